What follows belongs to an exercise in optimizing a design on an open flow for small area, a short achievable clock period and few clock cycles; a production flow would make more cautious choices. RTL that was checked went through simulation tests only; none was proved equivalent to the original. Order is by start time. A run may have started before the one above it ended, and the first run may already hold edits. The series may have gaps, and a smaller design here may also do less where the tests do not look. For runs 2, 4 to 6, 15 and 16, only the layout was checked, not whether the RTL still works.

**design/flow/config.mk**
```make
export PLATFORM = sky130hd
export DESIGN_NAME = CacheController
export DESIGN_NICKNAME = CacheController
export VERILOG_FILES = /design/flow/design.v
export SDC_FILE = /design/flow/constraint.sdc
export NUM_CORES = 4
export LEC_CHECK = 0
export CAP_MARGIN = 20
export CORE_MARGIN = 2
export CORE_UTILIZATION = 40
export SLEW_MARGIN = 20
```
**design/flow/constraint.sdc**
```tcl
create_clock -name core_clock -period 6.5 [get_ports {clk}]
set_input_delay 1.3000 -clock core_clock [delete_from_list [all_inputs] [get_ports {clk}]]
set_output_delay 1.3000 -clock core_clock [all_outputs]
set_load 0.01 [all_outputs]
```
**design/flow/design.v**
```verilog
`timescale 1ns / 1ps
module CacheController(
    rst,
    clk,
    wr,
    rd,
    data_rd,
    data_wr,
    addr_req,
    addr_resp,
    rdy,
    busy,
    wr_mem,
    rd_mem,
    busy_mem,
    data_rd_mem,
    data_wr_mem,
    addr_mem,
    cache_miss_count,
    cache_hit_count
    );
    input  rst; 
    input  clk; 
    input  wr;
    input  rd;
    output [31:0] data_rd;
    reg    [31:0] data_rd;
    input  [31:0] data_wr;
    input  [31:0] addr_req;
    output [31:0] addr_resp;
    reg    [31:0] addr_resp;
    output rdy;
    reg    rdy;
    output busy;
    output  wr_mem;
    output  rd_mem;
    input   busy_mem;
    input  [31:0] data_rd_mem;
    output [31:0] data_wr_mem;
    output [31:0] addr_mem;
    output [31:0] cache_miss_count;
    reg    [31:0] cache_miss_count;
    output [31:0] cache_hit_count;
    reg    [31:0] cache_hit_count;
    reg [15:0]  cache_valid;
    reg [23:0]  cache_tag [15:0];
    wire [23:0] addr_tag   = addr_req[31:8];
    wire [3:0]  addr_index = addr_req[7:4];
    assign busy        = busy_mem;
    assign rd_mem      = rd & ~rst;
    assign wr_mem      = wr & ~rst;
    assign addr_mem    = addr_req;
    assign data_wr_mem = data_wr;
    wire accept = (rd | wr) & ~busy_mem;
    wire hit    = cache_valid[addr_index] && (cache_tag[addr_index] == addr_tag);
    always @(posedge clk) begin
        addr_resp <= addr_req;
        data_rd   <= data_rd_mem;
    end
    always @(posedge clk) begin
        if (accept)
            cache_tag[addr_index] <= addr_tag;
    end
    always @(posedge clk or posedge rst) begin
        if (rst) begin
            rdy              <= 1'b0;
            cache_valid      <= 16'h0000;
            cache_hit_count  <= 32'h0;
            cache_miss_count <= 32'h0;
        end else begin
            rdy <= accept;
            if (accept) begin
                cache_valid[addr_index] <= 1'b1;
                if (hit)
                    cache_hit_count  <= cache_hit_count + 1'b1;
                else
                    cache_miss_count <= cache_miss_count + 1'b1;
            end
        end
    end
endmodule
```
**design/flow/run.sh**
```bash
#!/bin/bash
# synth_recipe.tcl (not shown) runs the flow's synth.tcl, then flattens the netlist and writes it again
# the make line also repeats each setting of config.mk as NAME=value (left out here)
make -C /OpenROAD-flow-scripts/flow DESIGN_CONFIG=/design/flow/config.mk WORK_HOME=/design/flow/orfs CLKGATE_MAP_FILE= SYNTH_SCRIPT=/design/flow/synth_recipe.tcl finish
```
==> flow_metrics.tcl, run 1 <==
set metrics [dict create \
    status "timing/DRC/antenna clean" \
    dp_hpwl_um 31900 \
    postSynthAreaPerCell_sq_um 17.1 \
    layout-drive-gt1-share_pct 15.9 \
    fin_crit_sh_pct 74.0 \
    ant_nets 0 \
    hold_path_depth 1 \
    cp_max_fo 60 \
    avgViaCountPerCell 5.35 \
    crit_cells 12 \
    dieWidth_um 233 \
    maxCapViolCount 0 \
    start_kind "input port" \
    grtUsageTotal_pct 18.6 \
    rr_worst_depth 10 \
    grt_max_degree 82 \
    min_from "cache_valid[11]" \
    cts_resized 0 \
    synth-seq-cells 529 \
    syn-cell-area_sq_mm 0.0210 \
    areaGrowthSynthToFinish_pct 21.7 \
    slew_headroom_pct 27.9 \
    synth_flop_cell "edfxtp_1" \
    ctsHtreeMaxLevel 2 \
    drc_errors 0 \
    worstMarginPinSlew_ps 1080 \
    initial_utilization_pct 40.2 \
    r2r_start "cache_tag[15][5]" \
    port_buffers 232 \
    via_count 11700 \
    insertion_delay_ps 620 \
    ys_warn_count 1 \
    antenna_cells 0 \
    grt_antenna_before_repair 0 \
    coreArea_sq_mm 0.0522 \
    timing.final.max_slew_violations 0 \
    crit_top_cell "buf_4" \
    synth_nets 1338 \
    grt_pass1_vias 11600 \
    skew_ps 16.3 \
    slowest_delay_ps 550 \
    wire_per_inst_um 23.2 \
    fin_crit_ps 4810 \
    drt_pass1_iterations 5 \
    drt-initial-drc-count 1035 \
    ys_types 60 \
    synthCells 1230 \
    post_cts_buffers 0 \
    path_cells "clkbuf_8 > buf_4 > mux4_2 > mux2i_1 > o32ai_1 > nor3_1 > nand4_1 > a2bb2oi_1 > nand3_2 > buf_4 > nor4_1 > xor2_1" \
    cts.sinks 529 \
    holdWs_ps 456 \
    startpoint "addr_req[4]" \
    critPathTopFamily "buffers and inverters" \
    synth-edff-count 384 \
    final_cell_area_sq_mm 0.0256 \
    gp_congestion 0.809 \
    final-setup-viol-count 0 \
    die_y_um 233 \
    criticalPathCategory "input port to flip-flop" \
    nNetsFinal 1558 \
    max_freq_mhz 208 \
    gr-total-overflow 0 \
    hold_class "flip-flop to flip-flop" \
    cts_root_buf "clkbuf_16" \
    fillerInstances 4423 \
    clockBufferDepth 3 \
    path_clk_slew_ps 60 \
    fin_tns_setup_ps 0 \
    cts_hold_buf 0 \
    grt_setup_unrepaired "no" \
    arrival_ps 5340 \
    cts_tree "yes" \
    synth_async_sr_flop_share_pct 15.3 \
    die-area_sq_mm 0.0544 \
    rows 84 \
    routed_wl_um 50700 \
    hold_viol 0 \
    cts_buffers 57 \
    dpl-instance-area_sq_mm 0.0238 \
    yosysSeqAreaShare_pct 70.6 \
    ios 297 \
    cp_slowest_cell "mux4_2" \
    endpoint_kind "flip-flop" \
    required_ps 7030 \
    grt_pass1_wl_um 74700 \
    cp_num_buf_inv 3 \
    final_util_pct 49.0 \
]
cell families (layout without fill, tap and decap cells):
| group | count (synthesis) | in the layout | synth area share [%] |
|---|---|---|---|
| adders and majority gates | 7 | 7 | 0.417 |
| muxes | 151 | 151 | 11.6 |
| xor gates and xnor gates | 91 | 91 | 3.79 |
| and+or+nand+nor | 208 | 208 | 5.78 |
| buffers and inverters | 143 | 411 | 4.20 |
| AOI/OAI and AO/OA | 101 | 101 | 3.64 |
| DFF | 529 | 529 | 70.6 |
Yosys cell counts, drive strengths merged, types with 2 or more instances:
cell / count / area [sq um]
edfxtp: 384 / 11500
buf: 97 / 709
dfrtp: 81 / 2030
mux2i: 74 / 741
mux4: 73 / 1640
dfxtp: 64 / 1280
xnor2: 59 / 517
nand2: 40 / 150
xor2: 32 / 280
and3: 31 / 194
nor2: 30 / 113
inv: 25 / 93.8
nand3: 25 / 130
nand4: 23 / 144
clkbuf: 21 / 78.8
a22oi: 16 / 120
nor3: 16 / 80.1
nor4: 16 / 178
a21o: 15 / 113
a21oi: 14 / 70.1
a22o: 9 / 78.8
and2: 8 / 50.1
ha: 7 / 87.6
nor2b: 6 / 37.5
nor4b: 6 / 90.1
a221oi: 5 / 43.8
a2bb2oi: 5 / 43.8
o21ai: 5 / 25.0
a31oi: 4 / 25.0
mux2: 4 / 45.0
a211oi: 3 / 27.5
nand2b: 3 / 18.8
o32ai: 3 / 26.3
a221o: 2 / 20.0
o2111ai: 2 / 17.5
o211ai: 2 / 15.0
o221a: 2 / 22.5
o22ai: 2 / 12.5
o2bb2ai: 2 / 17.5
o31ai: 2 / 15.0
or2: 2 / 12.5
sequential cells by signal (all words and copies together), names as in the netlist:
signal / cells
data_rd: 32
cache_tag: 384
rdy: 1
cache_hit_count: 32
cache_miss_count: 32
cache_valid: 16
addr_resp: 32
cell usage in the layout, fill, tap and decap left out, types with 28 or more instances in the layout:
cell and n:
nor2_1 28, nand2_1 40, xnor2_1 59, edfxtp_1 384, buf_4 45, dfxtp_1 64, dfrtp_1 81, clkdlybuf4s50_1 229
mux2i_1 74, clkbuf_16 58, xor2_1 32, mux4_2 73, and3_1 31
cell type report:
| class | count | area, sq um | share of cell area [%] |
|---|---|---|---|
| tap | 688 | 861 | 3.37 |
| clock buffer | 79 | 1560 | 6.10 |
| multi-input combinational | 558 | 5300 | 20.7 |
| timing repair buffer | 279 | 2690 | 10.5 |
| sequential | 529 | 14800 | 58.0 |
| inverter | 25 | 95.1 | 0.372 |
| clock inverter | 28 | 231 | 0.905 |
per-layer routing:
layer  GRT usage, %  part of all wire [%]  wire, um  up-vias
met5              0                     0         0        -
met4           5.75                   2.4      1230        0
met3           4.58                   8.1      4090       81
met2           29.6                    47     24000      462
met1           25.3                    42     21300     6035
li1               -                     -         -     5117
metrics by stage:
| stage | std cells | setup slack (ps) |
|---|---|---|
| after detailed placement | 2079 | 1150 |
| after global routing | 2186 | 1550 |
| after floorplan | 1230 | 2520 |
| final | 2186 | 1690 |
| after CTS | 2186 | 1780 |
| after global placement | 2079 | 1090 |
final timing paths:
check	endpoint	slack [ps]
setup / recovery	cache_hit_count[28]	1690
hold / removal	cache_valid[11]	460
setup reg to reg	cache_hit_count[28]	2940
hold reg to reg	cache_valid[11]	460
max in group asynchronous	cache_miss_count[27]	4720
min in group asynchronous	cache_miss_count[9]	1280
Testbench counts, summed over its fixed seeds: cycles 12,008.
Power of run 1 is not shown: the default activity estimate is doubtful for this run.
==> run 2: changes to the inputs <==
--- a/design/flow/design.v
+++ b/design/flow/design.v
@@ -32,6 +32,7 @@
     output rdy;
     reg    rdy;
     output busy;
+    reg    busy;
     output  wr_mem;
     output  rd_mem;
     input   busy_mem;
@@ -44,33 +45,60 @@
     reg    [31:0] cache_hit_count;
     reg [15:0]  cache_valid;
     reg [23:0]  cache_tag [15:0];
-    wire [23:0] addr_tag   = addr_req[31:8];
-    wire [3:0]  addr_index = addr_req[7:4];
-    assign busy        = busy_mem;
-    assign rd_mem      = rd & ~rst;
-    assign wr_mem      = wr & ~rst;
-    assign addr_mem    = addr_req;
-    assign data_wr_mem = data_wr;
-    wire accept = (rd | wr) & ~busy_mem;
-    wire hit    = cache_valid[addr_index] && (cache_tag[addr_index] == addr_tag);
+    reg         r_valid;
+    reg         r_wr;
+    reg  [31:0] r_addr;
+    reg  [31:0] r_data;
+    reg         s_wr;
+    assign rd_mem      = r_valid & ~r_wr;
+    assign wr_mem      = r_valid &  r_wr;
+    assign addr_mem    = r_addr;
+    assign data_wr_mem = r_data;
+    wire done   = r_valid & ~busy_mem;
+    wire accept = (rd | wr) & ~busy;
+    wire [23:0] r_tag   = r_addr[31:8];
+    wire [3:0]  r_index = r_addr[7:4];
+    wire        hit     = cache_valid[r_index] && (cache_tag[r_index] == r_tag);
     always @(posedge clk) begin
-        addr_resp <= addr_req;
-        data_rd   <= data_rd_mem;
-    end
-    always @(posedge clk) begin
+        if (done) begin
+            addr_resp <= r_addr;
+            data_rd   <= data_rd_mem;
+        end else if (accept & r_valid) begin
+            addr_resp <= addr_req;
+            data_rd   <= data_wr;
+        end
+        if (done & busy) begin
+            r_addr <= addr_resp;
+            r_data <= data_rd;
+            r_wr   <= s_wr;
+        end else if (accept & (done | ~r_valid)) begin
+            r_addr <= addr_req;
+            r_data <= data_wr;
+            r_wr   <= wr;
+        end
         if (accept)
-            cache_tag[addr_index] <= addr_tag;
+            s_wr <= wr;
+        if (done)
+            cache_tag[r_index] <= r_tag;
     end
     always @(posedge clk or posedge rst) begin
         if (rst) begin
             rdy              <= 1'b0;
+            busy             <= 1'b0;
+            r_valid          <= 1'b0;
             cache_valid      <= 16'h0000;
             cache_hit_count  <= 32'h0;
             cache_miss_count <= 32'h0;
         end else begin
-            rdy <= accept;
-            if (accept) begin
-                cache_valid[addr_index] <= 1'b1;
+            rdy <= done;
+            if (done)
+                busy <= 1'b0;
+            else if (accept & r_valid)
+                busy <= 1'b1;
+            if (done | accept)
+                r_valid <= busy | accept;
+            if (done) begin
+                cache_valid[r_index] <= 1'b1;
                 if (hit)
                     cache_hit_count  <= cache_hit_count + 1'b1;
                 else
==> run 2 against run 1 <==
Wire length is 37% higher. Final cell count is 29% higher. Count of clock-buffer cells in the layout is 9 higher. Design area is 24% higher. Maximum frequency is 7.8% higher. Synthesized cell count is 29% higher. Sequential share of layout area is 2.6 points lower. Sequential cell count is 72 higher. Non-clock buffer count is 68 higher. Hold slack worse by 2.0 ps. Largest cell class unchanged. Synthesized area is 21% higher. Critical path type is now flip-flop to flip-flop. Register-to-register slack worse by 900 ps. Still clean.
==> flow_metrics.tcl, run 2 <==
set metrics [dict create \
    port_buffers 296 \
    ys_types 67 \
    fin_tns_setup_ps 0 \
    dpl-instance-area_sq_mm 0.0294 \
    hold_path_depth 1 \
    status "timing/DRC/antenna clean" \
    dp_hpwl_um 43200 \
    cp_max_fo 31 \
    hold_class "flip-flop to flip-flop" \
    routed_wl_um 69500 \
    skew_ps 24.4 \
    via_count 15600 \
    wire_per_inst_um 24.6 \
    fin_crit_ps 4460 \
    ys_warn_count 1 \
    holdWs_ps 454 \
    max_freq_mhz 224 \
    grt_antenna_before_repair 4 \
    path_clk_slew_ps 60 \
    endpoint_kind "flip-flop" \
    coreArea_sq_mm 0.0629 \
    final_common_cell "edfxtp_1" \
    synth-seq-cells 601 \
    min_from "cache_valid[6]" \
    cts_resized 0 \
    grtUsageTotal_pct 21.1 \
    synth_flop_cell "edfxtp_1" \
    synth.area.top_cells "edfxtp_1 61%, dfrtp_1 8.2%, mux4_2 7.2%" \
    largest_register "cache_tag" \
    initial_utilization_pct 40.3 \
    syn-cell-area_sq_mm 0.0253 \
    layout_common_cells "514 x edfxtp_1, 296 x clkdlybuf4s50_1, 232 x nand2_1" \
    clockBufferDepth 3 \
    maxCapViolCount 0 \
    synth_commonest_cells "514 x edfxtp_1, 234 x nand2_1, 83 x dfrtp_1" \
    ctsHtreeMaxLevel 3 \
    grt_pass1_vias 16000 \
    arrival_ps 4890 \
    layout-drive-gt1-share_pct 18.0 \
    nNetsFinal 2030 \
    ant_nets 0 \
    yosys.cell_count.top_type "edfxtp_1" \
    required_ps 6930 \
    synth_top_area_share_pct 60.9 \
    cts_root_buf "clkbuf_16" \
    die-area_sq_mm 0.0654 \
    yosysSeqAreaShare_pct 69.5 \
    cts_hold_buf 0 \
    worstMarginPinSlew_ps 1100 \
    drt-initial-drc-count 1339 \
    post_cts_buffers 0 \
    grt_setup_unrepaired "no" \
    grt_max_degree 84 \
    slew_headroom_pct 26.8 \
    drc_errors 0 \
    avgViaCountPerCell 5.51 \
    final_cell_area_sq_mm 0.0317 \
    grt_pass1_wl_um 104000 \
    start_kind "flip-flop" \
    ios 297 \
    synthCells 1592 \
    criticalPathCategory "flip-flop to flip-flop" \
    cts_tree "yes" \
    cts.sinks 601 \
    postSynthAreaPerCell_sq_um 15.9 \
    fin_crit_sh_pct 68.6 \
    insertion_delay_ps 600 \
    timing.final.max_slew_violations 0 \
    die_y_um 256 \
    synth_async_sr_flop_share_pct 13.8 \
    rows 92 \
    final-setup-viol-count 0 \
    yosysTopAreaCell "edfxtp_1" \
    synth-edff-count 514 \
    dieWidth_um 256 \
    areaGrowthSynthToFinish_pct 25.3 \
    cts_buffers 66 \
    rr_worst_depth 10 \
    gp_congestion 0.844 \
    final_util_pct 50.5 \
    hold_viol 0 \
    synth_nets 1700 \
    drt_pass1_iterations 7 \
    largest_reg_flops 384 \
    gr-total-overflow 0 \
]
-- run 2: cell types whose count changed after synthesis, moves of 19 or more --
cell,change
mux2_2,+71
and3_1,-21
xnor2_1,-41
nand2_1,+194
nor4_1,+19
xor2_1,+31
edfxtp_1,+130
buf_4,-64
dfxtp_1,-60
-- run 2: worst paths after layout --
path                                        end  slack [ps]
setup / recovery           cache_miss_count[23]        2040
setup reg to reg           cache_miss_count[23]        2040
hold / removal                   cache_valid[6]         450
hold reg to reg                  cache_valid[6]         450
max in group asynchronous        cache_valid[7]        4730
min in group asynchronous   cache_hit_count[31]        1250
-- run 2: stage by stage --
step | setup WS, ps | instances
2_1_floorplan | 868 | 1592
3_3_place_gp | 1960 | 2698
3_5_place_dp | 1900 | 2698
4_1_cts | 2040 | 2820
5_1_grt | 1730 | 2824
6_report | 2040 | 2826
-- run 2: layer usage --
layer / up-vias / wire length, um / global-route usage [%]
met4: 0 / 2310 / 8.11
met2: 601 / 32000 / 32.6
li1: 6831 / - / -
met3: 121 / 5750 / 6.06
met1: 8006 / 29400 / 28.1
met5: - / 0 / 0
-- run 2: kinds of logic after synthesis --
family | Yosys count | share of synthesized area [%]
buffers and inverters | 107 | 2.05
XOR/XNOR | 81 | 2.80
flip-flops | 601 | 69.5
AND/OR/NAND/NOR | 451 | 8.54
adder cells (fa/ha/maj) | 7 | 0.346
AO/OA/AOI/OAI | 126 | 3.77
multiplexers | 219 | 13.0
-- run 2: layout make-up --
cell class / count / area, sq um
flip-flops and latches: 601 / 17600
diodes: 4 / 10.0
multi-input cells: 884 / 7310
clock inverters: 34 / 457
inverters: 22 / 85.1
clock buffers: 88 / 1830
well taps: 846 / 1060
repair buffers: 347 / 3380
fillers: 5310 / 31100
-- run 2: worst max-delay path, cell delays in order (launching register included) --
cell and delay [ps]:
dfxtp_4 740, buf_4 350, nor2b_1 510, buf_4 280, a22oi_1 120, and4b_1 230
nor4_1 660, nor4_1 120, and4_2 490, a2111oi_0 600, xor2_1 130
Power of run 2 is not shown: the default activity estimate is doubtful for this run.
==> run 3: changes to the inputs <==
==> design/flow/design.v (replaced) <==
`timescale 1ns / 1ps
module CacheController(
    rst,
    clk,
    wr,
    rd,
    data_rd,
    data_wr,
    addr_req,
    addr_resp,
    rdy,
    busy,
    wr_mem,
    rd_mem,
    busy_mem,
    data_rd_mem,
    data_wr_mem,
    addr_mem,
    cache_miss_count,
    cache_hit_count
    );
    input  rst; 
    input  clk; 
    input  wr;
    input  rd;
    output [31:0] data_rd;
    reg    [31:0] data_rd;
    input  [31:0] data_wr;
    input  [31:0] addr_req;
    output [31:0] addr_resp;
    reg    [31:0] addr_resp;
    output rdy;
    reg    rdy;
    output busy;
    output  wr_mem;
    output  rd_mem;
    input   busy_mem;
    input  [31:0] data_rd_mem;
    output [31:0] data_wr_mem;
    output [31:0] addr_mem;
    output [31:0] cache_miss_count;
    reg    [31:0] cache_miss_count;
    output [31:0] cache_hit_count;
    reg    [31:0] cache_hit_count;
    reg [15:0]  cache_valid;
    reg [23:0]  cache_tag [15:0];
    wire [23:0] addr_tag   = addr_req[31:8];
    wire [3:0]  addr_index = addr_req[7:4];
    assign busy        = busy_mem;
    assign rd_mem      = rd & ~rst;
    assign wr_mem      = wr & ~rst;
    assign addr_mem    = addr_req;
    assign data_wr_mem = data_wr;
    wire accept = (rd | wr) & ~busy_mem;
    wire hit    = cache_valid[addr_index] && (cache_tag[addr_index] == addr_tag);
    always @(posedge clk) begin
        addr_resp <= addr_req;
        data_rd   <= data_rd_mem;
    end
    always @(posedge clk) begin
        if (accept)
            cache_tag[addr_index] <= addr_tag;
    end
    always @(posedge clk or posedge rst) begin
        if (rst) begin
            rdy              <= 1'b0;
            cache_valid      <= 16'h0000;
            cache_hit_count  <= 32'h0;
            cache_miss_count <= 32'h0;
        end else begin
            rdy <= accept;
            if (accept) begin
                cache_valid[addr_index] <= 1'b1;
                if (hit)
                    cache_hit_count  <= cache_hit_count + 1'b1;
                else
                    cache_miss_count <= cache_miss_count + 1'b1;
            end
        end
    end
endmodule
--- a/design/flow/config.mk
+++ b/design/flow/config.mk
@@ -5,7 +5,9 @@
 export SDC_FILE = /design/flow/constraint.sdc
 export NUM_CORES = 4
 export LEC_CHECK = 0
+export ABC_CLOCK_PERIOD_IN_PS = 3000
 export CAP_MARGIN = 20
 export CORE_MARGIN = 2
-export CORE_UTILIZATION = 40
+export CORE_UTILIZATION = 55
+export SETUP_SLACK_MARGIN = 3.6
 export SLEW_MARGIN = 20
==> run 3 against run 2 <==
Global-route usage up 7.7 points. Synthesized area decreased by 17%. Register-to-register slack better by 1400 ps. Final cell count down 26%. Critical path type is now input port to flip-flop. Highest routed layer unchanged.
==> flow_metrics.tcl, run 3 <==
set metrics [dict create \
    path_clk_slew_ps 60 \
    via_count 12500 \
    grtUsageTotal_pct 28.8 \
    grtUsageMet2_pct 44.8 \
    r2r_start "cache_tag[9][22]" \
    yosysSeqAreaShare_pct 70.6 \
    worstSetupEndpoint "cache_hit_count[8]" \
    grt_busiest_layer "met2" \
    antenna_cells 0 \
    path_cells "clkbuf_8 > mux4_2 > xor2_1 > o31ai_2 > o2111ai_2 > nor3_4 > a2bb2oi_4 > nand3_4 > buf_12 > nor4_2 > xor2_1" \
    startpoint "addr_req[4]" \
    worst-r2r-setup-slack_ps 3400 \
    layout-drive-gt1-share_pct 30.8 \
    nNetsFinal 1650 \
    areaGrowthSynthToFinish_pct 32.1 \
    cp_slowest_cell "mux4_2" \
    wire_per_inst_um 26.9 \
    rr_worst_depth 10 \
    cts_hold_buf 0 \
    worstReg2RegEnd "cache_hit_count[8]" \
    yosysTopAreaCell "edfxtp_1" \
    synth_nets 1338 \
    clockBufferDepth 3 \
    largest_reg_flops 384 \
    syn-cell-area_sq_mm 0.0210 \
    final-setup-viol-count 0 \
    gp_congestion 0.824 \
    synth_flop_cell "edfxtp_1" \
    synth-seq-cells 529 \
    synth.area.top_cells "edfxtp_1 55%, dfrtp_1 9.6%, mux4_2 7.8%" \
    routed_wl_um 56400 \
    grt_pass1_wl_um 81500 \
    drc_errors 0 \
    crit_top_cell "xor2_1" \
    hold_viol 0 \
    synth_async_sr_flop_share_pct 15.3 \
    cts.sinks 529 \
    yosys.cell_count.top_type "edfxtp_1" \
    layout_common_cells "384 x edfxtp_1, 140 x clkdlybuf4s50_1, 76 x dfrtp_1" \
    arrival_ps 4140 \
    maxCapViolCount 0 \
    drt_pass1_iterations 5 \
    status "timing/DRC/antenna clean" \
    dp_hpwl_um 28600 \
    synth-edff-count 384 \
    synthCells 1230 \
    largest_register "cache_tag" \
    endpoint_kind "flip-flop" \
    cts_buffers 54 \
    grt_max_degree 82 \
    gr-total-overflow 0 \
    cts_tree "yes" \
    port_buffers 232 \
    start_kind "input port" \
    hold_class "flip-flop to flip-flop" \
    skew_ps 21.6 \
    slew_headroom_pct 35.8 \
    grt_antenna_before_repair 0 \
    die_y_um 199 \
    ys_types 60 \
    timing.final.max_slew_violations 0 \
    insertion_delay_ps 600 \
    ctsHtreeMaxLevel 2 \
    coreArea_sq_mm 0.0377 \
    required_ps 7000 \
    grt_pass1_vias 12300 \
    ys_warn_count 1 \
    grt_setup_unrepaired "yes" \
    worstMarginPinSlew_ps 962 \
    synth_top_area_share_pct 54.9 \
    slowest_delay_ps 510 \
    met3_usage_pct 5.47 \
    ios 297 \
    fin_tns_setup_ps 0 \
    fin_crit_sh_pct 56.0 \
    postSynthAreaPerCell_sq_um 17.1 \
    dieWidth_um 199 \
    cts_root_buf "clkbuf_16" \
    final_common_cell "edfxtp_1" \
    max_freq_mhz 275 \
    fin_crit_ps 3640 \
    cp_max_fo 6 \
    rows 71 \
    avgViaCountPerCell 5.95 \
    die-area_sq_mm 0.0398 \
    criticalPathCategory "input port to flip-flop" \
    ant_nets 0 \
    drt-initial-drc-count 1134 \
    initial_utilization_pct 55.8 \
    synth_commonest_cells "384 x edfxtp_1, 81 x dfrtp_1, 74 x buf_4, 74 x mux2i_1, 73 x mux4_2" \
    globalRouteMet1Util_pct 41.5 \
]
[run 3: cell count changes in the layout (fill, tap and decap cells not counted), sizes merged, moves of 16 or more]
cell,change
nand2,-194
clkdlybuf4s50,-156
buf,+133
edfxtp,-130
mux2,-72
dfxtp,+60
xnor2,+41
xor2,-31
and3,+21
a2111oi,-16
bufbuf,+16
[run 3: repair_timing]
action | CTS | global route
endpoints found under the setup margin | 498 | 107
gates resized for setup | 501 | 61
setup buffers | 60 | 11
cloned | 30 | 2
pin swaps | 35 | 31
[run 3: worst min path at each step]
stage                    start              end  slack [ps]  depth (start not counted)
3_5_place_dp   cache_valid[11]  cache_valid[11]         440                          1
2_1_floorplan  cache_valid[10]  cache_valid[10]         420                          1
5_1_grt        cache_valid[14]  cache_valid[14]         470                          1
6_report       cache_valid[11]  cache_valid[11]         450                          1
4_1_cts        cache_valid[11]  cache_valid[11]         460                          1
3_3_place_gp   cache_valid[11]  cache_valid[11]         430                          1
[run 3: worst max-delay path: cells and delay by family]
kind / cells / cell delay [ps]
AND/OR/NAND/NOR: 3 / 720
XOR/XNOR: 2 / 400
multiplexers: 1 / 510
AO/OA/AOI/OAI: 3 / 820
buffers and inverters: 2 / 360
[run 3: per-layer routing]
| layer | wire length [um] | share of wire, % |
|---|---|---|
| met1 | 23100 | 41 |
| met3 | 5170 | 9.2 |
| met4 | 1400 | 2.5 |
| met5 | 0 | 0 |
| met2 | 26700 | 47 |
[run 3: area by class of cell]
cell class,count,area [sq um]
Clock buffer,87,1660
Clock inverter,14,76.3
Fill cell,2378,9920
Inverter,25,100
Multi-Input combinational cell,563,6050
Sequential cell,529,14800
Tap cell,511,639
Timing Repair Buffer,369,4380
[run 3: kinds of logic (layout without fill, tap and decap cells)]
family                     count (synthesis)  after routing  synth area share, %
DFF                                      529            529                 70.6
and+or+nand+nor                          208            213                 5.78
muxes                                    151            151                 11.6
buffers and inverters                    143            495                 4.20
AOI/OAI and AO/OA                        101            101                 3.64
xor gates and xnor gates                  91             91                 3.79
adders and majority gates                  7              7                0.417
[run 3: through the flow]
step	worst slack, ps	hold WS [ps]	util, %	cells	area [sq um]
floorplan	2640	423	-	1230	21500
global placement	1080	433	63.3	1894	23900
detailed placement	999	441	63.3	1894	23900
CTS	3000	455	72.6	2085	27300
global route	2770	468	73.7	2098	27800
finish	2860	453	73.7	2098	27800
Testbench counts for the RTL of run 3, summed over its fixed seeds: cycles 12,008.
Power of run 3 is not shown: the default activity estimate is doubtful for this run.
==> run 4: changes to the inputs <==
==> design/flow/design.v: back to that of run 2 <==
==> design/flow/config.mk (replaced) <==
export PLATFORM = sky130hd
export DESIGN_NAME = CacheController
export DESIGN_NICKNAME = CacheController
export VERILOG_FILES = /design/flow/design.v
export SDC_FILE = /design/flow/constraint.sdc
export NUM_CORES = 4
export LEC_CHECK = 0
export ABC_CLOCK_PERIOD_IN_PS = 2300
export CAP_MARGIN = 20
export CORE_MARGIN = 2
export CORE_UTILIZATION = 55
export SETUP_SLACK_MARGIN = 4.2
export SLEW_MARGIN = 20
==> run 4 against run 3 <==
Non-clock buffer count grew 238. First-iteration DRC count rose by 110%. Clock skew rose by 4.2 ps. Still clean on timing, DRC and antenna. Critical endpoint is now cache_hit_count[20]. Maximum frequency shrank 0.84%. Critical path type is now flip-flop to flip-flop.
==> flow_metrics.tcl, run 4 <==
set metrics [dict create \
    synth-edff-count 514 \
    gp_congestion 0.829 \
    synth-seq-cells 601 \
    dp_hpwl_um 40900 \
    endpoint_kind "flip-flop" \
    fin_crit_ps 3670 \
    cp_num_buf_inv 6 \
    grt_busiest_layer "met2" \
    ctsHtreeMaxLevel 2 \
    worstSetupEndpoint "cache_hit_count[20]" \
    hold_viol 0 \
    drt_pass1_iterations 5 \
    yosys.cell_count.top_type "edfxtp_1" \
    path_cells "buf_12 > buf_12 > bufbuf_16 > mux2i_1 > a32oi_1 > a21boi_0 > nor3_1 > nor4bb_1 > nand4_1 > buf_6 > buf_12 > buf_16 > nor4_4 > xor2_1" \
    final-setup-viol-count 0 \
    cts_root_buf "clkbuf_16" \
    drc_errors 0 \
    largest_reg_flops 384 \
    coreArea_sq_mm 0.0454 \
    synth_nets 1700 \
    syn-cell-area_sq_mm 0.0253 \
    cp_slowest_cell "a32oi_1" \
    synth_top_area_share_pct 60.9 \
    slowest_delay_ps 430 \
    nNetsFinal 2307 \
    cts_buffers 60 \
    rr_worst_depth 14 \
    synthCells 1592 \
    initial_utilization_pct 55.8 \
    yosysTopAreaCell "edfxtp_1" \
    cts_tree "yes" \
    gr-total-overflow 0 \
    ys_types 67 \
    worst-r2r-setup-slack_ps 2830 \
    criticalPathCategory "flip-flop to flip-flop" \
    grtUsageMet2_pct 54.7 \
    cp_max_fo 15 \
    wire_per_inst_um 30.3 \
    postSynthAreaPerCell_sq_um 15.9 \
    path_clk_slew_ps 60 \
    grt_pass1_wl_um 122000 \
    synth.area.top_cells "edfxtp_1 61%, dfrtp_1 8.2%, mux4_2 7.2%" \
    critPathTopFamily "simple AND/OR/NAND/NOR gates" \
    required_ps 7030 \
    grt_antenna_before_repair 4 \
    max_freq_mhz 272 \
    yosysSeqAreaShare_pct 69.5 \
    areaGrowthSynthToFinish_pct 38.7 \
    status "timing/DRC/antenna clean" \
    die_y_um 219 \
    largest_register "cache_tag" \
    drt-initial-drc-count 2397 \
    clockBufferDepth 3 \
    cts.sinks 601 \
    ys_warn_count 1 \
    dieWidth_um 219 \
    worstMarginPinSlew_ps 1030 \
    timing.final.max_slew_violations 0 \
    synth_async_sr_flop_share_pct 13.8 \
    layout-drive-gt1-share_pct 41.5 \
    slew_headroom_pct 31.6 \
    grt_pass1_vias 17700 \
    insertion_delay_ps 640 \
    ios 297 \
    cts_hold_buf 0 \
    final_common_cell "edfxtp_1" \
    hold_class "flip-flop to flip-flop" \
    fin_tns_setup_ps 0 \
    crit_top_cell "buf_12" \
    via_count 18000 \
    maxCapViolCount 0 \
    fillerInstances 2634 \
    globalRouteMet1Util_pct 50.1 \
    fin_crit_sh_pct 56.5 \
    die-area_sq_mm 0.0478 \
    crit_cells 14 \
    arrival_ps 4210 \
    skew_ps 25.8 \
    layout_common_cells "514 x edfxtp_1, 227 x nand2_1, 207 x buf_4" \
    met3_usage_pct 10.4 \
    rows 78 \
    avgViaCountPerCell 6.33 \
    worstReg2RegEnd "cache_hit_count[20]" \
    ant_nets 0 \
    routed_wl_um 86500 \
    start_kind "flip-flop" \
    synth_flop_cell "edfxtp_1" \
    port_buffers 296 \
    grt_setup_unrepaired "yes" \
    synth_commonest_cells "514 x edfxtp_1, 234 x nand2_1, 83 x dfrtp_1" \
    grt_max_degree 64 \
    grtUsageTotal_pct 35.8 \
]
run 4: final cells by class:
cell class / instances / area, sq um / area share (%)
antenna: 1 / 2.50 / 0.00712
clock buffer: 74 / 1570 / 4.48
clock inverter: 38 / 537 / 1.53
inverter: 22 / 106 / 0.303
multi-input combinational: 904 / 8570 / 24.4
sequential: 601 / 17600 / 50.2
tap: 600 / 751 / 2.14
timing repair buffer: 607 / 5950 / 16.9
timing repair inverter: 3 / 22.5 / 0.0641
run 4: through the flow:
| step | instances | hold WS, ps | instance area (sq um) | setup WS [ps] | utilization [%] |
|---|---|---|---|---|---|
| 3_5_place_dp | 2422 | 442 | 29300 | 1880 | 64.6 |
| 5_1_grt | 2850 | 470 | 35100 | 2820 | 77.4 |
| 3_3_place_gp | 2422 | 432 | 29300 | 1970 | 64.6 |
| 2_1_floorplan | 1592 | 423 | 26200 | 3220 | - |
| 6_report | 2850 | 455 | 35100 | 2830 | 77.4 |
| 4_1_cts | 2788 | 456 | 34300 | 3090 | 75.5 |
run 4: worst min path at each step:
| stage | slack, ps | depth (start not counted) | to | from |
|---|---|---|---|---|
| after floorplan | 420 | 1 | cache_valid[14] | cache_valid[14] |
| after global placement | 430 | 1 | cache_valid[14] | cache_valid[14] |
| after detailed placement | 440 | 1 | cache_valid[15] | cache_valid[15] |
| after CTS | 460 | 1 | cache_valid[15] | cache_valid[15] |
| after global routing | 470 | 1 | cache_valid[3] | cache_valid[3] |
| final | 460 | 1 | cache_valid[7] | cache_valid[7] |
run 4: kinds of logic (layout without fill, tap and decap cells):
kind of cell    Yosys count  count (layout)  share of synthesized area [%]
flops                   601             601                           69.5
simple gates            451             470                           8.54
mux                     219             219                           13.0
compound gates          126             127                           3.77
buf+inv                 107             744                           2.05
xor+xnor                 81              81                           2.80
fa+ha+maj                 7               7                          0.346
other cells               0               1                              0
run 4: metal layers:
| layer | wire length (um) | part of all wire [%] | up-vias |
|---|---|---|---|
| met1 | 32200 | 37 | 9155 |
| li1 | - | - | 7430 |
| met4 | 3300 | 3.8 | 6 |
| met5 | 44 | 0.051 | - |
| met2 | 39900 | 46 | 1219 |
| met3 | 11000 | 13 | 225 |
run 4: timing repair:
action | in CTS | in global routing
gates cloned | 33 | 4
buffers inserted | 221 | 57
resized for setup | 1051 | 61
setup endpoints to repair | 978 | 504
pin swaps | 73 | 28
Power of run 4 is not shown: the default activity estimate is doubtful for this run.
==> run 5: changes to the inputs <==
==> design/flow/design.v (replaced) <==
`timescale 1ns / 1ps
module CacheController(
    rst,
    clk,
    wr,
    rd,
    data_rd,
    data_wr,
    addr_req,
    addr_resp,
    rdy,
    busy,
    wr_mem,
    rd_mem,
    busy_mem,
    data_rd_mem,
    data_wr_mem,
    addr_mem,
    cache_miss_count,
    cache_hit_count
    );
    input  rst; 
    input  clk; 
    input  wr;
    input  rd;
    output [31:0] data_rd;
    reg    [31:0] data_rd;
    input  [31:0] data_wr;
    input  [31:0] addr_req;
    output [31:0] addr_resp;
    reg    [31:0] addr_resp;
    output rdy;
    reg    rdy;
    output busy;
    output  wr_mem;
    output  rd_mem;
    input   busy_mem;
    input  [31:0] data_rd_mem;
    output [31:0] data_wr_mem;
    output [31:0] addr_mem;
    output [31:0] cache_miss_count;
    reg    [31:0] cache_miss_count;
    output [31:0] cache_hit_count;
    reg    [31:0] cache_hit_count;
    reg [15:0]  cache_valid;
    reg [23:0]  cache_tag [15:0];
    assign busy        = busy_mem;
    assign rd_mem      = rd & ~rst;
    assign wr_mem      = wr & ~rst;
    assign addr_mem    = addr_req;
    assign data_wr_mem = data_wr;
    wire accept = (rd | wr) & ~busy_mem;
    reg         v1;
    reg  [31:0] a1;
    reg  [31:0] d1;
    wire [23:0] a1_tag   = a1[31:8];
    wire [3:0]  a1_index = a1[7:4];
    wire        hit      = cache_valid[a1_index] && (cache_tag[a1_index] == a1_tag);
    always @(posedge clk) begin
        a1        <= addr_req;
        d1        <= data_rd_mem;
        addr_resp <= a1;
        data_rd   <= d1;
        if (v1)
            cache_tag[a1_index] <= a1_tag;
    end
    always @(posedge clk or posedge rst) begin
        if (rst) begin
            v1               <= 1'b0;
            rdy              <= 1'b0;
            cache_valid      <= 16'h0000;
            cache_hit_count  <= 32'h0;
            cache_miss_count <= 32'h0;
        end else begin
            v1  <= accept;
            rdy <= v1;
            if (v1) begin
                cache_valid[a1_index] <= 1'b1;
                if (hit)
                    cache_hit_count  <= cache_hit_count + 1'b1;
                else
                    cache_miss_count <= cache_miss_count + 1'b1;
            end
        end
    end
endmodule
==> design/flow/config.mk (replaced) <==
export PLATFORM = sky130hd
export DESIGN_NAME = CacheController
export DESIGN_NICKNAME = CacheController
export VERILOG_FILES = /design/flow/design.v
export SDC_FILE = /design/flow/constraint.sdc
export NUM_CORES = 4
export LEC_CHECK = 0
export ABC_CLOCK_PERIOD_IN_PS = 2500
export CAP_MARGIN = 20
export CORE_MARGIN = 2
export CORE_UTILIZATION = 55
export SETUP_SLACK_MARGIN = 3.7
export SLEW_MARGIN = 20
==> run 5 against run 4 <==
Utilization is 6.4 points lower. Worst setup slack gained 380 ps. Hold slack got worse by 140 ps. Critical path type unchanged. Largest cell class unchanged.
==> flow_metrics.tcl, run 5 <==
set metrics [dict create \
    initial_utilization_pct 56.0 \
    insertion_delay_ps 610 \
    final-setup-viol-count 0 \
    die_y_um 205 \
    synth_async_sr_flop_share_pct 13.8 \
    status "timing/DRC/antenna clean" \
    startpoint "a1[4]" \
    synthCells 1300 \
    fin_crit_ps 3290 \
    fin_crit_sh_pct 50.6 \
    gp_congestion 0.809 \
    ys_types 66 \
    path_clk_slew_ps 70 \
    cp_num_buf_inv 5 \
    cts_hold_buf 0 \
    synth-seq-cells 594 \
    critPathTopFamily "multiplexers" \
    drc_errors 0 \
    grt_setup_unrepaired "yes" \
    start_kind "flip-flop" \
    dp_hpwl_um 28700 \
    worstReg2RegEnd "cache_hit_count[1]" \
    dp_cells 1981 \
    coreArea_sq_mm 0.0398 \
    synth.area.top_cells "edfxtp_1 52%, dfxtp_1 11%, dfrtp_1 9.2%" \
    wire_per_inst_um 23.6 \
    final_common_cell "edfxtp_1" \
    nNetsFinal 1707 \
    antenna_cells 0 \
    fin_tns_setup_ps 0 \
    required_ps 6990 \
    path_cells "buf_12 > buf_16 > mux4_2 > mux2i_1 > xor2_1 > nand4_1 > buf_6 > a2111oi_4 > buf_4 > buf_12 > nand4_4 > mux2_2" \
    drt-initial-drc-count 913 \
    hold_class "flip-flop to flip-flop" \
    ys_warn_count 1 \
    synth-edff-count 384 \
    clockBufferDepth 3 \
    ctsHtreeMaxLevel 2 \
    cts.sinks 594 \
    endpoint_kind "flip-flop" \
    timing.final.max_slew_violations 0 \
    cp_max_fo 6 \
    rows 73 \
    hold_viol 0 \
    drt_pass1_iterations 7 \
    cts_root_buf "clkbuf_16" \
    ios 297 \
    r2r_start "a1[4]" \
    skew_ps 16.1 \
    arrival_ps 3780 \
    synth_commonest_cells "384 x edfxtp_1, 128 x dfxtp_1, 82 x dfrtp_1, 82 x mux2i_1, 73 x buf_4" \
    port_buffers 232 \
    ant_nets 0 \
    largest_register "cache_tag" \
    crit_top_cell "buf_12" \
    yosysTopAreaCell "edfxtp_1" \
    dieWidth_um 205 \
    avgViaCountPerCell 5.70 \
    grt_max_degree 83 \
    postSynthAreaPerCell_sq_um 17.1 \
    largest_reg_flops 384 \
    via_count 12400 \
    synth_nets 1408 \
    synth_top_area_share_pct 51.7 \
    grt_pass1_wl_um 76300 \
    cts_tree "yes" \
    worst-r2r-setup-slack_ps 3210 \
    worstMarginPinSlew_ps 877 \
    yosysSeqAreaShare_pct 72.4 \
    die-area_sq_mm 0.0422 \
    layout-drive-gt1-share_pct 28.0 \
    maxCapViolCount 0 \
    yosys.cell_count.top_type "edfxtp_1" \
    criticalPathCategory "flip-flop to flip-flop" \
    syn-cell-area_sq_mm 0.0223 \
    grtUsageTotal_pct 24.8 \
    areaGrowthSynthToFinish_pct 26.9 \
    gr-total-overflow 0 \
    grt_antenna_before_repair 0 \
    layout_common_cells "384 x edfxtp_1, 125 x dfxtp_1, 82 x clkdlybuf4s50_1, 82 x buf_4, 81 x dfrtp_1" \
    cts_buffers 58 \
    routed_wl_um 51400 \
    slew_headroom_pct 41.3 \
    finalNonFillerCells 2173 \
    max_freq_mhz 304 \
    cp_slowest_cell "mux4_2" \
    rr_worst_depth 12 \
    crit_cells 12 \
    grt_pass1_vias 12300 \
    synth_flop_cell "edfxtp_1" \
    slowest_delay_ps 510 \
    worstSetupEndpoint "cache_hit_count[1]" \
]
run 5: through the flow:
step	worst slack, ps	hold slack [ps]	util [%]	cell area (sq um)
final	3210	320	71.0	28300
after global routing	3130	331	71.0	28300
after CTS	3260	322	70.2	27900
after detailed placement	1710	312	62.5	24900
after global placement	1500	310	62.5	24900
after floorplan	3480	310	-	22400
run 5: layout make-up:
cell class	count	area (sq um)
clock buffer	95	1880
clock inverter	14	80.1
fill	2618	11500
inverter	29	120
multi-input combinational	569	5790
sequential	594	16200
tap	525	657
timing repair buffer	347	3610
run 5: how the worst min path moves through the flow:
stage,to,cells past startpoint,startpoint,slack (ps)
after global routing,data_rd[18],0,d1[18],330
after CTS,data_rd[15],0,d1[15],320
after detailed placement,data_rd[20],0,d1[20],310
after floorplan,addr_resp[0],0,a1[0],310
after global placement,data_rd[31],0,d1[31],310
final,data_rd[15],0,d1[15],320
run 5: kinds of logic after synthesis:
kind of cell | after synthesis | share of synthesized area [%]
DFF | 594 | 72.4
xor gates and xnor gates | 96 | 3.77
and+or+nand+nor | 212 | 4.88
adders and majority gates | 7 | 0.393
muxes | 158 | 11.2
buffers and inverters | 139 | 3.99
AOI/OAI and AO/OA | 94 | 3.37
run 5: layer usage:
metal	GRT usage (%)	vias up	wire (um)
li1	-	5492	-
met1	35.1	6306	21800
met2	39.0	494	24200
met3	4.48	100	3790
met4	8.84	0	1520
met5	0	-	0
run 5: worst reg2reg max path, stage by stage, from the launching register on:
cell	delay [ps]
dfxtp_4	380
buf_12	160
buf_16	150
mux4_2	520
mux2i_1	190
xor2_1	310
nand4_1	160
buf_6	180
a2111oi_4	330
buf_4	210
buf_12	110
nand4_4	150
mux2_2	320
run 5: repair_timing:
| action | CTS | global route |
|---|---|---|
| pin swaps | 18 | 19 |
| buffers inserted | 62 | 14 |
| setup endpoints to repair | 536 | 151 |
| gates resized for setup | 490 | 43 |
| gates cloned | 6 | 1 |
Power of run 5 is not shown: the default activity estimate is doubtful for this run.
==> run 6: changes to the inputs <==
--- a/design/flow/design.v
+++ b/design/flow/design.v
@@ -44,6 +44,7 @@
     reg    [31:0] cache_hit_count;
     reg [15:0]  cache_valid;
     reg [23:0]  cache_tag [15:0];
+    wire [3:0]  addr_index = addr_req[7:4];
     assign busy        = busy_mem;
     assign rd_mem      = rd & ~rst;
     assign wr_mem      = wr & ~rst;
@@ -53,12 +54,17 @@
     reg         v1;
     reg  [31:0] a1;
     reg  [31:0] d1;
+    reg  [23:0] old_tag;
+    reg         old_valid;
     wire [23:0] a1_tag   = a1[31:8];
     wire [3:0]  a1_index = a1[7:4];
-    wire        hit      = cache_valid[a1_index] && (cache_tag[a1_index] == a1_tag);
+    wire        hit      = old_valid && (old_tag == a1_tag);
+    wire        same_line = v1 && (a1_index == addr_index);
     always @(posedge clk) begin
         a1        <= addr_req;
         d1        <= data_rd_mem;
+        old_tag   <= same_line ? a1_tag : cache_tag[addr_index];
+        old_valid <= same_line | cache_valid[addr_index];
         addr_resp <= a1;
         data_rd   <= d1;
         if (v1)
==> run 6 against run 5 <==
Wire length increased by 4.6%. Critical path depth decreased by 1. Final cell count decreased by 1.5%. Clock skew decreased by 2.6 ps. Non-clock buffer count increased by 49. Count of clock-buffer cells in the layout decreased by 6. Die area increased by 0.15%. Synthesized area increased by 0.16%. Sequential cell count increased by 1. Synthesized cell count decreased by 5.7%. Via count about the same. Largest cell class unchanged.
==> flow_metrics.tcl, run 6 <==
set metrics [dict create \
    hold_viol 0 \
    arrival_ps 4020 \
    fin_crit_ps 3520 \
    grtUsageTotal_pct 25.4 \
    final_common_cell "edfxtp_1" \
    grt_pass1_vias 12400 \
    cts_buffers 59 \
    nNetsFinal 1674 \
    gp_congestion 0.774 \
    synth-seq-cells 595 \
    dieWidth_um 205 \
    avgViaCountPerCell 5.79 \
    routed_wl_um 53700 \
    synth.area.top_cells "edfxtp_1 52%, dfxtp_1 12%, mux4_2 10%" \
    cts_tree "yes" \
    synth_nets 1334 \
    dp_hpwl_um 28300 \
    wire_per_inst_um 25.1 \
    fin_crit_sh_pct 54.2 \
    layout-drive-gt1-share_pct 34.4 \
    synth_async_sr_flop_share_pct 13.8 \
    die-area_sq_mm 0.0422 \
    yosysTopAreaCell "edfxtp_1" \
    rr_worst_depth 11 \
    cts.sinks 595 \
    hold_class "flip-flop to flip-flop" \
    min_from "d1[21]" \
    endpoint_kind "flip-flop" \
    clockBufferDepth 3 \
    initial_utilization_pct 55.9 \
    status "timing/DRC/antenna clean" \
    grt_setup_unrepaired "yes" \
    skew_ps 13.5 \
    rows 73 \
    yosys.cell_count.top_type "edfxtp_1" \
    startpoint "a1[4]" \
    timing.final.max_slew_violations 0 \
    grt_antenna_before_repair 0 \
    ys_warn_count 1 \
    synth_top_area_share_pct 51.7 \
    ant_nets 0 \
    drc_errors 0 \
    port_buffers 232 \
    synthCells 1226 \
    cts_root_buf "clkbuf_16" \
    gr-total-overflow 0 \
    final-setup-viol-count 0 \
    grt_max_degree 58 \
    insertion_delay_ps 620 \
    layout_common_cells "384 x edfxtp_1, 125 x dfxtp_1, 112 x buf_4" \
    synth_flop_cell "edfxtp_1" \
    antenna_cells 0 \
    drt-initial-drc-count 1131 \
    largest_register "cache_tag" \
    maxCapViolCount 0 \
    ctsHtreeMaxLevel 2 \
    cts_hold_buf 0 \
    grt_pass1_wl_um 78100 \
    fin_tns_setup_ps 0 \
    slew_headroom_pct 30.4 \
    path_clk_slew_ps 60 \
    worstMarginPinSlew_ps 1040 \
    areaGrowthSynthToFinish_pct 31.8 \
    synth_commonest_cells "384 x edfxtp_1, 129 x dfxtp_1, 100 x mux4_2" \
    coreArea_sq_mm 0.0399 \
    ios 297 \
    hold_path_depth 0 \
    cp_max_fo 7 \
    yosysSeqAreaShare_pct 72.4 \
    syn-cell-area_sq_mm 0.0223 \
    required_ps 7000 \
    final_util_pct 73.7 \
    drt_pass1_iterations 5 \
    r2r_start "a1[4]" \
    postSynthAreaPerCell_sq_um 18.2 \
    synth-edff-count 384 \
    die_y_um 205 \
    largest_reg_flops 384 \
    criticalPathCategory "flip-flop to flip-flop" \
    start_kind "flip-flop" \
    via_count 12400 \
    max_freq_mhz 284 \
    holdWs_ps 323 \
    ys_types 55 \
]
-- run 6: changes by cell type in the layout (fill, tap and decap cells not counted), moves of 15 or more --
cell             previous run  this run
clkdlybuf4s50_1            82        60
xnor2_1                    58        43
mux2i_1                    77        20
buf_4                      82       112
o211ai_1                    1        18
mux4_2                     72       100
nor4_4                      0        27
-- run 6: layout make-up --
| class | count | area, sq um |
|---|---|---|
| inverter | 14 | 56.3 |
| clock buffer | 89 | 1730 |
| tap | 525 | 657 |
| timing repair buffer | 396 | 4250 |
| fill | 2447 | 10500 |
| clock inverter | 22 | 262 |
| multi-input combinational | 500 | 6280 |
| sequential | 595 | 16200 |
-- run 6: what timing repair did --
action / 4_1_cts / 5_1_grt
endpoints found under the setup margin: 463 / 246
pin swaps: 102 / 57
gates resized for setup: 565 / 73
buffers inserted: 83 / 40
cloned: 12 / 3
-- run 6: per-layer routing --
metal	vias up	global-route usage (%)	share of wire (%)
met2	421	39.9	49
met5	-	0	0
met1	6502	36.8	42
met3	85	4.18	6.4
met4	0	8.22	2.4
li1	5394	-	-
-- run 6: logic make-up (layout without fill, tap and decap cells) --
family	after synthesis	count (layout)	synth area share (%)
xor+xnor	95	95	3.73
simple gates	167	169	4.77
buf+inv	135	521	3.73
fa+ha+maj	7	7	0.392
flops	595	595	72.4
compound gates	96	98	3.47
mux	131	131	11.5
-- run 6: per-stage QoR --
stage / setup WS, ps / cell area [sq um] / cells
2_1_floorplan: 3450 / 22500 / 1226
3_3_place_gp: 1900 / 24900 / 1892
3_5_place_dp: 1830 / 24900 / 1892
4_1_cts: 3030 / 28600 / 2098
5_1_grt: 2870 / 29400 / 2141
6_report: 2980 / 29400 / 2141
-- run 6: worst paths after layout --
kind	endpoint	slack, ps
min	data_rd[21]	320
max	cache_hit_count[1]	2980
min reg2reg	data_rd[21]	320
max in group asynchronous	cache_hit_count[11]	4520
max reg2reg	cache_hit_count[1]	2980
min in group asynchronous	cache_miss_count[12]	850
-- run 6: worst max-delay path: stages (launching register included) --
cell and delay (ps):
dfxtp_4 370, buf_12 150, buf_12 140, mux4_2 520, mux4_2 540, xor2_4 210, nor4_4 390, o2111ai_4 190
buf_12 190, buf_12 140, nor3_4 220, mux2_4 320
Power of run 6 is not shown: the default activity estimate is doubtful for this run.
==> run 7: changes to the inputs <==
--- a/design/flow/design.v
+++ b/design/flow/design.v
@@ -67,9 +67,15 @@
         old_valid <= same_line | cache_valid[addr_index];
         addr_resp <= a1;
         data_rd   <= d1;
-        if (v1)
-            cache_tag[a1_index] <= a1_tag;
     end
+    genvar i;
+    generate
+        for (i = 0; i < 16; i = i + 1) begin : line
+            always @(posedge clk)
+                if (v1 && a1_index == i)
+                    cache_tag[i] <= a1_tag;
+        end
+    endgenerate
     always @(posedge clk or posedge rst) begin
         if (rst) begin
             v1               <= 1'b0;
==> run 7 against run 6 <==
Highest routed layer unchanged. Design area is 5.6% lower. Sequential cell count grew 24. Worst setup slack better by 600 ps. Maximum frequency grew 21%. Non-clock buffer count decreased by 78. Utilization is 5.4 points lower. Register-to-register slack gained 980 ps. Wire length is 11% higher. Die area increased by 1.2%. Count of clock-buffer cells in the layout is 5 lower. Still clean.
==> flow_metrics.tcl, run 7 <==
set metrics [dict create \
    synthSimpleGateAreaFrac_pct 8.08 \
    syn-cell-area_sq_mm 0.0226 \
    endpoint_kind "output pin" \
    cts_buffers 60 \
    insertion_delay_ps 640 \
    status "timing/DRC/antenna clean" \
    synth.area.top_cells "edfxtp_1 51%, dfxtp_1 14%, dfrtp_1 9.1%" \
    grt_setup_unrepaired "yes" \
    worstMarginPinSlew_ps 1010 \
    grt_max_degree 54 \
    cp_slowest_cell "nor2b_4" \
    fin_crit_sh_pct 44.9 \
    wire_per_inst_um 25.5 \
    synth_async_sr_flop_share_pct 13.2 \
    ys_warn_count 2 \
    port_buffers 232 \
    fin_tns_setup_ps 0 \
    coreArea_sq_mm 0.0406 \
    skew_ps 21.0 \
    hold_viol 0 \
    cts_tree "yes" \
    drt-initial-drc-count 1469 \
    yosysTopAreaCell "edfxtp_1" \
    synthCells 1499 \
    cp_num_buf_inv 2 \
    synth-edff-count 384 \
    hold_class "flip-flop to flip-flop" \
    cts.sinks 619 \
    synth_commonest_cells "384 x edfxtp_1, 153 x dfxtp_1, 82 x dfrtp_1" \
    timing.final.max_slew_violations 0 \
    drt_pass1_iterations 6 \
    avgViaCountPerCell 6.00 \
    largest_reg_flops 384 \
    clockBufferDepth 3 \
    criticalPathCategory "input port to output pin" \
    layout_common_cells "384 x edfxtp_1, 135 x dfxtp_1, 93 x dlygate4sd2_1" \
    synth_flop_cell "edfxtp_1" \
    die_y_um 207 \
    postSynthAreaPerCell_sq_um 15.1 \
    max_freq_mhz 342 \
    seq_area_sq_mm 0.0167 \
    ys_types 68 \
    required_ps 5200 \
    via_count 14000 \
    ctsHtreeMaxLevel 2 \
    ant_nets 0 \
    final-setup-viol-count 0 \
    gr-total-overflow 0 \
    nNetsFinal 1853 \
    dp_hpwl_um 33800 \
    synth_top_area_share_pct 51.0 \
    slowest_delay_ps 120 \
    final_common_cell "edfxtp_1" \
    cts_root_buf "clkbuf_16" \
    ios 297 \
    fin_crit_ps 2920 \
    cp_max_fo 2 \
    rows 74 \
    largest_register "cache_tag" \
    die-area_sq_mm 0.0427 \
    layout-drive-gt1-share_pct 19.2 \
    synthAdderAreaFrac_pct 0.388 \
    yosysSeqAreaShare_pct 73.7 \
    critPathTopFamily "buffers and inverters" \
    crit_top_cell "buf_6" \
    gp_congestion 0.844 \
    start_kind "input port" \
    grt_pass1_wl_um 86500 \
    synth-compound-area-share_pct 8.48 \
    synth-seq-cells 619 \
    path_cells "buf_6 > nor2b_4 > buf_6" \
    drc_errors 0 \
    path_clk_slew_ps 60 \
    slew_headroom_pct 32.2 \
    dieWidth_um 207 \
    maxCapViolCount 0 \
    areaGrowthSynthToFinish_pct 23.0 \
    synth_xor_area_share_pct 3.53 \
    antenna_cells 0 \
    multiInputGateArea_sq_mm 0.00526 \
    grt_antenna_before_repair 0 \
    initial_utilization_pct 55.6 \
    synth_nets 1607 \
    fillerInstances 2855 \
    synthMuxAreaShare_pct 1.91 \
    synth_top_family_by_area "compound AO/OA/AOI/OAI gates" \
    yosys.cell_count.top_type "edfxtp_1" \
    routed_wl_um 59500 \
    arrival_ps 1620 \
    grt_pass1_vias 13500 \
    grtUsageTotal_pct 28.2 \
]
## run 7: changes by cell type in the layout (fill, tap and decap cells not counted), moves of 20 or more
cell / delta
a221oi_1: +20
mux4_2: -94
buf_4: -31
nand2_1: +46
buf_12: -24
nand4_1: +33
a22oi_1: +47
nor4_4: -26
nor2_1: +35
a22o_1: +23
a21oi_1: +29
## run 7: path summary, 6_finish.rpt
check,slack [ps],cells after the start,end,from
worst max-delay path,3580,3,rd_mem,rd
worst min-delay path,320,0,data_rd[22],d1[22]
worst max register to register,3960,6,cache_miss_count[1],a1[16]
worst min register to register,320,0,data_rd[22],d1[22]
max in group asynchronous,4480,4,cache_hit_count[17],rst
min in group asynchronous,880,3,cache_miss_count[25],rst
## run 7: repair_timing
action                                  CTS  global route
endpoints found under the setup margin  217            98
hold buffers                              0             0
pin swaps                                 4             0
hold endpoints to repair                  0             0
cloned                                    3             0
setup buffers                            34            10
resized for setup                       453            50
## run 7: final cells by class
cell class | instances | share of cell area (%)
repair buffers | 318 | 11.3
multi-input cells | 726 | 18.9
clock buffers | 84 | 6.10
clock inverters | 30 | 0.977
well taps | 532 | 2.40
inverters | 20 | 0.284
flip-flops and latches | 619 | 60.0
## run 7: metrics by stage
stage / hold WS, ps / instance area [sq um] / utilization, % / worst slack [ps] / cells
global route: 322 / 27800 / 68.3 / 3560 / 2329
floorplan: 310 / 22600 / - / 3700 / 1499
global placement: 310 / 25200 / 61.9 / 2380 / 2168
finish: 322 / 27800 / 68.3 / 3580 / 2329
detailed placement: 312 / 25200 / 61.9 / 2240 / 2168
CTS: 322 / 27600 / 67.9 / 3540 / 2319
## run 7: layer usage
metal / vias up / share of wire, % / track usage [%]
met5: - / 0 / 0
met3: 111 / 8.9 / 4.95
met4: 0 / 3.1 / 10.4
li1: 6125 / - / -
met1: 7066 / 41 / 38.7
met2: 683 / 47 / 45.5
## run 7: kinds of logic (layout without fill, tap and decap cells)
family                   count (synthesis)  after routing
AND/OR/NAND/NOR                        336            336
buffers and inverters                  154            452
XOR/XNOR                                91             91
adder cells (fa/ha/maj)                  7              7
multiplexers                            34             34
flip-flops                             619            619
AO/OA/AOI/OAI                          258            258
Testbench counts for the RTL of run 7, summed over its fixed seeds: cycles 12,016.
Power of run 7 is not shown: the default activity estimate is doubtful for this run.
==> run 8: changes to the inputs <==
--- a/design/flow/config.mk
+++ b/design/flow/config.mk
@@ -8,6 +8,8 @@
 export ABC_CLOCK_PERIOD_IN_PS = 2500
 export CAP_MARGIN = 20
 export CORE_MARGIN = 2
-export CORE_UTILIZATION = 55
+export CORE_UTILIZATION = 65
+export CTS_CLUSTER_DIAMETER = 100
+export CTS_CLUSTER_SIZE = 20
 export SETUP_SLACK_MARGIN = 3.7
 export SLEW_MARGIN = 20
==> run 8 against run 7 <==
Still clean on timing, DRC and antenna. Non-clock buffer count up 35. Hold slack improved by 7.3 ps. Wire length shrank 2.6%. Design area down 2.1%. Die area fell by 15%. Critical path type unchanged. Highest routed layer unchanged.
==> flow_metrics.tcl, run 8 <==
set metrics [dict create \
    cp_max_fo 2 \
    worstMarginPinSlew_ps 1110 \
    largest_reg_flops 384 \
    ys_types 68 \
    synth_commonest_cells "384 x edfxtp_1, 153 x dfxtp_1, 82 x dfrtp_1" \
    post-place-ws_ps 2240 \
    yosysTopAreaCell "edfxtp_1" \
    final_common_cell "edfxtp_1" \
    r2r_start "a1[19]" \
    cts_buffers 36 \
    seq_area_sq_mm 0.0167 \
    antenna_cells 0 \
    drt_pass1_iterations 8 \
    yosys.cell_count.top_type "edfxtp_1" \
    hold_class "flip-flop to flip-flop" \
    avgViaCountPerCell 6.40 \
    grt_pass1_wl_um 85200 \
    fillerInstances 1970 \
    startpoint "wr" \
    synth.area.top_cells "edfxtp_1 51%, dfxtp_1 14%, dfrtp_1 9.1%" \
    postSynthAreaPerCell_sq_um 15.1 \
    fin_crit_sh_pct 45.1 \
    wire_per_inst_um 25.9 \
    grt_pass1_vias 13800 \
    routed_wl_um 57900 \
    drc_errors 0 \
    dpl-instance-area_sq_mm 0.0251 \
    cts_root_buf "clkbuf_16" \
    final_cell_area_sq_mm 0.0272 \
    required_ps 5200 \
    synth_nets 1607 \
    synth-seq-cells 619 \
    arrival_ps 1630 \
    dp_hpwl_um 33300 \
    ios 297 \
    clockBufferDepth 3 \
    slew_headroom_pct 25.8 \
    endpoint_kind "output pin" \
    via_count 14300 \
    start_kind "input port" \
    syn-cell-area_sq_mm 0.0226 \
    dieWidth_um 190 \
    areaGrowthSynthToFinish_pct 20.4 \
    path_clk_slew_ps 70 \
    final-setup-viol-count 0 \
    fin_crit_ps 2930 \
    skew_ps 15.4 \
    worstReg2RegEnd "cache_miss_count[1]" \
    synthCells 1499 \
    rows 68 \
    layout_common_cells "384 x edfxtp_1, 143 x dfxtp_1, 113 x clkdlybuf4s50_1" \
    synth_flop_cell "edfxtp_1" \
    hold_viol 0 \
    gp_congestion 0.852 \
    max_freq_mhz 341 \
    die-area_sq_mm 0.0363 \
    multiInputGateArea_sq_mm 0.00525 \
    drt-initial-drc-count 1690 \
    die_y_um 190 \
    rr_worst_depth 6 \
    ys_warn_count 2 \
    initial_utilization_pct 65.7 \
    fin_tns_setup_ps 0 \
    worstSetupEndpoint "wr_mem" \
    ant_nets 0 \
    synth_top_area_share_pct 51.0 \
    nNetsFinal 1864 \
    gr-total-overflow 0 \
    cts.sinks 619 \
    setup_ws_ps 3570 \
    insertion_delay_ps 570 \
    cts_tree "yes" \
    layout-drive-gt1-share_pct 17.9 \
    maxCapViolCount 0 \
    port_buffers 232 \
    synth_async_sr_flop_share_pct 13.2 \
    final_util_pct 79.1 \
    grt_setup_unrepaired "yes" \
    criticalPathCategory "input port to output pin" \
    largest_register "cache_tag" \
    worst-r2r-setup-slack_ps 3820 \
    ctsHtreeMaxLevel 2 \
    coreArea_sq_mm 0.0344 \
    synth-edff-count 384 \
    timing.final.max_slew_violations 0 \
    grt_max_degree 56 \
    yosysSeqAreaShare_pct 73.7 \
    grtUsageTotal_pct 31.9 \
    status "timing/DRC/antenna clean" \
    cts_hold_buf 0 \
    grt_antenna_before_repair 0 \
]
==> run 8: cell counts after synthesis <==
Identical to the previous run, type by type.
==> run 8: layout make-up <==
cell class / instances / share of cell area (%)
inverter: 20 / 0.304
clock buffer: 63 / 3.69
clock inverter: 3 / 0.166
tap: 455 / 2.09
sequential: 619 / 61.3
timing repair buffer: 353 / 13.2
multi-input combinational: 726 / 19.3
==> run 8: cells by family (layout without fill, tap and decap cells) <==
family,count (synthesis),after routing,share of synthesized area (%)
AND/OR/NAND/NOR,336,336,8.08
flip-flops,619,619,73.7
AO/OA/AOI/OAI,258,258,8.48
XOR/XNOR,91,91,3.53
buffers and inverters,154,439,3.93
adder cells (fa/ha/maj),7,7,0.388
multiplexers,34,34,1.91
==> run 8: per-stage QoR <==
| step | hold WS, ps | cells |
|---|---|---|
| final | 329 | 2239 |
| after floorplan | 310 | 1499 |
| after detailed placement | 312 | 2091 |
| after global routing | 336 | 2239 |
| after global placement | 310 | 2091 |
| after CTS | 331 | 2216 |
==> run 8: per-layer routing <==
layer / share of wire (%) / global-route usage (%)
met3: 12 / 6.55
met4: 3.8 / 11.7
met1: 37 / 43.6
met5: 0 / 0
met2: 47 / 51.4
==> run 8: worst min path at each step <==
stage               startpoint            to  slack, ps  cells after the start
finish                  d1[16]   data_rd[16]        330                      0
global route             d1[2]    data_rd[2]        340                      0
CTS                      a1[3]  addr_resp[3]        330                      0
detailed placement      d1[11]   data_rd[11]        310                      0
global placement         d1[1]    data_rd[1]        310                      0
floorplan                a1[0]  addr_resp[0]        310                      0
==> run 8: repair_timing <==
action | in CTS | in global routing
cloned | 4 | 1
gates resized for setup | 398 | 37
setup buffers | 55 | 22
pin swaps | 6 | 4
setup endpoints to repair | 182 | 82
==> run 8: worst max-delay path: stages <==
cell	delay, ps
buf_6	90
nor2b_1	110
buf_2	130
Power of run 8 is not shown: the default activity estimate is doubtful for this run.
==> run 9: changes to the inputs <==
--- a/design/flow/config.mk
+++ b/design/flow/config.mk
@@ -9,7 +9,8 @@
 export CAP_MARGIN = 20
 export CORE_MARGIN = 2
 export CORE_UTILIZATION = 65
-export CTS_CLUSTER_DIAMETER = 100
-export CTS_CLUSTER_SIZE = 20
+export CTS_BUF_LIST = sky130_fd_sc_hd__clkbuf_8
+export CTS_CLUSTER_DIAMETER = 60
+export CTS_CLUSTER_SIZE = 14
 export SETUP_SLACK_MARGIN = 3.7
 export SLEW_MARGIN = 20
==> run 9 against run 8 <==
Non-clock buffer count increased by 1. Count of clock-buffer cells in the layout decreased by 11. Register-to-register slack about the same. Via count increased by 0.73%. Hold slack about the same. Worst setup slack got worse by 26 ps. Die area unchanged. Largest cell class unchanged.
==> flow_metrics.tcl, run 9 <==
set metrics [dict create \
    status "timing/DRC/antenna clean" \
    yosys.cell_count.top_type "edfxtp_1" \
    synth-compound-area-share_pct 8.48 \
    postSynthAreaPerCell_sq_um 15.1 \
    hold_class "flip-flop to flip-flop" \
    ys_warn_count 2 \
    grt_pass1_wl_um 85100 \
    cts_hold_buf 0 \
    fin_tns_setup_ps 0 \
    criticalPathCategory "input port to output pin" \
    port_buffers 232 \
    grtUsageMet2_pct 51.1 \
    synth.area.top_cells "edfxtp_1 51%, dfxtp_1 14%, dfrtp_1 9.1%" \
    cp_max_fo 3 \
    globalRouteMet1Util_pct 42.4 \
    yosysTopAreaCell "edfxtp_1" \
    die_y_um 190 \
    cp_slowest_cell "buf_2" \
    synth_xor_area_share_pct 3.53 \
    seq_area_sq_mm 0.0167 \
    grtUsageTotal_pct 31.9 \
    avgViaCountPerCell 6.36 \
    hold_viol 0 \
    synthAdderAreaFrac_pct 0.388 \
    final_common_cell "edfxtp_1" \
    grt_busiest_layer "met2" \
    grt_max_degree 56 \
    die-area_sq_mm 0.0363 \
    multiInputGateArea_sq_mm 0.00524 \
    skew_ps 22.2 \
    final-setup-viol-count 0 \
    critPathTopFamily "buffers and inverters" \
    areaGrowthSynthToFinish_pct 19.2 \
    fin_crit_sh_pct 45.4 \
    grt_antenna_before_repair 1 \
    cts_tree "yes" \
    path_clk_slew_ps 90 \
    synthMuxAreaShare_pct 1.91 \
    synth_nets 1607 \
    cp_num_buf_inv 2 \
    cts_root_buf "clkbuf_8" \
    endpoint_kind "output pin" \
    synth-edff-count 384 \
    drt_pass1_iterations 6 \
    ys_types 68 \
    via_count 14400 \
    synth_top_area_share_pct 51.0 \
    rows 68 \
    coreArea_sq_mm 0.0344 \
    arrival_ps 1650 \
    drt-initial-drc-count 1735 \
    final_cell_area_sq_mm 0.0269 \
    grt_pass1_vias 14000 \
    synth-seq-cells 619 \
    layout-drive-gt1-share_pct 18.5 \
    synth_commonest_cells "384 x edfxtp_1, 153 x dfxtp_1, 82 x dfrtp_1" \
    gp_congestion 0.852 \
    synthCells 1499 \
    path_cells "buf_8 > nor2b_1 > buf_2" \
    synth_async_sr_flop_share_pct 13.2 \
    cts_buffers 50 \
    maxCapViolCount 0 \
    insertion_delay_ps 650 \
    dieWidth_um 190 \
    dp_cells 2091 \
    synthSimpleGateAreaFrac_pct 8.08 \
    antenna_cells 0 \
    finalNonFillerCells 2268 \
    ctsHtreeMaxLevel 2 \
    final_util_pct 78.3 \
    fillerInstances 2061 \
    nNetsFinal 1879 \
    met3_usage_pct 8.15 \
    dp_hpwl_um 33300 \
    grt_setup_unrepaired "yes" \
    cts.sinks 619 \
    worstMarginPinSlew_ps 1140 \
    initial_utilization_pct 65.7 \
    gr-total-overflow 0 \
    layout_common_cells "384 x edfxtp_1, 143 x dfxtp_1, 114 x buf_4" \
    synth_top_family_by_area "compound AO/OA/AOI/OAI gates" \
    clockBufferDepth 3 \
    ant_nets 0 \
    timing.final.max_slew_violations 0 \
    ios 297 \
    drc_errors 0 \
    syn-cell-area_sq_mm 0.0226 \
    required_ps 5200 \
    slew_headroom_pct 23.2 \
    yosysSeqAreaShare_pct 73.7 \
    synth_flop_cell "edfxtp_1" \
    wire_per_inst_um 25.5 \
    fin_crit_ps 2950 \
    start_kind "input port" \
    dpl-instance-area_sq_mm 0.0251 \
    slowest_delay_ps 140 \
    largest_reg_flops 384 \
    largest_register "cache_tag" \
    routed_wl_um 57900 \
    max_freq_mhz 339 \
]
[run 9: cell counts after synthesis]
Identical to the previous run, type by type.
[run 9: what timing repair did]
action,4_1_cts,5_1_grt
endpoints found under the setup margin,231,88
setup buffers,61,17
pin swaps,3,3
cloned,4,1
resized for setup,471,38
endpoints found under the hold margin,0,0
[run 9: kinds of logic after synthesis]
family / Yosys count
and+or+nand+nor: 336
xor gates and xnor gates: 91
buffers and inverters: 154
DFF: 619
AOI/OAI and AO/OA: 258
muxes: 34
adders and majority gates: 7
[run 9: path summary, 6_finish.rpt]
kind / start / endpoint / slack, ps / depth (start not counted)
hold / removal: d1[15] / data_rd[15] / 330 / 0
min in group asynchronous: rst / cache_valid[7] / 710 / 2
max in group asynchronous: rst / cache_hit_count[6] / 4680 / 3
setup / recovery: rst / wr_mem / 3550 / 3
setup reg to reg: a1[4] / cache_tag[3][15] / 3820 / 4
hold reg to reg: d1[15] / data_rd[15] / 330 / 0
[run 9: routing by layer]
metal	vias up	wire length, um	part of all wire (%)
li1	6160	-	-
met5	-	9	0.016
met2	1029	27400	47
met3	187	7260	13
met4	2	2240	3.9
met1	7052	21000	36
[run 9: area by class of cell]
type | instances | share of cell area, %
clock inverter | 42 | 0.730
tap | 455 | 2.11
multi-input combinational | 726 | 19.5
clock buffer | 52 | 2.66
sequential | 619 | 61.9
timing repair buffer | 354 | 12.8
inverter | 20 | 0.307
[run 9: metrics by stage]
| stage | hold WS, ps | worst slack [ps] |
|---|---|---|
| floorplan | 310 | 3700 |
| global placement | 310 | 2360 |
| detailed placement | 312 | 2240 |
| CTS | 331 | 3550 |
| global route | 339 | 3540 |
| finish | 329 | 3550 |
Power of run 9 is not shown: the default activity estimate is doubtful for this run.
==> run 10: changes to the inputs <==
--- a/design/flow/config.mk
+++ b/design/flow/config.mk
@@ -12,5 +12,5 @@
 export CTS_BUF_LIST = sky130_fd_sc_hd__clkbuf_8
 export CTS_CLUSTER_DIAMETER = 60
 export CTS_CLUSTER_SIZE = 14
-export SETUP_SLACK_MARGIN = 3.7
+export SETUP_SLACK_MARGIN = 3.45
 export SLEW_MARGIN = 20
==> run 10 against run 9 <==
Largest cell class unchanged. Wire length fell by 6.7%. Critical endpoint is now addr_mem[4]. Global-route usage fell by 2.1 points. First-iteration DRC count fell by 14%. Count of clock-buffer cells in the layout did not move. Die area did not move. Final cell count fell by 3.6%. Worst setup slack got worse by 71 ps. Clock skew rose by 16 ps.
==> flow_metrics.tcl, run 10 <==
set metrics [dict create \
    status "timing/DRC/antenna clean" \
    dieWidth_um 190 \
    wire_per_inst_um 24.7 \
    largest_register "cache_tag" \
    gr-total-overflow 0 \
    cp_max_fo 31 \
    path_cells "buf_16 > clkdlybuf4s15_2" \
    cts_buffers 50 \
    max_freq_mhz 331 \
    hold_path_depth 0 \
    drt-initial-drc-count 1497 \
    nNetsFinal 1800 \
    fin_tns_setup_ps 0 \
    synth_commonest_cells "384 x edfxtp_1, 153 x dfxtp_1, 82 x dfrtp_1" \
    coreArea_sq_mm 0.0344 \
    synth_top_area_share_pct 51.0 \
    ctsHtreeMaxLevel 2 \
    final-setup-viol-count 0 \
    initial_utilization_pct 65.7 \
    skew_ps 38.2 \
    yosys.cell_count.top_type "edfxtp_1" \
    syn-cell-area_sq_mm 0.0226 \
    ios 297 \
    hold_viol 0 \
    synth.area.top_cells "edfxtp_1 51%, dfxtp_1 14%, dfrtp_1 9.1%" \
    grtUsageTotal_pct 29.8 \
    r2r_start "a1[27]" \
    path_clk_slew_ps 90 \
    antenna_cells 0 \
    grt_pass1_wl_um 80000 \
    postSynthAreaPerCell_sq_um 15.1 \
    criticalPathCategory "input port to output pin" \
    via_count 13700 \
    grt_max_degree 83 \
    grt_antenna_before_repair 0 \
    layout-drive-gt1-share_pct 12.0 \
    cp_num_buf_inv 2 \
    yosysSeqAreaShare_pct 73.7 \
    dp_hpwl_um 32100 \
    insertion_delay_ps 630 \
    areaGrowthSynthToFinish_pct 14.6 \
    ys_types 68 \
    start_kind "input port" \
    cts.sinks 619 \
    routed_wl_um 54100 \
    required_ps 5200 \
    worstReg2RegEnd "cache_miss_count[1]" \
    maxCapViolCount 0 \
    drt_pass1_iterations 5 \
    synth-edff-count 384 \
    hold_class "flip-flop to flip-flop" \
    slew_headroom_pct 29.8 \
    layout_common_cells "384 x edfxtp_1, 161 x clkdlybuf4s50_1, 149 x dfxtp_1" \
    min_from "d1[29]" \
    die-area_sq_mm 0.0363 \
    arrival_ps 1720 \
    yosysTopAreaCell "edfxtp_1" \
    port_buffers 232 \
    ant_nets 0 \
    grt_pass1_vias 13300 \
    final_common_cell "edfxtp_1" \
    cp_slowest_cell "clkdlybuf4s15_2" \
    worstMarginPinSlew_ps 1050 \
    clockBufferDepth 3 \
    hold_path_end "data_rd[29]" \
    cts_root_buf "clkbuf_8" \
    rr_worst_depth 6 \
    fin_crit_ps 3020 \
    fin_crit_sh_pct 46.5 \
    synth_flop_cell "edfxtp_1" \
    avgViaCountPerCell 6.27 \
    synth_nets 1607 \
    timing.final.max_slew_violations 0 \
    synth-seq-cells 619 \
    cts_tree "yes" \
    worst-r2r-setup-slack_ps 3690 \
    fillerInstances 2245 \
    gp_congestion 0.806 \
    ys_warn_count 2 \
    drc_errors 0 \
    endpoint_kind "output pin" \
    critPathTopFamily "buffers and inverters" \
    synth_async_sr_flop_share_pct 13.2 \
    die_y_um 190 \
    synthCells 1499 \
    rows 68 \
    slowest_delay_ps 250 \
    largest_reg_flops 384 \
    grt_setup_unrepaired "no" \
]
-- run 10: layer usage --
layer  up-vias  global-route usage [%]  routed length, um
li1       6011                       -                  -
met1      6747                    42.0              20700
met2       840                    47.7              25600
met3       120                    5.80               6150
met4         0                    9.33               1590
met5         -                       0                  0
-- run 10: stage by stage --
step | worst slack [ps] | hold slack [ps] | util, % | instances | cell area, sq um
after floorplan | 3600 | 310 | - | 1499 | 22600
after global placement | 2430 | 310 | 72.9 | 2088 | 25000
after detailed placement | 2410 | 312 | 72.9 | 2088 | 25000
after CTS | 3060 | 326 | 75.3 | 2187 | 25900
after global routing | 3450 | 331 | 75.3 | 2187 | 25900
final | 3480 | 323 | 75.3 | 2187 | 25900
-- run 10: cell families (layout without fill, tap and decap cells) --
group | count (synthesis) | after routing | synth area share (%)
muxes | 34 | 34 | 1.91
AOI/OAI and AO/OA | 258 | 258 | 8.48
and+or+nand+nor | 336 | 336 | 8.08
buffers and inverters | 154 | 387 | 3.93
DFF | 619 | 619 | 73.7
adders and majority gates | 7 | 7 | 0.388
xor gates and xnor gates | 91 | 91 | 3.53
-- run 10: final cells by class --
type	count	area (sq um)	area share, %
Timing Repair Buffer	275	2510	9.71
Clock buffer	52	716	2.76
Sequential cell	619	16700	64.3
Tap cell	455	569	2.20
Multi-Input combinational cell	726	5200	20.1
Clock inverter	40	159	0.614
Inverter	20	78.8	0.304
-- run 10: how the worst max path moves through the flow --
stage / startpoint / slack [ps] / to / depth (start not counted)
floorplan: a1[4] / 3600 / cache_tag[0][0] / 4
global placement: addr_req[6] / 2430 / old_tag[17] / 7
detailed placement: addr_req[5] / 2410 / old_tag[15] / 8
CTS: addr_req[5] / 3060 / addr_mem[5] / 2
global route: addr_req[4] / 3450 / addr_mem[4] / 2
finish: addr_req[4] / 3480 / addr_mem[4] / 2
-- run 10: timing repair --
action                                  4_1_cts  5_1_grt
hold buffers                                  0        0
pin swaps                                     2        0
resized for setup                           195       14
endpoints found under the setup margin      118       33
buffers inserted                              7        0
Power of run 10 is not shown: the default activity estimate is doubtful for this run.
==> run 11: changes to the inputs <==
==> design/flow/flow/run.sh (new file) <==
#!/bin/bash
# The standard layout (standard.sh, unchanged synthesis and steps),
# with the port buffers that global placement inserts made of the smallest
# buffer cell instead of the one buffer_ports picks by itself; the resizer
# still upsizes any that timing or slew needs.
set -euo pipefail
export BUFFER_PORTS_ARGS="-buffer_cell sky130_fd_sc_hd__buf_1"
bash standard.sh > standard_flow.log 2>&1
==> design/flow/standard.sh (new file) <==
#!/bin/bash
# synth_recipe.tcl (not shown) runs the flow's synth.tcl, then flattens the netlist and writes it again
# the make line also repeats each setting of config.mk as NAME=value (left out here)
make -C /OpenROAD-flow-scripts/flow DESIGN_CONFIG=/design/flow/config.mk WORK_HOME=/design/flow/orfs CLKGATE_MAP_FILE= SYNTH_SCRIPT=/design/flow/synth_recipe.tcl "${@:-finish}"
--- a/design/flow/config.mk
+++ b/design/flow/config.mk
@@ -12,5 +12,5 @@
 export CTS_BUF_LIST = sky130_fd_sc_hd__clkbuf_8
 export CTS_CLUSTER_DIAMETER = 60
 export CTS_CLUSTER_SIZE = 14
-export SETUP_SLACK_MARGIN = 3.45
+export SETUP_SLACK_MARGIN = 3.7
 export SLEW_MARGIN = 20
removed: design/flow/run.sh
==> run 11 against run 10 <==
Final cell count is 2.2% higher. Non-clock buffer count is 49 higher. Count of clock-buffer cells in the layout is 2 lower. Clock skew is 14 ps lower. Sequential share of layout area is 0.96 points higher. Via count is 2.9% higher. Critical path depth is 1 higher. Die area stayed put. Design area is 1.5% lower.
==> flow_metrics.tcl, run 11 <==
set metrics [dict create \
    arrival_ps 1690 \
    areaGrowthSynthToFinish_pct 12.9 \
    synthCells 1499 \
    avgViaCountPerCell 6.31 \
    routed_wl_um 56500 \
    gr-total-overflow 0 \
    ctsHtreeMaxLevel 2 \
    rr_worst_depth 6 \
    grt_pass1_vias 13400 \
    hold_class "flip-flop to flip-flop" \
    coreArea_sq_mm 0.0344 \
    final-setup-viol-count 0 \
    start_kind "input port" \
    synth.area.top_cells "edfxtp_1 51%, dfxtp_1 14%, dfrtp_1 9.1%" \
    port_buffers 232 \
    grt_max_degree 83 \
    cts_root_buf "clkbuf_8" \
    worstSetupEndpoint "addr_mem[7]" \
    drt-initial-drc-count 1537 \
    yosys.cell_count.top_type "edfxtp_1" \
    synth-seq-cells 619 \
    synth-edff-count 384 \
    slew_headroom_pct 31.7 \
    hold_viol 0 \
    endpoint_kind "output pin" \
    yosysSeqAreaShare_pct 73.7 \
    antenna_cells 0 \
    final_common_cell "edfxtp_1" \
    startpoint "addr_req[7]" \
    max_freq_mhz 334 \
    min_from "a1[1]" \
    synth_flop_cell "edfxtp_1" \
    worst-r2r-setup-slack_ps 3830 \
    r2r_start "a1[13]" \
    insertion_delay_ps 660 \
    cts_tree "yes" \
    layout_common_cells "384 x edfxtp_1, 179 x buf_1, 145 x dfxtp_1" \
    cts_buffers 50 \
    ys_warn_count 2 \
    criticalPathCategory "input port to output pin" \
    status "timing/DRC/antenna clean" \
    drc_errors 0 \
    grt_antenna_before_repair 1 \
    cts.sinks 619 \
    drt_pass1_iterations 6 \
    nNetsFinal 1849 \
    die_y_um 190 \
    setup_ws_ps 3510 \
    synth_nets 1607 \
    via_count 14100 \
    ios 297 \
    worstMarginPinSlew_ps 1020 \
    grt_pass1_wl_um 82600 \
    clockBufferDepth 3 \
    grtUsageTotal_pct 31.2 \
    post-place-ws_ps 2560 \
    path_clk_slew_ps 80 \
    worstReg2RegEnd "cache_hit_count[1]" \
    required_ps 5200 \
    synth_commonest_cells "384 x edfxtp_1, 153 x dfxtp_1, 82 x dfrtp_1" \
    largest_reg_flops 384 \
    syn-cell-area_sq_mm 0.0226 \
    skew_ps 23.8 \
    synth_async_sr_flop_share_pct 13.2 \
    wire_per_inst_um 25.3 \
    die-area_sq_mm 0.0363 \
    cts_hold_buf 0 \
    cp_max_fo 2 \
    rows 68 \
    yosysTopAreaCell "edfxtp_1" \
    grt_setup_unrepaired "yes" \
    gp_congestion 0.858 \
    fin_crit_ps 2990 \
    postSynthAreaPerCell_sq_um 15.1 \
    ys_types 68 \
    fin_tns_setup_ps 0 \
    synth_top_area_share_pct 51.0 \
    dieWidth_um 190 \
    initial_utilization_pct 65.7 \
    dp_hpwl_um 31800 \
    largest_register "cache_tag" \
    fin_crit_sh_pct 46.0 \
    maxCapViolCount 0 \
    layout-drive-gt1-share_pct 15.7 \
    ant_nets 0 \
    timing.final.max_slew_violations 0 \
]
run 11: cell counts after synthesis:
Identical to the previous run, type by type.
run 11: kinds of logic after synthesis:
logic type	after synthesis	share of synthesized area, %
simple gates	336	8.08
fa+ha+maj	7	0.388
flops	619	73.7
mux	34	1.91
buf+inv	154	3.93
compound gates	258	8.48
xor+xnor	91	3.53
run 11: through the flow:
stage	hold WS [ps]	utilization (%)	cells	instance area (sq um)
after floorplan	310	-	1499	22600
after global placement	310	68.8	2092	23600
after detailed placement	312	68.8	2092	23600
after CTS	325	73.2	2224	25200
after global routing	330	74.2	2236	25500
final	324	74.2	2236	25500
run 11: area by class of cell:
type                    count  area (sq um)
flip-flops and latches    619         16700
fillers                  2208          8860
multi-input cells         726          5250
repair buffers            324          2070
clock buffers              50           688
well taps                 455           569
clock inverters            42           190
inverters                  20          83.8
run 11: what timing repair did:
item                       4_1_cts  5_1_grt
setup endpoints to repair      124       81
gates cloned                     5        0
resized for setup               76       70
buffers inserted                35       12
pin swaps                        5        3
run 11: worst min-delay path by stage:
stage | endpoint | cells after the start | slack (ps)
final | addr_resp[1] | 0 | 320
after global routing | data_rd[4] | 0 | 330
after CTS | addr_resp[1] | 0 | 320
after detailed placement | addr_resp[1] | 0 | 310
after global placement | addr_resp[0] | 0 | 310
after floorplan | addr_resp[0] | 0 | 310
run 11: worst max-delay path: stages:
cell	delay, ps
clkbuf_16	140
buf_16	130
buf_6	120
run 11: metal layers:
| layer | global-route usage, % | vias to the layer above | share of wire (%) | wire, um |
|---|---|---|---|---|
| met5 | 0 | - | 0.023 | 13 |
| met4 | 11.1 | 2 | 3.3 | 1890 |
| met3 | 6.96 | 139 | 12 | 6870 |
| met2 | 48.6 | 901 | 46 | 26100 |
| met1 | 44.0 | 6980 | 38 | 21700 |
| li1 | - | 6093 | - | - |
Power of run 11 is not shown: the default activity estimate is doubtful for this run.
==> run 12: changes to the inputs <==
--- a/design/flow/config.mk
+++ b/design/flow/config.mk
@@ -12,5 +12,5 @@
 export CTS_BUF_LIST = sky130_fd_sc_hd__clkbuf_8
 export CTS_CLUSTER_DIAMETER = 60
 export CTS_CLUSTER_SIZE = 14
-export SETUP_SLACK_MARGIN = 3.7
+export SETUP_SLACK_MARGIN = 3.5
 export SLEW_MARGIN = 20
==> run 12 against run 11 <==
Synthesized cell count unchanged. Utilization down 1.6 points. Sequential share of layout area up 1.4 points. Register-to-register slack worse by 210 ps. Non-clock buffer count down 38. Count of clock-buffer cells in the layout up 2. Hold slack worse by 3.8 ps. Final cell count down 1.6%. Die area unchanged. Wire length down 2.0%. Maximum frequency down 3.8%. Global-route usage down 1.0 points. Critical endpoint is now addr_mem[4]. Highest routed layer is now met4.
==> flow_metrics.tcl, run 12 <==
set metrics [dict create \
    fillerInstances 2314 \
    ys_types 68 \
    gp_congestion 0.867 \
    rows 68 \
    cp_max_fo 11 \
    yosysTopAreaCell "edfxtp_1" \
    insertion_delay_ps 620 \
    worstMarginPinSlew_ps 1120 \
    cp_num_buf_inv 4 \
    layout_common_cells "384 x edfxtp_1, 221 x buf_1, 152 x dfxtp_1" \
    min_from "d1[8]" \
    final_common_cell "edfxtp_1" \
    cp_slowest_cell "buf_12" \
    yosys.cell_count.top_type "edfxtp_1" \
    port_buffers 232 \
    layout-drive-gt1-share_pct 10.8 \
    synth_nets 1607 \
    required_ps 5200 \
    crit_top_cell "buf_16" \
    clockBufferDepth 3 \
    routed_wl_um 55400 \
    holdWs_ps 320 \
    cts_tree "yes" \
    rr_worst_depth 6 \
    wire_per_inst_um 25.2 \
    synth_async_sr_flop_share_pct 13.2 \
    ios 297 \
    synthCells 1499 \
    start_kind "input port" \
    grtUsageTotal_pct 30.2 \
    timing.final.max_slew_violations 0 \
    critPathTopFamily "buffers and inverters" \
    syn-cell-area_sq_mm 0.0226 \
    post-place-ws_ps 2190 \
    arrival_ps 1810 \
    final_cell_area_sq_mm 0.0250 \
    yosysSeqAreaShare_pct 73.7 \
    dp_hpwl_um 32200 \
    synth.area.top_cells "edfxtp_1 51%, dfxtp_1 14%, dfrtp_1 9.1%" \
    via_count 13800 \
    skew_ps 26.7 \
    fin_crit_ps 3110 \
    grt_setup_unrepaired "yes" \
    grt_max_degree 83 \
    ant_nets 0 \
    avgViaCountPerCell 6.29 \
    drt_pass1_iterations 6 \
    gr-total-overflow 0 \
    die-area_sq_mm 0.0363 \
    initial_utilization_pct 65.7 \
    multiInputGateArea_sq_mm 0.00521 \
    final-setup-viol-count 0 \
    hold_path_end "data_rd[8]" \
    cts_hold_buf 0 \
    cts_root_buf "clkbuf_8" \
    fin_tns_setup_ps 0 \
    grt_antenna_before_repair 0 \
    seq_area_sq_mm 0.0166 \
    hold_viol 0 \
    max_freq_mhz 322 \
    maxCapViolCount 0 \
    hold_path_depth 0 \
    worst-r2r-setup-slack_ps 3620 \
    slowest_delay_ps 140 \
    path_cells "buf_16 > buf_12 > buf_16 > buf_6" \
    synth_flop_cell "edfxtp_1" \
    cts_buffers 50 \
    hold_class "flip-flop to flip-flop" \
    drt-initial-drc-count 1682 \
    path_clk_slew_ps 100 \
    synth_commonest_cells "384 x edfxtp_1, 153 x dfxtp_1, 82 x dfrtp_1" \
    ctsHtreeMaxLevel 2 \
    fin_crit_sh_pct 47.8 \
    r2r_start "a1[13]" \
    areaGrowthSynthToFinish_pct 10.5 \
    setup_ws_ps 3390 \
    synth-seq-cells 619 \
    dieWidth_um 190 \
    coreArea_sq_mm 0.0344 \
    status "timing/DRC/antenna clean" \
    die_y_um 190 \
    criticalPathCategory "input port to output pin" \
    dpl-instance-area_sq_mm 0.0236 \
    largest_reg_flops 384 \
    grt_pass1_wl_um 80700 \
    endpoint_kind "output pin" \
    slew_headroom_pct 24.6 \
    largest_register "cache_tag" \
    synth-edff-count 384 \
    grt_pass1_vias 13200 \
    ys_warn_count 2 \
    worstReg2RegEnd "cache_hit_count[1]" \
    drc_errors 0 \
    postSynthAreaPerCell_sq_um 15.1 \
    cts.sinks 619 \
    synth_top_area_share_pct 51.0 \
    nNetsFinal 1811 \
]
==> run 12: worst max path at each step <==
stage                     start              end  depth (start not counted)
finish              addr_req[4]      addr_mem[4]                          4
global route        addr_req[4]      addr_mem[4]                          4
CTS                 addr_req[4]      addr_mem[4]                          4
detailed placement  addr_req[7]       old_tag[5]                          7
global placement    addr_req[7]       old_tag[5]                          7
floorplan                 a1[4]  cache_tag[0][0]                          4
==> run 12: area by class of cell <==
class / instances / area share (%)
clock inverter: 42 / 0.787
timing repair buffer: 286 / 6.15
tap: 455 / 2.28
clock buffer: 52 / 2.87
sequential: 619 / 66.7
antenna: 1 / 0.0100
multi-input combinational: 726 / 20.9
inverter: 20 / 0.321
==> run 12: layer usage <==
metal  track usage [%]  wire length, um
met2              46.9            25400
met4              10.4             1640
met1              43.7            22100
met3              5.28             6270
met5                 0                0
==> run 12: metrics by stage <==
step,util [%],std cells
2_1_floorplan,-,1499
3_3_place_gp,68.8,2090
3_5_place_dp,68.8,2090
4_1_cts,72.1,2193
5_1_grt,72.6,2200
6_report,72.6,2201
==> run 12: repair_timing <==
action	in CTS	in global routing
buffers inserted	7	2
pin swaps	2	0
gates resized for setup	32	17
gates cloned	2	4
setup endpoints to repair	92	8
==> run 12: kinds of logic after synthesis <==
family,Yosys count,synth area share (%)
AO/OA/AOI/OAI,258,8.48
adder cells (fa/ha/maj),7,0.388
multiplexers,34,1.91
AND/OR/NAND/NOR,336,8.08
XOR/XNOR,91,3.53
buffers and inverters,154,3.93
flip-flops,619,73.7
Power of run 12 is not shown: the default activity estimate is doubtful for this run.
==> run 13: changes to the inputs <==
--- a/design/flow/config.mk
+++ b/design/flow/config.mk
@@ -9,8 +9,7 @@
 export CAP_MARGIN = 20
 export CORE_MARGIN = 2
 export CORE_UTILIZATION = 65
-export CTS_BUF_LIST = sky130_fd_sc_hd__clkbuf_8
-export CTS_CLUSTER_DIAMETER = 60
-export CTS_CLUSTER_SIZE = 14
-export SETUP_SLACK_MARGIN = 3.5
+export CTS_CLUSTER_DIAMETER = 100
+export CTS_CLUSTER_SIZE = 20
+export SETUP_SLACK_MARGIN = 3.6
 export SLEW_MARGIN = 20
==> run 13 against run 12 <==
Still clean. Clock skew shrank 1.7 ps. Count of clock-buffer cells in the layout is 11 higher. Wire length fell by 0.97%. Worst setup slack gained 65 ps. Final cell count fell by 1.1%. Hold slack gained 0.77 ps. Synthesized area did not move. Register-to-register slack improved by 130 ps. Critical path depth shrank 1. Sequential share of layout area shrank 0.43 points. Non-clock buffer count is 5 higher. Critical path type unchanged.
==> flow_metrics.tcl, run 13 <==
set metrics [dict create \
    layout-drive-gt1-share_pct 10.8 \
    drt-initial-drc-count 1603 \
    hold_class "flip-flop to flip-flop" \
    ys_types 68 \
    drc_errors 0 \
    areaGrowthSynthToFinish_pct 11.2 \
    synthCells 1499 \
    ant_nets 0 \
    routed_wl_um 54900 \
    layout_common_cells "384 x edfxtp_1, 216 x buf_1, 147 x dfxtp_1" \
    grt_antenna_before_repair 0 \
    cts_root_buf "clkbuf_16" \
    port_buffers 232 \
    grt_max_degree 83 \
    yosys.cell_count.top_type "edfxtp_1" \
    die-area_sq_mm 0.0363 \
    timing.final.max_slew_violations 0 \
    largest_register "cache_tag" \
    postSynthAreaPerCell_sq_um 15.1 \
    max_freq_mhz 328 \
    crit_top_cell "buf_16" \
    arrival_ps 1740 \
    hold_viol 0 \
    yosysTopAreaCell "edfxtp_1" \
    die_y_um 190 \
    path_clk_slew_ps 80 \
    syn-cell-area_sq_mm 0.0226 \
    grt_pass1_vias 12900 \
    coreArea_sq_mm 0.0344 \
    final-setup-viol-count 0 \
    endpoint_kind "output pin" \
    synth_async_sr_flop_share_pct 13.2 \
    final_common_cell "edfxtp_1" \
    clockBufferDepth 3 \
    yosysSeqAreaShare_pct 73.7 \
    cts_buffers 36 \
    cp_slowest_cell "buf_16" \
    grtUsageTotal_pct 30.1 \
    via_count 13800 \
    worstMarginPinSlew_ps 1200 \
    synth.area.top_cells "edfxtp_1 51%, dfxtp_1 14%, dfrtp_1 9.1%" \
    ios 297 \
    dieWidth_um 190 \
    ctsHtreeMaxLevel 2 \
    cts_tree "yes" \
    rows 68 \
    synth_top_area_share_pct 51.0 \
    required_ps 5200 \
    synth_nets 1607 \
    slowest_delay_ps 150 \
    dp_hpwl_um 31600 \
    initial_utilization_pct 65.7 \
    cts.sinks 619 \
    wire_per_inst_um 25.2 \
    path_cells "buf_16 > buf_16 > clkbuf_2" \
    largest_reg_flops 384 \
    fillerInstances 2270 \
    cp_max_fo 17 \
    fin_crit_ps 3040 \
    status "timing/DRC/antenna clean" \
    grt_setup_unrepaired "yes" \
    avgViaCountPerCell 6.32 \
    antenna_cells 0 \
    gp_congestion 0.844 \
    synth_commonest_cells "384 x edfxtp_1, 153 x dfxtp_1, 82 x dfrtp_1" \
    criticalPathCategory "input port to output pin" \
    synth_flop_cell "edfxtp_1" \
    fin_crit_sh_pct 46.8 \
    maxCapViolCount 0 \
    gr-total-overflow 0 \
    skew_ps 25.0 \
    insertion_delay_ps 550 \
    fin_tns_setup_ps 0 \
    synth-seq-cells 619 \
    nNetsFinal 1802 \
    drt_pass1_iterations 6 \
    ys_warn_count 2 \
    slew_headroom_pct 19.7 \
    start_kind "input port" \
    grt_pass1_wl_um 80000 \
    synth-edff-count 384 \
]
-- run 13: cell counts after synthesis --
Identical to the previous run, type by type.
-- run 13: worst max-delay path: cells and delay by family --
kind	cells	cell delay, ps
buffers and inverters	3	420
-- run 13: cells by family (layout without fill, tap and decap cells) --
family | count (synthesis) | in the layout | synth area share [%]
XOR/XNOR | 91 | 91 | 3.53
AO/OA/AOI/OAI | 258 | 258 | 8.48
buffers and inverters | 154 | 376 | 3.93
multiplexers | 34 | 34 | 1.91
adder cells (fa/ha/maj) | 7 | 7 | 0.388
AND/OR/NAND/NOR | 336 | 336 | 8.08
flip-flops | 619 | 619 | 73.7
-- run 13: area by class of cell --
cell class / count / area [sq um] / area share [%]
inverter: 20 / 83.8 / 0.334
sequential: 619 / 16700 / 66.3
clock inverter: 2 / 25.0 / 0.0996
tap: 455 / 569 / 2.27
multi-input combinational: 726 / 5210 / 20.7
timing repair buffer: 291 / 1580 / 6.30
clock buffer: 63 / 1000 / 3.99
-- run 13: worst paths after layout --
path	start	to	cells past startpoint	slack, ps
worst max-delay path	addr_req[7]	addr_mem[7]	3	3460
min in group asynchronous	rst	cache_miss_count[21]	3	950
worst min register to register	d1[5]	data_rd[5]	0	320
max in group asynchronous	rst	cache_hit_count[17]	3	5010
worst max register to register	a1[8]	cache_hit_count[1]	6	3750
worst min-delay path	d1[5]	data_rd[5]	0	320
-- run 13: routing by layer --
layer	up-vias	GRT usage [%]	wire length, um
met5	-	0	0
met1	6785	43.5	21700
met2	841	46.9	25200
met4	0	10.6	1930
met3	132	5.08	6040
li1	6004	-	-
-- run 13: metrics by stage --
step / util, % / area, sq um / setup slack [ps] / std cells / hold WS [ps]
floorplan: - / 22600 / 3680 / 1499 / 310
global placement: 68.8 / 23600 / 2480 / 2091 / 309
detailed placement: 68.8 / 23600 / 2460 / 2091 / 312
CTS: 72.7 / 25000 / 3130 / 2173 / 324
global route: 73.1 / 25100 / 3450 / 2176 / 333
finish: 73.1 / 25100 / 3460 / 2176 / 321
-- run 13: repair_timing --
item                       CTS  global route
hold buffers                 0             0
setup buffers               16             1
gates cloned                 1             2
pin swaps                    2             1
setup endpoints to repair   94            24
resized for setup           40            25
Power of run 13 is not shown: the default activity estimate is doubtful for this run.
==> run 14: changes to the inputs <==
--- a/design/flow/config.mk
+++ b/design/flow/config.mk
@@ -8,8 +8,9 @@
 export ABC_CLOCK_PERIOD_IN_PS = 2500
 export CAP_MARGIN = 20
 export CORE_MARGIN = 2
-export CORE_UTILIZATION = 65
-export CTS_CLUSTER_DIAMETER = 100
-export CTS_CLUSTER_SIZE = 20
+export CORE_UTILIZATION = 75
+export CTS_BUF_LIST = sky130_fd_sc_hd__clkbuf_8
+export CTS_CLUSTER_DIAMETER = 60
+export CTS_CLUSTER_SIZE = 14
 export SETUP_SLACK_MARGIN = 3.6
 export SLEW_MARGIN = 20
==> run 14 against run 13 <==
Via count rose by 3.3%. Final cell count fell by 1.7%. Synthesized area did not move. First-iteration DRC count rose by 19%. Wire length rose by 0.65%. Sequential cell count did not move. Global-route usage rose by 5.3 points. Worst setup slack improved by 92 ps. Hold slack improved by 8.0 ps. Register-to-register slack got worse by 60 ps. Maximum frequency rose by 3.1%. Critical path depth did not move. Largest cell class unchanged. Highest routed layer unchanged.
==> flow_metrics.tcl, run 14 <==
set metrics [dict create \
    yosysSeqAreaShare_pct 73.7 \
    yosysTopAreaCell "edfxtp_1" \
    grt_pass1_vias 14000 \
    worstReg2RegEnd "cache_hit_count[1]" \
    r2r_start "a1[9]" \
    ios 297 \
    endpoint_kind "output pin" \
    synth_commonest_cells "384 x edfxtp_1, 153 x dfxtp_1, 82 x dfrtp_1" \
    start_kind "input port" \
    critPathTopFamily "buffers and inverters" \
    globalRouteMet1Util_pct 46.8 \
    coreArea_sq_mm 0.0296 \
    worstMarginPinSlew_ps 1070 \
    timing.final.max_slew_violations 0 \
    layout_common_cells "384 x edfxtp_1, 215 x buf_1, 148 x dfxtp_1" \
    rows 63 \
    gr-total-overflow 0 \
    drt-initial-drc-count 1908 \
    final-setup-viol-count 0 \
    nNetsFinal 1816 \
    min_from "d1[24]" \
    via_count 14200 \
    avgViaCountPerCell 6.64 \
    grtUsageTotal_pct 35.3 \
    drt_pass1_iterations 5 \
    maxCapViolCount 0 \
    synth_async_sr_flop_share_pct 13.2 \
    routed_wl_um 55200 \
    synth.area.top_cells "edfxtp_1 51%, dfxtp_1 14%, dfrtp_1 9.1%" \
    synth-seq-cells 619 \
    dp_hpwl_um 32000 \
    path_cells "clkbuf_16 > buf_12 > buf_6" \
    cp_num_buf_inv 3 \
    drc_errors 0 \
    cts_tree "yes" \
    synthCells 1499 \
    grt_busiest_layer "met2" \
    gp_congestion 0.839 \
    layout-drive-gt1-share_pct 11.7 \
    fin_crit_sh_pct 45.4 \
    ctsHtreeMaxLevel 2 \
    fillerInstances 1495 \
    criticalPathCategory "input port to output pin" \
    synth_nets 1607 \
    ys_types 68 \
    cts_root_buf "clkbuf_8" \
    slew_headroom_pct 28.3 \
    ant_nets 0 \
    yosys.cell_count.top_type "edfxtp_1" \
    hold_path_end "data_rd[24]" \
    hold_viol 0 \
    die-area_sq_mm 0.0315 \
    syn-cell-area_sq_mm 0.0226 \
    max_freq_mhz 339 \
    fin_crit_ps 2950 \
    hold_class "flip-flop to flip-flop" \
    synth-edff-count 384 \
    cp_max_fo 3 \
    ys_warn_count 2 \
    largest_reg_flops 384 \
    worst-r2r-setup-slack_ps 3690 \
    grt_pass1_wl_um 81600 \
    setup_ws_ps 3550 \
    grt_antenna_before_repair 0 \
    largest_register "cache_tag" \
    final_common_cell "edfxtp_1" \
    port_buffers 232 \
    skew_ps 30.7 \
    crit_cells 3 \
    areaGrowthSynthToFinish_pct 10.2 \
    status "timing/DRC/antenna clean" \
    grt_max_degree 83 \
    fin_tns_setup_ps 0 \
    grtUsageMet2_pct 54.6 \
    cts_hold_buf 0 \
    clockBufferDepth 3 \
    slowest_delay_ps 130 \
    cts_buffers 50 \
    synth_flop_cell "edfxtp_1" \
    hold_path_depth 0 \
    wire_per_inst_um 25.8 \
    required_ps 5200 \
    path_clk_slew_ps 90 \
    insertion_delay_ps 610 \
    post-place-ws_ps 2320 \
    rr_worst_depth 6 \
    postSynthAreaPerCell_sq_um 15.1 \
    dieWidth_um 178 \
    synth_top_area_share_pct 51.0 \
    die_y_um 178 \
    initial_utilization_pct 76.2 \
    cts.sinks 619 \
    cp_slowest_cell "clkbuf_16" \
    met3_usage_pct 9.92 \
    arrival_ps 1650 \
    grt_setup_unrepaired "yes" \
    antenna_cells 0 \
]
## run 14: worst max-delay path by stage
| stage | from | end | slack (ps) |
|---|---|---|---|
| global placement | addr_req[4] | old_tag[15] | 2430 |
| finish | addr_req[7] | addr_mem[7] | 3550 |
| global route | wr | wr_mem | 3500 |
| floorplan | addr_req[7] | old_tag[10] | 3680 |
| CTS | rd | rd_mem | 3530 |
| detailed placement | addr_req[4] | old_tag[13] | 2320 |
## run 14: per-stage QoR
stage	hold WS, ps	instance area (sq um)	util, %	cells
after detailed placement	312	23500	79.4	2021
final	329	24900	84.0	2140
after CTS	332	24800	83.6	2132
after global routing	333	24900	84.0	2140
after floorplan	310	22600	-	1499
after global placement	310	23500	79.4	2021
## run 14: layout make-up
class / count / area [sq um] / share of cell area (%)
sequential: 619 / 16700 / 66.9
multi-input combinational: 726 / 5210 / 20.9
timing repair buffer: 291 / 1590 / 6.38
clock buffer: 51 / 702 / 2.82
tap: 390 / 488 / 1.96
clock inverter: 43 / 179 / 0.718
inverter: 20 / 83.8 / 0.337
## run 14: cell families after synthesis
logic type | share of synthesized area [%]
adder cells (fa/ha/maj) | 0.388
buffers and inverters | 3.93
flip-flops | 73.7
XOR/XNOR | 3.53
multiplexers | 1.91
AND/OR/NAND/NOR | 8.08
AO/OA/AOI/OAI | 8.48
## run 14: routing by layer
layer  wire [um]  up-vias  part of all wire, %
met5           0        -                    0
met4        2920        0                  5.3
met3        7590      222                   14
met2       25400     1106                   46
met1       19300     6864                   35
li1            -     6020                    -
## run 14: worst register-to-register path: cells and delay by family (launching register included)
kind,cells,cell delay [ps]
xor gates and xnor gates,1,290
DFF,1,820
muxes,1,300
and+or+nand+nor,4,1300
## run 14: timing repair
item	CTS	global route
gates resized for setup	47	17
endpoints found under the setup margin	97	22
pin swaps	3	1
hold endpoints to repair	0	0
cloned	3	0
setup buffers	14	7
Power of run 14 is not shown: the default activity estimate is doubtful for this run.
==> run 15: changes to the inputs <==
--- a/design/flow/design.v
+++ b/design/flow/design.v
@@ -44,6 +44,7 @@
     reg    [31:0] cache_hit_count;
     reg [15:0]  cache_valid;
     reg [23:0]  cache_tag [15:0];
+    wire [23:0] addr_tag   = addr_req[31:8];
     wire [3:0]  addr_index = addr_req[7:4];
     assign busy        = busy_mem;
     assign rd_mem      = rd & ~rst;
@@ -51,20 +52,15 @@
     assign addr_mem    = addr_req;
     assign data_wr_mem = data_wr;
     wire accept = (rd | wr) & ~busy_mem;
+    wire hit    = cache_valid[addr_index] && (cache_tag[addr_index] == addr_tag);
     reg         v1;
+    reg         hit1;
     reg  [31:0] a1;
     reg  [31:0] d1;
-    reg  [23:0] old_tag;
-    reg         old_valid;
-    wire [23:0] a1_tag   = a1[31:8];
-    wire [3:0]  a1_index = a1[7:4];
-    wire        hit      = old_valid && (old_tag == a1_tag);
-    wire        same_line = v1 && (a1_index == addr_index);
     always @(posedge clk) begin
+        hit1      <= hit;
         a1        <= addr_req;
         d1        <= data_rd_mem;
-        old_tag   <= same_line ? a1_tag : cache_tag[addr_index];
-        old_valid <= same_line | cache_valid[addr_index];
         addr_resp <= a1;
         data_rd   <= d1;
     end
@@ -72,8 +68,8 @@
     generate
         for (i = 0; i < 16; i = i + 1) begin : line
             always @(posedge clk)
-                if (v1 && a1_index == i)
-                    cache_tag[i] <= a1_tag;
+                if (accept && addr_index == i)
+                    cache_tag[i] <= addr_tag;
         end
     endgenerate
     always @(posedge clk or posedge rst) begin
@@ -86,9 +82,10 @@
         end else begin
             v1  <= accept;
             rdy <= v1;
+            if (accept)
+                cache_valid[addr_index] <= 1'b1;
             if (v1) begin
-                cache_valid[a1_index] <= 1'b1;
-                if (hit)
+                if (hit1)
                     cache_hit_count  <= cache_hit_count + 1'b1;
                 else
                     cache_miss_count <= cache_miss_count + 1'b1;
==> run 15 against run 14 <==
Synthesized cell count is 9.3% lower. Critical path depth is 8 higher. Design area is 0.32% higher. Worst setup slack worse by 630 ps. First-iteration DRC count up 16%. Still clean on timing, DRC and antenna. Maximum frequency shrank 18%. Largest cell class unchanged. Count of clock-buffer cells in the layout fell by 1. Register-to-register slack gained 80 ps. Final cell count shrank 4.4%. Non-clock buffer count rose by 44. Sequential cell count decreased by 24. Highest routed layer unchanged. Wire length grew 3.5%.
==> flow_metrics.tcl, run 15 <==
set metrics [dict create \
    status "timing/DRC/antenna clean" \
    criticalPathCategory "input port to flip-flop" \
    hold_path_depth 0 \
    rows 62 \
    endpoint_kind "flip-flop" \
    cp_max_fo 11 \
    synth_commonest_cells "384 x edfxtp_1, 129 x dfxtp_1, 82 x dfrtp_1" \
    gp_congestion 0.855 \
    synth_nets 1467 \
    port_buffers 232 \
    postSynthAreaPerCell_sq_um 15.9 \
    coreArea_sq_mm 0.0285 \
    ant_nets 0 \
    required_ps 7030 \
    initial_utilization_pct 75.7 \
    dp_hpwl_um 28600 \
    fillerInstances 1238 \
    yosys.cell_count.top_type "edfxtp_1" \
    avgViaCountPerCell 6.78 \
    ys_types 67 \
    cts_tree "yes" \
    skew_ps 25.6 \
    arrival_ps 4110 \
    largest_reg_flops 384 \
    wire_per_inst_um 28.0 \
    cts.sinks 595 \
    die_y_um 174 \
    final-setup-viol-count 0 \
    r2r_start "cache_tag[9][11]" \
    synth_flop_cell "edfxtp_1" \
    ctsHtreeMaxLevel 2 \
    grt_pass1_wl_um 79600 \
    clockBufferDepth 3 \
    synth.area.top_cells "edfxtp_1 53%, dfxtp_1 12%, dfrtp_1 9.5%" \
    routed_wl_um 57200 \
    hold_viol 0 \
    grt_busiest_layer "met2" \
    synth-edff-count 384 \
    antenna_cells 0 \
    grt_pass1_vias 13000 \
    synth-seq-cells 595 \
    final_common_cell "edfxtp_1" \
    grt_max_degree 83 \
    synth_async_sr_flop_share_pct 13.8 \
    slew_headroom_pct 39.2 \
    drc_errors 0 \
    drt_pass1_iterations 7 \
    met3_usage_pct 7.96 \
    maxCapViolCount 0 \
    cts_hold_buf 0 \
    nNetsFinal 1730 \
    fin_crit_ps 3580 \
    die-area_sq_mm 0.0302 \
    grt_setup_unrepaired "yes" \
    dieWidth_um 174 \
    syn-cell-area_sq_mm 0.0216 \
    startpoint "addr_req[5]" \
    layout_common_cells "384 x edfxtp_1, 183 x buf_1, 129 x dfxtp_1" \
    cts_root_buf "clkbuf_8" \
    layout-drive-gt1-share_pct 18.1 \
    cts_buffers 48 \
    fin_crit_sh_pct 55.1 \
    areaGrowthSynthToFinish_pct 15.7 \
    worstReg2RegEnd "hit1" \
    multiInputGateArea_sq_mm 0.00497 \
    gr-total-overflow 0 \
    drt-initial-drc-count 2211 \
    rr_worst_depth 8 \
    ios 297 \
    grtUsageTotal_pct 35.9 \
    globalRouteMet1Util_pct 48.3 \
    worst-r2r-setup-slack_ps 3770 \
    start_kind "input port" \
    path_clk_slew_ps 100 \
    insertion_delay_ps 620 \
    yosysTopAreaCell "edfxtp_1" \
    max_freq_mhz 279 \
    ys_warn_count 2 \
    worstSetupEndpoint "hit1" \
    grtUsageMet2_pct 57.2 \
    yosysSeqAreaShare_pct 74.8 \
    seq_area_sq_mm 0.0162 \
    largest_register "cache_tag" \
    via_count 13900 \
    grt_antenna_before_repair 0 \
    fin_tns_setup_ps 0 \
    synthCells 1359 \
    timing.final.max_slew_violations 0 \
    hold_class "flip-flop to flip-flop" \
    synth_top_area_share_pct 53.4 \
    worstMarginPinSlew_ps 905 \
]
[run 15: per-stage QoR]
stage                     utilization [%]  std cells  cell area (sq um)  hold WS [ps]  setup slack [ps]
after global placement               78.9       1877              22500           310              1400
after detailed placement             78.9       1877              22500           312              1240
after global routing                 87.5       2045              25000           332              2930
after floorplan                         -       1359              21900           310              3000
after CTS                            85.1       2004              24300           329              3180
final                                87.5       2045              25000           328              2920
[run 15: critical path, stage by stage]
cell	delay, ps
buf_12	120
inv_4	50
ha_4	200
nor3_2	530
and2_4	350
a22o_1	170
a2111oi_2	50
xor2_1	260
nand4_1	140
or4_4	580
nor4_4	340
[run 15: how the worst min path moves through the flow]
stage | endpoint | startpoint | slack, ps
after CTS | data_rd[2] | d1[2] | 330
after floorplan | addr_resp[0] | a1[0] | 310
after global routing | data_rd[9] | d1[9] | 330
after global placement | addr_resp[19] | a1[19] | 310
after detailed placement | addr_resp[17] | a1[17] | 310
final | data_rd[9] | d1[9] | 330
[run 15: repair_timing]
action | 4_1_cts | 5_1_grt
gates cloned | 10 | 7
setup endpoints to repair | 410 | 185
pin swaps | 10 | 30
gates resized for setup | 146 | 63
setup buffers | 28 | 33
[run 15: kinds of logic after synthesis]
logic type	Yosys count	share of synthesized area, %
flip-flops	595	74.8
AND/OR/NAND/NOR	257	6.11
AO/OA/AOI/OAI	224	8.42
buffers and inverters	143	4.00
XOR/XNOR	88	3.57
multiplexers	45	2.65
adder cells (fa/ha/maj)	7	0.405
[run 15: area by class of cell]
class	instances	share of cell area, %
Clock buffer	50	2.75
Clock inverter	39	0.626
Tap cell	384	1.92
Multi-Input combinational cell	626	19.9
Timing Repair Buffer	335	9.78
Inverter	16	0.310
Sequential cell	595	64.7
[run 15: routing by layer]
| metal | wire (um) | vias to the layer above |
|---|---|---|
| met5 | 0 | - |
| met4 | 3480 | 0 |
| met3 | 7900 | 272 |
| met2 | 26800 | 1290 |
| met1 | 19000 | 6656 |
| li1 | - | 5655 |
Power of run 15 is not shown: the default activity estimate is doubtful for this run.
==> run 16: changes to the inputs <==
--- a/design/flow/config.mk
+++ b/design/flow/config.mk
@@ -8,7 +8,7 @@
 export ABC_CLOCK_PERIOD_IN_PS = 2500
 export CAP_MARGIN = 20
 export CORE_MARGIN = 2
-export CORE_UTILIZATION = 75
+export CORE_UTILIZATION = 85
 export CTS_BUF_LIST = sky130_fd_sc_hd__clkbuf_8
 export CTS_CLUSTER_DIAMETER = 60
 export CTS_CLUSTER_SIZE = 14
==> run 16 against run 15 <==
Synthesized cell count unchanged. The flow now stops in clock tree synthesis. Synthesized area unchanged.
==> flow_metrics.tcl, run 16 <==
set metrics [dict create \
    cts_root_buf "clkbuf_8" \
    cts_hold_buf 0 \
    dieWidth_um 163 \
    rows 58 \
    cts_resized 200 \
    cts.sinks 595 \
    port_buffers 232 \
    status "did not finish" \
    yosysTopAreaCell "edfxtp_1" \
    synth.area.top_cells "edfxtp_1 53%, dfxtp_1 12%, dfrtp_1 9.5%" \
    initial_utilization_pct 86.3 \
    synth_flop_cell "edfxtp_1" \
    ctsHtreeMaxLevel 2 \
    ys_types 67 \
    die_y_um 163 \
    synth_commonest_cells "384 x edfxtp_1, 129 x dfxtp_1, 82 x dfrtp_1" \
    ys_warn_count 2 \
    clockBufferDepth 3 \
    synth_nets 1467 \
    tool.error "[ERROR DPL-0033] detailed placement checks failed during check placement." \
    ios 297 \
    synth-edff-count 384 \
    cts_buffers 48 \
    postSynthAreaPerCell_sq_um 15.9 \
    synth-seq-cells 595 \
    gp_congestion 0.864 \
    yosys.cell_count.top_type "edfxtp_1" \
    post_cts_buffers 66 \
    synth_top_area_share_pct 53.4 \
    lastStage "clock tree synthesis" \
    syn-cell-area_sq_mm 0.0216 \
    yosysSeqAreaShare_pct 74.8 \
    dp_hpwl_um 32100 \
    synthCells 1359 \
    synth_async_sr_flop_share_pct 13.8 \
]
run 16: cell counts after synthesis:
No cell type changed its count.
run 16: worst max-delay path by stage:
stage	endpoint	slack [ps]
3_5_place_dp	hit1	1230
3_3_place_gp	hit1	1490
2_1_floorplan	hit1	3000
run 16: logic make-up after synthesis:
kind of cell               count (synthesis)  share of synthesized area, %
xor gates and xnor gates                  88                          3.57
buffers and inverters                    143                          4.00
adders and majority gates                  7                         0.405
AOI/OAI and AO/OA                        224                          8.42
DFF                                      595                          74.8
muxes                                     45                          2.65
and+or+nand+nor                          257                          6.11
run 16: metrics by stage:
step	setup slack [ps]	instances	hold slack (ps)	instance area, sq um	utilization, %
floorplan	3000	1359	310	21900	-
global placement	1490	1827	310	22500	89.8
detailed placement	1230	1827	312	22500	89.8
==> run 17: changes to the inputs <==
--- a/design/flow/design.v
+++ b/design/flow/design.v
@@ -52,13 +52,15 @@
     assign addr_mem    = addr_req;
     assign data_wr_mem = data_wr;
     wire accept = (rd | wr) & ~busy_mem;
-    wire hit    = cache_valid[addr_index] && (cache_tag[addr_index] == addr_tag);
     reg         v1;
-    reg         hit1;
     reg  [31:0] a1;
     reg  [31:0] d1;
+    reg  [23:0] old_tag;
+    reg         old_valid;
+    wire        hit1 = old_valid && (old_tag == a1[31:8]);
     always @(posedge clk) begin
-        hit1      <= hit;
+        old_tag   <= cache_tag[addr_index];
+        old_valid <= cache_valid[addr_index];
         a1        <= addr_req;
         d1        <= data_rd_mem;
         addr_resp <= a1;
--- a/design/flow/config.mk
+++ b/design/flow/config.mk
@@ -5,10 +5,9 @@
 export SDC_FILE = /design/flow/constraint.sdc
 export NUM_CORES = 4
 export LEC_CHECK = 0
-export ABC_CLOCK_PERIOD_IN_PS = 2500
 export CAP_MARGIN = 20
 export CORE_MARGIN = 2
-export CORE_UTILIZATION = 85
+export CORE_UTILIZATION = 75
 export CTS_BUF_LIST = sky130_fd_sc_hd__clkbuf_8
 export CTS_CLUSTER_DIAMETER = 60
 export CTS_CLUSTER_SIZE = 14
==> run 17 against run 16 <==
The run now finishes clean. Synthesized area grew 2.6%. Synthesized cell count grew 3.8%.
==> flow_metrics.tcl, run 17 <==
set metrics [dict create \
    status "timing/DRC/antenna clean" \
    start_kind "input port" \
    fillerInstances 1332 \
    layout-drive-gt1-share_pct 15.1 \
    synth-seq-cells 619 \
    ant_nets 0 \
    synth-edff-count 384 \
    ctsHtreeMaxLevel 2 \
    final_cell_area_sq_mm 0.0246 \
    synth.area.top_cells "edfxtp_1 52%, dfxtp_1 14%, dfrtp_1 9.3%" \
    cp_max_fo 8 \
    setup_ws_ps 3490 \
    grtUsageTotal_pct 35.6 \
    r2r_start "a1[21]" \
    path_clk_slew_ps 90 \
    dieWidth_um 176 \
    endpoint_kind "output pin" \
    gr-total-overflow 0 \
    synthCells 1410 \
    arrival_ps 1710 \
    hold_path_depth 0 \
    criticalPathCategory "input port to output pin" \
    worst-r2r-setup-slack_ps 3850 \
    dpl-instance-area_sq_mm 0.0229 \
    worstMarginPinSlew_ps 735 \
    timing.final.max_slew_violations 0 \
    hold_class "flip-flop to flip-flop" \
    synth_flop_cell "edfxtp_1" \
    via_count 13500 \
    grt_pass1_vias 13400 \
    cts_tree "yes" \
    required_ps 5200 \
    post-place-ws_ps 1960 \
    dr_wl_met2_um 26200 \
    final-setup-viol-count 0 \
    grt_setup_unrepaired "yes" \
    routed_wl_um 54800 \
    rr_worst_depth 6 \
    grt_max_degree 83 \
    yosysTopAreaCell "edfxtp_1" \
    maxCapViolCount 0 \
    hold_path_end "data_rd[13]" \
    die_y_um 176 \
    worstReg2RegEnd "cache_hit_count[23]" \
    clockBufferDepth 3 \
    rows 62 \
    slew_headroom_pct 51.0 \
    synth_commonest_cells "384 x edfxtp_1, 153 x dfxtp_1, 82 x dfrtp_1" \
    largest_register "cache_tag" \
    fin_crit_sh_pct 46.3 \
    ys_types 62 \
    yosysSeqAreaShare_pct 75.1 \
    fin_crit_ps 3010 \
    drt-initial-drc-count 2019 \
    initial_utilization_pct 76.8 \
    synth_nets 1518 \
    highest_layer "met4" \
    min_from "d1[13]" \
    skew_ps 35.6 \
    gp_congestion 0.825 \
    grt_pass1_wl_um 80700 \
    die-area_sq_mm 0.0309 \
    ios 297 \
    coreArea_sq_mm 0.0289 \
    cts_root_buf "clkbuf_8" \
    dp_hpwl_um 30700 \
    largest_reg_flops 384 \
    yosys.cell_count.top_type "edfxtp_1" \
    layout_common_cells "384 x edfxtp_1, 172 x buf_1, 153 x dfxtp_1" \
    grt_antenna_before_repair 0 \
    nNetsFinal 1707 \
    ys_warn_count 2 \
    drt_pass1_iterations 5 \
    antenna_cells 0 \
    synth_async_sr_flop_share_pct 13.2 \
    fin_tns_setup_ps 0 \
    synth_top_area_share_pct 52.1 \
    postSynthAreaPerCell_sq_um 15.7 \
    wl_met3_um 6710 \
    final_common_cell "edfxtp_1" \
    insertion_delay_ps 620 \
    port_buffers 232 \
    syn-cell-area_sq_mm 0.0222 \
    drc_errors 0 \
    m1WireLength_um 19000 \
    wire_per_inst_um 27.0 \
    areaGrowthSynthToFinish_pct 11.2 \
    max_freq_mhz 332 \
    cts_buffers 50 \
    hold_viol 0 \
    avgViaCountPerCell 6.67 \
    cts.sinks 619 \
]
-- run 17: cell count changes after synthesis, moves of 10 or more --
cell      change
buf_2        +12
a32oi_1      -16
a221oi_1     +10
xnor2_1      +10
and2_1       +20
dfxtp_1      +24
and3_1       +11
a22oi_1      +14
a41oi_1      +13
nor3_2       +15
-- run 17: what timing repair did --
item / CTS / global route
pin swaps: 2 / 2
gates resized for setup: 167 / 26
buffers inserted: 9 / 3
hold buffers: 0 / 0
setup endpoints to repair: 422 / 59
cloned: 7 / 1
-- run 17: logic make-up after synthesis --
group                    synth area share, %
flip-flops                              75.1
AND/OR/NAND/NOR                         7.26
AO/OA/AOI/OAI                           7.74
buffers and inverters                   3.87
XOR/XNOR                                3.52
multiplexers                            2.06
adder cells (fa/ha/maj)                0.395
-- run 17: per-layer routing --
| layer | GRT usage, % | vias up |
|---|---|---|
| li1 | - | 5622 |
| met1 | 47.3 | 6535 |
| met2 | 56.9 | 1122 |
| met3 | 7.62 | 219 |
| met4 | 17.6 | 0 |
| met5 | 0 | - |
-- run 17: worst max-delay path by stage --
stage,start,to,slack (ps),cells past startpoint
floorplan,addr_req[4],cache_tag[2][0],3600,6
global placement,addr_req[6],cache_tag[8][9],2020,4
detailed placement,addr_req[4],cache_tag[11][1],1960,5
CTS,addr_req[7],addr_mem[7],3470,3
global route,addr_req[7],addr_mem[7],3490,3
finish,addr_req[7],addr_mem[7],3490,3
-- run 17: critical path, cell delays in order --
cell       delay (ps)
clkbuf_16         150
buf_16            130
buf_2             130
-- run 17: layout make-up --
class / count / area [sq um] / area share (%)
clock buffer: 51 / 702 / 2.85
clock inverter: 43 / 200 / 0.813
inverter: 15 / 60.1 / 0.244
multi-input combinational: 644 / 4800 / 19.5
sequential: 619 / 16600 / 67.6
tap: 384 / 480 / 1.95
timing repair buffer: 269 / 1740 / 7.08
-- run 17: metrics by stage --
| stage | cells | hold slack [ps] | utilization [%] |
|---|---|---|---|
| after floorplan | 1410 | 310 | - |
| after global placement | 1911 | 310 | 79.4 |
| after detailed placement | 1911 | 312 | 79.4 |
| after CTS | 2021 | 323 | 84.8 |
| after global routing | 2025 | 336 | 85.4 |
| final | 2025 | 323 | 85.4 |
Testbench counts for the RTL of run 17, summed over its fixed seeds: cycles 12,016.
Power of run 17 is not shown: the default activity estimate is doubtful for this run.
==> run 18: changes to the inputs <==
==> design/flow/config.mk (replaced) <==
export PLATFORM = sky130hd
export DESIGN_NAME = CacheController
export DESIGN_NICKNAME = CacheController
export VERILOG_FILES = /design/flow/design.v
export SDC_FILE = /design/flow/constraint.sdc
export NUM_CORES = 4
export LEC_CHECK = 0
export CAP_MARGIN = 20
export CORE_MARGIN = 2
export CORE_UTILIZATION = 70
export CTS_BUF_LIST = sky130_fd_sc_hd__clkbuf_4
export CTS_CLUSTER_DIAMETER = 50
export CTS_CLUSTER_SIZE = 10
export SETUP_SLACK_MARGIN = 3.6
export SLEW_MARGIN = 20
==> run 18 against run 17 <==
Maximum frequency up 1.7%. Worst setup slack better by 49 ps. Sequential share of layout area about the same. Via count down 1.8%. Wire length down 4.6%. Critical path depth unchanged. Clock skew up 38 ps. Die area up 7.0%. Largest cell class unchanged. Utilization down 6.8 points.
==> flow_metrics.tcl, run 18 <==
set metrics [dict create \
    status "timing/DRC/antenna clean" \
    worstSetupEndpoint "rd_mem" \
    dp_hpwl_um 30200 \
    wire_per_inst_um 25.1 \
    die-area_sq_mm 0.0331 \
    worstReg2RegEnd "cache_hit_count[23]" \
    via_count 13200 \
    yosys.cell_count.top_type "edfxtp_1" \
    fin_crit_sh_pct 45.5 \
    synth_commonest_cells "384 x edfxtp_1, 153 x dfxtp_1, 82 x dfrtp_1" \
    yosysTopAreaCell "edfxtp_1" \
    worstMarginPinSlew_ps 730 \
    timing.final.max_slew_violations 0 \
    worst-r2r-setup-slack_ps 3790 \
    areaGrowthSynthToFinish_pct 11.3 \
    hold_class "flip-flop to flip-flop" \
    cts_root_buf "clkbuf_4" \
    largest_reg_flops 384 \
    path_clk_slew_ps 100 \
    synth_nets 1518 \
    ctsHtreeMaxLevel 3 \
    min_from "a1[1]" \
    required_ps 5200 \
    fin_tns_setup_ps 0 \
    max_freq_mhz 338 \
    die_y_um 182 \
    synth_flop_cell "edfxtp_1" \
    final_common_cell "edfxtp_1" \
    cts_tree "yes" \
    slew_headroom_pct 51.3 \
    synth_top_area_share_pct 52.1 \
    avgViaCountPerCell 6.38 \
    grt_setup_unrepaired "yes" \
    initial_utilization_pct 70.6 \
    port_buffers 232 \
    postSynthAreaPerCell_sq_um 15.7 \
    dieWidth_um 182 \
    grt_pass1_vias 13000 \
    rows 65 \
    synthCells 1410 \
    cts_hold_buf 0 \
    r2r_start "a1[15]" \
    ys_types 62 \
    arrival_ps 1660 \
    startpoint "rd" \
    gr-total-overflow 0 \
    nNetsFinal 1724 \
    final-setup-viol-count 0 \
    largest_register "cache_tag" \
    layout_common_cells "384 x edfxtp_1, 174 x buf_1, 153 x dfxtp_1" \
    gp_congestion 0.856 \
    grt_antenna_before_repair 1 \
    synth-edff-count 384 \
    final_cell_area_sq_mm 0.0247 \
    rr_worst_depth 6 \
    ant_nets 0 \
    drc_errors 0 \
    start_kind "input port" \
    ys_warn_count 2 \
    synth-seq-cells 619 \
    synth.area.top_cells "edfxtp_1 52%, dfxtp_1 14%, dfrtp_1 9.3%" \
    criticalPathCategory "input port to output pin" \
    dpl-instance-area_sq_mm 0.0229 \
    cts.sinks 619 \
    insertion_delay_ps 750 \
    cp_max_fo 2 \
    layout-drive-gt1-share_pct 18.9 \
    cts_buffers 72 \
    endpoint_kind "output pin" \
    clockBufferDepth 3 \
    fillerInstances 1831 \
    drt-initial-drc-count 1515 \
    maxCapViolCount 0 \
    grt_max_degree 79 \
    routed_wl_um 52200 \
    yosysSeqAreaShare_pct 75.1 \
    syn-cell-area_sq_mm 0.0222 \
    grtUsageTotal_pct 31.8 \
    ios 297 \
    coreArea_sq_mm 0.0314 \
    drt_pass1_iterations 6 \
    fin_crit_ps 2960 \
    skew_ps 73.2 \
    hold_viol 0 \
    synth_async_sr_flop_share_pct 13.2 \
    grt_pass1_wl_um 78000 \
]
[run 18: routing by layer]
layer | track usage [%] | part of all wire (%)
met1 | 44.3 | 38
met2 | 51.5 | 48
met3 | 5.70 | 11
met4 | 11.2 | 2.9
met5 | 0 | 0
[run 18: logic make-up (layout without fill, tap and decap cells)]
group           Yosys count  count (layout)  synth area share [%]
buf+inv                 150             411                  3.87
xor+xnor                 89              89                  3.52
simple gates            287             290                  7.26
mux                      36              36                  2.06
other cells               0               1                     0
compound gates          222             222                  7.74
flops                   619             619                  75.1
fa+ha+maj                 7               7                 0.395
[run 18: area by class of cell]
cell class                 instances  area, sq um  share of cell area (%)
multi-input combinational        644         4790                    19.4
timing repair buffer             264         1650                    6.67
sequential                       619        16600                    67.5
clock buffer                     124          931                    3.78
inverter                          15         60.1                   0.244
antenna                            1         2.50                  0.0102
tap                              402          503                    2.04
clock inverter                     8         78.8                   0.320
[run 18: through the flow]
step           utilization, %  hold slack [ps]  setup slack (ps)  instances
3_5_place_dp             73.0              312              2000       1928
2_1_floorplan               -              310              3600       1410
4_1_cts                  78.1              298              3530       2074
3_3_place_gp             73.0              310              2090       1928
6_report                 78.5              324              3540       2077
5_1_grt                  78.5              320              3520       2077
[run 18: worst min path at each step]
stage,cells after the start,endpoint,slack [ps]
after floorplan,0,addr_resp[0],310
after global placement,0,data_rd[2],310
after detailed placement,0,data_rd[8],310
after CTS,0,addr_resp[10],300
after global routing,0,data_rd[26],320
final,0,addr_resp[1],320
[run 18: worst max-delay path, cell delays in order]
cell and delay (ps):
buf_1 80, nor2b_1 130, buf_2 140
[run 18: timing repair]
item	CTS	global route
setup buffers	8	1
pin swaps	0	0
cloned	6	0
setup endpoints to repair	406	48
resized for setup	170	17
Power of run 18 is not shown: the default activity estimate is doubtful for this run.
==> run 19: changes to the inputs <==
--- a/design/flow/config.mk
+++ b/design/flow/config.mk
@@ -8,8 +8,8 @@
 export CAP_MARGIN = 20
 export CORE_MARGIN = 2
 export CORE_UTILIZATION = 70
-export CTS_BUF_LIST = sky130_fd_sc_hd__clkbuf_4
-export CTS_CLUSTER_DIAMETER = 50
-export CTS_CLUSTER_SIZE = 10
+export CTS_BUF_LIST = sky130_fd_sc_hd__clkbuf_8
+export CTS_CLUSTER_DIAMETER = 60
+export CTS_CLUSTER_SIZE = 14
 export SETUP_SLACK_MARGIN = 3.6
 export SLEW_MARGIN = 20
==> run 19 against run 18 <==
Hold slack about the same. Utilization down 0.096 points. Register-to-register slack better by 20 ps. First-iteration DRC count up 4.8%. Worst setup slack worse by 7.3 ps. Critical path depth up 4. Synthesized area unchanged. Critical endpoint is now cache_tag[1][5]. Largest cell class unchanged.
==> flow_metrics.tcl, run 19 <==
set metrics [dict create \
    status "timing/DRC/antenna clean" \
    die_y_um 182 \
    criticalPathCategory "input port to flip-flop" \
    drt-initial-drc-count 1588 \
    syn-cell-area_sq_mm 0.0222 \
    ant_nets 0 \
    grt_pass1_vias 12800 \
    synth_commonest_cells "384 x edfxtp_1, 153 x dfxtp_1, 82 x dfrtp_1" \
    rows 65 \
    maxCapViolCount 0 \
    timing.final.max_slew_violations 0 \
    initial_utilization_pct 70.6 \
    multiInputGateArea_sq_mm 0.00484 \
    cts.sinks 619 \
    path_clk_slew_ps 90 \
    gr-total-overflow 0 \
    coreArea_sq_mm 0.0314 \
    largest_reg_flops 384 \
    clockBufferDepth 3 \
    ctsHtreeMaxLevel 2 \
    seq_area_sq_mm 0.0166 \
    synth-seq-cells 619 \
    routed_wl_um 52900 \
    cp_max_fo 29 \
    die-area_sq_mm 0.0331 \
    synth_flop_cell "edfxtp_1" \
    yosysTopAreaCell "edfxtp_1" \
    final-setup-viol-count 0 \
    cts_buffers 50 \
    via_count 13100 \
    wire_per_inst_um 25.8 \
    synth.area.top_cells "edfxtp_1 52%, dfxtp_1 14%, dfrtp_1 9.3%" \
    ios 297 \
    synthCells 1410 \
    dp_hpwl_um 30200 \
    synth_async_sr_flop_share_pct 13.2 \
    yosysSeqAreaShare_pct 75.1 \
    grt_setup_unrepaired "yes" \
    fillerInstances 1800 \
    insertion_delay_ps 610 \
    slew_headroom_pct 47.8 \
    nNetsFinal 1712 \
    areaGrowthSynthToFinish_pct 11.2 \
    dieWidth_um 182 \
    start_kind "input port" \
    synth-edff-count 384 \
    fin_crit_ps 2970 \
    yosys.cell_count.top_type "edfxtp_1" \
    hold_class "flip-flop to flip-flop" \
    drt_pass1_iterations 6 \
    layout-drive-gt1-share_pct 15.2 \
    ys_types 62 \
    rr_worst_depth 6 \
    required_ps 6770 \
    worstMarginPinSlew_ps 783 \
    postSynthAreaPerCell_sq_um 15.7 \
    largest_register "cache_tag" \
    cts_tree "yes" \
    grt_pass1_wl_um 78200 \
    grt_antenna_before_repair 0 \
    avgViaCountPerCell 6.39 \
    grtUsageTotal_pct 32.0 \
    skew_ps 17.6 \
    port_buffers 232 \
    synth_nets 1518 \
    gp_congestion 0.856 \
    hold_path_depth 0 \
    fin_tns_setup_ps 0 \
    synth_top_area_share_pct 52.1 \
    hold_viol 0 \
    arrival_ps 3240 \
    layout_common_cells "384 x edfxtp_1, 174 x buf_1, 153 x dfxtp_1" \
    endpoint_kind "flip-flop" \
    cts_root_buf "clkbuf_8" \
    drc_errors 0 \
    antenna_cells 0 \
    max_freq_mhz 337 \
    ys_warn_count 2 \
    grt_max_degree 79 \
    fin_crit_sh_pct 45.6 \
    final_common_cell "edfxtp_1" \
]
==> run 19: cell counts after synthesis <==
No cell type changed its count.
==> run 19: logic make-up (layout without fill, tap and decap cells) <==
| kind of cell | after synthesis | after routing | synth area share, % |
|---|---|---|---|
| compound gates | 222 | 222 | 7.74 |
| mux | 36 | 36 | 2.06 |
| flops | 619 | 619 | 75.1 |
| simple gates | 287 | 296 | 7.26 |
| buf+inv | 150 | 377 | 3.87 |
| fa+ha+maj | 7 | 7 | 0.395 |
| xor+xnor | 89 | 89 | 3.52 |
==> run 19: metrics by stage <==
stage	instances	cell area [sq um]	utilization (%)	setup slack (ps)	hold WS [ps]
floorplan	1410	22300	-	3600	310
global placement	1928	22900	73.0	2090	310
detailed placement	1928	22900	73.0	2000	312
CTS	2042	24500	77.9	3460	332
global route	2048	24600	78.4	3500	335
finish	2048	24600	78.4	3530	324
==> run 19: layer usage <==
| metal | routed length (um) | up-vias | track usage, % |
|---|---|---|---|
| met3 | 5910 | 159 | 6.24 |
| met2 | 25300 | 881 | 51.9 |
| li1 | - | 5634 | - |
| met5 | 0 | - | 0 |
| met1 | 19400 | 6414 | 43.5 |
| met4 | 2310 | 0 | 13.0 |
==> run 19: final timing paths <==
path	endpoint	from	slack (ps)
worst max-delay path	cache_tag[1][5]	addr_req[5]	3530
worst min-delay path	data_rd[7]	d1[7]	320
worst max register to register	cache_hit_count[23]	a1[15]	3810
worst min register to register	data_rd[7]	d1[7]	320
max in group asynchronous	cache_miss_count[6]	rst	5090
min in group asynchronous	cache_hit_count[20]	rst	560
==> run 19: layout make-up <==
class | count | share of cell area, %
multi-input cells | 650 | 19.7
flip-flops and latches | 619 | 67.6
clock inverters | 43 | 0.716
repair buffers | 268 | 6.88
inverters | 15 | 0.244
well taps | 402 | 2.04
clock buffers | 51 | 2.85
==> run 19: critical path, cell delays in order <==
cell and delay [ps]:
buf_6 120, inv_1 100, ha_1 220, buf_6 310, and2_2 370, buf_4 360
and2_2 440
==> run 19: repair_timing <==
action                     4_1_cts  5_1_grt
cloned                          11        1
hold buffers                     0        0
buffers inserted                 9        4
pin swaps                        2        0
setup endpoints to repair      407       25
resized for setup              178       18
Power of run 19 is not shown: the default activity estimate is doubtful for this run.
==> run 20: changes to the inputs <==
--- a/design/flow/config.mk
+++ b/design/flow/config.mk
@@ -8,8 +8,8 @@
 export CAP_MARGIN = 20
 export CORE_MARGIN = 2
 export CORE_UTILIZATION = 70
-export CTS_BUF_LIST = sky130_fd_sc_hd__clkbuf_8
-export CTS_CLUSTER_DIAMETER = 60
-export CTS_CLUSTER_SIZE = 14
+export CTS_BUF_LIST = sky130_fd_sc_hd__clkbuf_16
+export CTS_CLUSTER_DIAMETER = 70
+export CTS_CLUSTER_SIZE = 30
 export SETUP_SLACK_MARGIN = 3.6
 export SLEW_MARGIN = 20
==> run 20 against run 19 <==
Sequential cell count stayed put. Hold slack improved by 4.1 ps. Critical path depth down 4. Global-route usage increased by 0.10 points. Highest routed layer is now met5. Critical path type is now input port to output pin. Count of clock-buffer cells in the layout shrank 19. Sequential share of layout area shrank 0.60 points. Die area is the same. Worst setup slack got worse by 20 ps. Largest cell class unchanged. Critical endpoint is now addr_mem[7].
==> flow_metrics.tcl, run 20 <==
set metrics [dict create \
    syn-cell-area_sq_mm 0.0222 \
    slowest_delay_ps 150 \
    fillerInstances 1754 \
    seq_area_sq_mm 0.0166 \
    grt_pass1_vias 12700 \
    worst-r2r-setup-slack_ps 3740 \
    grt_setup_unrepaired "yes" \
    yosysTopAreaCell "edfxtp_1" \
    cts_buffers 31 \
    nNetsFinal 1694 \
    hold_viol 0 \
    layout_common_cells "384 x edfxtp_1, 174 x buf_1, 153 x dfxtp_1" \
    hold_class "flip-flop to flip-flop" \
    status "timing/DRC/antenna clean" \
    layout-drive-gt1-share_pct 15.5 \
    criticalPathCategory "input port to output pin" \
    arrival_ps 1690 \
    dp_hpwl_um 30200 \
    worstMarginPinSlew_ps 638 \
    ctsHtreeMaxLevel 1 \
    synth_async_sr_flop_share_pct 13.2 \
    die-area_sq_mm 0.0331 \
    synth_commonest_cells "384 x edfxtp_1, 153 x dfxtp_1, 82 x dfrtp_1" \
    synth-seq-cells 619 \
    grt_max_degree 79 \
    synth-edff-count 384 \
    post-place-ws_ps 2000 \
    largest_reg_flops 384 \
    hold_path_depth 0 \
    fin_crit_ps 2990 \
    synth_flop_cell "edfxtp_1" \
    avgViaCountPerCell 6.47 \
    port_buffers 232 \
    yosys.cell_count.top_type "edfxtp_1" \
    synth_nets 1518 \
    ant_nets 0 \
    via_count 13000 \
    skew_ps 32.6 \
    finalNonFillerCells 2012 \
    drt_pass1_iterations 6 \
    dieWidth_um 182 \
    path_cells "clkbuf_16 > buf_16 > buf_6" \
    initial_utilization_pct 70.6 \
    drc_errors 0 \
    cts_tree "yes" \
    cts_hold_buf 0 \
    postSynthAreaPerCell_sq_um 15.7 \
    synthCells 1410 \
    cp_num_buf_inv 3 \
    routed_wl_um 53600 \
    grt_antenna_before_repair 1 \
    clockBufferDepth 3 \
    cts.sinks 619 \
    gr-total-overflow 0 \
    drt-initial-drc-count 1599 \
    final_common_cell "edfxtp_1" \
    fin_tns_setup_ps 0 \
    die_y_um 182 \
    yosysSeqAreaShare_pct 75.1 \
    grt_pass1_wl_um 78600 \
    wire_per_inst_um 26.6 \
    max_freq_mhz 335 \
    gp_congestion 0.856 \
    required_ps 5200 \
    critPathTopFamily "buffers and inverters" \
    r2r_start "a1[15]" \
    synth_top_area_share_pct 52.1 \
    worstReg2RegEnd "cache_hit_count[23]" \
    ios 297 \
    final-setup-viol-count 0 \
    slew_headroom_pct 57.4 \
    multiInputGateArea_sq_mm 0.00485 \
    setup_ws_ps 3510 \
    endpoint_kind "output pin" \
    timing.final.max_slew_violations 0 \
    start_kind "input port" \
    cp_max_fo 8 \
    dp_cells 1928 \
    ys_types 62 \
    synth.area.top_cells "edfxtp_1 52%, dfxtp_1 14%, dfrtp_1 9.3%" \
    fin_crit_sh_pct 45.9 \
    min_from "d1[11]" \
    antenna_cells 0 \
    insertion_delay_ps 620 \
    cts_root_buf "clkbuf_16" \
    ys_warn_count 2 \
    coreArea_sq_mm 0.0314 \
    areaGrowthSynthToFinish_pct 12.2 \
    grtUsageTotal_pct 32.1 \
    cp_slowest_cell "clkbuf_16" \
    rr_worst_depth 6 \
    largest_register "cache_tag" \
    path_clk_slew_ps 100 \
    maxCapViolCount 0 \
    hold_path_end "data_rd[11]" \
    rows 65 \
]
run 20: cell types whose count changed in the layout (fill, tap and decap cells not counted), sizes merged:
cell | before | now
clkinv | 0 | 7
and2 | 40 | 41
clkinvlp | 1 | 2
buf | 262 | 263
clkbuf | 56 | 36
inv | 57 | 31
run 20: how the worst max path moves through the flow:
stage	start	end	cells after the start
after CTS	addr_req[7]	addr_mem[7]	3
final	addr_req[7]	addr_mem[7]	3
after global placement	addr_req[7]	cache_tag[8][3]	4
after floorplan	addr_req[4]	cache_tag[2][0]	6
after global routing	addr_req[7]	addr_mem[7]	3
after detailed placement	addr_req[7]	cache_tag[4][3]	5
run 20: per-layer routing:
metal	vias to the layer above	share of wire (%)	GRT usage (%)
li1	5607	-	-
met4	4	3.4	10.5
met1	6406	38	44.8
met2	844	48	52.5
met5	-	0.045	0
met3	158	10	5.60
run 20: final cells by class:
type	count	area share, %
multi-input combinational	651	19.5
timing repair buffer	268	6.79
inverter	15	0.257
clock buffer	32	3.22
tap	402	2.02
clock inverter	25	1.16
sequential	619	67.0
run 20: kinds of logic after synthesis:
logic type,share of synthesized area (%)
mux,2.06
flops,75.1
fa+ha+maj,0.395
xor+xnor,3.52
simple gates,7.26
compound gates,7.74
buf+inv,3.87
run 20: through the flow:
step                area (sq um)  utilization (%)  hold WS [ps]
floorplan                  22300                -           310
global placement           22900             73.0           310
detailed placement         22900             73.0           312
CTS                        24700             78.6           330
global route               24800             79.1           333
finish                     24800             79.1           328
run 20: worst register-to-register path, cell delays in order (launching register included):
cell     delay [ps]
dfxtp_1         360
xnor2_1         250
nand4_1         320
nor4_4          640
nand3_2         490
nor4_2          410
xor2_1          190
run 20: timing repair:
action	in CTS	in global routing
gates cloned	12	1
endpoints found under the hold margin	0	0
setup endpoints to repair	409	45
buffers inserted	9	4
resized for setup	180	21
pin swaps	2	0
Power of run 20 is not shown: the default activity estimate is doubtful for this run.
==> run 21: changes to the inputs <==
--- a/design/flow/config.mk
+++ b/design/flow/config.mk
@@ -9,7 +9,7 @@
 export CORE_MARGIN = 2
 export CORE_UTILIZATION = 70
 export CTS_BUF_LIST = sky130_fd_sc_hd__clkbuf_16
-export CTS_CLUSTER_DIAMETER = 70
-export CTS_CLUSTER_SIZE = 30
-export SETUP_SLACK_MARGIN = 3.6
+export CTS_CLUSTER_DIAMETER = 100
+export CTS_CLUSTER_SIZE = 25
+export SETUP_SLACK_MARGIN = 3.3
 export SLEW_MARGIN = 20
==> run 21 against run 20 <==
First-iteration DRC count shrank 1.7%. Hold slack gained 1.6 ps. Register-to-register slack lost 90 ps. Sequential cell count is the same. Die area is the same. Wire length shrank 3.0%. Final cell count shrank 1.0%. Still clean. Largest cell class unchanged. Count of clock-buffer cells in the layout shrank 4. Non-clock buffer count shrank 9. Highest routed layer is now met4. Global-route usage shrank 0.47 points.
==> flow_metrics.tcl, run 21 <==
set metrics [dict create \
    wire_per_inst_um 26.1 \
    initial_utilization_pct 70.6 \
    synth_nets 1518 \
    synth_top_area_share_pct 52.1 \
    drt-initial-drc-count 1572 \
    ant_nets 0 \
    largest_reg_flops 384 \
    postSynthAreaPerCell_sq_um 15.7 \
    critPathTopFamily "buffers and inverters" \
    criticalPathCategory "input port to output pin" \
    cts_tree "yes" \
    required_ps 5200 \
    synth-edff-count 384 \
    routed_wl_um 52000 \
    path_clk_slew_ps 90 \
    die-area_sq_mm 0.0331 \
    cp_max_fo 18 \
    grt_max_degree 83 \
    fin_tns_setup_ps 0 \
    cts.sinks 619 \
    grt_pass1_wl_um 77200 \
    dp_hpwl_um 31200 \
    gr-total-overflow 0 \
    synth_flop_cell "edfxtp_1" \
    hold_viol 0 \
    synth.area.top_cells "edfxtp_1 52%, dfxtp_1 14%, dfrtp_1 9.3%" \
    gp_congestion 0.885 \
    hold_class "flip-flop to flip-flop" \
    maxCapViolCount 0 \
    fin_crit_ps 3190 \
    die_y_um 182 \
    insertion_delay_ps 600 \
    syn-cell-area_sq_mm 0.0222 \
    final-setup-viol-count 0 \
    status "timing/DRC/antenna clean" \
    ios 297 \
    layout_common_cells "384 x edfxtp_1, 204 x buf_1, 153 x dfxtp_1" \
    drc_errors 0 \
    fin_crit_sh_pct 49.0 \
    arrival_ps 1890 \
    slowest_delay_ps 200 \
    grt_antenna_before_repair 0 \
    endpoint_kind "output pin" \
    synth-seq-cells 619 \
    yosysTopAreaCell "edfxtp_1" \
    timing.final.max_slew_violations 0 \
    dieWidth_um 182 \
    cts_root_buf "clkbuf_16" \
    via_count 12800 \
    antenna_cells 0 \
    areaGrowthSynthToFinish_pct 8.38 \
    rows 65 \
    yosysSeqAreaShare_pct 75.1 \
    path_cells "clkbuf_8 > buf_12 > buf_1" \
    grtUsageTotal_pct 31.7 \
    clockBufferDepth 3 \
    final_common_cell "edfxtp_1" \
    grt_pass1_vias 12400 \
    synthCells 1410 \
    cts_hold_buf 0 \
    layout-drive-gt1-share_pct 11.0 \
    synth_async_sr_flop_share_pct 13.2 \
    nNetsFinal 1675 \
    slew_headroom_pct 37.6 \
    cp_num_buf_inv 3 \
    synth_commonest_cells "384 x edfxtp_1, 153 x dfxtp_1, 82 x dfrtp_1" \
    skew_ps 19.6 \
    ys_types 62 \
    drt_pass1_iterations 6 \
    avgViaCountPerCell 6.45 \
    yosys.cell_count.top_type "edfxtp_1" \
    largest_register "cache_tag" \
    max_freq_mhz 314 \
    ys_warn_count 2 \
    cp_slowest_cell "clkbuf_8" \
    port_buffers 232 \
    start_kind "input port" \
    coreArea_sq_mm 0.0314 \
    grt_setup_unrepaired "no" \
    ctsHtreeMaxLevel 1 \
    cts_buffers 28 \
    worstMarginPinSlew_ps 935 \
]
[run 21: cell count changes in the layout (fill, tap and decap cells not counted), sizes merged]
cell and change:
buf -8, clkbuf -5, clkinv -5, and2 -7, inv +5, clkinvlp -1
[run 21: stage by stage]
step | instance area, sq um | utilization (%) | instances | setup slack [ps] | hold slack (ps)
floorplan | 22200 | - | 1410 | 3320 | 310
global placement | 22900 | 73.1 | 1934 | 1880 | 310
CTS | 24000 | 76.4 | 1991 | 3320 | 333
global route | 24000 | 76.5 | 1991 | 3310 | 337
detailed placement | 22900 | 73.1 | 1934 | 1790 | 312
finish | 24000 | 76.5 | 1991 | 3310 | 330
[run 21: path summary, 6_finish.rpt]
check	end	depth (start not counted)	startpoint	slack, ps
worst max-delay path	addr_mem[7]	3	addr_req[7]	3310
worst min-delay path	data_rd[17]	0	d1[17]	330
worst max register to register	cache_hit_count[24]	6	a1[9]	3650
worst min register to register	data_rd[17]	0	d1[17]	330
max in group asynchronous	cache_miss_count[10]	3	rst	5030
min in group asynchronous	cache_valid[10]	3	rst	980
[run 21: routing by layer]
layer,vias to the layer above,GRT usage (%),share of wire [%]
li1,5546,-,-
met1,6348,44.3,38
met2,820,50.8,48
met3,127,6.24,11
met4,0,10.8,3.8
met5,-,0,0
[run 21: timing repair]
action | 4_1_cts | 5_1_grt
setup buffers | 1 | 0
pin swaps | 1 | 0
gates cloned | 4 | 0
setup endpoints to repair | 400 | 71
gates resized for setup | 86 | 7
endpoints found under the hold margin | 0 | 0
[run 21: cell families (layout without fill, tap and decap cells)]
logic type      Yosys count  count (layout)  share of synthesized area (%)
buf+inv                 150             326                           3.87
flops                   619             619                           75.1
fa+ha+maj                 7               7                          0.395
simple gates            287             290                           7.26
mux                      36              36                           2.06
xor+xnor                 89              89                           3.52
compound gates          222             222                           7.74
[run 21: cell type report]
type,count,area [sq um]
fillers,1905,7380
multi-input cells,644,4780
repair buffers,259,1210
flip-flops and latches,619,16600
clock inverters,24,108
inverters,15,60.1
well taps,402,503
clock buffers,28,701
Power of run 21 is not shown: the default activity estimate is doubtful for this run.
==> run 22: changes to the inputs <==
--- a/design/flow/config.mk
+++ b/design/flow/config.mk
@@ -11,5 +11,5 @@
 export CTS_BUF_LIST = sky130_fd_sc_hd__clkbuf_16
 export CTS_CLUSTER_DIAMETER = 100
 export CTS_CLUSTER_SIZE = 25
-export SETUP_SLACK_MARGIN = 3.3
+export SETUP_SLACK_MARGIN = 3.9
 export SLEW_MARGIN = 20
==> run 22 against run 21 <==
Count of clock-buffer cells in the layout unchanged. Global-route usage increased by 2.0 points. Sequential share of layout area is 4.7 points lower. Via count grew 6.2%. Maximum frequency increased by 7.8%. Design area rose by 7.4%. Non-clock buffer count grew 70. Die area unchanged. Worst setup slack gained 230 ps. Hold slack worse by 7.1 ps. First-iteration DRC count increased by 9.7%. Synthesized cell count stayed put. Critical path type unchanged. Largest cell class unchanged. Highest routed layer unchanged.
==> flow_metrics.tcl, run 22 <==
set metrics [dict create \
    drt_pass1_iterations 6 \
    skew_ps 35.9 \
    grtUsageTotal_pct 33.6 \
    grt_busiest_layer "met2" \
    via_count 13600 \
    grt_pass1_vias 12800 \
    synth_flop_cell "edfxtp_1" \
    synth-edff-count 384 \
    hold_class "flip-flop to flip-flop" \
    synth_commonest_cells "384 x edfxtp_1, 153 x dfxtp_1, 82 x dfrtp_1" \
    antenna_cells 0 \
    fin_tns_setup_ps 0 \
    met3_usage_pct 7.40 \
    clockBufferDepth 3 \
    drt-initial-drc-count 1724 \
    dieWidth_um 182 \
    routed_wl_um 58100 \
    layout_common_cells "384 x edfxtp_1, 165 x buf_1, 153 x dfxtp_1" \
    worstReg2RegEnd "cache_hit_count[24]" \
    grt_setup_unrepaired "yes" \
    synth_async_sr_flop_share_pct 13.2 \
    gr-total-overflow 0 \
    drc_errors 0 \
    wire_per_inst_um 28.0 \
    synth_top_area_share_pct 52.1 \
    grt_antenna_before_repair 0 \
    hold_path_depth 0 \
    cts_hold_buf 0 \
    fillerInstances 1612 \
    status "timing/DRC/antenna clean" \
    ys_warn_count 2 \
    rr_worst_depth 6 \
    maxCapViolCount 0 \
    slew_headroom_pct 49.9 \
    yosysSeqAreaShare_pct 75.1 \
    synth.area.top_cells "edfxtp_1 52%, dfxtp_1 14%, dfrtp_1 9.3%" \
    fin_crit_sh_pct 45.5 \
    initial_utilization_pct 70.6 \
    fin_crit_ps 2960 \
    cts.sinks 619 \
    layout-drive-gt1-share_pct 20.2 \
    cp_max_fo 2 \
    final-setup-viol-count 0 \
    dp_hpwl_um 29600 \
    nNetsFinal 1761 \
    criticalPathCategory "input port to output pin" \
    synth-seq-cells 619 \
    start_kind "input port" \
    grtUsageMet2_pct 54.3 \
    largest_reg_flops 384 \
    cts_tree "yes" \
    required_ps 5200 \
    worst-r2r-setup-slack_ps 4100 \
    rows 65 \
    r2r_start "a1[9]" \
    yosysTopAreaCell "edfxtp_1" \
    avgViaCountPerCell 6.57 \
    postSynthAreaPerCell_sq_um 15.7 \
    ctsHtreeMaxLevel 1 \
    ant_nets 0 \
    cts_buffers 28 \
    largest_register "cache_tag" \
    max_freq_mhz 338 \
    hold_path_end "data_rd[13]" \
    coreArea_sq_mm 0.0314 \
    worstMarginPinSlew_ps 751 \
    path_clk_slew_ps 100 \
    cts_root_buf "clkbuf_16" \
    grt_max_degree 83 \
    final_common_cell "edfxtp_1" \
    globalRouteMet1Util_pct 44.8 \
    ios 297 \
    endpoint_kind "output pin" \
    die_y_um 182 \
    synth_nets 1518 \
    timing.final.max_slew_violations 0 \
    ys_types 62 \
    port_buffers 232 \
    syn-cell-area_sq_mm 0.0222 \
    hold_viol 0 \
    arrival_ps 1660 \
    synthCells 1410 \
    min_from "d1[13]" \
    insertion_delay_ps 610 \
    gp_congestion 0.822 \
    yosys.cell_count.top_type "edfxtp_1" \
    die-area_sq_mm 0.0331 \
    areaGrowthSynthToFinish_pct 16.4 \
    grt_pass1_wl_um 81500 \
]
run 22: timing repair:
| item | CTS | global route |
|---|---|---|
| setup endpoints to repair | 497 | 433 |
| pin swaps | 5 | 8 |
| resized for setup | 245 | 36 |
| cloned | 15 | 9 |
| setup buffers | 49 | 29 |
run 22: worst max-delay path: stages:
cell and delay (ps):
clkbuf_16 130, buf_16 120, buf_6 110
run 22: final cells by class:
type	instances	area, sq um	share of cell area [%]
sequential	619	16600	64.6
inverter	15	76.3	0.296
tap	402	503	1.95
timing repair inverter	1	7.51	0.0291
timing repair buffer	329	2550	9.88
clock inverter	23	104	0.403
multi-input combinational	659	5190	20.1
clock buffer	28	701	2.72
run 22: cell families (layout without fill, tap and decap cells):
| family | count (synthesis) | in the layout | share of synthesized area (%) |
|---|---|---|---|
| XOR/XNOR | 89 | 89 | 3.52 |
| flip-flops | 619 | 619 | 75.1 |
| AO/OA/AOI/OAI | 222 | 222 | 7.74 |
| AND/OR/NAND/NOR | 287 | 305 | 7.26 |
| adder cells (fa/ha/maj) | 7 | 7 | 0.395 |
| buffers and inverters | 150 | 396 | 3.87 |
| multiplexers | 36 | 36 | 2.06 |
run 22: how the worst max path moves through the flow:
stage | start | slack (ps) | cells past startpoint | end
6_report | addr_req[7] | 3540 | 3 | addr_mem[7]
2_1_floorplan | addr_req[4] | 3640 | 10 | old_tag[20]
3_3_place_gp | addr_req[4] | 2240 | 5 | cache_tag[5][3]
4_1_cts | addr_req[7] | 3550 | 3 | addr_mem[7]
3_5_place_dp | addr_req[4] | 2200 | 5 | cache_tag[5][3]
5_1_grt | addr_req[7] | 3540 | 3 | addr_mem[7]
run 22: metal layers:
layer / wire length (um) / up-vias
li1: - / 5738
met1: 20200 / 6644
met2: 27600 / 1059
met3: 7530 / 190
met4: 2780 / 0
met5: 0 / -
run 22: through the flow:
step / area [sq um] / instances / hold WS (ps) / util (%) / worst slack (ps)
after global routing: 25800 / 2076 / 337 / 82.1 / 3540
final: 25800 / 2076 / 322 / 82.1 / 3540
after global placement: 23100 / 1923 / 310 / 73.7 / 2240
after CTS: 25400 / 2038 / 324 / 80.8 / 3550
after floorplan: 22900 / 1410 / 310 / - / 3640
after detailed placement: 23100 / 1923 / 312 / 73.7 / 2200
Power of run 22 is not shown: the default activity estimate is doubtful for this run.
==> run 23: changes to the inputs <==
--- a/design/flow/config.mk
+++ b/design/flow/config.mk
@@ -11,5 +11,5 @@
 export CTS_BUF_LIST = sky130_fd_sc_hd__clkbuf_16
 export CTS_CLUSTER_DIAMETER = 100
 export CTS_CLUSTER_SIZE = 25
-export SETUP_SLACK_MARGIN = 3.9
+export SETUP_SLACK_MARGIN = 3.7
 export SLEW_MARGIN = 20
==> run 23 against run 22 <==
Still clean on timing, DRC and antenna. Design area down 2.3%. Clock skew down 21 ps. Synthesized cell count unchanged. Count of clock-buffer cells in the layout up 1. Die area unchanged. Worst setup slack worse by 26 ps. Critical endpoint is now addr_mem[6].
==> flow_metrics.tcl, run 23 <==
set metrics [dict create \
    nNetsFinal 1729 \
    dpl-instance-area_sq_mm 0.0230 \
    synth_flop_cell "edfxtp_1" \
    cp_max_fo 5 \
    wire_per_inst_um 26.7 \
    layout-drive-gt1-share_pct 16.7 \
    arrival_ps 1680 \
    grt_setup_unrepaired "yes" \
    ctsHtreeMaxLevel 1 \
    coreArea_sq_mm 0.0314 \
    layout_common_cells "384 x edfxtp_1, 166 x buf_1, 153 x dfxtp_1" \
    insertion_delay_ps 590 \
    grt_pass1_vias 12800 \
    antenna_cells 0 \
    largest_register "cache_tag" \
    worstMarginPinSlew_ps 1020 \
    fillerInstances 1725 \
    yosysSeqAreaShare_pct 75.1 \
    fin_crit_ps 2980 \
    gr-total-overflow 0 \
    ys_warn_count 2 \
    synth_top_area_share_pct 52.1 \
    required_ps 5200 \
    synth_nets 1518 \
    skew_ps 14.8 \
    yosysTopAreaCell "edfxtp_1" \
    endpoint_kind "output pin" \
    yosys.cell_count.top_type "edfxtp_1" \
    initial_utilization_pct 70.6 \
    maxCapViolCount 0 \
    final_common_cell "edfxtp_1" \
    start_kind "input port" \
    largest_reg_flops 384 \
    final-setup-viol-count 0 \
    multiInputGateArea_sq_mm 0.00494 \
    dieWidth_um 182 \
    ios 297 \
    cts_tree "yes" \
    synth-edff-count 384 \
    fin_crit_sh_pct 45.9 \
    final_cell_area_sq_mm 0.0252 \
    fin_tns_setup_ps 0 \
    synth_commonest_cells "384 x edfxtp_1, 153 x dfxtp_1, 82 x dfrtp_1" \
    postSynthAreaPerCell_sq_um 15.7 \
    hold_class "flip-flop to flip-flop" \
    finalNonFillerCells 2045 \
    cts_buffers 28 \
    cts_root_buf "clkbuf_16" \
    grtUsageTotal_pct 32.2 \
    grt_pass1_wl_um 78900 \
    ant_nets 0 \
    slew_headroom_pct 31.6 \
    synthCells 1410 \
    drt_pass1_iterations 6 \
    grt_antenna_before_repair 0 \
    grt_max_degree 83 \
    die_y_um 182 \
    via_count 13300 \
    areaGrowthSynthToFinish_pct 13.7 \
    synth-seq-cells 619 \
    drc_errors 0 \
    timing.final.max_slew_violations 0 \
    max_freq_mhz 335 \
    synth_async_sr_flop_share_pct 13.2 \
    cts.sinks 619 \
    seq_area_sq_mm 0.0166 \
    dp_hpwl_um 29700 \
    criticalPathCategory "input port to output pin" \
    path_clk_slew_ps 90 \
    hold_viol 0 \
    gp_congestion 0.817 \
    drt-initial-drc-count 1791 \
    syn-cell-area_sq_mm 0.0222 \
    dp_cells 1926 \
    status "timing/DRC/antenna clean" \
    routed_wl_um 54600 \
    port_buffers 232 \
    avgViaCountPerCell 6.51 \
    ys_types 62 \
    synth.area.top_cells "edfxtp_1 52%, dfxtp_1 14%, dfrtp_1 9.3%" \
    clockBufferDepth 3 \
    rows 65 \
    die-area_sq_mm 0.0331 \
]
==> run 23: kinds of logic (layout without fill, tap and decap cells) <==
kind of cell	Yosys count	in the layout	synth area share, %
compound gates	222	222	7.74
flops	619	619	75.1
buf+inv	150	369	3.87
mux	36	36	2.06
fa+ha+maj	7	7	0.395
simple gates	287	301	7.26
xor+xnor	89	89	3.52
==> run 23: path summary, 6_finish.rpt <==
check,cells past startpoint,startpoint,end,slack [ps]
worst max-delay path,3,addr_req[6],addr_mem[6],3520
worst min-delay path,0,d1[23],data_rd[23],330
worst max register to register,6,a1[15],cache_hit_count[23],3870
worst min register to register,0,d1[23],data_rd[23],330
max in group asynchronous,3,rst,cache_miss_count[10],5070
min in group asynchronous,3,rst,cache_hit_count[20],890
==> run 23: what timing repair did <==
action,in CTS,in global routing
pin swaps,2,1
gates cloned,15,3
setup endpoints to repair,455,166
buffers inserted,36,13
gates resized for setup,241,18
hold buffers,0,0
==> run 23: final cells by class <==
type,instances,share of cell area (%)
tap,402,2.00
sequential,619,66.1
timing repair inverter,1,0.0199
multi-input combinational,655,19.6
clock buffer,29,2.88
clock inverter,23,0.363
inverter,15,0.303
timing repair buffer,301,8.76
==> run 23: metrics by stage <==
stage | util, % | hold slack [ps] | worst slack (ps)
2_1_floorplan | - | 310 | 3650
3_3_place_gp | 73.1 | 310 | 2130
3_5_place_dp | 73.1 | 312 | 2030
4_1_cts | 79.6 | 326 | 3300
5_1_grt | 80.2 | 336 | 3510
6_report | 80.2 | 326 | 3520
==> run 23: worst max-delay path, cell delays in order <==
cell	delay, ps
clkbuf_16	140
buf_16	130
buf_6	110
==> run 23: layer usage <==
metal  vias to the layer above  GRT usage, %  wire length (um)
met5                         -             0                 0
met4                         0          10.8              2030
met3                       160          4.95              6060
met2                       949          52.9             26400
met1                      6546          44.9             20200
li1                       5661             -                 -
Power of run 23 is not shown: the default activity estimate is doubtful for this run.
==> run 24: changes to the inputs <==
==> design/flow/design.v (replaced) <==
`timescale 1ns / 1ps
module CacheController(
    rst,
    clk,
    wr,
    rd,
    data_rd,
    data_wr,
    addr_req,
    addr_resp,
    rdy,
    busy,
    wr_mem,
    rd_mem,
    busy_mem,
    data_rd_mem,
    data_wr_mem,
    addr_mem,
    cache_miss_count,
    cache_hit_count
    );
    input  rst; 
    input  clk; 
    input  wr;
    input  rd;
    output [31:0] data_rd;
    reg    [31:0] data_rd;
    input  [31:0] data_wr;
    input  [31:0] addr_req;
    output [31:0] addr_resp;
    reg    [31:0] addr_resp;
    output rdy;
    reg    rdy;
    output busy;
    output  wr_mem;
    reg     wr_mem;
    output  rd_mem;
    reg     rd_mem;
    input   busy_mem;
    input  [31:0] data_rd_mem;
    output [31:0] data_wr_mem;
    reg    [31:0] data_wr_mem;
    output [31:0] addr_mem;
    reg    [31:0] addr_mem;
    output [31:0] cache_miss_count;
    reg    [31:0] cache_miss_count;
    output [31:0] cache_hit_count;
    reg    [31:0] cache_hit_count;
    reg [15:0]  cache_valid;
    reg [23:0]  cache_tag [15:0];
    reg  [23:0] old_tag;          
    reg         old_valid;
    wire [23:0] addr_tag   = addr_req[31:8];
    wire [3:0]  addr_index = addr_req[7:4];
    wire stall  = (rd_mem | wr_mem) & busy_mem;     
    wire done   = (rd_mem | wr_mem) & ~busy_mem;    
    assign busy = stall | (wr_mem & wr);
    wire accept = (rd | wr) & ~busy;
    wire hit = old_valid && (old_tag == addr_mem[31:8]);
    always @(posedge clk) begin
        if (!stall) begin
            addr_mem    <= addr_req;
            data_wr_mem <= data_wr;
        end
        if (accept) begin
            old_tag   <= cache_tag[addr_index];
            old_valid <= cache_valid[addr_index];
        end
        addr_resp <= addr_mem;
        data_rd   <= data_rd_mem;
    end
    genvar i;
    generate
        for (i = 0; i < 16; i = i + 1) begin : line
            always @(posedge clk)
                if (accept && addr_index == i)
                    cache_tag[i] <= addr_tag;
        end
    endgenerate
    always @(posedge clk or posedge rst) begin
        if (rst) begin
            rdy              <= 1'b0;
            rd_mem           <= 1'b0;
            wr_mem           <= 1'b0;
            cache_valid      <= 16'h0000;
            cache_hit_count  <= 32'h0;
            cache_miss_count <= 32'h0;
        end else begin
            rdy <= done;
            if (!stall) begin
                rd_mem <= rd & ~busy;
                wr_mem <= wr & ~busy;
            end
            if (accept)
                cache_valid[addr_index] <= 1'b1;
            if (done) begin
                if (hit)
                    cache_hit_count  <= cache_hit_count + 1'b1;
                else
                    cache_miss_count <= cache_miss_count + 1'b1;
            end
        end
    end
endmodule
--- a/design/flow/config.mk
+++ b/design/flow/config.mk
@@ -11,5 +11,5 @@
 export CTS_BUF_LIST = sky130_fd_sc_hd__clkbuf_16
 export CTS_CLUSTER_DIAMETER = 100
 export CTS_CLUSTER_SIZE = 25
-export SETUP_SLACK_MARGIN = 3.7
+export SETUP_SLACK_MARGIN = 3.6
 export SLEW_MARGIN = 20
==> run 24 against run 23 <==
Global-route usage grew 2.1 points. Sequential share of layout area grew 1.8 points. Die area rose by 1.9%. Final cell count grew 3.7%. Via count is 6.8% higher. Synthesized area is 1.9% higher. Synthesized cell count shrank 2.4%. Count of clock-buffer cells in the layout unchanged.
==> flow_metrics.tcl, run 24 <==
set metrics [dict create \
    status "timing/DRC/antenna clean" \
    synth.area.top_cells "edfxtp_1 63%, dfrtp_1 9.2%, dfxtp_1 5.7%" \
    coreArea_sq_mm 0.0316 \
    ys_warn_count 2 \
    fin_crit_ps 3040 \
    worstSetupEndpoint "busy" \
    drt_pass1_iterations 6 \
    antenna_cells 0 \
    fin_crit_sh_pct 46.8 \
    grt_pass1_wl_um 84100 \
    slew_headroom_pct 37.3 \
    rows 65 \
    nNetsFinal 1804 \
    layout_common_cells "473 x edfxtp_1, 289 x buf_1, 100 x nand2_1" \
    worstReg2RegEnd "cache_miss_count[19]" \
    rr_worst_depth 6 \
    ctsHtreeMaxLevel 1 \
    largest_reg_flops 384 \
    synth_async_sr_flop_share_pct 13.4 \
    final-setup-viol-count 0 \
    dpl-instance-area_sq_mm 0.0242 \
    synth-seq-cells 620 \
    cp_slowest_cell "buf_12" \
    endpoint_kind "output pin" \
    fin_tns_setup_ps 0 \
    hold_class "flip-flop to flip-flop" \
    ys_types 58 \
    grt_antenna_before_repair 0 \
    synth_top_area_share_pct 62.9 \
    grt_setup_unrepaired "yes" \
    grtUsageTotal_pct 34.2 \
    postSynthAreaPerCell_sq_um 16.4 \
    cts.sinks 620 \
    grt_max_degree 84 \
    routed_wl_um 58900 \
    critPathTopFamily "buffers and inverters" \
    ant_nets 0 \
    areaGrowthSynthToFinish_pct 14.5 \
    path_clk_slew_ps 90 \
    final_common_cell "edfxtp_1" \
    synth_flop_cell "edfxtp_1" \
    syn-cell-area_sq_mm 0.0226 \
    start_kind "input port" \
    timing.final.max_slew_violations 0 \
    layout-drive-gt1-share_pct 10.8 \
    drt-initial-drc-count 2069 \
    worstMarginPinSlew_ps 940 \
    die_y_um 184 \
    drc_errors 0 \
    largest_register "cache_tag" \
    clockBufferDepth 3 \
    insertion_delay_ps 590 \
    skew_ps 20.8 \
    post-place-ws_ps 1900 \
    arrival_ps 1740 \
    port_buffers 296 \
    dieWidth_um 184 \
    dp_hpwl_um 33000 \
    setup_ws_ps 3460 \
    slowest_delay_ps 120 \
    cts_buffers 28 \
    cp_max_fo 3 \
    cts_tree "yes" \
    startpoint "busy_mem" \
    synth_commonest_cells "473 x edfxtp_1, 105 x nand2_1, 83 x dfrtp_1" \
    required_ps 5200 \
    gp_congestion 0.844 \
    worst-r2r-setup-slack_ps 3760 \
    fillerInstances 1676 \
    cp_num_buf_inv 3 \
    synth-edff-count 473 \
    hold_viol 0 \
    wire_per_inst_um 27.8 \
    criticalPathCategory "input port to output pin" \
    die-area_sq_mm 0.0337 \
    synthCells 1376 \
    yosys.cell_count.top_type "edfxtp_1" \
    via_count 14200 \
    yosysTopAreaCell "edfxtp_1" \
    crit_cells 5 \
    ios 297 \
    synth_nets 1484 \
    initial_utilization_pct 71.4 \
    r2r_start "addr_mem[11]" \
    maxCapViolCount 0 \
    grt_pass1_vias 13800 \
    gr-total-overflow 0 \
    cts_root_buf "clkbuf_16" \
    max_freq_mhz 329 \
    path_cells "buf_8 > o21ai_4 > buf_12 > nand2_4 > buf_6" \
    yosysSeqAreaShare_pct 77.8 \
    avgViaCountPerCell 6.71 \
    final_cell_area_sq_mm 0.0259 \
    final_util_pct 81.7 \
]
run 24: cell count changes after synthesis, moves of 13 or more:
cell	change
xnor2_1	-16
buf_2	-14
xor2_1	+14
edfxtp_1	+89
clkbuf_1	+15
and2_1	-14
nor2_1	+13
dfxtp_1	-89
nand2_1	+36
o21ai_0	+14
nor3_2	-13
nor3_1	+16
buf_4	-65
run 24: worst min path at each step:
stage	startpoint	slack (ps)	to	cells past startpoint
after global routing	addr_mem[4]	400	addr_resp[4]	0
after detailed placement	addr_mem[4]	360	addr_resp[4]	0
after CTS	addr_mem[4]	380	addr_resp[4]	0
final	addr_mem[4]	380	addr_resp[4]	0
after floorplan	addr_mem[0]	420	addr_resp[0]	0
after global placement	addr_mem[0]	350	addr_resp[0]	0
run 24: layout make-up:
type	instances	area [sq um]	area share (%)
multi-input cells	687	5060	19.6
flip-flops and latches	620	17600	67.9
clock inverters	23	88.8	0.344
clock buffers	29	726	2.81
repair buffers	347	1850	7.14
well taps	402	503	1.95
inverters	12	70.1	0.271
run 24: routing by layer:
metal | vias up | global-route usage [%] | part of all wire (%)
met4 | 0 | 11.7 | 4.2
met5 | - | 0 | 0
met3 | 178 | 8.68 | 14
met2 | 1123 | 54.1 | 47
met1 | 6961 | 47.4 | 35
li1 | 5959 | - | -
run 24: cell families after synthesis:
group	synth area share, %
adder cells (fa/ha/maj)	0.388
buffers and inverters	1.42
flip-flops	77.8
XOR/XNOR	3.38
AND/OR/NAND/NOR	7.33
AO/OA/AOI/OAI	7.46
multiplexers	2.22
run 24: repair_timing:
action,4_1_cts,5_1_grt
setup endpoints to repair,337,355
gates cloned,10,2
hold buffers,0,0
setup buffers,9,23
gates resized for setup,44,22
pin swaps,12,22
run 24: stage by stage:
stage,hold WS [ps],std cells
after floorplan,416,1376
after global placement,350,2022
after detailed placement,359,2023
after CTS,381,2094
after global routing,396,2120
final,377,2120
Testbench counts for the RTL of run 24, summed over its fixed seeds: cycles 14,249.
Power of run 24 is not shown: the default activity estimate is doubtful for this run.
==> run 25: changes to the inputs <==
==> design/flow/design.v: back to that of run 17 <==
==> run 25 against run 24 <==
Highest routed layer unchanged. Maximum frequency rose by 2.6%. Critical path type unchanged. Utilization fell by 3.6 points. Global-route usage fell by 2.7 points. Sequential share of layout area fell by 0.075 points. Worst setup slack better by 76 ps.
==> flow_metrics.tcl, run 25 <==
set metrics [dict create \
    ctsHtreeMaxLevel 1 \
    path_cells "clkbuf_16 > buf_16 > buf_6" \
    coreArea_sq_mm 0.0314 \
    slew_headroom_pct 39.8 \
    die_y_um 182 \
    cp_max_fo 3 \
    clockBufferDepth 3 \
    criticalPathCategory "input port to output pin" \
    endpoint_kind "output pin" \
    fin_crit_ps 2960 \
    synthAdderAreaFrac_pct 0.395 \
    maxCapViolCount 0 \
    routed_wl_um 52400 \
    insertion_delay_ps 590 \
    ios 297 \
    yosysTopAreaCell "edfxtp_1" \
    dp_hpwl_um 30200 \
    final-setup-viol-count 0 \
    cts_buffers 28 \
    synth_nets 1518 \
    required_ps 5200 \
    syn-cell-area_sq_mm 0.0222 \
    worst-r2r-setup-slack_ps 3820 \
    cts_root_buf "clkbuf_16" \
    dieWidth_um 182 \
    synth_async_sr_flop_share_pct 13.2 \
    drt_pass1_iterations 5 \
    ant_nets 0 \
    port_buffers 232 \
    holdWs_ps 323 \
    slowest_delay_ps 130 \
    wire_per_inst_um 26.1 \
    via_count 12800 \
    ys_warn_count 2 \
    die-area_sq_mm 0.0331 \
    drc_errors 0 \
    cts.sinks 619 \
    drt-initial-drc-count 1507 \
    layout_common_cells "384 x edfxtp_1, 174 x buf_1, 153 x dfxtp_1" \
    synth-compound-area-share_pct 7.74 \
    status "timing/DRC/antenna clean" \
    hold_class "flip-flop to flip-flop" \
    ys_types 62 \
    path_clk_slew_ps 90 \
    synthCells 1410 \
    initial_utilization_pct 70.6 \
    arrival_ps 1660 \
    cts_hold_buf 0 \
    start_kind "input port" \
    rows 65 \
    synthSimpleGateAreaFrac_pct 7.26 \
    grt_antenna_before_repair 0 \
    skew_ps 13.0 \
    grt_setup_unrepaired "yes" \
    largest_reg_flops 384 \
    gp_congestion 0.856 \
    grtUsageTotal_pct 31.6 \
    fin_crit_sh_pct 45.6 \
    grt_pass1_vias 12500 \
    areaGrowthSynthToFinish_pct 10.8 \
    layout-drive-gt1-share_pct 14.0 \
    cp_slowest_cell "clkbuf_16" \
    synthMuxAreaShare_pct 2.06 \
    grt_pass1_wl_um 77500 \
    yosys.cell_count.top_type "edfxtp_1" \
    synth.area.top_cells "edfxtp_1 52%, dfxtp_1 14%, dfrtp_1 9.3%" \
    synth-seq-cells 619 \
    worstMarginPinSlew_ps 902 \
    timing.final.max_slew_violations 0 \
    nNetsFinal 1689 \
    avgViaCountPerCell 6.41 \
    hold_viol 0 \
    synth_top_family_by_area "compound AO/OA/AOI/OAI gates" \
    synth_commonest_cells "384 x edfxtp_1, 153 x dfxtp_1, 82 x dfrtp_1" \
    gr-total-overflow 0 \
    largest_register "cache_tag" \
    fin_tns_setup_ps 0 \
    final_common_cell "edfxtp_1" \
    synth_xor_area_share_pct 3.52 \
    max_freq_mhz 337 \
    postSynthAreaPerCell_sq_um 15.7 \
    synth_flop_cell "edfxtp_1" \
    yosysSeqAreaShare_pct 75.1 \
    synth_top_area_share_pct 52.1 \
    grt_max_degree 79 \
    synth-edff-count 384 \
    antenna_cells 0 \
    cts_tree "yes" \
]
==> run 25: cell count changes in the layout (fill, tap and decap cells not counted), moves of 16 or more <==
cell,delta
buf_1,-115
dfxtp_1,+89
edfxtp_1,-89
nand2_1,-31
nor2_4,-21
buf_12,-18
buf_6,+18
buf_8,+18
and2_4,+17
nor3_1,-17
xnor2_1,+16
==> run 25: cell families (layout without fill, tap and decap cells) <==
kind of cell / Yosys count / count (layout)
flops: 619 / 619
xor+xnor: 89 / 89
simple gates: 287 / 297
compound gates: 222 / 222
mux: 36 / 36
fa+ha+maj: 7 / 7
buf+inv: 150 / 332
==> run 25: layout make-up <==
cell class                 count  area, sq um
clock buffer                  29          726
clock inverter                22         87.6
tap                          402          503
timing repair buffer         266         1660
multi-input combinational    651         4850
inverter                      15         60.1
fill                        1810         6860
sequential                   619        16600
==> run 25: per-layer routing <==
metal  GRT usage, %  vias to the layer above  wire [um]
met5              0                        -          0
met4           11.4                        0       1860
met3           4.95                      119       5630
met2           51.7                      814      25200
met1           43.9                     6344      19700
li1               -                     5571          -
==> run 25: worst paths after layout <==
check	startpoint	end	cells past startpoint
setup / recovery	addr_req[7]	addr_mem[7]	3
hold / removal	d1[7]	data_rd[7]	0
setup reg to reg	a1[15]	cache_hit_count[23]	6
hold reg to reg	d1[7]	data_rd[7]	0
max in group asynchronous	rst	cache_miss_count[2]	4
min in group asynchronous	rst	cache_hit_count[20]	2
==> run 25: timing repair <==
item,in CTS,in global routing
hold endpoints to repair,0,0
setup endpoints to repair,410,33
cloned,12,1
buffers inserted,7,4
resized for setup,179,23
pin swaps,2,0
==> run 25: worst max-delay path: cells and delay by family <==
family / cells / cell delay (ps)
buffers and inverters: 3 / 360
==> run 25: metrics by stage <==
stage	util [%]	worst slack, ps	instances	area (sq um)
6_report	78.2	3540	2004	24500
5_1_grt	78.2	3510	2004	24500
4_1_cts	77.6	3460	1998	24400
3_5_place_dp	73.0	2000	1928	22900
3_3_place_gp	73.0	2090	1928	22900
2_1_floorplan	-	3600	1410	22300
Testbench counts for the RTL of run 25, summed over its fixed seeds: cycles 12,016.
Power of run 25 is not shown: the default activity estimate is doubtful for this run.
==> run 26: changes to the inputs <==
==> design/flow/design.v (replaced) <==
`timescale 1ns / 1ps
module CacheController(
    rst,
    clk,
    wr,
    rd,
    data_rd,
    data_wr,
    addr_req,
    addr_resp,
    rdy,
    busy,
    wr_mem,
    rd_mem,
    busy_mem,
    data_rd_mem,
    data_wr_mem,
    addr_mem,
    cache_miss_count,
    cache_hit_count
    );
    input  rst; 
    input  clk; 
    input  wr;
    input  rd;
    output [31:0] data_rd;
    reg    [31:0] data_rd;
    input  [31:0] data_wr;
    input  [31:0] addr_req;
    output [31:0] addr_resp;
    reg    [31:0] addr_resp;
    output rdy;
    reg    rdy;
    output busy;
    output  wr_mem;
    reg     wr_mem;
    output  rd_mem;
    reg     rd_mem;
    input   busy_mem;
    input  [31:0] data_rd_mem;
    output [31:0] data_wr_mem;
    reg    [31:0] data_wr_mem;
    output [31:0] addr_mem;
    reg    [31:0] addr_mem;
    output [31:0] cache_miss_count;
    reg    [31:0] cache_miss_count;
    output [31:0] cache_hit_count;
    reg    [31:0] cache_hit_count;
    reg [15:0]  cache_valid;
    reg [23:0]  cache_tag [15:0];
    reg  [23:0] old_tag;          
    reg         old_valid;
    wire [23:0] addr_tag   = addr_req[31:8];
    wire [3:0]  addr_index = addr_req[7:4];
    wire stall  = (rd_mem | wr_mem) & busy_mem;     
    wire done   = (rd_mem | wr_mem) & ~busy_mem;    
    assign busy = stall | (wr_mem & wr);
    wire accept = (rd | wr) & ~busy;
    wire hit = old_valid && (old_tag == addr_mem[31:8]);
    always @(posedge clk) begin
        if (!stall) begin
            addr_mem    <= addr_req;
            data_wr_mem <= data_wr;
            old_tag     <= cache_tag[addr_index];
            old_valid   <= cache_valid[addr_index];
        end
        addr_resp <= addr_mem;
        data_rd   <= data_rd_mem;
    end
    genvar i;
    generate
        for (i = 0; i < 16; i = i + 1) begin : line
            always @(posedge clk)
                if (accept && addr_index == i)
                    cache_tag[i] <= addr_tag;
        end
    endgenerate
    always @(posedge clk or posedge rst) begin
        if (rst) begin
            rdy              <= 1'b0;
            rd_mem           <= 1'b0;
            wr_mem           <= 1'b0;
            cache_valid      <= 16'h0000;
            cache_hit_count  <= 32'h0;
            cache_miss_count <= 32'h0;
        end else begin
            rdy <= done;
            if (!stall) begin
                rd_mem <= rd & ~busy;
                wr_mem <= wr & ~busy;
            end
            if (accept)
                cache_valid[addr_index] <= 1'b1;
            if (done) begin
                if (hit)
                    cache_hit_count  <= cache_hit_count + 1'b1;
                else
                    cache_miss_count <= cache_miss_count + 1'b1;
            end
        end
    end
endmodule
==> run 26 against run 25 <==
Hold slack improved by 62 ps. Wire length rose by 9.5%. Sequential cell count up 1. Design area is 4.4% higher. Via count grew 8.2%. Critical path type unchanged. Largest cell class unchanged.
==> flow_metrics.tcl, run 26 <==
set metrics [dict create \
    cts_buffers 28 \
    synth_async_sr_flop_share_pct 13.4 \
    fin_crit_sh_pct 45.4 \
    criticalPathCategory "input port to output pin" \
    r2r_start "addr_mem[18]" \
    yosys.cell_count.top_type "edfxtp_1" \
    ant_nets 0 \
    areaGrowthSynthToFinish_pct 14.4 \
    gr-total-overflow 0 \
    layout-drive-gt1-share_pct 10.1 \
    fin_tns_setup_ps 0 \
    max_freq_mhz 339 \
    cts.sinks 620 \
    worst-r2r-setup-slack_ps 3730 \
    via_count 13900 \
    initial_utilization_pct 70.9 \
    syn-cell-area_sq_mm 0.0224 \
    postSynthAreaPerCell_sq_um 16.8 \
    dieWidth_um 183 \
    grt_max_degree 84 \
    insertion_delay_ps 610 \
    start_kind "input port" \
    synth_nets 1444 \
    path_clk_slew_ps 90 \
    grtUsageTotal_pct 34.2 \
    hold_path_end "addr_resp[2]" \
    grt_setup_unrepaired "yes" \
    grt_antenna_before_repair 0 \
    ctsHtreeMaxLevel 1 \
    final_common_cell "edfxtp_1" \
    ys_warn_count 2 \
    synth_top_area_share_pct 63.5 \
    synth.area.top_cells "edfxtp_1 63%, dfrtp_1 9.3%, dfxtp_1 5.7%" \
    arrival_ps 1650 \
    dpl-instance-area_sq_mm 0.0241 \
    dp_hpwl_um 31200 \
    status "timing/DRC/antenna clean" \
    synth-edff-count 473 \
    timing.final.max_slew_violations 0 \
    yosysSeqAreaShare_pct 78.5 \
    final_cell_area_sq_mm 0.0256 \
    dp_cells 1989 \
    die-area_sq_mm 0.0334 \
    worstMarginPinSlew_ps 986 \
    nNetsFinal 1770 \
    rr_worst_depth 6 \
    wire_per_inst_um 27.5 \
    drt_pass1_iterations 8 \
    avgViaCountPerCell 6.66 \
    slew_headroom_pct 34.2 \
    worstReg2RegEnd "cache_miss_count[1]" \
    final-setup-viol-count 0 \
    port_buffers 296 \
    hold_viol 0 \
    yosysTopAreaCell "edfxtp_1" \
    cts_root_buf "clkbuf_16" \
    ios 297 \
    required_ps 5200 \
    grt_pass1_wl_um 83300 \
    drt-initial-drc-count 1907 \
    synthCells 1336 \
    endpoint_kind "output pin" \
    synth-seq-cells 620 \
    layout_common_cells "473 x edfxtp_1, 289 x buf_1, 83 x dfrtp_1" \
    rows 65 \
    ys_types 59 \
    fin_crit_ps 2950 \
    coreArea_sq_mm 0.0316 \
    cts_tree "yes" \
    grt_pass1_vias 13400 \
    clockBufferDepth 3 \
    min_from "addr_mem[2]" \
    largest_reg_flops 384 \
    synth_commonest_cells "473 x edfxtp_1, 83 x dfrtp_1, 64 x dfxtp_1" \
    die_y_um 183 \
    skew_ps 31.5 \
    synth_flop_cell "edfxtp_1" \
    largest_register "cache_tag" \
    hold_path_depth 0 \
    maxCapViolCount 0 \
    routed_wl_um 57400 \
    cp_max_fo 3 \
    drc_errors 0 \
    finalNonFillerCells 2087 \
    gp_congestion 0.822 \
    hold_class "flip-flop to flip-flop" \
]
-- run 26: cell types whose count changed in the layout (fill, tap and decap cells not counted), moves of 17 or more --
| cell | previous run | this run |
|---|---|---|
| and2_4 | 27 | 4 |
| buf_1 | 174 | 289 |
| buf_8 | 20 | 3 |
| dfxtp_1 | 153 | 64 |
| edfxtp_1 | 384 | 473 |
| nor2b_4 | 0 | 28 |
| nor4_1 | 2 | 19 |
| xnor2_1 | 61 | 37 |
| xor2_1 | 28 | 48 |
-- run 26: through the flow --
step,setup WS (ps),util (%),hold slack [ps]
global placement,2180,76.4,351
CTS,3490,80.5,384
finish,3550,81.2,384
detailed placement,2140,76.4,363
floorplan,2940,-,416
global route,3540,81.1,399
-- run 26: kinds of logic after synthesis --
| logic type | Yosys count | share of synthesized area [%] |
|---|---|---|
| flip-flops | 620 | 78.5 |
| multiplexers | 25 | 1.44 |
| XOR/XNOR | 87 | 3.40 |
| AO/OA/AOI/OAI | 226 | 8.03 |
| AND/OR/NAND/NOR | 285 | 6.79 |
| buffers and inverters | 86 | 1.48 |
| adder cells (fa/ha/maj) | 7 | 0.391 |
-- run 26: layout make-up --
type                    instances  area, sq um
flip-flops and latches        620        17600
fillers                      1703         5950
multi-input cells             645         4970
repair buffers                349         1680
clock buffers                  28          701
well taps                     402          503
clock inverters                24          105
inverters                      18         82.6
diodes                          1         2.50
-- run 26: repair_timing --
action                     in CTS  in global routing
setup endpoints to repair     444                 86
setup buffers                  17                 13
resized for setup              47                 13
hold buffers                    0                  0
pin swaps                       9                  4
gates cloned                   15                  0
-- run 26: how the worst max path moves through the flow --
stage,start,endpoint,slack [ps],depth (start not counted)
CTS,addr_req[7],cache_tag[10][5],3490,4
global placement,addr_req[4],cache_tag[15][14],2180,6
floorplan,busy_mem,busy,2940,2
finish,busy_mem,busy,3550,4
detailed placement,addr_req[4],cache_tag[15][14],2140,6
global route,busy_mem,busy,3540,4
-- run 26: per-layer routing --
metal  vias up  GRT usage (%)  wire length [um]
met4         0           13.6              2880
met2      1043           54.3             26900
li1       5893              -                 -
met5         -              0                 0
met3       190           6.89              7240
met1      6770           47.7             20400
-- run 26: worst max-delay path, cell delays in order --
cell and delay, ps:
buf_8 100, o21ai_4 50, nand2_1 60, buf_2 140
Testbench counts for the RTL of run 26, summed over its fixed seeds: cycles 14,249.
Power of run 26 is not shown: the default activity estimate is doubtful for this run.
==> run 27: changes to the inputs <==
==> design/flow/design.v: back to that of run 17 <==
--- a/design/flow/config.mk
+++ b/design/flow/config.mk
@@ -10,6 +10,6 @@
 export CORE_UTILIZATION = 70
 export CTS_BUF_LIST = sky130_fd_sc_hd__clkbuf_16
 export CTS_CLUSTER_DIAMETER = 100
-export CTS_CLUSTER_SIZE = 25
+export CTS_CLUSTER_SIZE = 28
 export SETUP_SLACK_MARGIN = 3.6
 export SLEW_MARGIN = 20
==> run 27 against run 26 <==
Utilization is 3.0 points lower. Synthesized area down 1.0%. Global-route usage is 2.1 points lower. Register-to-register slack gained 50 ps. Count of clock-buffer cells in the layout decreased by 2. Critical endpoint is now addr_mem[7]. Sequential cell count decreased by 1. Via count down 6.5%. Hold slack got worse by 60 ps. Wire length shrank 7.3%. Critical path type unchanged.
==> flow_metrics.tcl, run 27 <==
set metrics [dict create \
    cts_hold_buf 0 \
    drt_pass1_iterations 7 \
    setup_ws_ps 3530 \
    yosys.cell_count.top_type "edfxtp_1" \
    largest_register "cache_tag" \
    synth_async_sr_flop_share_pct 13.2 \
    final_cell_area_sq_mm 0.0245 \
    routed_wl_um 53200 \
    hold_class "flip-flop to flip-flop" \
    layout_common_cells "384 x edfxtp_1, 174 x buf_1, 153 x dfxtp_1" \
    worst-r2r-setup-slack_ps 3780 \
    worstReg2RegEnd "cache_hit_count[23]" \
    gp_congestion 0.856 \
    antenna_cells 0 \
    die-area_sq_mm 0.0331 \
    fin_tns_setup_ps 0 \
    cts_root_buf "clkbuf_16" \
    syn-cell-area_sq_mm 0.0222 \
    rows 65 \
    final_common_cell "edfxtp_1" \
    status "timing/DRC/antenna clean" \
    yosysTopAreaCell "edfxtp_1" \
    worstMarginPinSlew_ps 863 \
    ys_warn_count 2 \
    required_ps 5200 \
    final_util_pct 78.2 \
    synth_nets 1518 \
    crit_cells 3 \
    endpoint_kind "output pin" \
    dieWidth_um 182 \
    dp_hpwl_um 30200 \
    layout-drive-gt1-share_pct 14.0 \
    port_buffers 232 \
    worstSetupEndpoint "addr_mem[7]" \
    drc_errors 0 \
    slowest_delay_ps 130 \
    synth_top_area_share_pct 52.1 \
    ant_nets 0 \
    path_cells "clkbuf_16 > buf_16 > clkbuf_2" \
    cts_tree "yes" \
    nNetsFinal 1688 \
    grtUsageTotal_pct 32.0 \
    drt-initial-drc-count 1628 \
    timing.final.max_slew_violations 0 \
    start_kind "input port" \
    clockBufferDepth 3 \
    fin_crit_sh_pct 45.7 \
    synth-seq-cells 619 \
    synth.area.top_cells "edfxtp_1 52%, dfxtp_1 14%, dfrtp_1 9.3%" \
    startpoint "addr_req[7]" \
    ios 297 \
    synth_flop_cell "edfxtp_1" \
    grt_pass1_wl_um 78400 \
    synthCells 1410 \
    yosysSeqAreaShare_pct 75.1 \
    gr-total-overflow 0 \
    highest_layer "met4" \
    grt_antenna_before_repair 0 \
    fin_crit_ps 2970 \
    hold_viol 0 \
    ys_types 62 \
    fillerInstances 1803 \
    synth-edff-count 384 \
    avgViaCountPerCell 6.49 \
    path_clk_slew_ps 100 \
    cts_buffers 26 \
    rr_worst_depth 6 \
    largest_reg_flops 384 \
    slew_headroom_pct 42.4 \
    initial_utilization_pct 70.6 \
    ctsHtreeMaxLevel 1 \
    synth_commonest_cells "384 x edfxtp_1, 153 x dfxtp_1, 82 x dfrtp_1" \
    grt_pass1_vias 12600 \
    insertion_delay_ps 590 \
    cts.sinks 619 \
    wl_met3_um 5540 \
    via_count 13000 \
    grt_max_degree 79 \
    r2r_start "a1[15]" \
    dr_wl_met2_um 25700 \
    wire_per_inst_um 26.6 \
    dpl-instance-area_sq_mm 0.0229 \
    arrival_ps 1670 \
    max_freq_mhz 337 \
    die_y_um 182 \
    grt_setup_unrepaired "yes" \
    m1WireLength_um 20100 \
    skew_ps 23.6 \
    post-place-ws_ps 2000 \
    critPathTopFamily "buffers and inverters" \
    maxCapViolCount 0 \
    cp_num_buf_inv 3 \
    final-setup-viol-count 0 \
    areaGrowthSynthToFinish_pct 10.8 \
    coreArea_sq_mm 0.0314 \
    cp_slowest_cell "clkbuf_16" \
    postSynthAreaPerCell_sq_um 15.7 \
    criticalPathCategory "input port to output pin" \
    cp_max_fo 2 \
]
-- run 27: layer usage --
metal / vias up / GRT usage, %
met1: 6452 / 44.6
met2: 838 / 52.6
met5: - / 0
met4: 0 / 11.0
met3: 129 / 5.15
li1: 5575 / -
-- run 27: layout make-up --
class / count / area (sq um) / area share [%]
clock buffer: 26 / 651 / 2.65
clock inverter: 22 / 121 / 0.495
inverter: 15 / 60.1 / 0.245
multi-input combinational: 650 / 4850 / 19.8
sequential: 619 / 16600 / 67.8
tap: 402 / 503 / 2.05
timing repair buffer: 268 / 1710 / 6.97
-- run 27: stage by stage --
| stage | hold slack, ps | std cells |
|---|---|---|
| floorplan | 310 | 1410 |
| global placement | 310 | 1928 |
| detailed placement | 312 | 1928 |
| CTS | 330 | 1998 |
| global route | 331 | 2002 |
| finish | 324 | 2002 |
-- run 27: worst reg2reg max path, delay by kind of cell (launching register included) --
family	cells	cell delay, ps
AND/OR/NAND/NOR	4	1860
XOR/XNOR	2	440
flip-flops	1	360
-- run 27: worst min path at each step --
stage          start      endpoint  slack (ps)  cells past startpoint
3_3_place_gp   d1[2]    data_rd[2]         310                      0
2_1_floorplan  a1[0]  addr_resp[0]         310                      0
5_1_grt        d1[7]    data_rd[7]         330                      0
3_5_place_dp   d1[8]    data_rd[8]         310                      0
6_report       d1[7]    data_rd[7]         320                      0
4_1_cts        d1[7]    data_rd[7]         330                      0
-- run 27: cells by family after synthesis --
group	share of synthesized area [%]
flip-flops	75.1
AO/OA/AOI/OAI	7.74
multiplexers	2.06
adder cells (fa/ha/maj)	0.395
XOR/XNOR	3.52
AND/OR/NAND/NOR	7.26
buffers and inverters	3.87
-- run 27: what timing repair did --
item                                    CTS  global route
buffers inserted                         11             2
gates resized for setup                 184            18
endpoints found under the setup margin  410            36
gates cloned                             11             1
pin swaps                                 2             0
Testbench counts for the RTL of run 27, summed over its fixed seeds: cycles 12,016.
Power of run 27 is not shown: the default activity estimate is doubtful for this run.

afterwards: timing with drivers on the ports:
Ports are ideal in the flow. The routed layouts listed here were re-timed in OpenROAD. Step 1, drivers: a clkbuf_16 drives clk and a buf_2 each remaining input, both assumed. Step 2 also shifts input and output timing later by t, the mid clock arrival at the registers, as if the neighbouring blocks saw the same clock. Three values: no drivers, after step 1, after step 2; two values: the first two.
run | t (ns) | setup slack, ns | hold WS [ns]
run 1 | 0.662 | 1.689 / 1.695 / 1.033 | 0.456 / 0.456 / 0.456
run 2 | 0.655 | 2.040 / 2.040 / 2.031 | 0.454 / 0.454 / 0.454
run 3 | 0.644 | 2.859 / 2.552 / 1.908 | 0.453 / 0.453 / 0.453
run 4 | 0.681 | 2.829 / 2.829 / 2.829 | 0.455 / 0.455 / 0.455
run 5 | 0.658 | 3.213 / 3.213 / 3.213 | 0.320 / 0.320 / 0.320
run 6 | 0.670 | 2.979 / 2.979 / 2.979 | 0.323 / 0.323 / 0.323
run 7 | 0.690 | 3.580 / 3.515 / 2.971 | 0.322 / 0.322 / 0.322
run 8 | 0.613 | 3.572 / 3.457 / 2.972 | 0.329 / 0.329 / 0.329
run 9 | 0.680 | 3.546 / 3.455 / 2.876 | 0.329 / 0.329 / 0.329
run 10 | 0.661 | 3.476 / 3.384 / 2.870 | 0.323 / 0.323 / 0.323
run 11 | 0.698 | 3.509 / 3.408 / 3.002 | 0.324 / 0.324 / 0.324
run 12 | 0.656 | 3.391 / 3.248 / 2.739 | 0.320 / 0.320 / 0.320
run 13 | 0.593 | 3.456 / 3.274 / 2.927 | 0.321 / 0.321 / 0.321
run 14 | 0.651 | 3.547 / 3.462 / 2.946 | 0.329 / 0.329 / 0.329
run 15 | 0.663 | 2.916 / 2.850 / 2.187 | 0.328 / 0.328 / 0.328
run 17 | 0.656 | 3.492 / 3.317 / 2.775 | 0.323 / 0.323 / 0.323
run 18 | 0.764 | 3.541 / 3.420 / 2.759 | 0.324 / 0.324 / 0.324
run 19 | 0.649 | 3.533 / 3.370 / 2.754 | 0.324 / 0.324 / 0.324
run 20 | 0.653 | 3.513 / 3.373 / 2.785 | 0.328 / 0.328 / 0.328
run 21 | 0.639 | 3.314 / 3.241 / 2.745 | 0.330 / 0.330 / 0.330
run 22 | 0.643 | 3.544 / 3.417 / 3.142 | 0.322 / 0.322 / 0.322
run 23 | 0.633 | 3.517 / 3.387 / 2.980 | 0.326 / 0.326 / 0.326
run 24 | 0.624 | 3.460 / 3.416 / 2.900 | 0.377 / 0.377 / 0.377
run 25 | 0.632 | 3.536 / 3.392 / 2.778 | 0.323 / 0.323 / 0.323
run 26 | 0.649 | 3.550 / 3.501 / 2.969 | 0.384 / 0.384 / 0.384
run 27 | 0.629 | 3.528 / 3.376 / 2.814 | 0.324 / 0.324 / 0.324
After both steps setup and hold are still met in every run listed. For run 3, which loses most, drivers alone change the setup slack by -0.307 ns; drivers and shift together by -0.951 ns.
